Source: an optimization exercise on an open RTL-to-GDS flow (aim: small area). Production flows keep margins and buffers that such runs may drop. RTL that was checked went through simulation tests only; none was proved equivalent to the original. Runs are listed by start time; runs that overlapped did not see each other's results, and the first one shown may already differ from the original design. Some runs may be left out. An edit can pass the tests and still lose a function that they never use. No functional check of the RTL was part of runs 12 to 15, 21 to 23 and 26.

===== flow/design.v =====
`timescale 1ns / 1ps
module clk_div #(parameter Isysclk_Tns =20 , Osysclk_Tns=200)
(
    input       locked   ,
    input       clk_in ,              
    output reg clkout 
);
reg [4:0] cnt;
localparam bps_tx_low=Osysclk_Tns/Isysclk_Tns/2;
localparam bps_tx_hig=Osysclk_Tns/Isysclk_Tns;
always @(posedge clk_in) begin
  if(!locked) begin
    clkout  <=0;
    cnt     <=5'd0;
  end 
  else if(cnt == bps_tx_low-1)
  begin
    clkout <= ~clkout;
    cnt <=5'd0;
  end
  else begin
    cnt <= cnt + 5'd1;
    clkout <= clkout;
  end
end
endmodule
  `timescale 1ns / 1ps
  module ads1258 #(parameter Fs_Hz = 1000)
  (
       input                  sysclk            ,
       input                  locked           ,
       input                  Rx_0              ,
       output    reg          Tx_0              ,
       output    reg          Clk_0              ,
       output    reg          CS                ,
       output                   en_Ain0     , 
       output    reg [31:0]   Ain0          
      );
  parameter [4:0] Bit_Num=8       ;
  localparam K_Fs = 28'h2F003A0;
  localparam Num_Cha = 4'd2;
  reg [4:0] spi_reg_c;
  reg          data_32_en;
  reg          data_8_en ;
  reg          CLK_DIV_s ;
  reg          CLK_pp    ;
  wire [7:0] spi_reg [0:23];
  assign spi_reg[0] = 8'h60, spi_reg[1] = 8'h12;
  assign spi_reg[2] = 8'h61, spi_reg[3] = 8'h10;                                              
  assign spi_reg[4] = 8'h62, spi_reg[5] = 8'h00;                                              
  assign spi_reg[6] = 8'h63, spi_reg[7] = 8'h00;                                              
  assign spi_reg[8] = 8'h64, spi_reg[9] = 8'h07;     
  assign spi_reg[10]= 8'h65, spi_reg[11]= 8'h00;     
  assign spi_reg[12]= 8'h66, spi_reg[13]= 8'h00;                                              
  assign spi_reg[14]= 8'h67, spi_reg[15]= 8'hff;                                              
  assign spi_reg[16]= 8'h68, spi_reg[17]= 8'h00;                                              
  assign spi_reg[18]= 8'h80, spi_reg[19]= 8'h30;                                              
  assign spi_reg[20]= 8'hff;                                                                 
  assign spi_reg[21]= 8'hff;                                                                 
  assign spi_reg[22]= 8'hff;                                                                 
  assign spi_reg[23]= 8'hff;                                                                 
  wire Sclk;
  clk_div #(.Isysclk_Tns(20), .Osysclk_Tns(320)) u_sclk(
      .locked(locked)   ,
      .clk_in(sysclk)   ,              
      .clkout(Sclk)
  );
  always @(posedge sysclk ) begin
      if (!locked) begin
          CLK_DIV_s <= 0;
      end else begin
          CLK_DIV_s <= Sclk;
      end
  end
  always @(posedge sysclk ) begin
      if (!locked) begin
          CLK_pp <= 0;
      end else begin
          if (Sclk == 1 && CLK_DIV_s == 0) begin
              CLK_pp <= 1;
          end else begin
              CLK_pp <= 0;
          end
      end
  end    
  wire  [7:0] Tx_med;
  assign Tx_med = spi_reg[spi_reg_c];
  reg [3:0] SPI_Write_State ;
  reg [8:0] Send_Num          ;
  reg [7:0] WRITE_CODE,Send_Code        ;
  reg [7:0] In_Code_0;
  reg [7:0]     READ_CODE_0       ;
  reg         spi_stop,spi_start        ;
  always @(posedge sysclk ) begin
      if (!locked) begin
          SPI_Write_State <= 4'd0;
          Send_Num <= 0;
          CS <= 1'b1;
          Clk_0 <= 1'b0;
          Tx_0 <= 1'b0;
          Send_Code <= 8'b0;
          In_Code_0 <= 8'b0;
          READ_CODE_0 <= 8'b0;
          spi_stop <= 1'b0;
      end 
      else begin
          case (SPI_Write_State)
              0: begin
                  Tx_0 <= 1'b0;
                  spi_stop <= 1'b0;
                  if (spi_start == 1'b1) begin
                      Send_Num <= 0;
                      SPI_Write_State <= 1;
                  end
              end
              1: begin
                  if (CLK_pp == 1'b1) begin
                      Clk_0 <= 1'b0;
                      Send_Code <= WRITE_CODE;
                      SPI_Write_State <= SPI_Write_State + 1;
                  end
              end
              2: begin
                  if (CLK_pp == 1'b1) begin
                      Clk_0 <= 1'b0;
                      Tx_0 <= Send_Code[Bit_Num - 1];    
                      Send_Code <= Send_Code<<1;
                      Send_Num <= Send_Num + 1;
                      SPI_Write_State <= SPI_Write_State + 1;
                      CS <= 1'b0;
                  end
              end
              3: begin
                  if (CLK_pp == 1'b1) begin
                      Clk_0 <= 1'b1;
                      In_Code_0 <= {In_Code_0[Bit_Num - 2:0], Rx_0};           
                      if (Send_Num >= Bit_Num) begin
                          Send_Num <= 0;
                          SPI_Write_State <= SPI_Write_State + 1;
                      end else begin
                          SPI_Write_State <= 2;
                      end
                  end
              end
              4: begin
                  READ_CODE_0 <= In_Code_0;
                  if (CLK_pp == 1'b1) begin
                      Clk_0 <= 1'b0;
                      CS    <= 1'b0;
                      SPI_Write_State <= SPI_Write_State + 1;
                  end
              end
              5: begin
                  Tx_0 <= 1'b0;
                  Clk_0 <= 1'b0;
                  CS <= 1'b0;
                  SPI_Write_State <= 0;
                  spi_stop <= 1'b1;
              end
              default: begin
                  CS <= 1'b1;
                  Clk_0 <= 1'b0;
                  Tx_0 <= 1'b0;
                  Send_Num <= 0;
                  SPI_Write_State <= 0;
              end
          endcase
      end
  end
  reg [15:0] delay_c0 ;
  reg [27:0] delay_c1;
  always @(posedge sysclk ) begin
      if (!locked) begin
          spi_start <= 1'b0;
          WRITE_CODE <= 8'b0;
          spi_reg_c <= 5'd0;
          delay_c0 <= 16'b0;
          delay_c1 <= 28'b0;
          data_8_en <= 1'b0;
          data_32_en <= 1'b0;
      end else begin
          case (spi_reg_c)
              0: begin
                  if (delay_c0 == 16'hf000) begin
                      spi_start <= 1'b1;
                      WRITE_CODE <= Tx_med; 
                      spi_reg_c <= spi_reg_c + 1;
                      delay_c0 <= 16'b0;
                      data_8_en <= 1'b0;
                      data_32_en <= 1'b0;
                  end else begin
                      spi_start <= 1'b0;
                      delay_c0 <= delay_c0 + 1;
                      data_8_en <= 1'b0;
                      data_32_en <= 1'b0;
                  end
              end
              1, 2, 3, 4, 5, 6, 7, 8, 9, 10, 11, 12, 13, 14, 15, 16, 17, 18, 20: begin
                  data_8_en <= 1'b0;
                  data_32_en <= 1'b0;
                  if (spi_stop == 1'b1) begin
                      spi_start <= 1'b1;
                      WRITE_CODE <= Tx_med; 
                      spi_reg_c <= spi_reg_c + 1;
                  end else begin
                      spi_start <= 1'b0;
                  end
              end
              19: begin
                  data_8_en <= 1'b0;
                  data_32_en <= 1'b0;                
                  if (delay_c1 == 28'd98568 ) begin      
                      spi_start <= 1'b1;
                      WRITE_CODE <= Tx_med; 
                      spi_reg_c <= spi_reg_c + 1;
                      delay_c1 <= 28'b0;
                  end else begin
                      spi_start <= 1'b0;
                      delay_c1 <= delay_c1 + 1;
                  end
              end
              21, 22, 23: begin
                  data_32_en <= 1'b0;
                  if (spi_stop == 1'b1) begin
                      spi_start <= 1'b1;
                      WRITE_CODE <= Tx_med; 
                      spi_reg_c <= spi_reg_c + 1;
                      data_8_en <= 1'b1;
                  end else begin
                      spi_start <= 1'b0;
                      data_8_en <= 1'b0;
                  end
              end
              24: begin
                  if (spi_stop == 1'b1) begin
                      spi_start <= 1'b1;
                      WRITE_CODE <= spi_reg[18];
                      spi_reg_c <= spi_reg_c + 1;
                      data_8_en <= 1'b1;
                 end else begin
                      spi_start <= 1'b0;
                      data_8_en <= 1'b0;
                      data_32_en <= 1'b0;
                  end
              end
              25: begin
                  data_8_en <= 1'b0;
                  spi_reg_c <= 18 + 1;
                  data_32_en <= 1'b1;
              end
              default: begin
                  spi_start <= 1'b0;
                  WRITE_CODE <= 8'b00000000;
                  spi_reg_c <= 5'd0;
                  data_8_en <= 1'b0;
                  data_32_en <= 1'b0;
              end
          endcase
      end
  end
    reg [2:0]  Odata_bit_num;
    reg [0:0]  en_Ain0_med,en_Ain1_med;   
    assign en_Ain0 = en_Ain0_med ;
    assign en_Ain1 = en_Ain1_med ;
 always @(posedge sysclk ) begin
      if (!locked) begin
           Ain0 <= 32'b0   ;
           en_Ain0_med <= 1'b0;
           en_Ain1_med <= 1'b0;
           Odata_bit_num<=3'b000;
      end
      else if(data_8_en==1) begin  
           case (Odata_bit_num)
              3'b000: begin
                  Ain0 <= {READ_CODE_0,24'b0};
                  Odata_bit_num<=3'b001;
                 end
              3'b001:begin
                  Ain0 <= {Ain0[31:24],READ_CODE_0,16'b0};
                  Odata_bit_num<=3'b011;
                end  
              3'b011:begin
                  Ain0 <= {Ain0[31:16],READ_CODE_0,8'b0};
                  Odata_bit_num<=3'b010;
                end 
              3'b010:begin
                  Ain0 <= {Ain0[31:8],READ_CODE_0};
                  en_Ain0_med <= 1'b1 ;
                  Odata_bit_num<=3'b000;
                end
              default: ;
          endcase  
     end
     else begin
        en_Ain0_med <= 1'b0 ;
        en_Ain1_med <= 1'b0 ;
     end
  end
endmodule
`timescale 1ns / 1ps
module PID_UV_LED(
    input wire          clk         ,             
    input wire          rst_n       , 
    input wire [31:0]   P_measure           ,       
    input wire [31:0]   P_target    , 
    output reg [31:0]   i_current 
);
parameter KP = 32'd41943040;         
parameter KI = 32'd838861;         
parameter KD = 32'd83886;         
reg [31:0] error;          
reg [31:0] integral;       
reg [31:0] previous_error;  
reg [31:0] derivative;     
reg [31:0] control_signal;  
always @(posedge clk ) begin
    if (!rst_n) begin
        i_current       <= 32'd0;
        error           <= 32'd0;
        integral        <= 32'd0;
        previous_error  <= 32'd0;
        derivative      <= 32'd0;
        control_signal  <= 32'd0;
    end else begin
        error <= P_target - P_measure;
        integral <= integral + error;
        derivative <= error - previous_error ;
        control_signal <= ((KP * error) >> 23) + ((KI * integral) >> 23) + ((KD * derivative) >> 23);
        i_current <= i_current + control_signal;
        if (i_current < 32'd0) begin
            i_current <= 32'd0;
        end else if (i_current > 32'd167772 ) begin  
            i_current <= 32'd167772  ;
        end
        previous_error <= error;
    end
end
endmodule
module fft_top(
    input                   sys_clk     	,
    input                   sys_rst_n   	,
    input                   Rx_0            ,
    output                  Tx_0            ,
    output                  Clk_0            ,
    output                  CS               ,
    output  [31:0]          ad_data0        ,
    output  [31:0]          ad_data1     ,
    output  [31:0]          ad_data2        ,
    output                  en_Ain0       ,
    output                  en_Ain1       ,
    input   [31:0]          P_target        ,
    output  [31:0]          i_current       ,
    input   [31:0]          P_measure
    );
wire [31:0]  Ain0             ;
ads1258 #(.Fs_Hz(1000)) u_ads1258
(
    .sysclk    (sys_clk),
    .locked    (sys_rst_n),
    .Rx_0      (Rx_0 ),
    .Tx_0      (Tx_0 ),
    .Clk_0     (Clk_0),
    .CS        (CS   ),
    .en_Ain0   (en_Ain0   ),
    .Ain0       (Ain0   )
);
reg [31:0] ad_data0_med ;
reg [31:0] ad_data1_med ;
reg [31:0] ad_data2_med ;
assign en_Ain1 = en_Ain0;
assign ad_data0=ad_data0_med[23]? {9'b1,ad_data0_med[22:0]}:{9'b0,ad_data0_med[22:0]} ;
assign ad_data1=ad_data1_med[23]? {9'b1,ad_data1_med[22:0]}:{9'b0,ad_data1_med[22:0]} ;
assign ad_data2=ad_data2_med[23]? {9'b1,ad_data2_med[22:0]}:{9'b0,ad_data2_med[22:0]} ;
    always @(posedge sys_clk)
        begin
            if(!sys_rst_n)   begin
                ad_data0_med <= 32'b111;
                ad_data1_med <= 32'b111;
                ad_data2_med <= 32'd0   ;
            end
            else if(en_Ain0 ==1'b1) begin
                if (Ain0[31:24]== 8'h88) begin
                    ad_data0_med <= Ain0;
                end
                else if (Ain0[31:24]== 8'h89) begin
                    ad_data1_med <= Ain0;
                end
                else if (Ain0[31:24]== 8'h8A) begin
                    ad_data2_med <= Ain0;
                end
                else begin
                    ad_data0_med <= ad_data0_med ;
                    ad_data1_med <= ad_data1_med ;
                    ad_data2_med <= ad_data2_med ;
                end
            end
            else begin
                ad_data0_med <= ad_data0_med ;
                ad_data1_med <= ad_data1_med ;
                ad_data2_med <= ad_data2_med ;
            end
        end
PID_UV_LED PID_UV_LED(
    .clk       (sys_clk)    ,
    .rst_n     (sys_rst_n)   ,
    .P_measure (P_measure)           ,
    .P_target  (P_target)           ,
    .i_current (i_current)
);
endmodule

===== flow/run.sh =====
#!/bin/bash
# synth_recipe.tcl (not shown) runs the flow's synth.tcl, then flattens the netlist and writes it again
# the make line also repeats each setting of config.mk as NAME=value (left out here)
make -C /OpenROAD-flow-scripts/flow DESIGN_CONFIG=/design/flow/config.mk WORK_HOME=/design/flow/orfs CLKGATE_MAP_FILE= SYNTH_SCRIPT=/design/flow/synth_recipe.tcl finish

===== flow/config.mk =====
export PLATFORM = sky130hd
export DESIGN_NAME = fft_top
export DESIGN_NICKNAME = fft_top
export VERILOG_FILES = /design/flow/design.v
export SDC_FILE = /design/flow/constraint.sdc
export NUM_CORES = 4
export LEC_CHECK = 0
export CAP_MARGIN = 20
export CORE_MARGIN = 2
export CORE_UTILIZATION = 40
export SLEW_MARGIN = 20

===== flow/constraint.sdc =====
create_clock -name core_clock -period 10.0 [get_ports {sys_clk}]
set_input_delay 2.0000 -clock core_clock [delete_from_list [all_inputs] [get_ports {sys_clk}]]
set_output_delay 2.0000 -clock core_clock [all_outputs]
set_load 0.01 [all_outputs]

==> results of run 1 <==
## stage by stage
stage / util / cells / area, µm²
2_1_floorplan: - / 3648 / 32700
3_3_place_gp: 0.439 / 4784 / 35300
3_5_place_dp: 0.439 / 4784 / 35300
4_1_cts: 0.457 / 4856 / 36800
5_1_grt: 0.457 / 4856 / 36800
6_report: 0.457 / 4856 / 36800
## state kept, by name (all words and copies together) (netlist names), 5 cells and up
signal / flops
u_ads1258.READ_CODE_0: 8
PID_UV_LED.control_signal: 11
PID_UV_LED.error: 32
u_ads1258.u_sclk.cnt: 5
u_ads1258.WRITE_CODE: 8
u_ads1258.Send_Code: 8
ad_data0_med: 24
u_ads1258.Send_Num: 9
u_ads1258.Ain0: 32
PID_UV_LED.integral: 32
u_ads1258.delay_c0: 16
PID_UV_LED.i_current: 32
u_ads1258.In_Code_0: 8
ad_data2_med: 24
u_ads1258.delay_c1: 28
u_ads1258.spi_reg_c: 5
PID_UV_LED.derivative: 31
ad_data1_med: 24
PID_UV_LED.previous_error: 31
## cell usage after synthesis (all sizes together), types with 29 or more instances
cell type | instances | area share
clkbuf | 72 | 0.0083
inv | 588 | 0.068
nor3 | 44 | 0.0069
nor2 | 282 | 0.033
a21o | 51 | 0.012
xor2 | 88 | 0.024
buf | 34 | 0.0069
and3 | 32 | 0.0061
ha | 446 | 0.17
dfxtp | 384 | 0.24
fa | 328 | 0.20
and2 | 54 | 0.010
xnor2 | 126 | 0.034
nor2b | 30 | 0.0060
a21oi | 257 | 0.040
nand3 | 62 | 0.0095
o21ai | 120 | 0.019
nand2 | 293 | 0.034
nand4 | 29 | 0.0056
## placed cells by master, fill, tap and decap left out, types with 25 or more instances in the layout
master,Yosys,routed
inv_1,586,586
ha_1,446,446
dfxtp_1,384,384
fa_1,328,328
nand2_1,293,293
nor2_1,282,282
a21oi_1,256,256
clkdlybuf4s50_1,0,174
xnor2_1,126,126
o21ai_0,115,115
xor2_1,88,88
nand3_1,62,62
and2_1,53,53
a21o_1,51,51
clkbuf_16,0,44
nor3_1,43,42
conb_1,1,38
and3_1,32,32
nand4_1,29,29
nor2b_1,29,29
or3_1,26,26
nand2b_1,25,25
mux2i_1,25,25
## final cells by class
class                   instances  area (µm²)  share of cell area
inverters                     588        2210              0.0602
well taps                    1060        1330              0.0361
clock buffers                  61        1240              0.0338
repair buffers                182        1800              0.0490
multi-input cells            2570       22300               0.607
flip-flops and latches        384        7690               0.209
clock inverters                11         190             0.00517
## worst max path at each step
| stage | start | to | slack, ps | cells past startpoint |
|---|---|---|---|---|
| 2_1_floorplan | PID_UV_LED.integral[1] | PID_UV_LED.control_signal[9] | 2550 | 31 |
| 3_3_place_gp | PID_UV_LED.integral[1] | PID_UV_LED.control_signal[9] | 2010 | 31 |
| 3_5_place_dp | PID_UV_LED.integral[1] | PID_UV_LED.control_signal[9] | 1920 | 31 |
| 4_1_cts | PID_UV_LED.integral[1] | PID_UV_LED.control_signal[9] | 1900 | 31 |
| 5_1_grt | PID_UV_LED.integral[1] | PID_UV_LED.control_signal[9] | 1250 | 31 |
| 6_report | PID_UV_LED.integral[1] | PID_UV_LED.control_signal[9] | 1880 | 31 |
## critical path, delay by kind of cell, from the launching register on
| family | cells | cell delay, ps |
|---|---|---|
| adders and majority gates | 11 | 4370 |
| and+or+nand+nor | 5 | 730 |
| AOI/OAI and AO/OA | 9 | 1550 |
| xor gates and xnor gates | 4 | 710 |
| buffers and inverters | 2 | 90 |
| DFF | 1 | 530 |
## per-layer routing
metal | part of all wire | GRT usage | vias up
met5 | 0 | 0 | -
met3 | 0.041 | 0.0264 | 83
li1 | - | - | 12100
met2 | 0.45 | 0.314 | 409
met1 | 0.48 | 0.281 | 11500
met4 | 0.019 | 0.0455 | 0
## logic make-up (layout without fill, tap and decap cells)
logic type               Yosys count  count (layout)
XOR/XNOR                         214             214
buffers and inverters            694             842
adder cells (fa/ha/maj)          774             774
AND/OR/NAND/NOR                  916             916
multiplexers                      25              25
AO/OA/AOI/OAI                    603             603
flip-flops                       384             384
other                              1              38
==> results.json, run 1 <==
{
  "status": "timing/DRC/antenna clean",
  "num_vias": 24100,
  "yosys.area_share.xor_xnor": 0.0576,
  "post-place-ws_ps": 1920,
  "num_io_pins": 200,
  "grt-ovfl-total": 0,
  "track_usage": 0.196,
  "place_congestion": 0.892,
  "cts_buffers": 44,
  "post-cts-setup-buffers": 0,
  "fin_ws_ps": 1880,
  "syn-instance-count": 3611,
  "syn_to_final_growth_pct": 13.0,
  "fmax_mhz": 123,
  "clkSinkCount": 384,
  "slowest_stage": "fa_1",
  "path_max_fanout": 9,
  "r2r_cells": 31,
  "end_kind": "flip-flop",
  "r2r_setup_slack_ps": 1880,
  "n_antenna_cell": 0,
  "synth_adder_area_share": 0.373,
  "drt_wl_total_um": 80400,
  "rr_startpoint": "PID_UV_LED.integral[1]",
  "clk_path_buf_depth": 3,
  "hold_viol": 0,
  "syn-mean-instance-area_um2": 9.02,
  "synth.cell_area_um2": 32600,
  "muxShareOfSynthArea": 0.00769,
  "holdPathStages": 1,
  "clock-root-buffer": "clkbuf_16",
  "start_util": 0.404,
  "r2r-end": "PID_UV_LED.control_signal[9]",
  "ys_ff_latch": 384,
  "worstMarginPinSlew_ps": 1140,
  "max_slew_margin": 0.233,
  "synth_top_family_by_area": "adder cells",
  "hp-start": "u_ads1258.u_sclk.cnt[0]",
  "max_cap_viol_count": 0,
  "fin_skew_ps": 35.9,
  "grt_max_degree": 92,
  "cpPeakStageDelay_ps": 540,
  "grt_pass1_vias": 24300,
  "synth_edf_count": 0,
  "cpMostUsedCell": "fa_1",
  "num-fill-cells": 7703,
  "async_reset_ff_frac": 0,
  "layout-drive-gt1-share": 0.0271,
  "final.setup.tns_ps": 0,
  "antenna_found_initial": 1,
  "yosysWarnings": 5,
  "ys_types": 78,
  "hold_path_end": "u_ads1258.u_sclk.cnt[0]",
  "synth-simple-area-share": 0.129,
  "via_per_inst": 4.96,
  "die_h_um": 289,
  "htreeDepth": 2,
  "clock_latency_ps": 590,
  "crit_arrival_ps": 8580,
  "clk_pin_slew_worst_paths_ps": 60,
  "critPathLaunchType": "flip-flop",
  "synth_compound_area_frac": 0.113,
  "fin_crit_sh": 0.812,
  "required_ps": 10450,
  "avgRoutedWirePerCell_um": 16.6,
  "drtIter0Drc": 1234,
  "portBuffers": 175,
  "row_count": 104,
  "hold_class": "flip-flop to flip-flop",
  "hold_buffers": 0,
  "die_width_um": 289,
  "setup_viol": 0,
  "die_area_um2": 83700,
  "post_cts_resize_count": 0,
  "drtAntennaViolNets": 0,
  "drv_slew": 0,
  "rsz0062_at_grt": "no",
  "criticalPathCategory": "flip-flop to flip-flop",
  "fin_nets": 4611,
  "synth_ff_type": "dfxtp_1",
  "dp_hpwl_um": 64600,
  "coreArea_um2": 80500,
  "yosysSeqAreaShare": 0.236,
  "route.detailed.drc": 0,
  "grt_pass1_wl_um": 131000,
  "holdWs_ps": 447,
  "drt_pass1_iterations": 5,
  "cts_tree": "done",
  "min_period_ps": 8120
}
Power of run 1 is left out: the tool's default activity adds up to more than one toggle a clock period on the data nets, which glitch-free logic cannot reach.
==> inputs of run 2 (changes only) <==
==> flow/design.v (replaced) <==
module clk_div (
    input            clk,
    input            rst_n,
    output reg [3:0] p
);
always @(posedge clk) begin
    if (!rst_n) p <= 4'd0;
    else        p <= p + 4'd1;
end
endmodule
module ads1258 (
    input             sysclk,
    input             locked,
    input             Rx_0,
    output reg        Tx_0,
    output reg        Clk_0,
    output reg        CS,
    output reg        en_Ain0,
    output reg [1:0]  tag,       
    output reg [23:0] sr         
);
wire [3:0] p;
clk_div u_sclk (.clk(sysclk), .rst_n(locked), .p(p));
wire pp = (p == 4'd9);
reg [2:0]  st;         
reg [2:0]  bn;         
reg        spi_stop, spi_start;
reg [4:0]  c;          
reg [12:0] wc;         
reg [7:0] code;
always @(*) begin
    case (c)
        5'd1:  code = 8'h60;  5'd2:  code = 8'h12;
        5'd3:  code = 8'h61;  5'd4:  code = 8'h10;
        5'd5:  code = 8'h62;  5'd6:  code = 8'h00;
        5'd7:  code = 8'h63;  5'd8:  code = 8'h00;
        5'd9:  code = 8'h64;  5'd10: code = 8'h07;
        5'd11: code = 8'h65;  5'd12: code = 8'h00;
        5'd13: code = 8'h66;  5'd14: code = 8'h00;
        5'd15: code = 8'h67;  5'd16: code = 8'hff;
        5'd17: code = 8'h68;  5'd18: code = 8'h00;
        5'd19: code = 8'h80;  5'd20: code = 8'h30;
        5'd21: code = 8'hff;  5'd22: code = 8'hff;
        5'd23: code = 8'hff;  5'd24: code = 8'hff;
        5'd26: code = 8'h80;
        default: code = 8'h00;
    endcase
end
wire txbit = code[~bn];
always @(posedge sysclk) begin
    if (!locked) begin
        st <= 3'd0; bn <= 3'd0;
        CS <= 1'b1; Clk_0 <= 1'b0; Tx_0 <= 1'b0;
        spi_stop <= 1'b0;
    end else begin
        if (pp) Clk_0 <= (st == 3'd3);
        case (st)
            3'd0: begin
                Tx_0 <= 1'b0;
                spi_stop <= 1'b0;
                if (spi_start) st <= 3'd1;
            end
            3'd1: if (pp) st <= 3'd2;
            3'd2: if (pp) begin
                Tx_0 <= txbit;
                bn <= bn + 3'd1;
                st <= 3'd3;
                CS <= 1'b0;
            end
            3'd3: if (pp) st <= (bn == 3'd0) ? 3'd4 : 3'd2;
            3'd4: if (pp) st <= 3'd5;
            default: begin
                Tx_0 <= 1'b0;
                st <= 3'd0;
                spi_stop <= 1'b1;
            end
        endcase
    end
end
always @(posedge sysclk) begin
    if (st == 3'd3 && pp) sr <= {sr[22:0], Rx_0};
end
wire wait_done = (c == 5'd0)  ? (wc == 13'd3840 && p == 4'd0) :
                 (c == 5'd19) ? (wc == 13'd6161 && p == 4'd4) :
                                (wc == 13'd6161 && p == 4'd5);
always @(posedge sysclk) begin
    if (!locked) begin
        spi_start <= 1'b0;
        c <= 5'd0;
        wc <= 13'd0;
        en_Ain0 <= 1'b0;
        tag <= 2'd3;
    end else begin
        en_Ain0 <= (c == 5'd25);
        if (c == 5'd21 && spi_stop)
            tag <= (sr[7:2] == 6'b100010) ? sr[1:0] : 2'd3;
        case (c)
            5'd0, 5'd19, 5'd26: begin
                if (wait_done) begin
                    spi_start <= 1'b1;
                    c <= (c == 5'd0) ? 5'd1 : 5'd20;
                    wc <= 13'd0;
                end else begin
                    spi_start <= 1'b0;
                    if (p == 4'd15) wc <= wc + 13'd1;
                end
            end
            5'd25: begin
                spi_start <= 1'b0;
                c <= 5'd26;
            end
            default: begin
                spi_start <= spi_stop;
                if (spi_stop) c <= c + 5'd1;
            end
        endcase
    end
end
endmodule
module PID_UV_LED (
    input  wire        clk,
    input  wire        rst_n,
    input  wire [31:0] P_measure,
    input  wire [31:0] P_target,
    output wire [31:0] i_current
);
reg [31:0] error, integral;
reg [30:0] prev;
reg [8:0]  cv;
reg [10:0] cs;
reg [17:0] ic;
wire [30:0] dd = error[30:0] - prev;
wire [30:0] yy = dd * 31'd41943;
wire [31:0] rr = integral * 32'd838861;
wire [8:0]  aa = error[8:0] * 9'd5;
always @(posedge clk) begin
    if (!rst_n) begin
        error <= 0; integral <= 0; prev <= 0; cv <= 0; cs <= 0; ic <= 0;
    end else begin
        error <= P_target - P_measure;
        integral <= integral + error;
        prev <= error[30:0];
        cv <= yy[30:22];
        cs <= {2'b0, aa} + {2'b0, rr[31:23]} + {2'b0, cv};
        ic <= (ic > 18'd167772) ? 18'd167772 : ic + {7'b0, cs};
    end
end
assign i_current = {14'd0, ic};
endmodule
module fft_top(
    input          sys_clk,
    input          sys_rst_n,
    input          Rx_0,
    output         Tx_0,
    output         Clk_0,
    output         CS,
    output [31:0]  ad_data0,
    output [31:0]  ad_data1,
    output [31:0]  ad_data2,
    output         en_Ain0,
    output         en_Ain1,
    input  [31:0]  P_target,
    output [31:0]  i_current,
    input  [31:0]  P_measure
);
wire [1:0]  tag;
wire [23:0] sr;
ads1258 u_ads1258 (
    .sysclk(sys_clk), .locked(sys_rst_n), .Rx_0(Rx_0),
    .Tx_0(Tx_0), .Clk_0(Clk_0), .CS(CS),
    .en_Ain0(en_Ain0), .tag(tag), .sr(sr)
);
assign en_Ain1 = en_Ain0;
reg [23:0] d0, d1, d2;
always @(posedge sys_clk) begin
    if (!sys_rst_n) begin
        d0 <= 24'd7; d1 <= 24'd7; d2 <= 24'd0;
    end else if (en_Ain0) begin
        if (tag == 2'd0) d0 <= sr;
        if (tag == 2'd1) d1 <= sr;
        if (tag == 2'd2) d2 <= sr;
    end
end
assign ad_data0 = {8'd0, d0};
assign ad_data1 = {8'd0, d1};
assign ad_data2 = {8'd0, d2};
PID_UV_LED PID_UV_LED (
    .clk(sys_clk), .rst_n(sys_rst_n),
    .P_measure(P_measure), .P_target(P_target), .i_current(i_current)
);
endmodule
==> run 2 against run 1 <==
Final cell count decreased by 13%. Register-to-register slack got worse by 770 ps. Area after synthesis down 12%. Clock-buffer cell count down 15. Routed wire length down 17%. Still clean. Critical path depth up 2. Core utilization decreased by 0.24 points. Sequential share of layout area fell by 3.2 points. Sequential cell count decreased by 111.
==> results.json, run 2 <==
{
  "status": "timing/DRC/antenna clean",
  "syn-mean-instance-area_um2": 9.21,
  "grt_pass1_vias": 20400,
  "clock-root-buffer": "clkbuf_16",
  "portBuffers": 161,
  "clkSinkCount": 273,
  "grt_pass1_wl_um": 110000,
  "hold_class": "flip-flop to flip-flop",
  "final.setup.tns_ps": 0,
  "crit_arrival_ps": 9400,
  "slowest_stage": "fa_1",
  "rsz0062_at_grt": "no",
  "antenna_found_initial": 0,
  "synth_common_cells": "inv_1, ha_1, fa_1, dfxtp_1, nand2_1",
  "hold_viol": 0,
  "placed_cells": 4183,
  "fmax_mhz": 112,
  "yosysWarnings": 4,
  "critPathLaunchType": "flip-flop",
  "synth_area_leader_cell": "fa_1",
  "cts_tree": "done",
  "post-cts-setup-buffers": 0,
  "clk_path_buf_depth": 3,
  "yosysMostFrequentCell": "inv_1",
  "drtAntennaViolNets": 0,
  "worstMarginPinSlew_ps": 1020,
  "layout-drive-gt1-share": 0.0319,
  "die_area_um2": 73700,
  "die_width_um": 271,
  "post_cts_resize_count": 0,
  "fin_skew_ps": 13.3,
  "seq_area_um2": 5710,
  "drtIter0Drc": 1043,
  "path_max_fanout": 6,
  "worst-path-buf-inv": 6,
  "grt-ovfl-total": 0,
  "htreeDepth": 1,
  "n_antenna_cell": 0,
  "clk_pin_slew_worst_paths_ps": 60,
  "synth_ff_type": "dfxtp_1",
  "hold_buffers": 0,
  "ys_types": 79,
  "synth_edf_count": 24,
  "drt_wl_total_um": 67100,
  "syn-instance-count": 3107,
  "start_util": 0.402,
  "avgRoutedWirePerCell_um": 15.8,
  "place_congestion": 0.887,
  "coreArea_um2": 71100,
  "num-fill-cells": 6970,
  "post-place-ws_ps": 1130,
  "cts_buffers": 31,
  "die_h_um": 271,
  "row_count": 98,
  "setup_viol": 0,
  "criticalPathCategory": "flip-flop to flip-flop",
  "max_cap_viol_count": 0,
  "cpLargestDelayFamily": "adder cells",
  "layout_common_cells": "inv_1, ha_1, fa_1",
  "drv_slew": 0,
  "synth.cell_area_um2": 28600,
  "fin_nets": 4110,
  "cpPeakStageDelay_ps": 590,
  "top_regs": "PID_UV_LED.error: 32 flops, PID_UV_LED.integral: 32 flops, PID_UV_LED.prev: 31 flops",
  "syn_to_final_growth_pct": 13.0,
  "via_per_inst": 4.79,
  "required_ps": 10510,
  "dp_hpwl_um": 55500,
  "multi_input_comb_area_um2": 20100,
  "netlist.area_leader.share": 0.230,
  "ys_ff_latch": 273,
  "yosysSeqAreaShare": 0.199,
  "max_slew_margin": 0.315,
  "layout_commonest_cell": "inv_1",
  "fin_ws_ps": 1110,
  "num_vias": 20300,
  "min_period_ps": 8890,
  "num_io_pins": 200,
  "route.detailed.drc": 0,
  "drt_pass1_iterations": 5,
  "clock_latency_ps": 590,
  "stdcell_count": 4240,
  "end_kind": "flip-flop",
  "grt_max_degree": 92,
  "fin_crit_sh": 0.889,
  "synth_area_leaders": "fa_1, ha_1, dfxtp_1, inv_1, xnor2_1",
  "track_usage": 0.186,
  "async_reset_ff_frac": 0
}
-- run 2: cell types whose count changed after synthesis, sizes merged, moves of 16 or more --
cell    previous run  this run
a21oi            257       177
a22oi             16         0
and3              32        12
clkbuf            72        45
dfxtp            384       249
edfxtp             0        24
inv              588       665
nand2            293       224
nand3             62        38
nor2             282       187
o21ai            120        72
xor2              88        62
-- run 2: cell families after synthesis --
family | synth area share
AND/OR/NAND/NOR | 0.106
other | 0.000131
buffers and inverters | 0.105
multiplexers | 0.00656
XOR/XNOR | 0.0552
flip-flops | 0.199
adder cells (fa/ha/maj) | 0.426
AO/OA/AOI/OAI | 0.101
-- run 2: final cells by class --
cell class              instances  share of cell area
clock buffers                  46              0.0289
clock inverters                11             0.00558
well taps                     950              0.0368
inverters                     665              0.0774
flip-flops and latches        273               0.177
repair buffers                179              0.0539
multi-input cells            2116               0.621
-- run 2: routing by layer --
metal | wire length (µm) | up-vias | part of all wire | global-route usage
li1 | - | 10200 | - | -
met1 | 32300 | 9638 | 0.48 | 0.264
met2 | 30000 | 405 | 0.45 | 0.299
met3 | 3650 | 58 | 0.054 | 0.0318
met4 | 1140 | 0 | 0.017 | 0.0331
met5 | 0 | - | 0 | 0
-- run 2: through the flow --
stage / util / hold WS, ps / area [µm²]
floorplan: - / 462 / 28700
global placement: 0.438 / 433 / 31200
detailed placement: 0.438 / 441 / 31200
CTS: 0.454 / 451 / 32300
global route: 0.454 / 469 / 32300
finish: 0.454 / 446 / 32300
-- run 2: final timing paths --
check                       from  slack, ps          endpoint  cells past startpoint
max          PID_UV_LED.error[0]       1110  PID_UV_LED.cv[8]                     33
min                 u_ads1258.CS        450      u_ads1258.CS                      2
max reg2reg  PID_UV_LED.error[0]       1110  PID_UV_LED.cv[8]                     33
min reg2reg         u_ads1258.CS        450      u_ads1258.CS                      2
-- run 2: worst min-delay path, delay by kind of cell, from the launching register on --
kind             cells  cell delay (ps)
DFF                  1              310
and+or+nand+nor      2               90
Power of run 2 is left out for the same reason.
==> inputs of run 3 (changes only) <==
--- a/flow/design.v
+++ b/flow/design.v
@@ -117,6 +117,42 @@
     end
 end
 endmodule
+module pid_rca #(parameter N = 16) (
+    input  [N-1:0] a,
+    input  [N-1:0] b,
+    input          ci,
+    output [N-1:0] s,
+    output         co
+);
+wire [N:0] c;
+assign c[0] = ci;
+genvar j;
+generate for (j = 0; j < N; j = j + 1) begin : g
+    assign s[j]   = a[j] ^ b[j] ^ c[j];
+    assign c[j+1] = (a[j] & b[j]) | (a[j] & c[j]) | (b[j] & c[j]);
+end endgenerate
+assign co = c[N];
+endmodule
+module pid_div5 #(parameter N = 16) (
+    input  [N-1:0] x,
+    input          bi,
+    input          r2i,
+    input          r1i,
+    output [N-1:0] r,
+    output         bo
+);
+wire [N+1:0] rr;
+wire [N:0]   b;
+assign rr[1:0] = {r1i, r2i};
+assign rr[N+1:2] = r;
+assign b[0] = bi;
+genvar j;
+generate for (j = 0; j < N; j = j + 1) begin : g
+    assign r[j]   = x[j] ^ rr[j] ^ b[j];
+    assign b[j+1] = (~x[j] & rr[j]) | (~x[j] & b[j]) | (rr[j] & b[j]);
+end endgenerate
+assign bo = b[N];
+endmodule
 module PID_UV_LED (
     input  wire        clk,
     input  wire        rst_n,
@@ -124,25 +160,79 @@
     input  wire [31:0] P_target,
     output wire [31:0] i_current
 );
-reg [31:0] error, integral;
-reg [30:0] prev;
-reg [8:0]  cv;
-reg [10:0] cs;
-reg [17:0] ic;
-wire [30:0] dd = error[30:0] - prev;
-wire [30:0] yy = dd * 31'd41943;
-wire [31:0] rr = integral * 32'd838861;
-wire [8:0]  aa = error[8:0] * 9'd5;
+reg  [31:0] eb;
+reg         ke;
+wire [15:0] eb_lo_n, eb_hi_n;
+wire        ke_n;
+pid_rca #(16) u_e0 (.a(P_target[15:0]),  .b(~P_measure[15:0]),  .ci(1'b1), .s(eb_lo_n), .co(ke_n));
+pid_rca #(16) u_e1 (.a(P_target[31:16]), .b(~P_measure[31:16]), .ci(1'b0), .s(eb_hi_n), .co());
+wire [15:0] er_hi;
+pid_rca #(16) u_e2 (.a(eb[31:16]), .b(16'd0), .ci(ke), .s(er_hi), .co());
+wire [31:0] er = {er_hi, eb[15:0]};
+reg  [31:0] ib;
+reg         ki;
+wire [15:0] ib_lo_n, ib_hi_n;
+wire        ki_n;
+pid_rca #(16) u_i0 (.a(ib[15:0]),  .b(eb[15:0]), .ci(1'b0), .s(ib_lo_n), .co(ki_n));
+pid_rca #(16) u_i1 (.a(ib[31:16]), .b(er_hi),    .ci(ki),   .s(ib_hi_n), .co());
+wire [15:0] rl;
+wire        rl_b;
+pid_div5 #(16) u_r0 (.x(ib_lo_n), .bi(1'b0), .r2i(1'b0), .r1i(1'b0), .r(rl), .bo(rl_b));
+reg  [2:0]  rs;
+wire [15:0] xh, rh;
+pid_rca  #(16) u_x  (.a(ib[31:16]), .b({ib[9:0], 6'd0}), .ci(ki), .s(xh), .co());
+pid_div5 #(16) u_r1 (.x(xh), .bi(rs[2]), .r2i(rs[1]), .r1i(rs[0]), .r(rh), .bo());
+reg  [30:0] pe;
+wire [15:0] xl;
+wire        xl_c;
+pid_rca #(16) u_d0 (.a(pe[15:0]), .b(~eb[15:0]), .ci(1'b1), .s(xl), .co(xl_c));
+wire [10:0] q_hi;
+pid_rca #(11) u_d1 (.a(pe[30:20]), .b(~xl[10:0]), .ci(1'b1), .s(q_hi), .co());
+wire [15:0] vl, wl;
+wire        vl_b, wl_b;
+pid_div5 #(16) u_v0 (.x(xl), .bi(1'b0), .r2i(1'b0), .r1i(1'b0), .r(vl), .bo(vl_b));
+pid_div5 #(16) u_w0 (.x(vl), .bi(1'b0), .r2i(1'b0), .r1i(1'b0), .r(wl), .bo(wl_b));
+reg  [14:0] dq;
+reg         dbw;
+reg  [2:0]  vs, ws;
+wire [14:0] xph, vh, wh;
+pid_rca  #(15) u_d2 (.a(dq), .b(~pe[30:16]), .ci(~dbw), .s(xph), .co());
+pid_div5 #(15) u_v1 (.x(xph), .bi(vs[2]), .r2i(vs[1]), .r1i(vs[0]), .r(vh), .bo());
+pid_div5 #(15) u_w1 (.x(vh),  .bi(ws[2]), .r2i(ws[1]), .r1i(ws[0]), .r(wh), .bo());
+reg  [8:0]  bv, cv;
+wire [6:0]  a_hi;
+pid_rca #(7) u_a (.a(pe[8:2]), .b(pe[6:0]), .ci(1'b0), .s(a_hi), .co());
+wire [8:0]  aa = {a_hi, pe[1:0]};
+wire [8:0]  s1 = aa ^ bv ^ cv;
+wire [8:0]  k1 = (aa & bv) | (aa & cv) | (bv & cv);
+wire [9:0]  cs;
+wire        cs_c;
+pid_rca #(9) u_c (.a({1'b0, s1[8:1]}), .b(k1), .ci(1'b0), .s(cs[9:1]), .co(cs_c));
+assign cs[0] = s1[0];
+reg  [17:0] ic;
+wire [17:0] ic_sum;
+pid_rca #(18) u_s (.a(ic), .b({7'd0, cs_c, cs}), .ci(1'b0), .s(ic_sum), .co());
+wire        clamp = (ic > 18'd167772);
 always @(posedge clk) begin
     if (!rst_n) begin
-        error <= 0; integral <= 0; prev <= 0; cv <= 0; cs <= 0; ic <= 0;
+        eb <= 32'd0; ke <= 1'b0;
+        ib <= 32'd0; ki <= 1'b0;
+        rs <= 3'd0;
+        pe <= 31'd0;
+        dq <= 15'd0; dbw <= 1'b0; vs <= 3'd0; ws <= 3'd0;
+        bv <= 9'd0; cv <= 9'd0;
+        ic <= 18'd0;
     end else begin
-        error <= P_target - P_measure;
-        integral <= integral + error;
-        prev <= error[30:0];
-        cv <= yy[30:22];
-        cs <= {2'b0, aa} + {2'b0, rr[31:23]} + {2'b0, cv};
-        ic <= (ic > 18'd167772) ? 18'd167772 : ic + {7'b0, cs};
+        eb <= {eb_hi_n, eb_lo_n}; ke <= ke_n;
+        ib <= {ib_hi_n, ib_lo_n}; ki <= ki_n;
+        rs <= {rl_b, rl[14], rl[15]};
+        pe <= er[30:0];
+        dq <= {q_hi, pe[19:16]}; dbw <= ~xl_c;
+        vs <= {vl_b, vl[14], vl[15]};
+        ws <= {wl_b, wl[14], wl[15]};
+        bv <= rh[15:7];
+        cv <= wh[14:6];
+        ic <= clamp ? 18'd167772 : ic_sum;
     end
 end
 assign i_current = {14'd0, ic};
==> run 3 against run 2 <==
Clock-buffer cell count grew 1. Via count decreased by 48%. Synthesized cell count shrank 47%. Worst setup slack improved by 410 ps. Final cell count decreased by 45%. Highest routed layer unchanged.
==> results.json, run 3 <==
{
  "via_per_inst": 4.51,
  "clkSinkCount": 298,
  "drv_slew": 0,
  "crit_arrival_ps": 8860,
  "fmax_mhz": 118,
  "layout_common_cells": "inv_1, dfxtp_1, fa_1",
  "synth_area_leader_cell": "dfxtp_1",
  "die_width_um": 206,
  "start_util": 0.403,
  "cts_buffers": 35,
  "end_kind": "flip-flop",
  "num_vias": 10500,
  "route.detailed.drc": 0,
  "grt_pass1_vias": 11100,
  "synth_edf_count": 24,
  "cpLargestDelayFamily": "adder cells",
  "path_max_fanout": 1,
  "synth_common_cells": "inv_1, dfxtp_1, fa_1, nand2_1, nor2_1",
  "min_period_ps": 8480,
  "synth.cell_area_um2": 16400,
  "drt_pass1_iterations": 4,
  "cpMostUsedCell": "fa_1",
  "post-cts-setup-buffers": 0,
  "yosysWarnings": 4,
  "worstMarginPinSlew_ps": 986,
  "fin_crit_sh": 0.848,
  "die_area_um2": 42500,
  "syn-instance-count": 1636,
  "layout_commonest_cell": "inv_1",
  "rsz0062_at_grt": "no",
  "netlist.area_leader.share": 0.335,
  "antenna_found_initial": 0,
  "setup_viol": 0,
  "n_antenna_cell": 0,
  "num_io_pins": 200,
  "status": "timing/DRC/antenna clean",
  "num-fill-cells": 3783,
  "criticalPathCategory": "primary input to flip-flop",
  "track_usage": 0.155,
  "cts_tree": "done",
  "clk_pin_slew_worst_paths_ps": 60,
  "grt-ovfl-total": 0,
  "drtAntennaViolNets": 0,
  "die_h_um": 206,
  "dp_hpwl_um": 23900,
  "place_congestion": 0.793,
  "fin_skew_ps": 20.9,
  "ys_ff_latch": 298,
  "required_ps": 10390,
  "fin_nets": 2117,
  "grt_max_degree": 86,
  "grt_pass1_wl_um": 53400,
  "clock_latency_ps": 510,
  "hold_viol": 0,
  "yosysSeqAreaShare": 0.379,
  "drtIter0Drc": 371,
  "worst-path-buf-inv": 3,
  "cpPeakStageDelay_ps": 450,
  "hold_class": "flip-flop to flip-flop",
  "max_slew_margin": 0.343,
  "syn_to_final_growth_pct": 19.0,
  "synth_area_leaders": "dfxtp_1, fa_1, inv_1, ha_1, edfxtp_1",
  "htreeDepth": 2,
  "critPathLaunchType": "primary input",
  "avgRoutedWirePerCell_um": 13.5,
  "synth_ff_type": "dfxtp_1",
  "row_count": 74,
  "coreArea_um2": 40600,
  "syn-mean-instance-area_um2": 10.0,
  "top_regs": "PID_UV_LED.eb: 32 flops, PID_UV_LED.ib: 32 flops, PID_UV_LED.pe: 31 flops",
  "clock-root-buffer": "clkbuf_16",
  "max_cap_viol_count": 0,
  "layout-drive-gt1-share": 0.0493,
  "final.setup.tns_ps": 0,
  "crit_chain": "clkdlybuf4s50_1 -> inv_1 -> ha_1 -> fa_1 -> fa_1 -> fa_1 -> fa_1 -> fa_1 -> fa_1 -> fa_1 -> fa_1 -> fa_1 -> fa_1 -> fa_1 -> fa_1 -> fa_1 -> fa_1 -> inv_1 -> fa_1 -> and2_1",
  "ys_types": 70,
  "yosysMostFrequentCell": "inv_1",
  "post_cts_resize_count": 0,
  "slowest_stage": "clkdlybuf4s50_1",
  "hold_buffers": 0,
  "clk_path_buf_depth": 3,
  "portBuffers": 161,
  "drt_wl_total_um": 31600,
  "async_reset_ff_frac": 0
}
[run 3: cell types whose count changed after synthesis, sizes merged, moves of 27 or more]
cell / previous run / this run
nand2: 224 / 165
nor2b: 28 / 1
ha: 448 / 65
xnor2: 111 / 35
a21o: 64 / 2
inv: 665 / 310
a21oi: 177 / 94
fa: 329 / 202
xor2: 62 / 26
o21ai: 72 / 11
[run 3: final cells by class]
class | count | area, µm² | share of cell area
multi-input combinational | 969 | 8600 | 0.442
sequential | 298 | 6210 | 0.319
timing repair buffer | 168 | 1670 | 0.0861
inverter | 311 | 1170 | 0.0603
clock buffer | 47 | 1010 | 0.0521
tap | 532 | 666 | 0.0342
clock inverter | 13 | 121 | 0.00624
[run 3: metrics by stage]
step                      utilization  instances  worst slack, ps  cell area (µm²)  hold WS [ps]
after CTS                       0.479       2337             1530            19400           457
after floorplan                     -       1673             1790            16500           427
after detailed placement        0.451       2277              998            18300           449
final                           0.480       2338             1520            19500           452
after global routing            0.480       2338             1270            19500           469
after global placement          0.451       2276             1070            18300           441
[run 3: final timing paths]
kind	slack, ps	endpoint	from	depth (start not counted)
worst max-delay path	1520	PID_UV_LED.eb[15]	P_target[0]	20
worst min-delay path	450	PID_UV_LED.dq[0]	PID_UV_LED.pe[16]	2
worst max register to register	1960	PID_UV_LED.cv[8]	PID_UV_LED.dbw	26
worst min register to register	450	PID_UV_LED.dq[0]	PID_UV_LED.pe[16]	2
[run 3: tightest hold or removal path, stage by stage (launching register included)]
cell	delay, ps
dfxtp_1	290
inv_1	70
nor2_1	40
[run 3: layer usage]
layer  GRT usage  share of wire  vias up  wire [µm]
li1            -              -     5193          -
met1       0.197           0.44     5106      14000
met2       0.281           0.50      210      15700
met3      0.0214          0.045       36       1430
met4      0.0352          0.015        0        469
met5           0              0        -          0
[run 3: kinds of logic (layout without fill, tap and decap cells)]
family	Yosys count	after routing	synth area share
AOI/OAI and AO/OA	142	142	0.0530
xor gates and xnor gates	61	61	0.0327
adders and majority gates	274	274	0.301
buffers and inverters	406	539	0.104
DFF	298	298	0.379
muxes	10	10	0.00773
other	1	38	0.000229
and+or+nand+nor	444	444	0.122
Power of run 3 is left out for the same reason.
==> inputs of run 4 (changes only) <==
--- a/flow/design.v
+++ b/flow/design.v
@@ -135,23 +135,50 @@
 endmodule
 module pid_div5 #(parameter N = 16) (
     input  [N-1:0] x,
-    input          bi,
-    input          r2i,
-    input          r1i,
+    input          nbi,
+    input          nr2i,
+    input          nr1i,
     output [N-1:0] r,
-    output         bo
-);
-wire [N+1:0] rr;
-wire [N:0]   b;
-assign rr[1:0] = {r1i, r2i};
-assign rr[N+1:2] = r;
-assign b[0] = bi;
+    output         nbo
+);
+wire [N+1:0] nrr;
+wire [N:0]   nb;
+assign nrr[1:0] = {nr1i, nr2i};
+assign nrr[N+1:2] = ~r;
+assign nb[0] = nbi;
 genvar j;
 generate for (j = 0; j < N; j = j + 1) begin : g
-    assign r[j]   = x[j] ^ rr[j] ^ b[j];
-    assign b[j+1] = (~x[j] & rr[j]) | (~x[j] & b[j]) | (rr[j] & b[j]);
+    assign r[j]    = x[j] ^ nrr[j] ^ nb[j];
+    assign nb[j+1] = (x[j] & nrr[j]) | (x[j] & nb[j]) | (nrr[j] & nb[j]);
 end endgenerate
-assign bo = b[N];
+assign nbo = nb[N];
+endmodule
+module pid_div25 #(parameter N = 16) (
+    input  [N-1:0] nx,
+    input  [3:0]   wi,       
+    input          b1i,
+    input          b2i,
+    output [N-1:0] w,
+    output         b1o,
+    output         b2o
+);
+wire [N+3:0] ww;
+wire [N-1:0] np, nw;
+wire [N:0]   b1, b2;
+assign ww[3:0] = wi;
+assign ww[N+3:4] = w;
+assign b1[0] = b1i;
+assign b2[0] = b2i;
+genvar j;
+generate for (j = 0; j < N; j = j + 1) begin : g
+    assign np[j]   = nx[j] ^ ww[j+1] ^ b1[j];
+    assign b1[j+1] = (nx[j] & ww[j+1]) | (nx[j] & b1[j]) | (ww[j+1] & b1[j]);
+    assign nw[j]   = np[j] ^ ww[j] ^ b2[j];
+    assign b2[j+1] = (np[j] & ww[j]) | (np[j] & b2[j]) | (ww[j] & b2[j]);
+    assign w[j]    = ~nw[j];
+end endgenerate
+assign b1o = b1[N];
+assign b2o = b2[N];
 endmodule
 module PID_UV_LED (
     input  wire        clk,
@@ -162,13 +189,13 @@
 );
 reg  [31:0] eb;
 reg         ke;
-wire [15:0] eb_lo_n, eb_hi_n;
-wire        ke_n;
-pid_rca #(16) u_e0 (.a(P_target[15:0]),  .b(~P_measure[15:0]),  .ci(1'b1), .s(eb_lo_n), .co(ke_n));
-pid_rca #(16) u_e1 (.a(P_target[31:16]), .b(~P_measure[31:16]), .ci(1'b0), .s(eb_hi_n), .co());
+wire [15:0] neb_lo_n, neb_hi_n;
+wire        nke_n;
+wire [31:0] nP_target = ~P_target;
+pid_rca #(16) u_e0 (.a(nP_target[15:0]),  .b(P_measure[15:0]),  .ci(1'b0), .s(neb_lo_n), .co(nke_n));
+pid_rca #(16) u_e1 (.a(nP_target[31:16]), .b(P_measure[31:16]), .ci(1'b1), .s(neb_hi_n), .co());
 wire [15:0] er_hi;
 pid_rca #(16) u_e2 (.a(eb[31:16]), .b(16'd0), .ci(ke), .s(er_hi), .co());
-wire [31:0] er = {er_hi, eb[15:0]};
 reg  [31:0] ib;
 reg         ki;
 wire [15:0] ib_lo_n, ib_hi_n;
@@ -176,62 +203,59 @@
 pid_rca #(16) u_i0 (.a(ib[15:0]),  .b(eb[15:0]), .ci(1'b0), .s(ib_lo_n), .co(ki_n));
 pid_rca #(16) u_i1 (.a(ib[31:16]), .b(er_hi),    .ci(ki),   .s(ib_hi_n), .co());
 wire [15:0] rl;
-wire        rl_b;
-pid_div5 #(16) u_r0 (.x(ib_lo_n), .bi(1'b0), .r2i(1'b0), .r1i(1'b0), .r(rl), .bo(rl_b));
-reg  [2:0]  rs;
+wire        nrl_b;
+pid_div5 #(16) u_r0 (.x(ib_lo_n), .nbi(1'b1), .nr2i(1'b1), .nr1i(1'b1), .r(rl), .nbo(nrl_b));
+reg  [2:0]  nrs;
 wire [15:0] xh, rh;
 pid_rca  #(16) u_x  (.a(ib[31:16]), .b({ib[9:0], 6'd0}), .ci(ki), .s(xh), .co());
-pid_div5 #(16) u_r1 (.x(xh), .bi(rs[2]), .r2i(rs[1]), .r1i(rs[0]), .r(rh), .bo());
-reg  [30:0] pe;
-wire [15:0] xl;
-wire        xl_c;
-pid_rca #(16) u_d0 (.a(pe[15:0]), .b(~eb[15:0]), .ci(1'b1), .s(xl), .co(xl_c));
+pid_div5 #(16) u_r1 (.x(xh), .nbi(nrs[2]), .nr2i(nrs[1]), .nr1i(nrs[0]), .r(rh), .nbo());
+reg  [15:0] npe_lo;
+reg  [14:0] pe_hi;
+wire [15:0] nxl;
+wire        dbw_n;
+pid_rca #(16) u_d0 (.a(npe_lo), .b(eb[15:0]), .ci(1'b0), .s(nxl), .co(dbw_n));
 wire [10:0] q_hi;
-pid_rca #(11) u_d1 (.a(pe[30:20]), .b(~xl[10:0]), .ci(1'b1), .s(q_hi), .co());
-wire [15:0] vl, wl;
-wire        vl_b, wl_b;
-pid_div5 #(16) u_v0 (.x(xl), .bi(1'b0), .r2i(1'b0), .r1i(1'b0), .r(vl), .bo(vl_b));
-pid_div5 #(16) u_w0 (.x(vl), .bi(1'b0), .r2i(1'b0), .r1i(1'b0), .r(wl), .bo(wl_b));
-reg  [14:0] dq;
+pid_rca #(11) u_d1 (.a(pe_hi[14:4]), .b(nxl[10:0]), .ci(1'b1), .s(q_hi), .co());
+wire [15:0] wl;
+wire        wl_b1, wl_b2;
+pid_div25 #(16) u_w0 (.nx(nxl), .wi(4'd0), .b1i(1'b0), .b2i(1'b0), .w(wl), .b1o(wl_b1), .b2o(wl_b2));
+reg  [14:0] ndq;
 reg         dbw;
-reg  [2:0]  vs, ws;
-wire [14:0] xph, vh, wh;
-pid_rca  #(15) u_d2 (.a(dq), .b(~pe[30:16]), .ci(~dbw), .s(xph), .co());
-pid_div5 #(15) u_v1 (.x(xph), .bi(vs[2]), .r2i(vs[1]), .r1i(vs[0]), .r(vh), .bo());
-pid_div5 #(15) u_w1 (.x(vh),  .bi(ws[2]), .r2i(ws[1]), .r1i(ws[0]), .r(wh), .bo());
-reg  [8:0]  bv, cv;
+reg  [5:0]  ws;
+wire [14:0] nxph, wh;
+pid_rca   #(15) u_d2 (.a(ndq), .b(pe_hi), .ci(dbw), .s(nxph), .co());
+pid_div25 #(15) u_w1 (.nx(nxph), .wi(ws[5:2]), .b1i(ws[1]), .b2i(ws[0]), .w(wh), .b1o(), .b2o());
 wire [6:0]  a_hi;
-pid_rca #(7) u_a (.a(pe[8:2]), .b(pe[6:0]), .ci(1'b0), .s(a_hi), .co());
-wire [8:0]  aa = {a_hi, pe[1:0]};
-wire [8:0]  s1 = aa ^ bv ^ cv;
-wire [8:0]  k1 = (aa & bv) | (aa & cv) | (bv & cv);
-wire [9:0]  cs;
-wire        cs_c;
-pid_rca #(9) u_c (.a({1'b0, s1[8:1]}), .b(k1), .ci(1'b0), .s(cs[9:1]), .co(cs_c));
-assign cs[0] = s1[0];
+pid_rca #(7) u_a (.a(eb[8:2]), .b(eb[6:0]), .ci(1'b0), .s(a_hi), .co());
+wire [8:0]  aa = {a_hi, eb[1:0]};
+wire [8:0]  bb = rh[15:7];
+wire [8:0]  cc = wh[14:6];
+wire [8:0]  s1 = aa ^ bb ^ cc;
+wire [8:0]  k1 = (aa & bb) | (aa & cc) | (bb & cc);
+wire [9:0]  cs_hi;
+pid_rca #(9) u_c (.a({1'b0, s1[8:1]}), .b(k1), .ci(1'b0), .s(cs_hi[8:0]), .co(cs_hi[9]));
+reg  [10:0] cs;
 reg  [17:0] ic;
 wire [17:0] ic_sum;
-pid_rca #(18) u_s (.a(ic), .b({7'd0, cs_c, cs}), .ci(1'b0), .s(ic_sum), .co());
+pid_rca #(18) u_s (.a(ic), .b({7'd0, cs}), .ci(1'b0), .s(ic_sum), .co());
 wire        clamp = (ic > 18'd167772);
 always @(posedge clk) begin
     if (!rst_n) begin
         eb <= 32'd0; ke <= 1'b0;
         ib <= 32'd0; ki <= 1'b0;
-        rs <= 3'd0;
-        pe <= 31'd0;
-        dq <= 15'd0; dbw <= 1'b0; vs <= 3'd0; ws <= 3'd0;
-        bv <= 9'd0; cv <= 9'd0;
+        nrs <= 3'b111;
+        npe_lo <= 16'hffff; pe_hi <= 15'd0;
+        ndq <= 15'h7fff; dbw <= 1'b0; ws <= 6'd0;
+        cs <= 11'd0;
         ic <= 18'd0;
     end else begin
-        eb <= {eb_hi_n, eb_lo_n}; ke <= ke_n;
+        eb <= ~{neb_hi_n, neb_lo_n}; ke <= ~nke_n;
         ib <= {ib_hi_n, ib_lo_n}; ki <= ki_n;
-        rs <= {rl_b, rl[14], rl[15]};
-        pe <= er[30:0];
-        dq <= {q_hi, pe[19:16]}; dbw <= ~xl_c;
-        vs <= {vl_b, vl[14], vl[15]};
-        ws <= {wl_b, wl[14], wl[15]};
-        bv <= rh[15:7];
-        cv <= wh[14:6];
+        nrs <= {nrl_b, ~rl[14], ~rl[15]};
+        npe_lo <= ~eb[15:0]; pe_hi <= er_hi[14:0];
+        ndq <= ~{q_hi, pe_hi[3:0]}; dbw <= dbw_n;
+        ws <= {wl[15], wl[14], wl[13], wl[12], wl_b1, wl_b2};
+        cs <= {cs_hi, s1[0]};
         ic <= clamp ? 18'd167772 : ic_sum;
     end
 end
==> run 4 against run 3 <==
Maximum frequency decreased by 8.4%. Non-clock buffer count decreased by 2. Final cell count down 3.1%. Critical path type is now flip-flop to flip-flop.
==> results.json, run 4 <==
{
  "hold_class": "flip-flop to flip-flop",
  "drt_wl_total_um": 33700,
  "min_period_ps": 9250,
  "die_width_um": 204,
  "via_per_inst": 4.53,
  "clock-root-buffer": "clkbuf_16",
  "async_reset_ff_frac": 0,
  "fin_crit_sh": 0.925,
  "fin_nets": 2055,
  "startpoint": "PID_UV_LED.dbw",
  "die_area_um2": 41400,
  "fin_skew_ps": 15.2,
  "syn-instance-count": 1568,
  "criticalPathCategory": "flip-flop to flip-flop",
  "clk_pin_slew_worst_paths_ps": 60,
  "synth_edf_count": 24,
  "clkSinkCount": 291,
  "num_io_pins": 200,
  "ys_ff_latch": 291,
  "syn_to_final_growth_pct": 19.4,
  "post_cts_resize_count": 0,
  "cpPeakStageDelay_ps": 590,
  "final.setup.tns_ps": 0,
  "worst-path-buf-inv": 5,
  "critPathLaunchType": "flip-flop",
  "grt_pass1_wl_um": 56100,
  "crit_arrival_ps": 9660,
  "max_cap_viol_count": 0,
  "clock_latency_ps": 510,
  "synth_ff_type": "dfxtp_1",
  "top_regs": "PID_UV_LED.eb: 32 flops, PID_UV_LED.ib: 32 flops",
  "route.detailed.drc": 0,
  "holdWs_ps": 388,
  "drt_pass1_iterations": 5,
  "num_vias": 10300,
  "use_met3": 0.0243,
  "synth_common_cells": "inv_1, dfxtp_1, fa_1, nand2_1, nor2_1",
  "cpMostUsedCell": "fa_1",
  "synth_area_leader_cell": "dfxtp_1",
  "required_ps": 10410,
  "hold_viol": 0,
  "setup_viol": 0,
  "clk_path_buf_depth": 3,
  "grt_max_degree": 109,
  "path_max_fanout": 3,
  "yosysSeqAreaShare": 0.381,
  "yosysMostFrequentCell": "inv_1",
  "start_util": 0.403,
  "dp_hpwl_um": 25800,
  "track_usage": 0.170,
  "netlist.area_leader.share": 0.336,
  "status": "timing/DRC/antenna clean",
  "cts_tree": "done",
  "ys_types": 71,
  "synth_area_leaders": "dfxtp_1, fa_1, inv_1, nand2_1, edfxtp_1",
  "seq_area_um2": 6070,
  "max_slew_margin": 0.291,
  "drv_slew": 0,
  "slowest_stage": "fa_1",
  "hold_buffers": 0,
  "drtIter0Drc": 442,
  "layout_commonest_cell": "inv_1",
  "row_count": 73,
  "hp-start": "PID_UV_LED.eb[11]",
  "r2r_setup_slack_ps": 750,
  "coreArea_um2": 39500,
  "cpLargestDelayFamily": "adder cells",
  "fmax_mhz": 108,
  "syn-mean-instance-area_um2": 10.2,
  "portBuffers": 161,
  "synth.cell_area_um2": 15900,
  "postLayoutCellArea_um2": 19000,
  "num-fill-cells": 3608,
  "met2_usage": 0.290,
  "grt_pass1_vias": 10800,
  "busiest_layer": "met2",
  "avgRoutedWirePerCell_um": 14.9,
  "post-cts-setup-buffers": 0,
  "n_antenna_cell": 0,
  "crit_chain": "fa_1 -> fa_1 -> fa_1 -> inv_1 -> fa_1 -> fa_1 -> fa_1 -> inv_1 -> fa_1 -> fa_1 -> inv_1 -> fa_1 -> fa_1 -> inv_1 -> fa_1 -> inv_1 -> fa_1 -> fa_1 -> fa_1 -> fa_1 -> fa_1 -> fa_1 -> ha_1 -> and2_1",
  "grt_util_met1": 0.230,
  "yosysWarnings": 4,
  "rr_startpoint": "PID_UV_LED.dbw",
  "htreeDepth": 2,
  "drtAntennaViolNets": 0,
  "end_kind": "flip-flop",
  "rsz0062_at_grt": "no",
  "die_h_um": 204,
  "multi_input_comb_area_um2": 8410,
  "layout-drive-gt1-share": 0.0500,
  "cts_buffers": 35,
  "worstMarginPinSlew_ps": 1060,
  "layout_common_cells": "inv_1, dfxtp_1, fa_1",
  "grt-ovfl-total": 0,
  "antenna_found_initial": 0,
  "post_dp_cell_area_um2": 17900,
  "place_congestion": 0.854
}
## run 4: cell types whose count changed in the layout (fill, tap and decap cells not counted), sizes merged, moves of 13 or more
cell / delta
xnor2: -13
xor2: -14
nor2: -31
fa: +14
nand2: +40
inv: -15
## run 4: path summary, 6_finish.rpt
path                                end  cells after the start
setup / recovery       PID_UV_LED.cs[9]                     24
hold / removal    PID_UV_LED.npe_lo[11]                      1
setup reg to reg       PID_UV_LED.cs[9]                     24
hold reg to reg   PID_UV_LED.npe_lo[11]                      1
## run 4: area by class of cell
type / count / share of cell area
flip-flops and latches: 291 / 0.319
multi-input cells: 928 / 0.442
well taps: 525 / 0.0345
clock inverters: 15 / 0.00658
repair buffers: 166 / 0.0874
inverters: 295 / 0.0587
clock buffers: 46 / 0.0520
## run 4: cell families (layout without fill, tap and decap cells)
logic type / Yosys count / count (layout) / synth area share
buffers and inverters: 386 / 522 / 0.101
adders and majority gates: 271 / 271 / 0.315
DFF: 291 / 291 / 0.381
AOI/OAI and AO/OA: 134 / 134 / 0.0526
xor gates and xnor gates: 34 / 34 / 0.0187
other: 1 / 38 / 0.000235
and+or+nand+nor: 438 / 438 / 0.122
muxes: 13 / 13 / 0.00997
## run 4: routing by layer
metal  vias up  wire (µm)
li1       4981          -
met2       158      16500
met3        35       1150
met4         0        525
met1      5080      15500
met5         -          0
## run 4: metrics by stage
stage           util  setup slack, ps  std cells
2_1_floorplan      -             1050       1605
3_3_place_gp   0.452              814       2202
3_5_place_dp   0.452              697       2202
4_1_cts        0.480              696       2263
5_1_grt        0.481              296       2266
6_report       0.481              748       2266
Power of run 4 is left out for the same reason.
==> inputs of run 5 (changes only) <==
--- a/flow/config.mk
+++ b/flow/config.mk
@@ -8,4 +8,5 @@
 export CAP_MARGIN = 20
 export CORE_MARGIN = 2
 export CORE_UTILIZATION = 40
+export CTS_BUF_LIST = sky130_fd_sc_hd__clkbuf_4
 export SLEW_MARGIN = 20
==> run 5 against run 4 <==
Worst setup slack lost 2.2 ps. Sequential cell count did not move. Die area is the same. Routed wire length increased by 2.3%. Still clean on timing, DRC and antenna. Global-route usage rose by 0.57 points. Maximum frequency hardly changed. Non-clock buffer count down 1. Clock-buffer cell count up 80. Final cell count is 3.8% higher. Area after synthesis unchanged.
==> results.json, run 5 <==
{
  "grt_pass1_wl_um": 57400,
  "layout_commonest_cell": "inv_1",
  "cpMostUsedCell": "fa_1",
  "critPathLaunchType": "flip-flop",
  "required_ps": 10610,
  "num_io_pins": 200,
  "rsz0062_at_grt": "no",
  "syn_to_final_growth_pct": 19.1,
  "drt_wl_total_um": 34500,
  "max_slew_margin": 0.260,
  "clkSinkCount": 291,
  "fmax_mhz": 108,
  "cts_tree": "done",
  "synth-simple-area-share": 0.122,
  "cts_buffers": 83,
  "criticalPathCategory": "flip-flop to flip-flop",
  "synth_area_leaders": "dfxtp_1, fa_1, inv_1, nand2_1, edfxtp_1",
  "portBuffers": 161,
  "dp_hpwl_um": 25800,
  "crit_arrival_ps": 9870,
  "synth_compound_area_frac": 0.0526,
  "avgRoutedWirePerCell_um": 14.6,
  "grt-ovfl-total": 0,
  "die_area_um2": 41400,
  "stdcell_count": 2353,
  "yosysMostFrequentCell": "inv_1",
  "drt_pass1_iterations": 5,
  "die_width_um": 204,
  "num_vias": 10600,
  "htreeDepth": 3,
  "hold_viol": 0,
  "track_usage": 0.176,
  "holdWs_ps": 383,
  "fin_crit_sh": 0.925,
  "post-cts-setup-buffers": 0,
  "clock_latency_ps": 740,
  "max_cap_viol_count": 0,
  "fin_skew_ps": 35.3,
  "path_max_fanout": 3,
  "r2r_setup_slack_ps": 750,
  "muxShareOfSynthArea": 0.00997,
  "clk_pin_slew_worst_paths_ps": 60,
  "top_regs": "PID_UV_LED.eb: 32 flops, PID_UV_LED.ib: 32 flops",
  "min_period_ps": 9250,
  "synth_ff_type": "dfxtp_1",
  "async_reset_ff_frac": 0,
  "grt_max_degree": 109,
  "row_count": 73,
  "hold_class": "flip-flop to flip-flop",
  "antenna_found_initial": 1,
  "layout-drive-gt1-share": 0.0914,
  "setup_viol": 0,
  "ys_ff_latch": 291,
  "fin_nets": 2102,
  "synth_area_leader_cell": "dfxtp_1",
  "drtIter0Drc": 440,
  "via_per_inst": 4.49,
  "syn-mean-instance-area_um2": 10.2,
  "yosysSeqAreaShare": 0.381,
  "synth_top_family_by_area": "adder cells",
  "clk_path_buf_depth": 3,
  "cpPeakStageDelay_ps": 590,
  "netlist.area_leader.share": 0.336,
  "drtAntennaViolNets": 0,
  "synth_edf_count": 24,
  "slowest_stage": "fa_1",
  "layout_common_cells": "inv_1, dfxtp_1, fa_1",
  "place_congestion": 0.854,
  "die_h_um": 204,
  "synth.cell_area_um2": 15900,
  "clock-root-buffer": "clkbuf_4",
  "grt_pass1_vias": 11300,
  "syn-instance-count": 1568,
  "hold_buffers": 0,
  "end_kind": "flip-flop",
  "yosysWarnings": 4,
  "final.setup.tns_ps": 0,
  "status": "timing/DRC/antenna clean",
  "multi_input_comb_area_um2": 8410,
  "post_cts_resize_count": 0,
  "worstMarginPinSlew_ps": 1110,
  "num-fill-cells": 3667,
  "placed_cells": 2202,
  "crit_chain": "fa_1 -> fa_1 -> fa_1 -> inv_1 -> fa_1 -> fa_1 -> fa_1 -> inv_1 -> fa_1 -> fa_1 -> inv_1 -> fa_1 -> fa_1 -> inv_1 -> fa_1 -> inv_1 -> fa_1 -> fa_1 -> fa_1 -> fa_1 -> fa_1 -> fa_1 -> ha_1 -> and2_1",
  "synth_common_cells": "inv_1, dfxtp_1, fa_1, nand2_1, nor2_1",
  "drv_slew": 0,
  "synth_adder_area_share": 0.315,
  "route.detailed.drc": 0,
  "ys_types": 71,
  "coreArea_um2": 39500,
  "yosys.area_share.xor_xnor": 0.0187,
  "start_util": 0.403,
  "seq_area_um2": 6070
}
[run 5: path summary, 6_finish.rpt]
path	start	endpoint	depth (start not counted)
worst max-delay path	PID_UV_LED.dbw	PID_UV_LED.cs[9]	24
worst min-delay path	PID_UV_LED.pe_hi[2]	PID_UV_LED.ndq[2]	1
worst max register to register	PID_UV_LED.dbw	PID_UV_LED.cs[9]	24
worst min register to register	PID_UV_LED.pe_hi[2]	PID_UV_LED.ndq[2]	1
[run 5: layout make-up]
type,count,area share
clock inverter,22,0.00646
antenna,1,0.000132
timing repair buffer,165,0.0869
inverter,295,0.0589
tap,525,0.0346
sequential,291,0.320
multi-input combinational,928,0.443
clock buffer,126,0.0499
[run 5: stage by stage]
step / cell area [µm²] / worst slack, ps / util
detailed placement: 17900 / 697 / 0.452
finish: 19000 / 746 / 0.480
CTS: 18900 / 717 / 0.479
floorplan: 16100 / 1050 / -
global placement: 17900 / 814 / 0.452
global route: 19000 / 317 / 0.480
[run 5: metal layers]
metal	wire, µm	vias to the layer above	share of wire	global-route usage
met5	0	-	0	0
met4	546	0	0.016	0.0555
met3	1650	46	0.048	0.0374
met2	16800	211	0.49	0.293
met1	15500	5162	0.45	0.229
li1	-	5139	-	-
[run 5: worst max-delay path: cells and delay by family (launching register included)]
kind                       cells  cell delay [ps]
and+or+nand+nor                1              150
buffers and inverters          5              390
adders and majority gates     18             8300
DFF                            1              320
[run 5: cells by family after synthesis]
family | Yosys count
multiplexers | 13
adder cells (fa/ha/maj) | 271
AND/OR/NAND/NOR | 438
flip-flops | 291
XOR/XNOR | 34
buffers and inverters | 386
other | 1
AO/OA/AOI/OAI | 134
Power of run 5 is left out for the same reason.
==> inputs of run 6 (changes only) <==
--- a/flow/design.v
+++ b/flow/design.v
@@ -1,11 +1,19 @@
 module clk_div (
-    input            clk,
-    input            rst_n,
-    output reg [3:0] p
-);
+    input             clk,
+    input             rst_n,
+    input             wclr,
+    output reg [3:0]  p,
+    output reg [12:0] wc
+);
+wire [16:0] nx = {wc, p} + 17'd1;
 always @(posedge clk) begin
-    if (!rst_n) p <= 4'd0;
-    else        p <= p + 4'd1;
+    if (!rst_n) begin
+        p  <= 4'd0;
+        wc <= 13'd0;
+    end else begin
+        p  <= nx[3:0];
+        wc <= wclr ? 13'd0 : nx[16:4];
+    end
 end
 endmodule
 module ads1258 (
@@ -19,14 +27,18 @@
     output reg [1:0]  tag,       
     output reg [23:0] sr         
 );
-wire [3:0] p;
-clk_div u_sclk (.clk(sysclk), .rst_n(locked), .p(p));
+localparam IDLE = 3'd0, WAIT1 = 3'd1, BIT = 3'd2, CLKH = 3'd3, ENDB = 3'd4;
+reg  [4:0]  c;          
+reg  [2:0]  st;         
+reg  [2:0]  bn;         
+wire [3:0]  p;
+wire [12:0] wc;
+wire in_wait   = (c == 5'd0) || (c == 5'd19) || (c == 5'd26);
+wire wait_done = in_wait && (p == 4'd0) &&
+                 (wc == ((c == 5'd0) ? 13'd3840 : 13'd6161));
+clk_div u_sclk (.clk(sysclk), .rst_n(locked), .wclr(!in_wait || wait_done), .p(p), .wc(wc));
 wire pp = (p == 4'd9);
-reg [2:0]  st;         
-reg [2:0]  bn;         
-reg        spi_stop, spi_start;
-reg [4:0]  c;          
-reg [12:0] wc;         
+wire byte_done = (st == ENDB) && pp;
 reg [7:0] code;
 always @(*) begin
     case (c)
@@ -46,73 +58,48 @@
         default: code = 8'h00;
     endcase
 end
-wire txbit = code[~bn];
 always @(posedge sysclk) begin
     if (!locked) begin
-        st <= 3'd0; bn <= 3'd0;
+        st <= IDLE; bn <= 3'd0;
         CS <= 1'b1; Clk_0 <= 1'b0; Tx_0 <= 1'b0;
-        spi_stop <= 1'b0;
-    end else begin
-        if (pp) Clk_0 <= (st == 3'd3);
+    end else begin
+        if (pp) Clk_0 <= (st == CLKH);
         case (st)
-            3'd0: begin
+            IDLE: begin
                 Tx_0 <= 1'b0;
-                spi_stop <= 1'b0;
-                if (spi_start) st <= 3'd1;
+                if (wait_done) st <= WAIT1;
             end
-            3'd1: if (pp) st <= 3'd2;
-            3'd2: if (pp) begin
-                Tx_0 <= txbit;
+            WAIT1: begin
+                Tx_0 <= 1'b0;
+                if (pp) st <= BIT;
+            end
+            BIT: if (pp) begin
+                Tx_0 <= code[~bn];
                 bn <= bn + 3'd1;
-                st <= 3'd3;
+                st <= CLKH;
                 CS <= 1'b0;
             end
-            3'd3: if (pp) st <= (bn == 3'd0) ? 3'd4 : 3'd2;
-            3'd4: if (pp) st <= 3'd5;
-            default: begin
-                Tx_0 <= 1'b0;
-                st <= 3'd0;
-                spi_stop <= 1'b1;
-            end
+            CLKH: if (pp) st <= (bn == 3'd0) ? ENDB : BIT;
+            default: if (pp) st <= (c == 5'd19 || c == 5'd26) ? IDLE : WAIT1;
         endcase
     end
 end
 always @(posedge sysclk) begin
-    if (st == 3'd3 && pp) sr <= {sr[22:0], Rx_0};
-end
-wire wait_done = (c == 5'd0)  ? (wc == 13'd3840 && p == 4'd0) :
-                 (c == 5'd19) ? (wc == 13'd6161 && p == 4'd4) :
-                                (wc == 13'd6161 && p == 4'd5);
+    if (st == CLKH && pp) sr <= {sr[22:0], Rx_0};
+    if (c == 5'd21 && byte_done)
+        tag <= (sr[7:2] == 6'b100010) ? sr[1:0] : 2'd3;
+end
 always @(posedge sysclk) begin
     if (!locked) begin
-        spi_start <= 1'b0;
         c <= 5'd0;
-        wc <= 13'd0;
         en_Ain0 <= 1'b0;
-        tag <= 2'd3;
-    end else begin
-        en_Ain0 <= (c == 5'd25);
-        if (c == 5'd21 && spi_stop)
-            tag <= (sr[7:2] == 6'b100010) ? sr[1:0] : 2'd3;
+    end else begin
+        en_Ain0 <= (c == 5'd25) && (p == 4'd12);
         case (c)
-            5'd0, 5'd19, 5'd26: begin
-                if (wait_done) begin
-                    spi_start <= 1'b1;
-                    c <= (c == 5'd0) ? 5'd1 : 5'd20;
-                    wc <= 13'd0;
-                end else begin
-                    spi_start <= 1'b0;
-                    if (p == 4'd15) wc <= wc + 13'd1;
-                end
-            end
-            5'd25: begin
-                spi_start <= 1'b0;
-                c <= 5'd26;
-            end
-            default: begin
-                spi_start <= spi_stop;
-                if (spi_stop) c <= c + 5'd1;
-            end
+            5'd0:          if (wait_done) c <= 5'd1;
+            5'd19, 5'd26:  if (wait_done) c <= 5'd20;
+            5'd25:         if (p == 4'd12) c <= 5'd26;
+            default:       if (byte_done) c <= c + 5'd1;
         endcase
     end
 end
@@ -239,9 +226,12 @@
 wire [17:0] ic_sum;
 pid_rca #(18) u_s (.a(ic), .b({7'd0, cs}), .ci(1'b0), .s(ic_sum), .co());
 wire        clamp = (ic > 18'd167772);
+reg  rst_d;
+wire run = rst_n & ~rst_d;
 always @(posedge clk) begin
-    if (!rst_n) begin
-        eb <= 32'd0; ke <= 1'b0;
+    rst_d <= ~rst_n;
+    eb <= ~{neb_hi_n, neb_lo_n}; ke <= ~nke_n;
+    if (!run) begin
         ib <= 32'd0; ki <= 1'b0;
         nrs <= 3'b111;
         npe_lo <= 16'hffff; pe_hi <= 15'd0;
@@ -249,7 +239,6 @@
         cs <= 11'd0;
         ic <= 18'd0;
     end else begin
-        eb <= ~{neb_hi_n, neb_lo_n}; ke <= ~nke_n;
         ib <= {ib_hi_n, ib_lo_n}; ki <= ki_n;
         nrs <= {nrl_b, ~rl[14], ~rl[15]};
         npe_lo <= ~eb[15:0]; pe_hi <= er_hi[14:0];
--- a/flow/config.mk
+++ b/flow/config.mk
@@ -8,5 +8,4 @@
 export CAP_MARGIN = 20
 export CORE_MARGIN = 2
 export CORE_UTILIZATION = 40
-export CTS_BUF_LIST = sky130_fd_sc_hd__clkbuf_4
 export SLEW_MARGIN = 20
==> run 6 against run 5 <==
Maximum frequency up 1.0%. Via count down 7.7%. Critical path depth unchanged. Clock skew down 24 ps. Register-to-register slack better by 90 ps. Final cell count down 5.4%. Die area down 1.4%. Hold slack worse by 4.1 ps. Sequential cell count down 1. Routed wire length down 9.1%. Critical path type unchanged. Critical endpoint unchanged. Largest cell class unchanged.
==> results.json, run 6 <==
{
  "status": "timing/DRC/antenna clean",
  "holdWs_ps": 379,
  "clk_path_buf_depth": 3,
  "yosysMostFrequentCell": "inv_1",
  "track_usage": 0.159,
  "hp-start": "PID_UV_LED.eb[10]",
  "drtIter0Drc": 384,
  "grt_pass1_vias": 10200,
  "synth_edf_count": 26,
  "htreeDepth": 1,
  "place_congestion": 0.804,
  "max_cap_viol_count": 0,
  "clock-root-buffer": "clkbuf_16",
  "syn-instance-count": 1530,
  "rr_startpoint": "PID_UV_LED.dbw",
  "synth_common_cells": "inv_1, dfxtp_1, fa_1, nand2_1",
  "crit_arrival_ps": 9620,
  "clkSinkCount": 290,
  "min_period_ps": 9160,
  "clk_pin_slew_worst_paths_ps": 60,
  "post_dp_cell_area_um2": 17700,
  "portBuffers": 161,
  "drtAntennaViolNets": 0,
  "cpPeakStageDelay_ps": 580,
  "cts_buffers": 30,
  "synth_ff_type": "dfxtp_1",
  "placed_cells": 2167,
  "die_h_um": 202,
  "n_antenna_cell": 0,
  "slowest_stage": "fa_1",
  "r2r-end": "PID_UV_LED.cs[9]",
  "syn_to_final_growth_pct": 19.0,
  "dp_hpwl_um": 24100,
  "start_util": 0.405,
  "postLayoutCellArea_um2": 18700,
  "fin_nets": 2019,
  "die_area_um2": 40900,
  "avgRoutedWirePerCell_um": 14.1,
  "num_io_pins": 200,
  "r2r_cells": 24,
  "hold_class": "flip-flop to flip-flop",
  "layout_commonest_cell": "inv_1",
  "fin_skew_ps": 11.5,
  "drv_slew": 0,
  "setup_viol": 0,
  "rsz0062_at_grt": "no",
  "synth.cell_area_um2": 15700,
  "hold_buffers": 0,
  "coreArea_um2": 38700,
  "synth_area_leaders": "dfxtp_1, fa_1, inv_1, edfxtp_1, nand2_1",
  "holdPathStages": 1,
  "path_max_fanout": 3,
  "required_ps": 10460,
  "fin_crit_sh": 0.916,
  "stdcell_count": 2225,
  "async_reset_ff_frac": 0,
  "grt-ovfl-total": 0,
  "post-cts-setup-buffers": 0,
  "drt_pass1_iterations": 4,
  "ys_types": 63,
  "layout_common_cells": "inv_1, dfxtp_1, fa_1",
  "criticalPathCategory": "flip-flop to flip-flop",
  "crit_chain": "fa_1 -> fa_1 -> fa_1 -> inv_1 -> fa_1 -> fa_1 -> fa_1 -> inv_1 -> fa_1 -> fa_1 -> inv_1 -> fa_1 -> fa_1 -> inv_1 -> fa_1 -> inv_1 -> fa_1 -> fa_1 -> fa_1 -> fa_1 -> fa_1 -> fa_1 -> ha_1 -> and2_1",
  "drt_wl_total_um": 31300,
  "critPathLaunchType": "flip-flop",
  "syn-mean-instance-area_um2": 10.3,
  "grt_pass1_wl_um": 52000,
  "antenna_found_initial": 0,
  "top_regs": "PID_UV_LED.eb: 32 flops, PID_UV_LED.ib: 32 flops",
  "die_width_um": 202,
  "hold_viol": 0,
  "route.detailed.drc": 0,
  "post_cts_resize_count": 0,
  "grt_max_degree": 80,
  "synth_area_leader_cell": "dfxtp_1",
  "end_kind": "flip-flop",
  "hold_path_end": "PID_UV_LED.npe_lo[10]",
  "worstMarginPinSlew_ps": 1010,
  "row_count": 72,
  "netlist.area_leader.share": 0.337,
  "num_vias": 9745,
  "ys_ff_latch": 290,
  "yosysSeqAreaShare": 0.386,
  "fmax_mhz": 109,
  "final.setup.tns_ps": 0,
  "max_slew_margin": 0.324,
  "layout-drive-gt1-share": 0.0504,
  "yosysWarnings": 4,
  "cpMostUsedCell": "fa_1",
  "cts_tree": "done",
  "r2r_setup_slack_ps": 840,
  "via_per_inst": 4.38,
  "clock_latency_ps": 570
}
run 6: changes by cell type after synthesis, moves of 4 or more:
cell      before  now
and2_1        28   19
and3_1         1   11
clkbuf_1      46   40
inv_1        293  332
nand2_1      204  193
nand3_1       19   23
nor2_1       132   86
o211ai_1       1    6
o21ai_0       13    5
or2_2          2    6
run 6: final cells by class:
cell class	instances	area, µm²
fillers	3581	20000
multi-input cells	857	8040
flip-flops and latches	290	6070
repair buffers	171	1700
inverters	334	1250
clock buffers	43	880
well taps	518	648
clock inverters	12	105
run 6: stage by stage:
stage,setup slack [ps],util
2_1_floorplan,1070,-
3_3_place_gp,856,0.456
3_5_place_dp,771,0.456
4_1_cts,761,0.482
5_1_grt,403,0.483
6_report,838,0.483
run 6: logic make-up after synthesis:
logic type | Yosys count | synth area share
buffers and inverters | 420 | 0.112
adders and majority gates | 268 | 0.317
AOI/OAI and AO/OA | 120 | 0.0457
and+or+nand+nor | 381 | 0.109
other | 1 | 0.000239
DFF | 290 | 0.386
xor gates and xnor gates | 37 | 0.0206
muxes | 13 | 0.0101
run 6: worst max-delay path by stage:
stage	from	end	depth (start not counted)
after global routing	PID_UV_LED.pe_hi[0]	PID_UV_LED.cs[9]	24
after detailed placement	PID_UV_LED.dbw	PID_UV_LED.cs[9]	24
after CTS	PID_UV_LED.dbw	PID_UV_LED.cs[9]	24
after floorplan	PID_UV_LED.dbw	PID_UV_LED.cs[9]	24
after global placement	PID_UV_LED.dbw	PID_UV_LED.cs[9]	24
final	PID_UV_LED.dbw	PID_UV_LED.cs[9]	24
run 6: metal layers:
layer | part of all wire | global-route usage
met5 | 0 | 0
met4 | 0.022 | 0.0438
met3 | 0.043 | 0.0237
met2 | 0.45 | 0.251
met1 | 0.48 | 0.228
run 6: critical path, delay by kind of cell, from the launching register on:
kind	cells	cell delay, ps
and+or+nand+nor	1	130
DFF	1	320
adders and majority gates	18	8240
buffers and inverters	5	360
Power of run 6 is left out for the same reason.
==> inputs of run 7 (changes only) <==
--- a/flow/config.mk
+++ b/flow/config.mk
@@ -8,4 +8,7 @@
 export CAP_MARGIN = 20
 export CORE_MARGIN = 2
 export CORE_UTILIZATION = 40
+export CTS_BUF_LIST = sky130_fd_sc_hd__clkbuf_8
+export CTS_CLUSTER_DIAMETER = 60
+export CTS_CLUSTER_SIZE = 12
 export SLEW_MARGIN = 20
==> run 7 against run 6 <==
Clock-buffer cell count is 13 lower. Hold slack got worse by 5.7 ps. Design area fell by 2.6%. Via count decreased by 1.2%.
==> results.json, run 7 <==
{
  "status": "timing/DRC/antenna clean",
  "max_cap_viol_count": 0,
  "drt_pass1_iterations": 5,
  "async_reset_ff_frac": 0,
  "yosysMostFrequentCell": "inv_1",
  "r2r_cells": 24,
  "worstMarginPinSlew_ps": 1020,
  "clk_path_buf_depth": 3,
  "synth_common_cells": "inv_1, dfxtp_1, fa_1, nand2_1",
  "clk_pin_slew_worst_paths_ps": 90,
  "num_vias": 9629,
  "final.setup.tns_ps": 0,
  "end_kind": "flip-flop",
  "post-place-ws_ps": 771,
  "fin_crit_sh": 0.918,
  "synth_area_leaders": "dfxtp_1, fa_1, inv_1, edfxtp_1, nand2_1",
  "ys_ff_latch": 290,
  "required_ps": 10510,
  "avgRoutedWirePerCell_um": 14.1,
  "hold_class": "flip-flop to flip-flop",
  "die_h_um": 202,
  "hold_viol": 0,
  "holdPathStages": 1,
  "fmax_mhz": 109,
  "synth_area_leader_cell": "dfxtp_1",
  "synth_edf_count": 26,
  "portBuffers": 161,
  "num_io_pins": 200,
  "fin_nets": 2018,
  "layout_common_cells": "inv_1, dfxtp_1, fa_1",
  "row_count": 72,
  "netlist.area_leader.share": 0.337,
  "crit_arrival_ps": 9690,
  "grt_pass1_vias": 10100,
  "grt_max_degree": 80,
  "clock_latency_ps": 630,
  "min_period_ps": 9180,
  "syn_to_final_growth_pct": 15.9,
  "grt-ovfl-total": 0,
  "die_area_um2": 40900,
  "drtIter0Drc": 335,
  "critPathLaunchType": "flip-flop",
  "drtAntennaViolNets": 0,
  "yosysWarnings": 4,
  "grt_pass1_wl_um": 51900,
  "drt_wl_total_um": 31100,
  "via_per_inst": 4.35,
  "cts_buffers": 29,
  "setup_viol": 0,
  "synth_ff_type": "dfxtp_1",
  "route.detailed.drc": 0,
  "max_slew_margin": 0.320,
  "fin_ws_ps": 818,
  "yosysSeqAreaShare": 0.386,
  "post-cts-setup-buffers": 0,
  "syn-mean-instance-area_um2": 10.3,
  "criticalPathCategory": "flip-flop to flip-flop",
  "dp_hpwl_um": 24100,
  "cts_tree": "done",
  "track_usage": 0.158,
  "r2r_setup_slack_ps": 820,
  "clkSinkCount": 290,
  "path_max_fanout": 3,
  "n_antenna_cell": 0,
  "post_cts_resize_count": 0,
  "layout-drive-gt1-share": 0.0406,
  "ys_types": 63,
  "coreArea_um2": 38700,
  "fin_skew_ps": 40.5,
  "antenna_found_initial": 0,
  "hold_buffers": 0,
  "htreeDepth": 1,
  "holdWs_ps": 373,
  "syn-instance-count": 1530,
  "place_congestion": 0.804,
  "postLayoutCellArea_um2": 18200,
  "drv_slew": 0,
  "layout_commonest_cell": "inv_1",
  "top_regs": "PID_UV_LED.eb: 32 flops, PID_UV_LED.ib: 32 flops",
  "post_dp_cell_area_um2": 17700,
  "synth.cell_area_um2": 15700,
  "die_width_um": 202,
  "rsz0062_at_grt": "no",
  "start_util": 0.405,
  "clock-root-buffer": "clkbuf_8"
}
-- run 7: cell count changes in the layout (fill, tap and decap cells not counted), sizes merged --
cell      previous run  this run
inv                334       349
clkinvlp             2         0
clkinv               9         1
bufinv               1         0
clkbuf              43        30
-- run 7: per-stage QoR --
| step | util | std cells |
|---|---|---|
| after floorplan | - | 1567 |
| after CTS | 0.469 | 2213 |
| after global placement | 0.456 | 2167 |
| after detailed placement | 0.456 | 2167 |
| final | 0.470 | 2216 |
| after global routing | 0.470 | 2216 |
-- run 7: logic make-up (layout without fill, tap and decap cells) --
group / after synthesis / count (layout) / share of synthesized area
buffers and inverters: 420 / 551 / 0.112
and+or+nand+nor: 381 / 381 / 0.109
DFF: 290 / 290 / 0.386
adders and majority gates: 268 / 268 / 0.317
AOI/OAI and AO/OA: 120 / 120 / 0.0457
xor gates and xnor gates: 37 / 37 / 0.0206
muxes: 13 / 13 / 0.0101
other: 1 / 38 / 0.000239
-- run 7: final timing paths --
kind	start	to
max	PID_UV_LED.dbw	PID_UV_LED.cs[9]
min	PID_UV_LED.eb[6]	PID_UV_LED.npe_lo[6]
max reg2reg	PID_UV_LED.dbw	PID_UV_LED.cs[9]
min reg2reg	PID_UV_LED.eb[6]	PID_UV_LED.npe_lo[6]
-- run 7: routing by layer --
metal,vias up,track usage,wire [µm]
met4,0,0.0386,589
li1,4793,-,-
met1,4618,0.228,15200
met5,-,0,0
met2,177,0.251,14100
met3,41,0.0218,1230
-- run 7: final cells by class --
type | count | area [µm²]
Inverter | 334 | 1250
Tap cell | 518 | 648
Fill cell | 3649 | 20500
Sequential cell | 290 | 6070
Clock buffer | 30 | 413
Multi-Input combinational cell | 857 | 8040
Timing Repair Buffer | 171 | 1700
Clock inverter | 16 | 80.1
-- run 7: critical path, stage by stage, from the launching register on --
cell and delay, ps:
dfxtp_1 320, fa_1 500, fa_1 460, fa_1 540, inv_1 50, fa_1 440
fa_1 540, fa_1 430, inv_1 70, fa_1 430, fa_1 580, inv_1 110
fa_1 460, fa_1 540, inv_1 50, fa_1 580, inv_1 80, fa_1 480
fa_1 460, fa_1 390, fa_1 390, fa_1 390, fa_1 370, ha_1 260
and2_1 130
Power of run 7 is left out for the same reason.
==> inputs of run 8 (changes only) <==
==> flow/flow/run.sh (new file) <==
#!/bin/bash
# Own layout flow: the standard flow, with two changes.
#  1. Port buffers are the smallest buffer cell (buffer_ports -buffer_cell).
#  2. After the standard synthesis, flow/faflip.py re-chooses the polarity
#     of the full-adder cells to drop inverters (registers untouched).
# Each tool's output goes to a log file of its own in this folder.
set -euo pipefail
export BUFFER_PORTS_ARGS="-buffer_cell sky130_fd_sc_hd__buf_1"
R=orfs/results/${FLOW_PLATFORM}/fft_top/base
bash standard.sh synth > synth.log 2>&1
cp $R/1_2_yosys.v 1_2_yosys.standard.v
python3 flow/faflip.py 1_2_yosys.standard.v $R/1_2_yosys.v > faflip.log 2>&1
bash standard.sh > layout.log 2>&1
==> flow/flow/faflip.py (new file) <==
#!/usr/bin/env python3
"""Re-choose the polarity of full-adder cells in a mapped netlist.

A full adder is self-dual: complementing its three inputs complements both
outputs. Yosys picks the polarity of each extracted adder on its own, which
leaves inverters on many adder inputs and outputs. This script chooses, for
every sky130 fa cell, whether to use it as is or complemented so that fewer
signals need an inverter, then rebuilds the inverters the netlist needs.
Registers and all other cells are left as they are.

usage: faflip.py IN.v OUT.v
"""
import re, sys, random, collections

src = open(sys.argv[1]).read()
m = re.search(r'module\s+(\w+)\s*\((.*?)\);', src, re.S)
top = m.group(1)
body = src[m.end():src.rindex('endmodule')]

decls = []      # port / wire declaration lines, kept verbatim
cells = []      # [type, name, {pin: net}]
pos = 0
cell_re = re.compile(r'\s*(\S+)\s+(\\\S+\s|\S+)\s*\((.*?)\);', re.S)
for stmt in re.finditer(r'(input|output|inout|wire)\b[^;]*;|(\S+)\s+(\\\S+\s|\S+)\s*\(((?:[^;])*?)\);', body, re.S):
    if stmt.group(1):
        decls.append(stmt.group(0).strip())
    else:
        typ, name, conns = stmt.group(2), stmt.group(3), stmt.group(4)
        pins = {}
        for pm in re.finditer(r'\.(\w+)\s*\(\s*((?:\\\S+\s)|[^()\s]+(?:\s*\[[^\]]*\])?)\s*\)', conns):
            pins[pm.group(1)] = pm.group(2).strip() if not pm.group(2).startswith('\\') else pm.group(2).rstrip() + ' '
        cells.append([typ, name, pins])

OUTP = {'X', 'Y', 'Q', 'Q_N', 'SUM', 'COUT', 'HI', 'LO'}
def is_inv(t):
    return re.match(r'sky130_fd_sc_hd__(clk)?inv_\d+$', t) is not None
def is_fa(t):
    return re.match(r'sky130_fd_sc_hd__fa_\d+$', t) is not None

inputs, outputs = set(), set()
for d in decls:
    mm = re.match(r'(input|output)\s*(\[(\d+):(\d+)\])?\s*(.*?);', d, re.S)
    if not mm:
        continue
    names = [x.strip() for x in mm.group(5).split(',')]
    for nm in names:
        if mm.group(2):
            hi, lo = int(mm.group(3)), int(mm.group(4))
            bits = [f'{nm}[{i}]' for i in range(min(hi, lo), max(hi, lo) + 1)]
        else:
            bits = [nm]
        (inputs if mm.group(1) == 'input' else outputs).update(bits)

def key(n):
    return n.strip()

driver = {}
loads = collections.defaultdict(list)
for ci, (t, nm, pins) in enumerate(cells):
    for p, n in pins.items():
        if p in OUTP:
            driver[key(n)] = (ci, p)
        else:
            loads[key(n)].append((ci, p))
for o in outputs:
    loads[o].append((None, 'PORT'))

netname = {}
for t, nm, pins in cells:
    for p, n in pins.items():
        netname[key(n)] = n

# root of each net through inverter chains
rootmemo = {}
def root(n):
    if n in rootmemo:
        return rootmemo[n]
    d = driver.get(n)
    if d is not None and is_inv(cells[d[0]][0]):
        a = key(cells[d[0]][2]['A'])
        r, p = root(a)
        res = (r, p ^ 1)
    else:
        res = (n, 0)
    rootmemo[n] = res
    return res

allnets = set(driver) | set(loads)
# consumers per root: list of (cell index or None, pin, polarity)
cons = collections.defaultdict(list)
for n in allnets:
    r, p = root(n)
    for ci, pin in loads.get(n, []):
        if ci is not None and is_inv(cells[ci][0]):
            continue
        cons[r].append((ci, pin, p))
fa_ids = [i for i, c in enumerate(cells) if is_fa(c[0])]
x = {i: 0 for i in fa_ids}
fixed = set()
# never flip an adder whose output net is a port or has no usable name
for i in fa_ids:
    for p in ('SUM', 'COUT'):
        n = cells[i][2].get(p)
        if n is not None and key(n) in outputs:
            fixed.add(i)

def drv_flip(r):
    d = driver.get(r)
    if d is not None and d[0] in x:
        return x[d[0]]
    return 0

def cost(r):
    f = drv_flip(r)
    for ci, pin, p in cons[r]:
        if (p ^ (x[ci] if ci in x else 0) ^ f):
            return 1
    return 0

roots_of = collections.defaultdict(set)
for r in cons:
    d = driver.get(r)
    if d is not None and d[0] in x:
        roots_of[d[0]].add(r)
    for ci, pin, p in cons[r]:
        if ci in x:
            roots_of[ci].add(r)
roots = list(cons)
before = sum(cost(r) for r in roots)

def delta(group):
    rs = set()
    for i in group:
        rs |= roots_of[i]
    b = sum(cost(r) for r in rs)
    for i in group:
        x[i] ^= 1
    a = sum(cost(r) for r in rs)
    for i in group:
        x[i] ^= 1
    return a - b

# carry-chain neighbours
nbr = collections.defaultdict(set)
for i in fa_ids:
    for r in roots_of[i]:
        for j in [driver.get(r, (None,))[0]] + [ci for ci, _, _ in cons[r]]:
            if j in x and j != i:
                nbr[i].add(j)

rng = random.Random(1)
free = [i for i in fa_ids if i not in fixed]
best = dict(x); bestc = before; cur = before
T = 1.0
for it in range(200000):
    i = rng.choice(free)
    if rng.random() < 0.3 and nbr[i]:
        j = rng.choice(sorted(nbr[i]))
        g = [i] if j in fixed else [i, j]
    else:
        g = [i]
    dl = delta(g)
    if dl <= 0 or rng.random() < pow(2.718, -dl / T):
        for k in g:
            x[k] ^= 1
        cur += dl
        if cur < bestc:
            bestc = cur; best = dict(x)
    T = max(0.02, 1.0 * (1 - it / 150000))
x = best
after = sum(cost(r) for r in roots)

# rebuild
FLIP = {'A': 'A', 'B': 'B', 'CIN': 'CIN'}
newcells = []
newwires = []
cnt = [0]
def fresh(base):
    cnt[0] += 1
    nm = 'faflip_n%d' % cnt[0]
    newwires.append(nm)
    return nm
invnet = {}   # root -> net carrying the complement of the physical root
for r in roots:
    f = drv_flip(r)
    need = [(ci, pin) for ci, pin, p in cons[r] if p ^ (x[ci] if ci in x else 0) ^ f]
    if not need:
        continue
    ports = [1 for ci, pin in need if ci is None]
    assert not ports, ('output port needs an inverted value', r)
    invnet[r] = fresh(r)
# connect consumers
for r in roots:
    f = drv_flip(r)
    for ci, pin, p in cons[r]:
        if ci is None:
            continue
        want = p ^ (x[ci] if ci in x else 0) ^ f
        cells[ci][2][pin] = invnet[r] if want else netname.get(r, r)
for r, nn in invnet.items():
    newcells.append(['sky130_fd_sc_hd__inv_1', 'faflip_i%s' % nn.split('n')[-1], {'A': netname.get(r, r), 'Y': nn}])
# an output port that was fed through inverters must now be driven directly
for o in outputs:
    r, p = root(o)
    assert p == 0 and drv_flip(r) == 0, ('port polarity', o)

out = ['/* faflip: %d -> %d inverted signals */' % (before, after),
       'module %s(%s);' % (top, m.group(2).strip())]
for d in decls:
    out.append('  ' + d)
for w in newwires:
    out.append('  wire %s;' % w)
for t, nm, pins in cells:
    if is_inv(t):
        continue
    out.append('  %s %s (%s);' % (t, nm, ', '.join('.%s(%s)' % (p, n) for p, n in pins.items())))
for t, nm, pins in newcells:
    out.append('  %s %s (%s);' % (t, nm, ', '.join('.%s(%s)' % (p, n) for p, n in pins.items())))
out.append('endmodule')
open(sys.argv[2], 'w').write('\n'.join(out) + '\n')
ninv = sum(1 for c in cells if is_inv(c[0]))
print('adders %d, flipped %d; inverted signals %d -> %d; inverter cells %d -> %d'
      % (len(fa_ids), sum(x.values()), before, after, ninv, len(newcells)))
==> flow/standard.sh (new file) <==
#!/bin/bash
# synth_recipe.tcl (not shown) runs the flow's synth.tcl, then flattens the netlist and writes it again
# the make line also repeats each setting of config.mk as NAME=value (left out here)
make -C /OpenROAD-flow-scripts/flow DESIGN_CONFIG=/design/flow/config.mk WORK_HOME=/design/flow/orfs CLKGATE_MAP_FILE= SYNTH_SCRIPT=/design/flow/synth_recipe.tcl "${@:-finish}"
removed: flow/run.sh
==> run 8 against run 7 <==
Clock skew is 16 ps lower. Critical path type unchanged. Via count shrank 4.6%. Sequential share of layout area rose by 3.1 points.
==> results.json, run 8 <==
{
  "status": "timing/DRC/antenna clean",
  "num_io_pins": 200,
  "critPathLaunchType": "flip-flop",
  "portBuffers": 161,
  "route.detailed.drc": 0,
  "post_cts_resize_count": 0,
  "antenna_found_initial": 0,
  "critPathCapture": "PID_UV_LED.cs[9]",
  "via_per_inst": 4.49,
  "num_vias": 9190,
  "die_width_um": 198,
  "use_met3": 0.0250,
  "criticalPathCategory": "flip-flop to flip-flop",
  "drtAntennaViolNets": 0,
  "max_slew_margin": 0.282,
  "rsz0062_at_grt": "no",
  "grt_pass1_wl_um": 48600,
  "grt-ovfl-total": 0,
  "end_kind": "flip-flop",
  "die_area_um2": 39200,
  "layout_commonest_cell": "dfxtp_1",
  "fmax_mhz": 104,
  "fin_crit_sh": 0.960,
  "required_ps": 10490,
  "fin_nets": 1849,
  "hold_buffers": 0,
  "row_count": 71,
  "busiest_layer": "met2",
  "start_util": 0.403,
  "setup_viol": 0,
  "drt_wl_total_um": 29400,
  "synth.cell_area_um2": 15100,
  "layout-drive-gt1-share": 0.0489,
  "path_max_fanout": 1,
  "cts_buffers": 31,
  "drtIter0Drc": 350,
  "r2r_cells": 22,
  "coreArea_um2": 37400,
  "rr_startpoint": "PID_UV_LED.dbw",
  "clkSinkCount": 290,
  "min_period_ps": 9600,
  "syn_to_final_growth_pct": 10.6,
  "place_congestion": 0.806,
  "avgRoutedWirePerCell_um": 14.4,
  "post-cts-setup-buffers": 0,
  "n_antenna_cell": 0,
  "max_cap_viol_count": 0,
  "dp_hpwl_um": 22700,
  "syn-mean-instance-area_um2": 11.1,
  "cts_tree": "done",
  "die_h_um": 198,
  "grt_pass1_vias": 9429,
  "syn-instance-count": 1361,
  "worstMarginPinSlew_ps": 1070,
  "r2r-end": "PID_UV_LED.cs[9]",
  "seq_area_um2": 6070,
  "final.setup.tns_ps": 0,
  "num-fill-cells": 3581,
  "hold_viol": 0,
  "track_usage": 0.155,
  "r2r_setup_slack_ps": 400,
  "htreeDepth": 1,
  "multi_input_comb_area_um2": 8050,
  "grt_util_met1": 0.225,
  "hold_class": "flip-flop to flip-flop",
  "crit_arrival_ps": 10090,
  "met2_usage": 0.245,
  "drv_slew": 0,
  "layout_common_cells": "dfxtp_1, fa_1, nand2_1",
  "clock-root-buffer": "clkbuf_8",
  "startpoint": "PID_UV_LED.dbw",
  "top_regs": "PID_UV_LED.eb: 32 flops, PID_UV_LED.ib: 32 flops",
  "clk_pin_slew_worst_paths_ps": 70,
  "drt_pass1_iterations": 4,
  "clk_path_buf_depth": 3,
  "yosysWarnings": 4,
  "fin_skew_ps": 24.9,
  "clock_latency_ps": 610,
  "grt_max_degree": 63
}
## run 8: worst min path at each step
stage | start | end | slack [ps] | cells past startpoint
6_report | PID_UV_LED.pe_hi[1] | PID_UV_LED.ndq[1] | 400 | 1
5_1_grt | PID_UV_LED.pe_hi[1] | PID_UV_LED.ndq[1] | 420 | 1
2_1_floorplan | PID_UV_LED.pe_hi[0] | PID_UV_LED.ndq[0] | 370 | 1
3_3_place_gp | PID_UV_LED.pe_hi[0] | PID_UV_LED.ndq[0] | 380 | 1
4_1_cts | PID_UV_LED.pe_hi[1] | PID_UV_LED.ndq[1] | 400 | 1
3_5_place_dp | PID_UV_LED.pe_hi[1] | PID_UV_LED.ndq[1] | 380 | 1
## run 8: final cells by class
cell class,instances,area share
clock buffer,33,0.0272
timing repair buffer,169,0.0408
multi-input combinational,857,0.483
tap,511,0.0384
clock inverter,21,0.00953
sequential,290,0.364
inverter,165,0.0372
## run 8: per-layer routing
| metal | part of all wire | up-vias |
|---|---|---|
| met1 | 0.48 | 4470 |
| met3 | 0.057 | 38 |
| met2 | 0.45 | 219 |
| met4 | 0.016 | 0 |
| met5 | 0 | - |
| li1 | - | 4463 |
## run 8: critical path: stages (launching register included)
cell and delay, ps:
dfxtp_1 320, fa_1 440, fa_1 460, fa_1 460, fa_1 460, fa_1 460
fa_1 470, fa_2 410, fa_1 450, fa_1 460, fa_1 460, fa_1 460
fa_1 460, fa_1 460, fa_1 570, fa_1 440, fa_1 520, inv_1 50
fa_1 460, fa_1 440, fa_1 370, ha_1 270, and2_1 130
## run 8: per-stage QoR
stage | setup WS [ps] | hold WS [ps] | instance area (µm²) | cells | utilization
2_1_floorplan | 513 | 371 | 15200 | 1398 | -
3_3_place_gp | 372 | 378 | 16000 | 1989 | 0.428
3_5_place_dp | 283 | 383 | 16000 | 1990 | 0.429
4_1_cts | 244 | 401 | 16600 | 2044 | 0.445
5_1_grt | 47.0 | 423 | 16700 | 2046 | 0.446
6_report | 404 | 398 | 16700 | 2046 | 0.446
Power of run 8 is left out for the same reason.
==> inputs of run 9 (changes only) <==
--- a/flow/config.mk
+++ b/flow/config.mk
@@ -7,8 +7,8 @@
 export LEC_CHECK = 0
 export CAP_MARGIN = 20
 export CORE_MARGIN = 2
-export CORE_UTILIZATION = 40
+export CORE_UTILIZATION = 65
 export CTS_BUF_LIST = sky130_fd_sc_hd__clkbuf_8
 export CTS_CLUSTER_DIAMETER = 60
-export CTS_CLUSTER_SIZE = 12
+export CTS_CLUSTER_SIZE = 16
 export SLEW_MARGIN = 20
==> run 9 against run 8 <==
Via count is 0.18% lower. Clock-buffer cell count down 5. Die area fell by 38%.
==> results.json, run 9 <==
{
  "status": "timing/DRC/antenna clean",
  "grt-ovfl-total": 0,
  "layout-drive-gt1-share": 0.0472,
  "syn-mean-instance-area_um2": 11.1,
  "post_dp_cell_area_um2": 15700,
  "max_cap_viol_count": 0,
  "startpoint": "PID_UV_LED.dbw",
  "hold_viol": 0,
  "seq_area_um2": 6070,
  "clock-root-buffer": "clkbuf_8",
  "coreArea_um2": 22700,
  "die_h_um": 156,
  "hp-start": "PID_UV_LED.pe_hi[0]",
  "path_max_fanout": 1,
  "grt_pass1_vias": 9051,
  "r2r_cells": 22,
  "slowest_stage": "fa_1",
  "fmax_mhz": 105,
  "via_per_inst": 5.07,
  "postLayoutCellArea_um2": 16300,
  "synth.cell_area_um2": 15100,
  "track_usage": 0.235,
  "rsz0062_at_grt": "no",
  "cpPeakStageDelay_ps": 570,
  "fin_nets": 1844,
  "grt_pass1_wl_um": 45300,
  "hold_class": "flip-flop to flip-flop",
  "clock_latency_ps": 560,
  "die_width_um": 156,
  "drtIter0Drc": 498,
  "end_kind": "flip-flop",
  "yosysWarnings": 4,
  "portBuffers": 161,
  "drtAntennaViolNets": 0,
  "required_ps": 10450,
  "syn-instance-count": 1361,
  "row_count": 55,
  "cts_tree": "done",
  "fin_crit_sh": 0.957,
  "num-fill-cells": 1726,
  "antenna_found_initial": 0,
  "rr_startpoint": "PID_UV_LED.dbw",
  "crit_arrival_ps": 10020,
  "place_congestion": 0.813,
  "holdPathStages": 1,
  "max_slew_margin": 0.274,
  "syn_to_final_growth_pct": 8.08,
  "top_regs": "PID_UV_LED.eb: 32 flops, PID_UV_LED.ib: 32 flops",
  "layout_commonest_cell": "dfxtp_1",
  "start_util": 0.664,
  "clk_pin_slew_worst_paths_ps": 100,
  "crit_chain": "fa_1 -> fa_1 -> fa_1 -> fa_1 -> fa_1 -> fa_1 -> fa_1 -> fa_1 -> fa_2 -> fa_2 -> fa_1 -> fa_1 -> fa_1 -> fa_1 -> fa_1 -> fa_1 -> inv_1 -> fa_1 -> fa_1 -> fa_1 -> ha_1 -> and2_1",
  "critPathLaunchType": "flip-flop",
  "hold_path_end": "PID_UV_LED.ndq[0]",
  "drv_slew": 0,
  "htreeDepth": 1,
  "drt_pass1_iterations": 4,
  "r2r-end": "PID_UV_LED.cs[9]",
  "avgRoutedWirePerCell_um": 15.2,
  "grt_max_degree": 81,
  "multi_input_comb_area_um2": 8060,
  "worst-path-buf-inv": 1,
  "drt_wl_total_um": 27500,
  "min_period_ps": 9570,
  "clk_path_buf_depth": 3,
  "criticalPathCategory": "flip-flop to flip-flop",
  "num_io_pins": 200,
  "clkSinkCount": 290,
  "dp_hpwl_um": 20900,
  "route.detailed.drc": 0,
  "post-cts-setup-buffers": 0,
  "die_area_um2": 24400,
  "cpMostUsedCell": "fa_1",
  "r2r_setup_slack_ps": 430,
  "final.setup.tns_ps": 0,
  "cts_buffers": 25,
  "cpLargestDelayFamily": "adder cells",
  "layout_common_cells": "dfxtp_1, fa_1, nand2_1",
  "num_vias": 9173,
  "fin_skew_ps": 23.2,
  "setup_viol": 0,
  "worstMarginPinSlew_ps": 1090
}
run 9: how the worst max path moves through the flow:
stage	end	cells past startpoint
final	PID_UV_LED.cs[9]	22
after global routing	PID_UV_LED.cs[9]	23
after CTS	PID_UV_LED.cs[9]	22
after detailed placement	PID_UV_LED.cs[9]	22
after global placement	PID_UV_LED.cs[9]	22
after floorplan	PID_UV_LED.cs[9]	22
run 9: worst reg2reg max path, cell delays in order (launching register included):
cell	delay, ps
dfxtp_1	330
fa_1	440
fa_1	460
fa_1	460
fa_1	460
fa_1	460
fa_1	470
fa_1	470
fa_1	460
fa_2	410
fa_2	400
fa_1	450
fa_1	460
fa_1	460
fa_1	570
fa_1	450
fa_1	520
inv_1	50
fa_1	460
fa_1	450
fa_1	380
ha_1	270
and2_1	130
run 9: metal layers:
metal | GRT usage | vias up | share of wire
li1 | - | 4452 | -
met1 | 0.355 | 4461 | 0.48
met2 | 0.372 | 225 | 0.46
met3 | 0.0271 | 35 | 0.047
met4 | 0.0516 | 0 | 0.019
met5 | 0 | - | 0
run 9: final cells by class:
class	count	share of cell area
diodes	1	0.000154
clock buffers	28	0.0237
clock inverters	15	0.00768
inverters	165	0.0380
multi-input cells	857	0.495
flip-flops and latches	290	0.372
well taps	285	0.0219
repair buffers	170	0.0416
run 9: stage by stage:
stage	cells	utilization	hold slack [ps]	setup slack, ps
final	1811	0.717	407	435
after global routing	1810	0.717	414	6.52
after CTS	1807	0.716	405	258
after detailed placement	1764	0.693	384	269
after global placement	1764	0.693	378	372
after floorplan	1398	-	371	513
run 9: repair_timing:
| item | 4_1_cts | 5_1_grt |
|---|---|---|
| hold endpoints to repair | 0 | 0 |
| endpoints found under the setup margin | 0 | 1 |
| hold buffers | 0 | 0 |
| resized for setup | 0 | 2 |
Power of run 9 is left out for the same reason.
==> inputs of run 10 (changes only) <==
==> flow/config.mk (replaced) <==
export PLATFORM = sky130hd
export DESIGN_NAME = fft_top
export DESIGN_NICKNAME = fft_top
export VERILOG_FILES = /design/flow/design.v
export SDC_FILE = /design/flow/constraint.sdc
export NUM_CORES = 4
export LEC_CHECK = 0
export ABC_AREA = 1
export CAP_MARGIN = 20
export CORE_MARGIN = 2
export CORE_UTILIZATION = 65
export CTS_BUF_LIST = sky130_fd_sc_hd__clkbuf_8
export CTS_CLUSTER_DIAMETER = 50
export CTS_CLUSTER_SIZE = 20
export SLEW_MARGIN = 20
==> run 10 against run 9 <==
Still clean. Via count increased by 2.2%. Core utilization is 0.51 points higher. Area after synthesis decreased by 0.46%. Register-to-register slack improved by 30 ps. Clock skew is 9.6 ps higher. Synthesized cell count grew 5.0%. Sequential cell count stayed put. Worst setup slack better by 28 ps. Maximum frequency grew 0.30%. Sequential share of layout area fell by 0.15 points. Die area shrank 0.45%. First-iteration DRC count decreased by 37%. Largest cell class unchanged. Highest routed layer unchanged.
==> results.json, run 10 <==
{
  "status": "timing/DRC/antenna clean",
  "cts_buffers": 27,
  "hold_class": "flip-flop to flip-flop",
  "antenna_found_initial": 0,
  "r2r_setup_slack_ps": 460,
  "synth.cell_area_um2": 15000,
  "rsz0062_at_grt": "no",
  "placed_cells": 1842,
  "hold_buffers": 0,
  "start_util": 0.663,
  "grt_max_degree": 88,
  "required_ps": 10420,
  "startpoint": "PID_UV_LED.dbw",
  "max_cap_viol_count": 0,
  "grt_pass1_wl_um": 47900,
  "critPathCapture": "PID_UV_LED.cs[9]",
  "hp-start": "PID_UV_LED.pe_hi[1]",
  "die_area_um2": 24300,
  "drv_slew": 0,
  "clock_latency_ps": 570,
  "syn-mean-instance-area_um2": 10.5,
  "hold_viol": 0,
  "cpPeakStageDelay_ps": 570,
  "crit_chain": "fa_1 -> fa_2 -> fa_1 -> fa_1 -> fa_1 -> fa_1 -> fa_2 -> fa_1 -> fa_1 -> fa_1 -> fa_2 -> fa_1 -> fa_1 -> fa_1 -> fa_1 -> fa_1 -> xor2_1 -> xnor2_1 -> xor2_1 -> fa_1 -> fa_1 -> ha_1 -> inv_1 -> nor2_1",
  "htreeDepth": 1,
  "critPathLaunchType": "flip-flop",
  "cts_tree": "done",
  "clock-root-buffer": "clkbuf_8",
  "max_slew_margin": 0.322,
  "crit_arrival_ps": 9960,
  "fin_nets": 1921,
  "n_antenna_cell": 0,
  "postLayoutCellArea_um2": 16400,
  "layout_commonest_cell": "dfxtp_1",
  "cpMostUsedCell": "fa_1",
  "top_regs": "PID_UV_LED.eb: 32 flops, PID_UV_LED.ib: 32 flops",
  "num_io_pins": 200,
  "num-fill-cells": 1736,
  "grt-ovfl-total": 0,
  "stdcell_count": 1891,
  "clkSinkCount": 290,
  "grt_pass1_vias": 9963,
  "clk_path_buf_depth": 3,
  "min_period_ps": 9540,
  "portBuffers": 161,
  "post_dp_cell_area_um2": 15700,
  "row_count": 55,
  "drtIter0Drc": 314,
  "r2r-end": "PID_UV_LED.cs[9]",
  "place_congestion": 0.914,
  "route.detailed.drc": 0,
  "r2r_cells": 24,
  "drt_wl_total_um": 28200,
  "final.setup.tns_ps": 0,
  "post-cts-setup-buffers": 0,
  "avgRoutedWirePerCell_um": 14.9,
  "drt_pass1_iterations": 5,
  "coreArea_um2": 22600,
  "path_max_fanout": 1,
  "track_usage": 0.247,
  "slowest_stage": "fa_1",
  "num_vias": 9375,
  "fin_crit_sh": 0.954,
  "rr_startpoint": "PID_UV_LED.dbw",
  "fin_skew_ps": 32.8,
  "holdWs_ps": 411,
  "end_kind": "flip-flop",
  "syn_to_final_growth_pct": 9.03,
  "die_width_um": 156,
  "clk_pin_slew_worst_paths_ps": 110,
  "via_per_inst": 4.96,
  "layout_common_cells": "dfxtp_1, inv_1, fa_1",
  "die_h_um": 156,
  "setup_viol": 0,
  "fmax_mhz": 105,
  "syn-instance-count": 1429,
  "layout-drive-gt1-share": 0.0523,
  "worstMarginPinSlew_ps": 1020,
  "dp_hpwl_um": 22000,
  "yosysWarnings": 4,
  "drtAntennaViolNets": 0,
  "criticalPathCategory": "flip-flop to flip-flop"
}
-- run 10: layout make-up --
class                   instances  area [µm²]  area share
clock buffers                  28         385      0.0236
inverters                     232         871      0.0533
multi-input cells             868        7770       0.475
clock inverters                21         250      0.0153
repair buffers                167         651      0.0398
well taps                     285         357      0.0218
flip-flops and latches        290        6070       0.371
-- run 10: through the flow --
stage                     utilization  setup slack (ps)
after floorplan                     -               540
after global placement          0.694               390
after detailed placement        0.694               304
after CTS                       0.722               256
after global routing            0.722              12.5
final                           0.722               463
-- run 10: worst min path at each step --
stage          depth (start not counted)  slack, ps                end
3_3_place_gp                           1        390  PID_UV_LED.ndq[0]
6_report                               1        410  PID_UV_LED.ndq[1]
2_1_floorplan                          1        380  PID_UV_LED.ndq[0]
4_1_cts                                1        410  PID_UV_LED.ndq[0]
5_1_grt                                1        440  PID_UV_LED.ndq[0]
3_5_place_dp                           1        390  PID_UV_LED.ndq[0]
-- run 10: worst max-delay path: cells and delay by family (launching register included) --
kind / cells / cell delay [ps]
xor+xnor: 3 / 570
fa+ha+maj: 19 / 8420
buf+inv: 1 / 50
flops: 1 / 330
simple gates: 1 / 30
-- run 10: repair_timing --
item | 4_1_cts | 5_1_grt
gates resized for setup | 0 | 3
endpoints found under the setup margin | 0 | 2
hold endpoints to repair | 0 | 0
-- run 10: layer usage --
metal | track usage | vias to the layer above | share of wire
met5 | 0 | - | 0
met3 | 0.0481 | 52 | 0.055
met2 | 0.447 | 199 | 0.51
met1 | 0.308 | 4515 | 0.41
li1 | - | 4609 | -
met4 | 0.0607 | 0 | 0.023
Power of run 10 is left out for the same reason.
==> inputs of run 11 (changes only) <==
--- a/flow/config.mk
+++ b/flow/config.mk
@@ -8,8 +8,8 @@
 export ABC_AREA = 1
 export CAP_MARGIN = 20
 export CORE_MARGIN = 2
-export CORE_UTILIZATION = 65
+export CORE_UTILIZATION = 80
 export CTS_BUF_LIST = sky130_fd_sc_hd__clkbuf_8
-export CTS_CLUSTER_DIAMETER = 50
-export CTS_CLUSTER_SIZE = 20
+export CTS_CLUSTER_DIAMETER = 60
+export CTS_CLUSTER_SIZE = 16
 export SLEW_MARGIN = 20
==> run 11 against run 10 <==
Critical endpoint unchanged. Worst setup slack worse by 120 ps. Design area down 2.0%. Non-clock buffer count up 1. Area after synthesis unchanged. Synthesized cell count unchanged. Routed wire length up 8.4%. Critical path depth unchanged. Sequential cell count unchanged. Die area down 18%. Global-route usage up 7.6 points. Clock skew up 4.0 ps. Final cell count down 3.5%.
==> results.json, run 11 <==
{
  "htreeDepth": 1,
  "dp_hpwl_um": 23900,
  "track_usage": 0.323,
  "n_antenna_cell": 0,
  "routed-wl-met2_um": 16100,
  "num_vias": 9766,
  "die_width_um": 141,
  "die_h_um": 141,
  "end_kind": "flip-flop",
  "rsz0062_at_grt": "no",
  "top_regs": "PID_UV_LED.eb: 32 flops, PID_UV_LED.ib: 32 flops",
  "min_period_ps": 9660,
  "drt_wl_total_um": 30500,
  "path_max_fanout": 1,
  "layout_commonest_cell": "dfxtp_1",
  "hold_class": "flip-flop to flip-flop",
  "fin_crit_sh": 0.966,
  "clock_latency_ps": 570,
  "num_io_pins": 200,
  "yosysWarnings": 4,
  "critPathLaunchType": "flip-flop",
  "grt_max_degree": 88,
  "cts_tree": "done",
  "crit_arrival_ps": 10090,
  "fin_skew_ps": 36.7,
  "drtAntennaViolNets": 0,
  "criticalPathCategory": "flip-flop to flip-flop",
  "drtIter0Drc": 628,
  "die_area_um2": 19900,
  "coreArea_um2": 18600,
  "route.detailed.drc": 0,
  "syn_to_final_growth_pct": 6.86,
  "cpPeakStageDelay_ps": 590,
  "clk_pin_slew_worst_paths_ps": 100,
  "syn-mean-instance-area_um2": 10.5,
  "status": "timing/DRC/antenna clean",
  "cpMostUsedCell": "fa_1",
  "wl_met3_um": 1770,
  "start_util": 0.807,
  "layout_common_cells": "dfxtp_1, inv_1, fa_1",
  "antenna_found_initial": 0,
  "required_ps": 10430,
  "crit_chain": "fa_1 -> fa_2 -> fa_2 -> fa_1 -> fa_1 -> fa_1 -> fa_1 -> fa_1 -> fa_1 -> fa_1 -> fa_1 -> fa_2 -> fa_2 -> fa_1 -> fa_1 -> fa_1 -> xor2_1 -> xnor2_1 -> xor2_1 -> fa_1 -> fa_1 -> ha_1 -> inv_1 -> nor2_1",
  "top_layer_used": "met4",
  "drt_pass1_iterations": 8,
  "hold_viol": 0,
  "grt_pass1_vias": 10700,
  "clk_path_buf_depth": 3,
  "max_slew_margin": 0.280,
  "syn-instance-count": 1429,
  "max_cap_viol_count": 0,
  "clkSinkCount": 290,
  "setup_viol": 0,
  "synth.cell_area_um2": 15000,
  "place_congestion": 0.850,
  "grt_pass1_wl_um": 50500,
  "drv_slew": 0,
  "slowest_stage": "fa_1",
  "row_count": 50,
  "final.setup.tns_ps": 0,
  "via_per_inst": 5.35,
  "avgRoutedWirePerCell_um": 16.7,
  "layout-drive-gt1-share": 0.0403,
  "cts_buffers": 22,
  "fmax_mhz": 104,
  "met1Wirelength_um": 11200,
  "fin_nets": 1917,
  "grt-ovfl-total": 0,
  "clock-root-buffer": "clkbuf_8",
  "worstMarginPinSlew_ps": 1080,
  "portBuffers": 161
}
run 11: cell types whose count changed in the layout (fill, tap and decap cells not counted), sizes merged:
cell	before	now
buf	166	167
inv	241	240
clkinvlp	0	1
clkinv	11	0
bufinv	1	0
clkbuf	29	24
run 11: layer usage:
layer	vias up	global-route usage
met1	4764	0.381
met2	339	0.581
met3	87	0.0571
met4	0	0.150
li1	4576	-
met5	-	0
run 11: final timing paths:
path	startpoint	endpoint	slack, ps	cells after the start
setup / recovery	PID_UV_LED.ndq[0]	PID_UV_LED.cs[9]	340	24
hold / removal	PID_UV_LED.pe_hi[2]	PID_UV_LED.ndq[2]	410	1
setup reg to reg	PID_UV_LED.ndq[0]	PID_UV_LED.cs[9]	340	24
hold reg to reg	PID_UV_LED.pe_hi[2]	PID_UV_LED.ndq[2]	410	1
run 11: what timing repair did:
item / in CTS / in global routing
endpoints found under the setup margin: 0 / 3
setup buffers: 0 / 0
resized for setup: 0 / 4
hold buffers: 0 / 0
run 11: worst max-delay path, delay by kind of cell (launching register included):
family | cells | cell delay, ps
DFF | 1 | 350
xor gates and xnor gates | 3 | 680
buffers and inverters | 1 | 50
and+or+nand+nor | 1 | 40
adders and majority gates | 19 | 8390
run 11: area by class of cell:
class / instances / area (µm²)
fillers: 1002 / 2550
multi-input cells: 868 / 7780
inverters: 232 / 871
flip-flops and latches: 290 / 6070
clock buffers: 23 / 317
clock inverters: 9 / 47.5
repair buffers: 168 / 658
well taps: 234 / 293
run 11: per-stage QoR:
stage	hold slack (ps)	instance area (µm²)	instances	util	setup slack (ps)
2_1_floorplan	380	15100	1466	-	540
3_3_place_gp	387	15700	1792	0.842	395
3_5_place_dp	397	15700	1792	0.842	72.5
4_1_cts	412	16000	1824	0.862	101
5_1_grt	439	16000	1824	0.863	19.3
6_report	413	16000	1824	0.863	338
Power of run 11 is left out for the same reason.
==> inputs of run 12 (changes only) <==
--- a/flow/design.v
+++ b/flow/design.v
@@ -21,9 +21,9 @@
     input             locked,
     input             Rx_0,
     output reg        Tx_0,
-    output reg        Clk_0,
-    output reg        CS,
-    output reg        en_Ain0,
+    output            Clk_0,
+    output            CS,
+    output            en_Ain0,
     output reg [1:0]  tag,       
     output reg [23:0] sr         
 );
@@ -39,6 +39,9 @@
 clk_div u_sclk (.clk(sysclk), .rst_n(locked), .wclr(!in_wait || wait_done), .p(p), .wc(wc));
 wire pp = (p == 4'd9);
 wire byte_done = (st == ENDB) && pp;
+assign en_Ain0 = (c == 5'd25) && (p == 4'd13);
+assign Clk_0 = (st == ENDB) || (st == BIT && bn != 3'd0);
+assign CS = (c == 5'd0) || (c == 5'd1 && bn == 3'd0 && (st == WAIT1 || st == BIT));
 reg [7:0] code;
 always @(*) begin
     case (c)
@@ -61,9 +64,8 @@
 always @(posedge sysclk) begin
     if (!locked) begin
         st <= IDLE; bn <= 3'd0;
-        CS <= 1'b1; Clk_0 <= 1'b0; Tx_0 <= 1'b0;
-    end else begin
-        if (pp) Clk_0 <= (st == CLKH);
+        Tx_0 <= 1'b0;
+    end else begin
         case (st)
             IDLE: begin
                 Tx_0 <= 1'b0;
@@ -77,7 +79,6 @@
                 Tx_0 <= code[~bn];
                 bn <= bn + 3'd1;
                 st <= CLKH;
-                CS <= 1'b0;
             end
             CLKH: if (pp) st <= (bn == 3'd0) ? ENDB : BIT;
             default: if (pp) st <= (c == 5'd19 || c == 5'd26) ? IDLE : WAIT1;
@@ -92,13 +93,11 @@
 always @(posedge sysclk) begin
     if (!locked) begin
         c <= 5'd0;
-        en_Ain0 <= 1'b0;
-    end else begin
-        en_Ain0 <= (c == 5'd25) && (p == 4'd12);
+    end else begin
         case (c)
             5'd0:          if (wait_done) c <= 5'd1;
             5'd19, 5'd26:  if (wait_done) c <= 5'd20;
-            5'd25:         if (p == 4'd12) c <= 5'd26;
+            5'd25:         if (p == 4'd13) c <= 5'd26;
             default:       if (byte_done) c <= c + 5'd1;
         endcase
     end
--- a/flow/flow/faflip.py
+++ b/flow/flow/faflip.py
@@ -181,14 +181,29 @@
     newwires.append(nm)
     return nm
 invnet = {}   # root -> net carrying the complement of the physical root
+portcells = []
 for r in roots:
     f = drv_flip(r)
-    need = [(ci, pin) for ci, pin, p in cons[r] if p ^ (x[ci] if ci in x else 0) ^ f]
-    if not need:
+    need = [(ci, pin) for ci, pin, p in cons[r] if ci is not None and p ^ (x[ci] if ci in x else 0) ^ f]
+    if need:
+        invnet[r] = fresh(r)
+    # output ports read the value of the root directly or through inverters;
+    # drive each from the physical root net with an inverter or a buffer
+    for ci, pin, p in cons[r]:
+        if ci is not None:
+            continue
+        pass
+for o in sorted(outputs):
+    r, p = root(o)
+    want = p ^ drv_flip(r)
+    if o == r:
+        assert want == 0, ('port polarity', o)
         continue
-    ports = [1 for ci, pin in need if ci is None]
-    assert not ports, ('output port needs an inverted value', r)
-    invnet[r] = fresh(r)
+    src = netname.get(r, r)
+    if want:
+        portcells.append(['sky130_fd_sc_hd__inv_1', 'faflip_po%d' % len(portcells), {'A': src, 'Y': o}])
+    else:
+        portcells.append(['sky130_fd_sc_hd__buf_1', 'faflip_po%d' % len(portcells), {'A': src, 'X': o}])
 # connect consumers
 for r in roots:
     f = drv_flip(r)
@@ -199,10 +214,7 @@
         cells[ci][2][pin] = invnet[r] if want else netname.get(r, r)
 for r, nn in invnet.items():
     newcells.append(['sky130_fd_sc_hd__inv_1', 'faflip_i%s' % nn.split('n')[-1], {'A': netname.get(r, r), 'Y': nn}])
-# an output port that was fed through inverters must now be driven directly
-for o in outputs:
-    r, p = root(o)
-    assert p == 0 and drv_flip(r) == 0, ('port polarity', o)
+newcells += portcells
 
 out = ['/* faflip: %d -> %d inverted signals */' % (before, after),
        'module %s(%s);' % (top, m.group(2).strip())]
--- a/flow/config.mk
+++ b/flow/config.mk
@@ -5,7 +5,6 @@
 export SDC_FILE = /design/flow/constraint.sdc
 export NUM_CORES = 4
 export LEC_CHECK = 0
-export ABC_AREA = 1
 export CAP_MARGIN = 20
 export CORE_MARGIN = 2
 export CORE_UTILIZATION = 80
==> run 12 against run 11 <==
Still clean. Via count is 1.0% higher. Clock-buffer cell count is 2 higher. Non-clock buffer count is 1 lower. Clock skew is 21 ps lower. Final cell count is 3.7% lower. Hold slack worse by 9.7 ps. First-iteration DRC count is 6.2% higher. Critical path type unchanged.
==> results.json, run 12 <==
{
  "grt-ovfl-total": 0,
  "post-place-ws_ps": 137,
  "clock-root-buffer": "clkbuf_8",
  "synth.cell_area_um2": 15100,
  "end_kind": "flip-flop",
  "start_util": 0.812,
  "portBuffers": 161,
  "place_congestion": 0.884,
  "avgRoutedWirePerCell_um": 19.1,
  "clk_pin_slew_worst_paths_ps": 100,
  "route.detailed.drc": 0,
  "placed_cells": 1720,
  "stdcell_count": 1757,
  "hold_viol": 0,
  "die_h_um": 141,
  "via_per_inst": 5.62,
  "die_width_um": 141,
  "layout-drive-gt1-share": 0.0466,
  "min_period_ps": 9700,
  "rsz0062_at_grt": "no",
  "syn_to_final_growth_pct": 6.97,
  "status": "timing/DRC/antenna clean",
  "post-cts-setup-buffers": 0,
  "seq_area_um2": 6010,
  "track_usage": 0.344,
  "drtAntennaViolNets": 0,
  "fin_ws_ps": 305,
  "drt_pass1_iterations": 5,
  "n_antenna_cell": 0,
  "num-fill-cells": 932,
  "row_count": 50,
  "cts_buffers": 22,
  "path_max_fanout": 1,
  "fmax_mhz": 103,
  "drt_wl_total_um": 33600,
  "slowest_stage": "fa_2",
  "criticalPathCategory": "flip-flop to flip-flop",
  "coreArea_um2": 18600,
  "fin_nets": 1845,
  "yosysWarnings": 4,
  "hold_class": "flip-flop to flip-flop",
  "drv_slew": 0,
  "max_slew_margin": 0.319,
  "die_area_um2": 20000,
  "setup_viol": 0,
  "worstMarginPinSlew_ps": 1020,
  "cpPeakStageDelay_ps": 600,
  "layout_common_cells": "dfxtp_1, fa_1, nand2_1",
  "htreeDepth": 1,
  "final.setup.tns_ps": 0,
  "cpMostUsedCell": "fa_1",
  "multi_input_comb_area_um2": 8210,
  "required_ps": 10460,
  "dp_hpwl_um": 25000,
  "num_vias": 9867,
  "grt_max_degree": 73,
  "critPathLaunchType": "flip-flop",
  "crit_arrival_ps": 10150,
  "clk_path_buf_depth": 3,
  "fin_skew_ps": 15.3,
  "syn-mean-instance-area_um2": 11.0,
  "top_regs": "PID_UV_LED.eb: 32 flops, PID_UV_LED.ib: 32 flops",
  "layout_commonest_cell": "dfxtp_1",
  "max_cap_viol_count": 0,
  "clock_latency_ps": 560,
  "fin_crit_sh": 0.970,
  "cts_tree": "done",
  "syn-instance-count": 1367,
  "num_io_pins": 200,
  "grt_pass1_wl_um": 52900,
  "antenna_found_initial": 0,
  "crit_chain": "fa_1 -> fa_1 -> fa_1 -> fa_1 -> fa_1 -> fa_1 -> fa_1 -> fa_2 -> fa_1 -> fa_1 -> fa_1 -> fa_1 -> fa_2 -> fa_1 -> fa_1 -> fa_2 -> inv_1 -> fa_1 -> fa_1 -> fa_1 -> ha_1 -> and2_1",
  "drtIter0Drc": 667,
  "clkSinkCount": 287,
  "grt_pass1_vias": 10200
}
[run 12: layout make-up]
type,count,area share
clock buffers,25,0.0213
inverters,154,0.0358
well taps,234,0.0181
multi-input cells,878,0.509
flip-flops and latches,287,0.372
repair buffers,167,0.0402
clock inverters,12,0.00326
[run 12: path summary, 6_finish.rpt]
kind                                     startpoint                 to  slack [ps]  cells after the start
worst max-delay path                 PID_UV_LED.dbw   PID_UV_LED.cs[9]         300                     22
worst max register to register       PID_UV_LED.dbw   PID_UV_LED.cs[9]         300                     22
worst min register to register  PID_UV_LED.pe_hi[3]  PID_UV_LED.ndq[3]         400                      1
worst min-delay path            PID_UV_LED.pe_hi[3]  PID_UV_LED.ndq[3]         400                      1
[run 12: per-layer routing]
| metal | track usage | part of all wire |
|---|---|---|
| met2 | 0.591 | 0.51 |
| met5 | 0 | 0 |
| met4 | 0.142 | 0.047 |
| met3 | 0.0537 | 0.058 |
| met1 | 0.444 | 0.38 |
[run 12: per-stage QoR]
stage          instance area (µm²)  hold slack (ps)   util
3_5_place_dp                 15700              392  0.846
3_3_place_gp                 15700              379  0.846
5_1_grt                      16100              421  0.868
6_report                     16100              403  0.868
2_1_floorplan                15200              371      -
4_1_cts                      16100              407  0.867
[run 12: worst max-delay path, delay by kind of cell (launching register included)]
family / cells / cell delay [ps]
DFF: 1 / 330
adders and majority gates: 20 / 9070
and+or+nand+nor: 1 / 140
buffers and inverters: 1 / 50
[run 12: repair_timing]
item / 4_1_cts / 5_1_grt
setup endpoints to repair: 0 / 2
resized for setup: 0 / 6
endpoints found under the hold margin: 0 / 0
hold buffers: 0 / 0
Power of run 12 is left out for the same reason.
==> inputs of run 13 (changes only) <==
--- a/flow/config.mk
+++ b/flow/config.mk
@@ -7,7 +7,7 @@
 export LEC_CHECK = 0
 export CAP_MARGIN = 20
 export CORE_MARGIN = 2
-export CORE_UTILIZATION = 80
+export CORE_UTILIZATION = 90
 export CTS_BUF_LIST = sky130_fd_sc_hd__clkbuf_8
 export CTS_CLUSTER_DIAMETER = 60
 export CTS_CLUSTER_SIZE = 16
==> run 13 against run 12 <==
The run now fails in clock tree synthesis (4_1_cts). Synthesized cell count did not move. Area after synthesis unchanged.
==> results.json, run 13 <==
{
  "start_util": 0.916,
  "clock-root-buffer": "clkbuf_8",
  "post_dp_cell_area_um2": 15700,
  "error_line": "[ERROR DPL-0033] detailed placement checks failed during check placement.",
  "htreeDepth": 1,
  "cts_buffers": 21,
  "hold_buffers": 0,
  "status": "aborted with a tool error",
  "post-cts-setup-buffers": 0,
  "post-place-ws_ps": -39.2,
  "die_h_um": 133,
  "syn-mean-instance-area_um2": 11.0,
  "num_io_pins": 200,
  "yosysWarnings": 4,
  "place_congestion": 0.880,
  "portBuffers": 161,
  "post_cts_resize_count": 7,
  "die_width_um": 133,
  "clk_path_buf_depth": 3,
  "row_count": 47,
  "haltStage": "clock tree synthesis (4_1_cts)",
  "syn-instance-count": 1367,
  "dp_hpwl_um": 32000,
  "synth.cell_area_um2": 15100
}
-- run 13: worst max-delay path by stage --
stage                        start  depth (start not counted)               end  slack (ps)
global placement    PID_UV_LED.dbw                         22  PID_UV_LED.cs[9]         370
detailed placement  PID_UV_LED.dbw                         23  PID_UV_LED.cs[9]         -40
floorplan           PID_UV_LED.dbw                         22  PID_UV_LED.cs[9]         510
-- run 13: metrics by stage --
step / util / instances
after floorplan: - / 1404
after global placement: 0.953 / 1704
after detailed placement: 0.953 / 1704
==> inputs of run 14 (changes only) <==
--- a/flow/config.mk
+++ b/flow/config.mk
@@ -5,9 +5,10 @@
 export SDC_FILE = /design/flow/constraint.sdc
 export NUM_CORES = 4
 export LEC_CHECK = 0
+export ABC_AREA = 1
 export CAP_MARGIN = 20
 export CORE_MARGIN = 2
-export CORE_UTILIZATION = 90
+export CORE_UTILIZATION = 80
 export CTS_BUF_LIST = sky130_fd_sc_hd__clkbuf_8
 export CTS_CLUSTER_DIAMETER = 60
 export CTS_CLUSTER_SIZE = 16
==> run 14 against run 13 <==
Now clean on timing, DRC and antenna. Area after synthesis increased by 0.76%. Synthesized cell count increased by 4.6%.
==> results.json, run 14 <==
{
  "clk_path_buf_depth": 3,
  "n_antenna_cell": 0,
  "synth.cell_area_um2": 15200,
  "cpLargestDelayFamily": "adder cells",
  "rr_startpoint": "PID_UV_LED.dbw",
  "portBuffers": 161,
  "coreArea_um2": 18700,
  "avgRoutedWirePerCell_um": 18.0,
  "rsz0062_at_grt": "no",
  "path_max_fanout": 1,
  "top_regs": "PID_UV_LED.eb: 32 flops, PID_UV_LED.ib: 32 flops",
  "fin_crit_sh": 0.967,
  "clk_pin_slew_worst_paths_ps": 100,
  "dp_hpwl_um": 24500,
  "num_io_pins": 200,
  "slowest_stage": "fa_1",
  "post-cts-setup-buffers": 0,
  "cts_tree": "done",
  "final.setup.tns_ps": 0,
  "die_width_um": 142,
  "cpMostUsedCell": "fa_1",
  "clkSinkCount": 287,
  "end_kind": "flip-flop",
  "drtIter0Drc": 597,
  "grt_max_degree": 79,
  "startpoint": "PID_UV_LED.dbw",
  "drt_pass1_iterations": 5,
  "hold_viol": 0,
  "die_h_um": 142,
  "worst-path-buf-inv": 1,
  "syn_to_final_growth_pct": 7.29,
  "track_usage": 0.344,
  "post-place-ws_ps": 150,
  "clock-root-buffer": "clkbuf_8",
  "min_period_ps": 9670,
  "hold_buffers": 0,
  "grt_pass1_wl_um": 54000,
  "hold_class": "flip-flop to flip-flop",
  "holdPathStages": 1,
  "clock_latency_ps": 570,
  "status": "timing/DRC/antenna clean",
  "r2r_cells": 24,
  "setup_viol": 0,
  "crit_arrival_ps": 10090,
  "grt_pass1_vias": 10900,
  "max_slew_margin": 0.309,
  "wl_met3_um": 2330,
  "htreeDepth": 1,
  "max_cap_viol_count": 0,
  "cpPeakStageDelay_ps": 600,
  "syn-instance-count": 1430,
  "syn-mean-instance-area_um2": 10.6,
  "die_area_um2": 20100,
  "layout_commonest_cell": "dfxtp_1",
  "hold_path_end": "PID_UV_LED.ndq[1]",
  "layout_common_cells": "dfxtp_1, inv_1, fa_1",
  "required_ps": 10410,
  "met1Wirelength_um": 12500,
  "fmax_mhz": 103,
  "yosysWarnings": 4,
  "cts_buffers": 23,
  "drt_wl_total_um": 32900,
  "drtAntennaViolNets": 0,
  "antenna_found_initial": 2,
  "criticalPathCategory": "flip-flop to flip-flop",
  "fin_skew_ps": 26.2,
  "top_layer_used": "met5",
  "routed-wl-met2_um": 16900,
  "layout-drive-gt1-share": 0.0583,
  "grt-ovfl-total": 0,
  "via_per_inst": 5.56,
  "crit_chain": "fa_2 -> fa_2 -> fa_2 -> fa_1 -> fa_2 -> fa_1 -> fa_1 -> fa_2 -> fa_1 -> fa_1 -> fa_1 -> fa_1 -> fa_1 -> fa_1 -> fa_1 -> fa_1 -> xor2_1 -> xnor2_1 -> xor2_1 -> fa_1 -> fa_1 -> ha_1 -> inv_1 -> nor2_1",
  "row_count": 50,
  "r2r-end": "PID_UV_LED.cs[9]",
  "start_util": 0.813,
  "fin_ws_ps": 329,
  "r2r_setup_slack_ps": 330,
  "post_cts_resize_count": 0,
  "worstMarginPinSlew_ps": 1040,
  "fin_nets": 1916,
  "critPathLaunchType": "flip-flop",
  "num_vias": 10200,
  "route.detailed.drc": 0,
  "place_congestion": 0.876,
  "hp-start": "PID_UV_LED.pe_hi[1]",
  "drv_slew": 0
}
==> run 14: per-layer routing <==
metal  GRT usage  vias to the layer above
met5           0                        -
met4       0.124                        2
met3      0.0722                      107
met2       0.592                      417
met1       0.437                     5009
li1            -                     4633
==> run 14: per-stage QoR <==
stage / instance area (µm²) / utilization / instances / hold WS, ps
global placement: 15800 / 0.847 / 1790 / 387
finish: 16300 / 0.872 / 1830 / 427
detailed placement: 15800 / 0.847 / 1790 / 396
global route: 16300 / 0.872 / 1830 / 436
CTS: 16300 / 0.871 / 1830 / 423
floorplan: 15300 / - / 1467 / 380
==> run 14: layout make-up <==
cell class                      instances  area (µm²)
Clock buffer                           23         317
Clock inverter                         17         138
Fill cell                             925        2400
Inverter                              248         945
Multi-Input combinational cell        852        7950
Sequential cell                       287        6010
Tap cell                              234         293
Timing Repair Buffer                  169         666
==> run 14: worst register-to-register path, delay by kind of cell (launching register included) <==
kind	cells	cell delay (ps)
xor+xnor	3	700
fa+ha+maj	19	8410
buf+inv	1	50
flops	1	330
simple gates	1	40
==> run 14: worst max-delay path by stage <==
stage                             endpoint  depth (start not counted)
after floorplan           PID_UV_LED.cs[9]                         23
after global placement    PID_UV_LED.cs[9]                         24
after detailed placement  PID_UV_LED.cs[9]                         24
after CTS                 PID_UV_LED.cs[9]                         24
after global routing      PID_UV_LED.cs[9]                         24
final                     PID_UV_LED.cs[9]                         24
Power of run 14 is left out for the same reason.
==> inputs of run 15 (changes only) <==
--- a/flow/config.mk
+++ b/flow/config.mk
@@ -8,7 +8,7 @@
 export ABC_AREA = 1
 export CAP_MARGIN = 20
 export CORE_MARGIN = 2
-export CORE_UTILIZATION = 80
+export CORE_UTILIZATION = 75
 export CTS_BUF_LIST = sky130_fd_sc_hd__clkbuf_8
 export CTS_CLUSTER_DIAMETER = 60
 export CTS_CLUSTER_SIZE = 16
==> run 15 against run 14 <==
Hold slack worse by 5.6 ps. Via count is 3.2% lower. Final cell count increased by 2.1%. Routed wire length decreased by 8.2%. Clock skew shrank 4.6 ps. Design area up 0.16%. Maximum frequency barely moved. Critical endpoint unchanged. Largest cell class unchanged.
==> results.json, run 15 <==
{
  "required_ps": 10450,
  "start_util": 0.759,
  "syn-instance-count": 1430,
  "post-cts-setup-buffers": 0,
  "setup_viol": 0,
  "drtIter0Drc": 540,
  "busiest_layer": "met2",
  "drt_wl_total_um": 30200,
  "cts_tree": "done",
  "row_count": 52,
  "fin_nets": 1918,
  "fmax_mhz": 103,
  "top_regs": "PID_UV_LED.eb: 32 flops, PID_UV_LED.ib: 32 flops",
  "grt_max_degree": 69,
  "clock-root-buffer": "clkbuf_8",
  "synth.cell_area_um2": 15200,
  "use_met3": 0.0659,
  "end_kind": "flip-flop",
  "syn_to_final_growth_pct": 7.47,
  "grt_pass1_wl_um": 50500,
  "portBuffers": 161,
  "met2_usage": 0.489,
  "clock_latency_ps": 570,
  "cts_buffers": 24,
  "place_congestion": 0.851,
  "avgRoutedWirePerCell_um": 16.2,
  "die_area_um2": 21400,
  "status": "timing/DRC/antenna clean",
  "rsz0062_at_grt": "no",
  "num_vias": 9840,
  "clk_path_buf_depth": 3,
  "min_period_ps": 9670,
  "clk_pin_slew_worst_paths_ps": 100,
  "max_slew_margin": 0.374,
  "syn-mean-instance-area_um2": 10.6,
  "grt_pass1_vias": 10300,
  "dp_hpwl_um": 22700,
  "final.setup.tns_ps": 0,
  "drtAntennaViolNets": 0,
  "hold_class": "flip-flop to flip-flop",
  "die_width_um": 146,
  "fin_skew_ps": 21.6,
  "via_per_inst": 5.27,
  "clkSinkCount": 287,
  "hold_viol": 0,
  "critPathLaunchType": "flip-flop",
  "crit_arrival_ps": 10120,
  "grt-ovfl-total": 0,
  "antenna_found_initial": 2,
  "layout-drive-gt1-share": 0.0582,
  "route.detailed.drc": 0,
  "post-route-util": 0.815,
  "drt_pass1_iterations": 4,
  "path_max_fanout": 1,
  "criticalPathCategory": "flip-flop to flip-flop",
  "worstMarginPinSlew_ps": 939,
  "grt_util_met1": 0.395,
  "drv_slew": 0,
  "layout_commonest_cell": "dfxtp_1",
  "die_h_um": 146,
  "coreArea_um2": 20000,
  "yosysWarnings": 4,
  "htreeDepth": 1,
  "track_usage": 0.296,
  "num_io_pins": 200,
  "fin_crit_sh": 0.967,
  "n_antenna_cell": 0,
  "max_cap_viol_count": 0,
  "layout_common_cells": "dfxtp_1, inv_1, fa_1"
}
run 15: worst paths after layout:
kind / startpoint / end / slack (ps) / cells past startpoint
min reg2reg: PID_UV_LED.pe_hi[1] / PID_UV_LED.ndq[1] / 420 / 1
min: PID_UV_LED.pe_hi[1] / PID_UV_LED.ndq[1] / 420 / 1
max: PID_UV_LED.dbw / PID_UV_LED.cs[9] / 330 / 24
max reg2reg: PID_UV_LED.dbw / PID_UV_LED.cs[9] / 330 / 24
run 15: cell type report:
type,instances,area (µm²)
fillers,1229,3700
repair buffers,170,673
flip-flops and latches,287,6010
multi-input cells,852,7940
inverters,248,945
well taps,270,338
clock buffers,25,344
clock inverters,16,93.8
run 15: metrics by stage:
step / cells / area, µm² / hold WS, ps / setup WS, ps
finish: 1868 / 16300 / 421 / 329
global route: 1868 / 16300 / 442 / 0.386
CTS: 1868 / 16300 / 418 / 230
detailed placement: 1827 / 15900 / 398 / 278
global placement: 1827 / 15900 / 387 / 380
floorplan: 1467 / 15300 / 380 / 540
run 15: critical path, cell delays in order (launching register included):
cell and delay (ps):
dfxtp_1 330, fa_1 450, fa_1 470, fa_1 470, fa_1 460, fa_1 460
fa_1 460, fa_1 460, fa_1 460, fa_1 460, fa_1 470, fa_1 480
fa_2 410, fa_1 450, fa_1 570, fa_1 440, fa_1 430, xor2_1 210
xnor2_1 160, xor2_1 210, fa_1 470, fa_1 440, ha_1 270, inv_1 50
nor2_1 40
run 15: what timing repair did:
action / CTS / global route
gates resized for setup: 0 / 1
setup endpoints to repair: 0 / 2
hold buffers: 0 / 0
run 15: per-layer routing:
metal  up-vias  part of all wire
met2       273              0.49
met3        71             0.066
met4         4             0.033
met1      4855              0.41
li1       4637                 -
met5         -           0.00089
Power of run 15 is left out for the same reason.
==> inputs of run 16 (changes only) <==
--- a/flow/design.v
+++ b/flow/design.v
@@ -273,15 +273,17 @@
     .en_Ain0(en_Ain0), .tag(tag), .sr(sr)
 );
 assign en_Ain1 = en_Ain0;
-reg [23:0] d0, d1, d2;
+reg  [23:0] d0, d1, d2;
+wire [23:0] rkeep = {24{sys_rst_n}};
+wire [23:0] dat01 = (sr & rkeep) | {21'd0, ~rkeep[2:0]};
+wire [23:0] dat2  = sr & rkeep;
+wire ld0 = (en_Ain0 && tag == 2'd0) || !sys_rst_n;
+wire ld1 = (en_Ain0 && tag == 2'd1) || !sys_rst_n;
+wire ld2 = (en_Ain0 && tag == 2'd2) || !sys_rst_n;
 always @(posedge sys_clk) begin
-    if (!sys_rst_n) begin
-        d0 <= 24'd7; d1 <= 24'd7; d2 <= 24'd0;
-    end else if (en_Ain0) begin
-        if (tag == 2'd0) d0 <= sr;
-        if (tag == 2'd1) d1 <= sr;
-        if (tag == 2'd2) d2 <= sr;
-    end
+    if (ld0) d0 <= dat01;
+    if (ld1) d1 <= dat01;
+    if (ld2) d2 <= dat2;
 end
 assign ad_data0 = {8'd0, d0};
 assign ad_data1 = {8'd0, d1};
--- a/flow/config.mk
+++ b/flow/config.mk
@@ -5,10 +5,9 @@
 export SDC_FILE = /design/flow/constraint.sdc
 export NUM_CORES = 4
 export LEC_CHECK = 0
-export ABC_AREA = 1
 export CAP_MARGIN = 20
 export CORE_MARGIN = 2
-export CORE_UTILIZATION = 75
+export CORE_UTILIZATION = 80
 export CTS_BUF_LIST = sky130_fd_sc_hd__clkbuf_8
 export CTS_CLUSTER_DIAMETER = 60
 export CTS_CLUSTER_SIZE = 16
==> run 16 against run 15 <==
Die area decreased by 7.8%. Clock-buffer cell count decreased by 3. Worst setup slack got worse by 64 ps. Still clean. First-iteration DRC count increased by 3.7%. Sequential share of layout area increased by 5.1 points. Highest routed layer is now met4. Routed wire length increased by 4.4%. Final cell count decreased by 16%. Synthesized cell count decreased by 19%. Core utilization increased by 6.9 points. Hold slack got worse by 3.4 ps. Design area decreased by 1.7%.
==> results.json, run 16 <==
{
  "r2r_cells": 22,
  "grt_pass1_wl_um": 50700,
  "critPathLaunchType": "flip-flop",
  "drv_slew": 0,
  "post-cts-setup-buffers": 0,
  "portBuffers": 161,
  "grt_pass1_vias": 9686,
  "rsz0062_at_grt": "no",
  "fin_crit_sh": 0.974,
  "r2r_setup_slack_ps": 260,
  "syn-instance-count": 1162,
  "syn_to_final_growth_pct": 7.59,
  "row_count": 49,
  "end_kind": "flip-flop",
  "track_usage": 0.339,
  "criticalPathCategory": "flip-flop to flip-flop",
  "final.setup.tns_ps": 0,
  "yosysWarnings": 4,
  "die_width_um": 141,
  "clk_pin_slew_worst_paths_ps": 100,
  "drtAntennaViolNets": 0,
  "dp_hpwl_um": 22400,
  "avgRoutedWirePerCell_um": 20.2,
  "fmax_mhz": 103,
  "num_io_pins": 200,
  "status": "timing/DRC/antenna clean",
  "setup_viol": 0,
  "hold_viol": 0,
  "grt-ovfl-total": 0,
  "max_slew_margin": 0.275,
  "multi_input_comb_area_um2": 7410,
  "worstMarginPinSlew_ps": 1080,
  "htreeDepth": 1,
  "path_max_fanout": 1,
  "drtIter0Drc": 560,
  "synth.cell_area_um2": 14900,
  "hold_path_end": "PID_UV_LED.ndq[2]",
  "post_dp_cell_area_um2": 15600,
  "holdPathStages": 1,
  "fin_skew_ps": 32.8,
  "num_vias": 8917,
  "route.detailed.drc": 0,
  "crit_arrival_ps": 10210,
  "layout_commonest_cell": "fa_1",
  "drt_wl_total_um": 31600,
  "layout_common_cells": "fa_1, dfxtp_1, inv_1",
  "clock-root-buffer": "clkbuf_8",
  "place_congestion": 0.880,
  "cts_tree": "done",
  "start_util": 0.822,
  "cts_buffers": 22,
  "min_period_ps": 9740,
  "num-fill-cells": 779,
  "n_antenna_cell": 0,
  "fin_nets": 1656,
  "grt_max_degree": 64,
  "seq_area_um2": 6730,
  "layout-drive-gt1-share": 0.0458,
  "syn-mean-instance-area_um2": 12.8,
  "clkSinkCount": 287,
  "hp-start": "PID_UV_LED.pe_hi[2]",
  "hold_buffers": 0,
  "die_area_um2": 19800,
  "required_ps": 10470,
  "antenna_found_initial": 1,
  "hold_class": "flip-flop to flip-flop",
  "max_cap_viol_count": 0,
  "postLayoutCellArea_um2": 16100,
  "drt_pass1_iterations": 5,
  "clock_latency_ps": 570,
  "coreArea_um2": 18100,
  "clk_path_buf_depth": 3,
  "rr_startpoint": "PID_UV_LED.dbw",
  "via_per_inst": 5.71,
  "top_regs": "PID_UV_LED.eb: 32 flops, PID_UV_LED.ib: 32 flops",
  "die_h_um": 141,
  "r2r-end": "PID_UV_LED.cs[9]"
}
==> run 16: changes by cell type in the layout (fill, tap and decap cells not counted), sizes merged, moves of 9 or more <==
cell / before / now
inv: 258 / 167
dfxtp: 261 / 189
edfxtp: 26 / 98
nand2: 124 / 54
a21oi: 78 / 9
o21ai: 67 / 11
and2: 1 / 50
nor2: 145 / 105
nand4: 31 / 4
nand3: 33 / 15
xnor2: 13 / 25
nand2b: 0 / 10
nor3: 14 / 5
==> run 16: how the worst max path moves through the flow <==
stage	start	end	depth (start not counted)
floorplan	PID_UV_LED.dbw	PID_UV_LED.cs[9]	22
global placement	PID_UV_LED.dbw	PID_UV_LED.cs[9]	22
detailed placement	PID_UV_LED.dbw	PID_UV_LED.cs[9]	22
CTS	PID_UV_LED.dbw	PID_UV_LED.cs[9]	23
global route	PID_UV_LED.dbw	PID_UV_LED.cs[9]	23
finish	PID_UV_LED.dbw	PID_UV_LED.cs[9]	22
==> run 16: worst max-delay path, stage by stage (launching register included) <==
cell     delay (ps)
dfxtp_1         340
fa_1            460
fa_1            460
fa_1            460
fa_1            470
fa_1            460
fa_1            460
fa_1            470
fa_2            430
fa_2            410
fa_1            460
fa_2            410
fa_1            450
fa_1            460
fa_1            570
fa_1            460
fa_2            550
inv_1            60
fa_1            480
fa_1            460
fa_1            410
ha_1            300
and2_1          150
==> run 16: per-stage QoR <==
stage / worst slack [ps] / std cells / utilization / hold WS [ps]
5_1_grt: 36.8 / 1562 / 0.885 / 431
3_5_place_dp: 154 / 1526 / 0.860 / 389
2_1_floorplan: 513 / 1199 / - / 371
6_report: 265 / 1562 / 0.885 / 418
3_3_place_gp: 416 / 1526 / 0.860 / 377
4_1_cts: 36.2 / 1562 / 0.883 / 416
==> run 16: what timing repair did <==
action,in CTS,in global routing
endpoints found under the setup margin,1,2
gates resized for setup,2,5
gates cloned,0,0
pin swaps,1,2
==> run 16: final cells by class <==
class,count,area share
well taps,229,0.0178
repair buffers,165,0.0395
flip-flops and latches,287,0.419
inverters,155,0.0362
multi-input cells,690,0.461
clock inverters,14,0.00717
clock buffers,22,0.0189
==> run 16: metal layers <==
metal | track usage | vias to the layer above | share of wire | routed length [µm]
li1 | - | 3882 | - | -
met1 | 0.437 | 4456 | 0.37 | 11800
met2 | 0.587 | 470 | 0.52 | 16300
met3 | 0.0489 | 109 | 0.066 | 2090
met4 | 0.140 | 0 | 0.044 | 1380
met5 | 0 | - | 0 | 0
Power of run 16 is left out for the same reason.
==> inputs of run 17 (changes only) <==
--- a/flow/config.mk
+++ b/flow/config.mk
@@ -9,6 +9,6 @@
 export CORE_MARGIN = 2
 export CORE_UTILIZATION = 80
 export CTS_BUF_LIST = sky130_fd_sc_hd__clkbuf_8
-export CTS_CLUSTER_DIAMETER = 60
-export CTS_CLUSTER_SIZE = 16
+export CTS_CLUSTER_DIAMETER = 45
+export CTS_CLUSTER_SIZE = 22
 export SLEW_MARGIN = 20
==> run 17 against run 16 <==
Still clean. Register-to-register slack lost 20 ps. Design area grew 1.7%. Hold slack gained 7.4 ps. Non-clock buffer count grew 1. Via count grew 2.5%. Clock-buffer cell count grew 10. Critical path type unchanged. Critical endpoint unchanged. Largest cell class unchanged.
==> results.json, run 17 <==
{
  "max_slew_margin": 0.461,
  "drt_pass1_iterations": 6,
  "post-route-util": 0.900,
  "htreeDepth": 1,
  "syn-instance-count": 1162,
  "r2r-end": "PID_UV_LED.cs[9]",
  "criticalPathCategory": "flip-flop to flip-flop",
  "end_kind": "flip-flop",
  "yosysWarnings": 4,
  "holdWs_ps": 425,
  "fmax_mhz": 102,
  "r2r_cells": 22,
  "post_cts_resize_count": 0,
  "row_count": 49,
  "via_per_inst": 5.78,
  "min_period_ps": 9760,
  "top_regs": "PID_UV_LED.eb: 32 flops, PID_UV_LED.ib: 32 flops",
  "layout_common_cells": "fa_1, dfxtp_1, buf_1",
  "holdPathStages": 0,
  "num_io_pins": 200,
  "post-cts-setup-buffers": 0,
  "clock_latency_ps": 620,
  "layout_commonest_cell": "fa_1",
  "die_area_um2": 19800,
  "status": "timing/DRC/antenna clean",
  "clkSinkCount": 287,
  "crit_arrival_ps": 10270,
  "hold_class": "flip-flop to flip-flop",
  "dp_hpwl_um": 23100,
  "cts_buffers": 29,
  "portBuffers": 161,
  "syn-mean-instance-area_um2": 12.8,
  "hold_path_end": "u_ads1258.sr[9]",
  "clk_path_buf_depth": 3,
  "place_congestion": 0.881,
  "fin_crit_sh": 0.976,
  "hp-start": "u_ads1258.sr[8]",
  "grt_pass1_wl_um": 54500,
  "slowest_stage": "fa_1",
  "crit_chain": "fa_1 -> fa_1 -> fa_1 -> fa_1 -> fa_1 -> fa_1 -> fa_1 -> fa_1 -> fa_1 -> fa_1 -> fa_2 -> fa_2 -> fa_1 -> fa_1 -> fa_1 -> fa_2 -> inv_1 -> fa_1 -> fa_1 -> fa_1 -> ha_1 -> and2_1",
  "num_vias": 9136,
  "seq_area_um2": 6730,
  "r2r_setup_slack_ps": 240,
  "fin_nets": 1664,
  "track_usage": 0.367,
  "coreArea_um2": 18100,
  "setup_viol": 0,
  "hold_viol": 0,
  "start_util": 0.822,
  "grt_max_degree": 64,
  "synth.cell_area_um2": 14900,
  "grt-ovfl-total": 0,
  "drtIter0Drc": 725,
  "path_max_fanout": 1,
  "critPathLaunchType": "flip-flop",
  "drtAntennaViolNets": 0,
  "clock-root-buffer": "clkbuf_8",
  "num-fill-cells": 693,
  "fin_skew_ps": 46.6,
  "syn_to_final_growth_pct": 9.47,
  "antenna_found_initial": 0,
  "rr_startpoint": "PID_UV_LED.dbw",
  "n_antenna_cell": 0,
  "route.detailed.drc": 0,
  "drt_wl_total_um": 34700,
  "die_h_um": 141,
  "multi_input_comb_area_um2": 7380,
  "worstMarginPinSlew_ps": 802,
  "cpPeakStageDelay_ps": 580,
  "drv_slew": 0,
  "cpMostUsedCell": "fa_1",
  "layout-drive-gt1-share": 0.0629,
  "required_ps": 10510,
  "max_cap_viol_count": 0,
  "cts_tree": "done",
  "clk_pin_slew_worst_paths_ps": 110,
  "avgRoutedWirePerCell_um": 22.0,
  "grt_pass1_vias": 10200,
  "hold_buffers": 0,
  "die_width_um": 141,
  "final.setup.tns_ps": 0
}
==> run 17: cell types whose count changed in the layout (fill, tap and decap cells not counted), moves of 2 or more <==
| cell | change |
|---|---|
| clkbuf_8 | +10 |
| clkinv_8 | +4 |
| inv_1 | -9 |
| inv_12 | +2 |
| inv_6 | +4 |
| inv_8 | +4 |
| xnor2_1 | +2 |
| xnor2_2 | -2 |
==> run 17: area by class of cell <==
class	count	share of cell area
Multi-Input combinational cell	690	0.452
Inverter	155	0.0356
Clock inverter	21	0.0167
Clock buffer	32	0.0270
Timing Repair Buffer	166	0.0393
Sequential cell	287	0.412
Tap cell	229	0.0175
==> run 17: worst max path at each step <==
stage,endpoint,depth (start not counted),slack [ps],start
floorplan,PID_UV_LED.cs[9],22,510,PID_UV_LED.dbw
global placement,PID_UV_LED.cs[9],22,410,PID_UV_LED.dbw
detailed placement,PID_UV_LED.cs[9],23,190,PID_UV_LED.dbw
CTS,PID_UV_LED.cs[9],23,80,PID_UV_LED.dbw
global route,PID_UV_LED.cs[9],22,-20,PID_UV_LED.dbw
finish,PID_UV_LED.cs[9],22,240,PID_UV_LED.dbw
==> run 17: through the flow <==
step / worst slack [ps] / instances / area, µm²
6_report: 240 / 1580 / 16300
5_1_grt: -21.4 / 1580 / 16300
4_1_cts: 76.5 / 1580 / 16300
3_5_place_dp: 193 / 1527 / 15600
3_3_place_gp: 413 / 1527 / 15600
2_1_floorplan: 513 / 1199 / 15100
==> run 17: worst max-delay path, delay by kind of cell, from the launching register on <==
| kind | cells | cell delay [ps] |
|---|---|---|
| AND/OR/NAND/NOR | 1 | 170 |
| flip-flops | 1 | 330 |
| buffers and inverters | 1 | 50 |
| adder cells (fa/ha/maj) | 20 | 9120 |
==> run 17: metal layers <==
metal,GRT usage,part of all wire,vias up
met1,0.438,0.35,4606
met5,0,0,-
li1,-,-,3913
met3,0.0738,0.072,124
met2,0.651,0.52,493
met4,0.165,0.050,0
Power of run 17 is left out for the same reason.
==> inputs of run 18 (changes only) <==
==> flow/flow/run.sh (replaced) <==
#!/bin/bash
# Own layout flow: the standard flow, with these changes.
#  1. Port buffers are the smallest buffer cell (buffer_ports -buffer_cell).
#  2. The synthesis's single tie-low cell is kept for all constant outputs
#     (no per-load tie cells).
#  3. After the standard synthesis, flow/faflip.py re-chooses the polarity
#     of the full-adder cells to drop inverters (registers untouched).
# Each tool's output goes to a log file of its own in this folder.
set -euo pipefail
export BUFFER_PORTS_ARGS="-buffer_cell sky130_fd_sc_hd__buf_1"
export SKIP_REPAIR_TIE_FANOUT=1
R=orfs/results/${FLOW_PLATFORM}/fft_top/base
bash standard.sh synth > synth.log 2>&1
cp $R/1_2_yosys.v 1_2_yosys.standard.v
python3 flow/faflip.py 1_2_yosys.standard.v $R/1_2_yosys.v > faflip.log 2>&1
bash standard.sh > layout.log 2>&1
--- a/flow/config.mk
+++ b/flow/config.mk
@@ -9,6 +9,6 @@
 export CORE_MARGIN = 2
 export CORE_UTILIZATION = 80
 export CTS_BUF_LIST = sky130_fd_sc_hd__clkbuf_8
-export CTS_CLUSTER_DIAMETER = 45
-export CTS_CLUSTER_SIZE = 22
+export CTS_CLUSTER_DIAMETER = 60
+export CTS_CLUSTER_SIZE = 16
 export SLEW_MARGIN = 20
==> run 18 against run 17 <==
Critical path depth stayed put. Global-route usage decreased by 5.5 points. Worst setup slack gained 64 ps. Register-to-register slack improved by 60 ps. Sequential share of layout area is 1.0 points higher. Area after synthesis stayed put.
==> results.json, run 18 <==
{
  "status": "timing/DRC/antenna clean",
  "num_vias": 8654,
  "coreArea_um2": 18100,
  "startpoint": "PID_UV_LED.dbw",
  "die_width_um": 141,
  "fin_crit_sh": 0.970,
  "num_io_pins": 200,
  "hold_class": "flip-flop to flip-flop",
  "avgRoutedWirePerCell_um": 19.4,
  "hp-start": "PID_UV_LED.pe_hi[0]",
  "fin_nets": 1620,
  "required_ps": 10450,
  "r2r_setup_slack_ps": 300,
  "clk_pin_slew_worst_paths_ps": 100,
  "worstMarginPinSlew_ps": 1100,
  "clk_path_buf_depth": 3,
  "via_per_inst": 5.67,
  "r2r_cells": 22,
  "cts_buffers": 22,
  "drv_slew": 0,
  "track_usage": 0.312,
  "fmax_mhz": 103,
  "yosysWarnings": 4,
  "num-fill-cells": 786,
  "layout_common_cells": "fa_1, dfxtp_1, inv_1",
  "syn_to_final_growth_pct": 6.88,
  "drtAntennaViolNets": 0,
  "dp_hpwl_um": 21600,
  "layout_commonest_cell": "fa_1",
  "path_max_fanout": 2,
  "layout-drive-gt1-share": 0.0455,
  "crit_arrival_ps": 10150,
  "drt_pass1_iterations": 7,
  "syn-mean-instance-area_um2": 12.8,
  "criticalPathCategory": "flip-flop to flip-flop",
  "rsz0062_at_grt": "no",
  "end_kind": "flip-flop",
  "setup_viol": 0,
  "antenna_found_initial": 0,
  "syn-instance-count": 1162,
  "critPathCapture": "PID_UV_LED.cs[9]",
  "route.detailed.drc": 0,
  "grt_max_degree": 64,
  "top_regs": "PID_UV_LED.eb: 32 flops, PID_UV_LED.ib: 32 flops",
  "drt_wl_total_um": 29700,
  "drtIter0Drc": 543,
  "critPathLaunchType": "flip-flop",
  "rr_startpoint": "PID_UV_LED.dbw",
  "htreeDepth": 1,
  "grt-ovfl-total": 0,
  "clock-root-buffer": "clkbuf_8",
  "synth.cell_area_um2": 14900,
  "start_util": 0.822,
  "grt_pass1_wl_um": 47500,
  "max_slew_margin": 0.266,
  "clock_latency_ps": 550,
  "die_h_um": 141,
  "hold_buffers": 0,
  "clkSinkCount": 287,
  "n_antenna_cell": 0,
  "place_congestion": 0.870,
  "row_count": 49,
  "fin_skew_ps": 20.0,
  "die_area_um2": 19800,
  "portBuffers": 161,
  "grt_pass1_vias": 9523,
  "final.setup.tns_ps": 0,
  "hold_viol": 0,
  "cts_tree": "done",
  "min_period_ps": 9700,
  "max_cap_viol_count": 0,
  "r2r-end": "PID_UV_LED.cs[9]"
}
[run 18: cell types whose count changed in the layout (fill, tap and decap cells not counted), moves of 2 or more]
cell and change:
clkbuf_8 -7, clkinv_8 -4, conb_1 -37, inv_1 +7, inv_12 -2, inv_6 -6, inv_8 -4
[run 18: routing by layer]
| metal | part of all wire | wire (µm) | global-route usage | vias up |
|---|---|---|---|---|
| li1 | - | - | - | 3855 |
| met1 | 0.40 | 11900 | 0.413 | 4324 |
| met2 | 0.51 | 15200 | 0.551 | 406 |
| met3 | 0.058 | 1740 | 0.0414 | 69 |
| met4 | 0.031 | 908 | 0.0963 | 0 |
| met5 | 0 | 0 | 0 | - |
[run 18: repair_timing]
| item | CTS | global route |
|---|---|---|
| hold endpoints to repair | 0 | 0 |
| setup endpoints to repair | 0 | 2 |
| buffers inserted | 0 | 0 |
| resized for setup | 0 | 3 |
[run 18: how the worst min path moves through the flow]
stage,endpoint,slack [ps],depth (start not counted)
after floorplan,PID_UV_LED.ndq[0],370,1
after CTS,PID_UV_LED.ndq[1],400,1
after global routing,PID_UV_LED.ndq[0],440,1
final,PID_UV_LED.ndq[0],420,1
after global placement,PID_UV_LED.ndq[0],380,1
after detailed placement,PID_UV_LED.ndq[1],390,1
[run 18: critical path, stage by stage (launching register included)]
cell and delay, ps:
dfxtp_1 340, fa_1 440, fa_1 460, fa_1 470, fa_1 460, fa_1 470, fa_2 410, fa_1 470
fa_2 410, fa_2 400, fa_1 470, fa_1 460, fa_1 550, fa_1 550, fa_1 550, inv_1 80
fa_1 490, fa_1 470, fa_1 420, fa_1 400, fa_1 380, ha_1 290, and2_1 140
[run 18: metrics by stage]
stage	instances	setup slack [ps]	hold slack [ps]	instance area, µm²	util
finish	1526	305	416	15900	0.879
global route	1526	20.1	438	15900	0.879
CTS	1525	122	403	15900	0.877
detailed placement	1489	138	386	15500	0.852
global placement	1489	372	378	15500	0.852
floorplan	1162	513	371	14900	-
[run 18: area by class of cell]
cell class / count / area [µm²] / share of cell area
Clock inverter: 11 / 120 / 0.00753
Multi-Input combinational cell: 653 / 7240 / 0.454
Clock buffer: 25 / 344 / 0.0216
Tap cell: 229 / 287 / 0.0180
Timing Repair Buffer: 166 / 649 / 0.0407
Inverter: 155 / 582 / 0.0365
Sequential cell: 287 / 6730 / 0.422
Power of run 18 is left out for the same reason.
==> inputs of run 19 (changes only) <==
--- a/flow/config.mk
+++ b/flow/config.mk
@@ -8,7 +8,7 @@
 export CAP_MARGIN = 20
 export CORE_MARGIN = 2
 export CORE_UTILIZATION = 80
-export CTS_BUF_LIST = sky130_fd_sc_hd__clkbuf_8
+export CTS_BUF_LIST = sky130_fd_sc_hd__clkbuf_16
 export CTS_CLUSTER_DIAMETER = 60
-export CTS_CLUSTER_SIZE = 16
+export CTS_CLUSTER_SIZE = 24
 export SLEW_MARGIN = 20
==> run 19 against run 18 <==
Final cell count is essentially flat. Sequential cell count stayed put. Design area is 1.1% higher. Via count fell by 0.76%. Routed wire length shrank 2.0%. Register-to-register slack better by 80 ps. Non-clock buffer count increased by 1. Critical path depth did not move. Hold slack got worse by 7.0 ps. Maximum frequency grew 0.86%. Largest cell class unchanged. Highest routed layer unchanged.
==> results.json, run 19 <==
{
  "drtAntennaViolNets": 0,
  "row_count": 49,
  "place_congestion": 0.874,
  "cts_tree": "done",
  "htreeDepth": 1,
  "setup_viol": 0,
  "track_usage": 0.312,
  "yosysWarnings": 4,
  "drtIter0Drc": 571,
  "die_width_um": 141,
  "worstMarginPinSlew_ps": 695,
  "post-cts-setup-buffers": 0,
  "grt_pass1_wl_um": 47400,
  "clk_pin_slew_worst_paths_ps": 80,
  "die_area_um2": 19800,
  "layout_common_cells": "fa_1, dfxtp_1, buf_1",
  "post-place-ws_ps": 202,
  "syn_to_final_growth_pct": 8.08,
  "drt_wl_total_um": 29100,
  "path_max_fanout": 1,
  "top_regs": "PID_UV_LED.eb: 32 flops, PID_UV_LED.ib: 32 flops",
  "fin_ws_ps": 388,
  "worst-path-buf-inv": 1,
  "max_slew_margin": 0.537,
  "critPathLaunchType": "flip-flop",
  "min_period_ps": 9610,
  "clock_latency_ps": 510,
  "required_ps": 10390,
  "synth.cell_area_um2": 14900,
  "holdWs_ps": 409,
  "cpPeakStageDelay_ps": 590,
  "grt-ovfl-total": 0,
  "drv_slew": 0,
  "final.setup.tns_ps": 0,
  "syn-mean-instance-area_um2": 12.8,
  "cts_buffers": 19,
  "slowest_stage": "fa_1",
  "fin_skew_ps": 25.3,
  "die_h_um": 141,
  "crit_arrival_ps": 10000,
  "rsz0062_at_grt": "no",
  "drt_pass1_iterations": 5,
  "num_vias": 8588,
  "cpLargestDelayFamily": "adder cells",
  "max_cap_viol_count": 0,
  "grt_pass1_vias": 9541,
  "end_kind": "flip-flop",
  "fin_crit_sh": 0.961,
  "via_per_inst": 5.63,
  "hold_class": "flip-flop to flip-flop",
  "start_util": 0.822,
  "clock-root-buffer": "clkbuf_16",
  "crit_chain": "fa_2 -> fa_2 -> fa_1 -> fa_2 -> fa_1 -> fa_1 -> fa_1 -> fa_1 -> fa_1 -> fa_1 -> fa_2 -> fa_1 -> fa_1 -> fa_1 -> fa_1 -> fa_2 -> inv_1 -> fa_1 -> fa_2 -> fa_1 -> ha_1 -> and2_1",
  "n_antenna_cell": 0,
  "grt_max_degree": 64,
  "hold_buffers": 0,
  "fin_nets": 1618,
  "antenna_found_initial": 0,
  "syn-instance-count": 1162,
  "portBuffers": 161,
  "layout-drive-gt1-share": 0.0502,
  "coreArea_um2": 18100,
  "clk_path_buf_depth": 3,
  "status": "timing/DRC/antenna clean",
  "layout_commonest_cell": "fa_1",
  "criticalPathCategory": "flip-flop to flip-flop",
  "post_cts_resize_count": 0,
  "avgRoutedWirePerCell_um": 19.1,
  "dp_hpwl_um": 22200,
  "fmax_mhz": 104,
  "cpMostUsedCell": "fa_1",
  "route.detailed.drc": 0,
  "num_io_pins": 200,
  "clkSinkCount": 287,
  "hold_viol": 0
}
run 19: metrics by stage:
| stage | utilization | instance area [µm²] | cells |
|---|---|---|---|
| after floorplan | - | 14900 | 1162 |
| after global placement | 0.852 | 15500 | 1490 |
| after detailed placement | 0.852 | 15500 | 1490 |
| after CTS | 0.887 | 16100 | 1524 |
| after global routing | 0.889 | 16100 | 1525 |
| final | 0.889 | 16100 | 1525 |
run 19: worst paths after layout:
path | startpoint | end | slack (ps) | cells past startpoint
setup reg to reg | PID_UV_LED.dbw | PID_UV_LED.cs[9] | 390 | 22
hold reg to reg | PID_UV_LED.pe_hi[0] | PID_UV_LED.ndq[0] | 410 | 1
setup / recovery | PID_UV_LED.dbw | PID_UV_LED.cs[9] | 390 | 22
hold / removal | PID_UV_LED.pe_hi[0] | PID_UV_LED.ndq[0] | 410 | 1
run 19: worst register-to-register path: stages (launching register included):
cell and delay (ps):
dfxtp_1 330, fa_2 410, fa_2 410, fa_1 460, fa_2 420, fa_1 460
fa_1 460, fa_1 460, fa_1 460, fa_1 460, fa_1 470, fa_2 410
fa_1 470, fa_1 470, fa_1 590, fa_1 450, fa_2 550, inv_1 60
fa_1 470, fa_2 410, fa_1 380, ha_1 310, and2_1 160
run 19: cell type report:
class | count | area, µm²
flip-flops and latches | 287 | 6730
clock buffers | 19 | 475
fillers | 730 | 2020
repair buffers | 167 | 653
clock inverters | 15 | 149
multi-input cells | 653 | 7250
well taps | 229 | 287
inverters | 155 | 582
run 19: routing by layer:
| layer | GRT usage | vias to the layer above | part of all wire |
|---|---|---|---|
| li1 | - | 3854 | - |
| met1 | 0.401 | 4307 | 0.39 |
| met2 | 0.545 | 344 | 0.51 |
| met3 | 0.0540 | 83 | 0.062 |
| met4 | 0.113 | 0 | 0.037 |
| met5 | 0 | - | 0 |
Power of run 19 is left out for the same reason.
==> inputs of run 20 (changes only) <==
--- a/flow/config.mk
+++ b/flow/config.mk
@@ -8,7 +8,7 @@
 export CAP_MARGIN = 20
 export CORE_MARGIN = 2
 export CORE_UTILIZATION = 80
-export CTS_BUF_LIST = sky130_fd_sc_hd__clkbuf_16
-export CTS_CLUSTER_DIAMETER = 60
-export CTS_CLUSTER_SIZE = 24
+export CTS_BUF_LIST = sky130_fd_sc_hd__clkbuf_4
+export CTS_CLUSTER_DIAMETER = 45
+export CTS_CLUSTER_SIZE = 10
 export SLEW_MARGIN = 20
==> run 20 against run 19 <==
Still clean on timing, DRC and antenna. Clock skew increased by 26 ps. Sequential cell count unchanged. Final cell count increased by 1.8%. Design area decreased by 0.67%. First-iteration DRC count decreased by 10%. Maximum frequency decreased by 1.1%. Critical path depth increased by 1. Core utilization decreased by 0.60 points. Via count increased by 1.3%. Area after synthesis unchanged. Clock-buffer cell count increased by 32. Critical endpoint unchanged.
==> results.json, run 20 <==
{
  "track_usage": 0.309,
  "portBuffers": 161,
  "max_cap_viol_count": 0,
  "num-fill-cells": 825,
  "syn-instance-count": 1162,
  "route.detailed.drc": 0,
  "r2r_setup_slack_ps": 280,
  "clock_latency_ps": 660,
  "path_max_fanout": 1,
  "min_period_ps": 9720,
  "num_vias": 8700,
  "drt_pass1_iterations": 6,
  "critPathLaunchType": "flip-flop",
  "start_util": 0.822,
  "place_congestion": 0.878,
  "grt_max_degree": 64,
  "hold_viol": 0,
  "grt_pass1_vias": 9316,
  "stdcell_count": 1553,
  "drv_slew": 0,
  "hold_class": "flip-flop to flip-flop",
  "hp-start": "PID_UV_LED.pe_hi[2]",
  "layout-drive-gt1-share": 0.0733,
  "htreeDepth": 2,
  "hold_buffers": 0,
  "syn_to_final_growth_pct": 7.35,
  "required_ps": 10570,
  "multi_input_comb_area_um2": 7260,
  "drtIter0Drc": 514,
  "fin_nets": 1635,
  "grt-ovfl-total": 0,
  "cts_tree": "done",
  "layout_common_cells": "fa_1, dfxtp_1, buf_1",
  "crit_arrival_ps": 10290,
  "layout_commonest_cell": "fa_1",
  "via_per_inst": 5.60,
  "clk_pin_slew_worst_paths_ps": 120,
  "dp_hpwl_um": 21800,
  "criticalPathCategory": "flip-flop to flip-flop",
  "row_count": 49,
  "clkSinkCount": 287,
  "die_width_um": 141,
  "end_kind": "flip-flop",
  "rr_startpoint": "PID_UV_LED.dbw",
  "syn-mean-instance-area_um2": 12.8,
  "cts_buffers": 37,
  "r2r_cells": 23,
  "coreArea_um2": 18100,
  "avgRoutedWirePerCell_um": 18.6,
  "fmax_mhz": 103,
  "antenna_found_initial": 0,
  "placed_cells": 1489,
  "holdPathStages": 1,
  "drt_wl_total_um": 28800,
  "die_h_um": 141,
  "fin_crit_sh": 0.972,
  "n_antenna_cell": 0,
  "num_io_pins": 200,
  "r2r-end": "PID_UV_LED.cs[9]",
  "die_area_um2": 19800,
  "setup_viol": 0,
  "status": "timing/DRC/antenna clean",
  "clk_path_buf_depth": 3,
  "synth.cell_area_um2": 14900,
  "hold_path_end": "PID_UV_LED.ndq[2]",
  "clock-root-buffer": "clkbuf_4",
  "fin_skew_ps": 51.3,
  "post-route-util": 0.883,
  "worstMarginPinSlew_ps": 1110,
  "seq_area_um2": 6730,
  "grt_pass1_wl_um": 46500,
  "top_regs": "PID_UV_LED.eb: 32 flops, PID_UV_LED.ib: 32 flops",
  "max_slew_margin": 0.261,
  "yosysWarnings": 4,
  "drtAntennaViolNets": 0
}
==> run 20: worst max path at each step <==
stage	startpoint	end	slack, ps	cells past startpoint
after floorplan	PID_UV_LED.dbw	PID_UV_LED.cs[9]	510	22
after global placement	PID_UV_LED.dbw	PID_UV_LED.cs[9]	390	22
after detailed placement	PID_UV_LED.dbw	PID_UV_LED.cs[9]	90	23
after CTS	PID_UV_LED.dbw	PID_UV_LED.cs[9]	50	23
after global routing	PID_UV_LED.dbw	PID_UV_LED.cs[9]	-20	23
final	PID_UV_LED.dbw	PID_UV_LED.cs[9]	280	23
==> run 20: layout make-up <==
class	count	share of cell area
clock inverter	12	0.00711
timing repair buffer	166	0.0413
tap	229	0.0179
sequential	287	0.420
clock buffer	51	0.0239
multi-input combinational	653	0.454
inverter	155	0.0363
==> run 20: layer usage <==
layer | global-route usage | up-vias | part of all wire | wire length [µm]
li1 | - | 3906 | - | -
met1 | 0.403 | 4338 | 0.38 | 11100
met2 | 0.526 | 385 | 0.51 | 14700
met3 | 0.0663 | 71 | 0.074 | 2150
met4 | 0.108 | 0 | 0.033 | 945
met5 | 0 | - | 0 | 0
==> run 20: stage by stage <==
| stage | TNS (ps) | setup slack (ps) | area (µm²) | hold WS [ps] |
|---|---|---|---|---|
| 2_1_floorplan | 0 | 513 | 14900 | 371 |
| 3_3_place_gp | 0 | 390 | 15500 | 378 |
| 3_5_place_dp | 0 | 88.2 | 15500 | 387 |
| 4_1_cts | 0 | 53.2 | 16000 | 404 |
| 5_1_grt | -17.6 | -17.6 | 16000 | 430 |
| 6_report | 0 | 281 | 16000 | 404 |
==> run 20: repair_timing <==
item	in CTS	in global routing
gates resized for setup	0	7
setup buffers	0	0
endpoints found under the setup margin	0	2
==> run 20: critical path: stages, from the launching register on <==
cell,delay [ps]
dfxtp_1,350
fa_2,410
fa_2,410
fa_1,460
fa_1,460
fa_1,460
fa_1,470
fa_1,470
fa_1,460
fa_1,470
fa_2,410
fa_1,460
fa_1,470
fa_1,460
fa_1,570
fa_1,460
fa_2,400
xor2_2,200
xnor2_2,260
xnor2_2,130
fa_1,520
fa_1,450
ha_1,290
and2_1,140
Power of run 20 is left out for the same reason.
==> inputs of run 21 (changes only) <==
--- a/flow/design.v
+++ b/flow/design.v
@@ -25,7 +25,7 @@
     output            CS,
     output            en_Ain0,
     output reg [1:0]  tag,       
-    output reg [23:0] sr         
+    output reg [23:0] nsr        
 );
 localparam IDLE = 3'd0, WAIT1 = 3'd1, BIT = 3'd2, CLKH = 3'd3, ENDB = 3'd4;
 reg  [4:0]  c;          
@@ -86,9 +86,9 @@
     end
 end
 always @(posedge sysclk) begin
-    if (st == CLKH && pp) sr <= {sr[22:0], Rx_0};
+    if (st == CLKH && pp) nsr <= {nsr[22:0], ~Rx_0};
     if (c == 5'd21 && byte_done)
-        tag <= (sr[7:2] == 6'b100010) ? sr[1:0] : 2'd3;
+        tag <= (nsr[7:2] == 6'b011101) ? ~nsr[1:0] : 2'd3;
 end
 always @(posedge sysclk) begin
     if (!locked) begin
@@ -266,17 +266,17 @@
     input  [31:0]  P_measure
 );
 wire [1:0]  tag;
-wire [23:0] sr;
+wire [23:0] nsr;
 ads1258 u_ads1258 (
     .sysclk(sys_clk), .locked(sys_rst_n), .Rx_0(Rx_0),
     .Tx_0(Tx_0), .Clk_0(Clk_0), .CS(CS),
-    .en_Ain0(en_Ain0), .tag(tag), .sr(sr)
+    .en_Ain0(en_Ain0), .tag(tag), .nsr(nsr)
 );
 assign en_Ain1 = en_Ain0;
 reg  [23:0] d0, d1, d2;
 wire [23:0] rkeep = {24{sys_rst_n}};
-wire [23:0] dat01 = (sr & rkeep) | {21'd0, ~rkeep[2:0]};
-wire [23:0] dat2  = sr & rkeep;
+wire [23:0] dat01 = (~nsr & rkeep) | {21'd0, ~rkeep[2:0]};
+wire [23:0] dat2  = ~nsr & rkeep;
 wire ld0 = (en_Ain0 && tag == 2'd0) || !sys_rst_n;
 wire ld1 = (en_Ain0 && tag == 2'd1) || !sys_rst_n;
 wire ld2 = (en_Ain0 && tag == 2'd2) || !sys_rst_n;
--- a/flow/config.mk
+++ b/flow/config.mk
@@ -8,7 +8,7 @@
 export CAP_MARGIN = 20
 export CORE_MARGIN = 2
 export CORE_UTILIZATION = 80
-export CTS_BUF_LIST = sky130_fd_sc_hd__clkbuf_4
-export CTS_CLUSTER_DIAMETER = 45
-export CTS_CLUSTER_SIZE = 10
+export CTS_BUF_LIST = sky130_fd_sc_hd__clkbuf_8
+export CTS_CLUSTER_DIAMETER = 60
+export CTS_CLUSTER_SIZE = 16
 export SLEW_MARGIN = 20
==> run 21 against run 20 <==
Still clean. Non-clock buffer count did not move. Clock-buffer cell count fell by 29. Design area fell by 1.2%. Critical path depth fell by 1. Worst setup slack got worse by 2.7 ps. Clock skew fell by 36 ps. Register-to-register slack barely moved. Final cell count fell by 1.8%. Global-route usage barely moved. Sequential share of layout area rose by 0.50 points. Area after synthesis barely moved.
==> results.json, run 21 <==
{
  "coreArea_um2": 18100,
  "die_width_um": 141,
  "clkSinkCount": 287,
  "cts_tree": "done",
  "startpoint": "PID_UV_LED.dbw",
  "num_vias": 8614,
  "layout_commonest_cell": "fa_1",
  "fmax_mhz": 103,
  "min_period_ps": 9720,
  "required_ps": 10460,
  "r2r-end": "PID_UV_LED.cs[9]",
  "via_per_inst": 5.65,
  "clk_path_buf_depth": 3,
  "top_regs": "PID_UV_LED.eb: 32 flops, PID_UV_LED.ib: 32 flops",
  "critPathLaunchType": "flip-flop",
  "syn-mean-instance-area_um2": 12.8,
  "drv_slew": 0,
  "grt_max_degree": 64,
  "max_slew_margin": 0.271,
  "clock-root-buffer": "clkbuf_8",
  "htreeDepth": 1,
  "antenna_found_initial": 0,
  "drtIter0Drc": 504,
  "dp_hpwl_um": 22100,
  "track_usage": 0.309,
  "clk_pin_slew_worst_paths_ps": 100,
  "final.setup.tns_ps": 0,
  "max_cap_viol_count": 0,
  "drtAntennaViolNets": 0,
  "syn-instance-count": 1161,
  "hold_viol": 0,
  "fin_crit_sh": 0.972,
  "worstMarginPinSlew_ps": 1090,
  "hold_class": "flip-flop to flip-flop",
  "route.detailed.drc": 0,
  "path_max_fanout": 1,
  "portBuffers": 161,
  "criticalPathCategory": "flip-flop to flip-flop",
  "num_io_pins": 200,
  "drt_wl_total_um": 28900,
  "avgRoutedWirePerCell_um": 18.9,
  "start_util": 0.822,
  "row_count": 49,
  "n_antenna_cell": 0,
  "cts_buffers": 22,
  "die_area_um2": 19800,
  "fin_nets": 1619,
  "grt_pass1_vias": 9564,
  "critPathCapture": "PID_UV_LED.cs[9]",
  "post-cts-setup-buffers": 0,
  "yosysWarnings": 4,
  "end_kind": "flip-flop",
  "crit_arrival_ps": 10180,
  "place_congestion": 0.844,
  "die_h_um": 141,
  "setup_viol": 0,
  "num-fill-cells": 810,
  "syn_to_final_growth_pct": 6.13,
  "layout-drive-gt1-share": 0.0440,
  "drt_pass1_iterations": 5,
  "layout_common_cells": "fa_1, dfxtp_1, inv_1",
  "status": "timing/DRC/antenna clean",
  "r2r_setup_slack_ps": 280,
  "rr_startpoint": "PID_UV_LED.dbw",
  "grt-ovfl-total": 0,
  "clock_latency_ps": 560,
  "r2r_cells": 22,
  "fin_skew_ps": 15.7,
  "rsz0062_at_grt": "no",
  "synth.cell_area_um2": 14900,
  "grt_pass1_wl_um": 47200
}
run 21: changes by cell type in the layout (fill, tap and decap cells not counted), sizes merged, moves of 4 or more:
cell    before  now
clkinv       8    2
o31ai        7    3
nand2b      10    2
clkbuf      51   22
nor2       105  125
inv        156  169
and2        50   29
run 21: per-layer routing:
metal / share of wire / global-route usage / vias to the layer above / routed length, µm
met4: 0.037 / 0.117 / 0 / 1080
met5: 0 / 0 / - / 0
met3: 0.055 / 0.0492 / 87 / 1570
met1: 0.36 / 0.372 / 4362 / 10400
li1: - / - / 3839 / -
met2: 0.55 / 0.567 / 326 / 15800
run 21: area by class of cell:
cell class	count	area, µm²	share of cell area
multi-input combinational	650	7200	0.455
sequential	287	6730	0.425
timing repair buffer	166	654	0.0413
inverter	157	589	0.0372
clock buffer	22	303	0.0191
tap	229	287	0.0181
clock inverter	14	68.8	0.00435
run 21: what timing repair did:
item | CTS | global route
endpoints found under the hold margin | 0 | 0
gates resized for setup | 0 | 3
endpoints found under the setup margin | 0 | 1
hold buffers | 0 | 0
run 21: worst max-delay path, stage by stage (launching register included):
cell and delay, ps:
dfxtp_1 330, fa_1 440, fa_1 460, fa_1 470, fa_1 470, fa_1 470, fa_2 410, fa_1 460
fa_1 460, fa_1 460, fa_1 470, fa_1 470, fa_1 460, fa_1 470, fa_1 580, fa_1 450
fa_2 560, inv_1 50, fa_1 460, fa_1 440, fa_1 380, ha_1 270, and2_1 130
run 21: per-stage QoR:
| step | instances | setup WS (ps) | hold WS, ps | utilization | area, µm² |
|---|---|---|---|---|---|
| after detailed placement | 1488 | 189 | 392 | 0.850 | 15400 |
| after CTS | 1524 | 158 | 415 | 0.870 | 15800 |
| final | 1525 | 279 | 409 | 0.872 | 15800 |
| after floorplan | 1161 | 513 | 371 | - | 14900 |
| after global placement | 1488 | 383 | 378 | 0.850 | 15400 |
| after global routing | 1525 | 1.44 | 428 | 0.872 | 15800 |
run 21: how the worst min path moves through the flow:
stage / to / start / depth (start not counted) / slack (ps)
3_5_place_dp: PID_UV_LED.ndq[0] / PID_UV_LED.pe_hi[0] / 1 / 390
3_3_place_gp: PID_UV_LED.ndq[0] / PID_UV_LED.pe_hi[0] / 1 / 380
5_1_grt: PID_UV_LED.ndq[0] / PID_UV_LED.pe_hi[0] / 1 / 430
6_report: PID_UV_LED.ndq[0] / PID_UV_LED.pe_hi[0] / 1 / 410
2_1_floorplan: PID_UV_LED.ndq[0] / PID_UV_LED.pe_hi[0] / 1 / 370
4_1_cts: PID_UV_LED.ndq[0] / PID_UV_LED.pe_hi[0] / 1 / 420
Power of run 21 is left out for the same reason.
==> inputs of run 22 (changes only) <==
--- a/flow/config.mk
+++ b/flow/config.mk
@@ -7,8 +7,8 @@
 export LEC_CHECK = 0
 export CAP_MARGIN = 20
 export CORE_MARGIN = 2
-export CORE_UTILIZATION = 80
+export CORE_UTILIZATION = 85
 export CTS_BUF_LIST = sky130_fd_sc_hd__clkbuf_8
-export CTS_CLUSTER_DIAMETER = 60
-export CTS_CLUSTER_SIZE = 16
+export CTS_CLUSTER_DIAMETER = 50
+export CTS_CLUSTER_SIZE = 12
 export SLEW_MARGIN = 20
==> run 22 against run 21 <==
Core utilization is 5.7 points higher. Register-to-register slack hardly changed. Design area is 1.2% higher. Clock-buffer cell count is 9 higher. Die area is 5.7% lower. Worst setup slack better by 3.4 ps. Via count is 17% higher. Final cell count is 0.66% higher. Critical path depth is 1 higher.
==> results.json, run 22 <==
{
  "die_area_um2": 18600,
  "die_width_um": 136,
  "status": "timing/DRC/antenna clean",
  "num_vias": 10100,
  "drtAntennaViolNets": 0,
  "post-cts-setup-buffers": 0,
  "route.detailed.drc": 0,
  "row_count": 48,
  "hold_class": "flip-flop to flip-flop",
  "fin_nets": 1627,
  "slowest_stage": "fa_1",
  "die_h_um": 136,
  "layout_common_cells": "fa_1, dfxtp_1, inv_1",
  "portBuffers": 161,
  "max_cap_viol_count": 0,
  "clock_latency_ps": 630,
  "critPathLaunchType": "flip-flop",
  "cts_tree": "done",
  "seq_area_um2": 6730,
  "syn-mean-instance-area_um2": 12.8,
  "track_usage": 0.475,
  "cpLargestDelayFamily": "adder cells",
  "drt_wl_total_um": 41500,
  "drtIter0Drc": 1350,
  "grt-ovfl-total": 0,
  "fin_skew_ps": 55.5,
  "place_congestion": 0.819,
  "syn-instance-count": 1161,
  "clock-root-buffer": "clkbuf_8",
  "hold_viol": 0,
  "antenna_found_initial": 1,
  "rsz0062_at_grt": "no",
  "syn_to_final_growth_pct": 7.44,
  "start_util": 0.865,
  "drv_slew": 0,
  "top_regs": "PID_UV_LED.eb: 32 flops, PID_UV_LED.ib: 32 flops",
  "fin_crit_sh": 0.972,
  "num-fill-cells": 490,
  "cts_buffers": 30,
  "dp_hpwl_um": 25300,
  "crit_arrival_ps": 10240,
  "clkSinkCount": 287,
  "coreArea_um2": 17200,
  "multi_input_comb_area_um2": 7200,
  "criticalPathCategory": "flip-flop to flip-flop",
  "cpMostUsedCell": "fa_1",
  "yosysWarnings": 4,
  "final.setup.tns_ps": 0,
  "num_io_pins": 200,
  "grt_pass1_vias": 11200,
  "clk_path_buf_depth": 3,
  "required_ps": 10520,
  "max_slew_margin": 0.489,
  "crit_chain": "fa_1 -> fa_1 -> fa_1 -> fa_2 -> fa_2 -> fa_1 -> fa_1 -> fa_1 -> fa_1 -> fa_1 -> fa_1 -> fa_1 -> fa_1 -> fa_1 -> fa_1 -> fa_1 -> xor2_1 -> xnor2_1 -> xnor2_1 -> fa_1 -> fa_1 -> ha_1 -> and2_1",
  "layout_commonest_cell": "fa_1",
  "post-route-util": 0.930,
  "hold_buffers": 0,
  "worstMarginPinSlew_ps": 767,
  "worst-path-buf-inv": 0,
  "grt_pass1_wl_um": 63200,
  "drt_pass1_iterations": 8,
  "post_cts_resize_count": 0,
  "clk_pin_slew_worst_paths_ps": 90,
  "layout-drive-gt1-share": 0.0535,
  "via_per_inst": 6.58,
  "htreeDepth": 1,
  "grt_max_degree": 64,
  "avgRoutedWirePerCell_um": 27.1,
  "fmax_mhz": 103,
  "end_kind": "flip-flop",
  "min_period_ps": 9720,
  "path_max_fanout": 1,
  "cpPeakStageDelay_ps": 580,
  "synth.cell_area_um2": 14900,
  "setup_viol": 0
}
run 22: final timing paths:
kind | end | cells after the start | startpoint | slack [ps]
worst max-delay path | PID_UV_LED.cs[9] | 23 | PID_UV_LED.dbw | 280
worst min-delay path | PID_UV_LED.ndq[2] | 1 | PID_UV_LED.pe_hi[2] | 430
worst max register to register | PID_UV_LED.cs[9] | 23 | PID_UV_LED.dbw | 280
worst min register to register | PID_UV_LED.ndq[2] | 1 | PID_UV_LED.pe_hi[2] | 430
run 22: metrics by stage:
step           setup slack, ps  area (µm²)  hold WS [ps]  instances
2_1_floorplan              513       14900           371       1161
3_3_place_gp               381       15400           377       1484
5_1_grt                   8.10       16000           431       1534
6_report                   282       16000           430       1535
4_1_cts                    140       16000           430       1533
3_5_place_dp               211       15400           394       1484
run 22: cell type report:
| type | count | area share |
|---|---|---|
| Tap cell | 225 | 0.0176 |
| Clock buffer | 31 | 0.0266 |
| Sequential cell | 287 | 0.420 |
| Multi-Input combinational cell | 650 | 0.449 |
| Antenna cell | 1 | 0.000156 |
| Timing Repair Buffer | 166 | 0.0413 |
| Clock inverter | 18 | 0.00859 |
| Inverter | 157 | 0.0368 |
run 22: worst register-to-register path: stages (launching register included):
cell     delay (ps)
dfxtp_1         330
fa_1            450
fa_1            470
fa_1            470
fa_2            420
fa_2            410
fa_1            460
fa_1            460
fa_1            460
fa_1            470
fa_1            470
fa_1            460
fa_1            470
fa_1            470
fa_1            580
fa_1            450
fa_1            420
xor2_1          190
xnor2_1         220
xnor2_1         130
fa_1            540
fa_1            430
ha_1            280
and2_1          150
run 22: layer usage:
layer	wire length (µm)	share of wire	up-vias	track usage
li1	-	-	3875	-
met5	0	0	-	0
met3	3920	0.094	380	0.107
met2	20900	0.50	993	0.806
met4	4590	0.11	0	0.397
met1	12100	0.29	4847	0.502
Power of run 22 is left out for the same reason.
==> inputs of run 23 (changes only) <==
--- a/flow/design.v
+++ b/flow/design.v
@@ -33,7 +33,7 @@
 reg  [2:0]  bn;         
 wire [3:0]  p;
 wire [12:0] wc;
-wire in_wait   = (c == 5'd0) || (c == 5'd19) || (c == 5'd26);
+wire in_wait   = (c == 5'd0) || (c == 5'd19);
 wire wait_done = in_wait && (p == 4'd0) &&
                  (wc == ((c == 5'd0) ? 13'd3840 : 13'd6161));
 clk_div u_sclk (.clk(sysclk), .rst_n(locked), .wclr(!in_wait || wait_done), .p(p), .wc(wc));
@@ -57,7 +57,7 @@
         5'd19: code = 8'h80;  5'd20: code = 8'h30;
         5'd21: code = 8'hff;  5'd22: code = 8'hff;
         5'd23: code = 8'hff;  5'd24: code = 8'hff;
-        5'd26: code = 8'h80;
+        5'd25: code = 8'h80;
         default: code = 8'h00;
     endcase
 end
@@ -81,7 +81,7 @@
                 st <= CLKH;
             end
             CLKH: if (pp) st <= (bn == 3'd0) ? ENDB : BIT;
-            default: if (pp) st <= (c == 5'd19 || c == 5'd26) ? IDLE : WAIT1;
+            default: if (pp) st <= (c == 5'd19) ? IDLE : WAIT1;
         endcase
     end
 end
@@ -96,8 +96,8 @@
     end else begin
         case (c)
             5'd0:          if (wait_done) c <= 5'd1;
-            5'd19, 5'd26:  if (wait_done) c <= 5'd20;
-            5'd25:         if (p == 4'd13) c <= 5'd26;
+            5'd19:         if (wait_done) c <= 5'd20;
+            5'd25:         if (p == 4'd13) c <= 5'd19;
             default:       if (byte_done) c <= c + 5'd1;
         endcase
     end
--- a/flow/config.mk
+++ b/flow/config.mk
@@ -7,8 +7,8 @@
 export LEC_CHECK = 0
 export CAP_MARGIN = 20
 export CORE_MARGIN = 2
-export CORE_UTILIZATION = 85
+export CORE_UTILIZATION = 80
 export CTS_BUF_LIST = sky130_fd_sc_hd__clkbuf_8
-export CTS_CLUSTER_DIAMETER = 50
-export CTS_CLUSTER_SIZE = 12
+export CTS_CLUSTER_DIAMETER = 60
+export CTS_CLUSTER_SIZE = 16
 export SLEW_MARGIN = 20
==> run 23 against run 22 <==
First-iteration DRC count is 66% lower. Design area decreased by 1.3%. Area after synthesis is 0.74% lower. Largest cell class unchanged. Register-to-register slack better by 110 ps. Hold slack worse by 20 ps. Maximum frequency up 1.1%. Synthesized cell count about the same. Critical path type unchanged.
==> results.json, run 23 <==
{
  "status": "timing/DRC/antenna clean",
  "grt_max_degree": 64,
  "seq_area_um2": 6730,
  "criticalPathCategory": "flip-flop to flip-flop",
  "clock-root-buffer": "clkbuf_8",
  "hold_viol": 0,
  "syn-mean-instance-area_um2": 12.7,
  "crit_arrival_ps": 10060,
  "antenna_found_initial": 0,
  "htreeDepth": 1,
  "min_period_ps": 9610,
  "grt_pass1_vias": 9394,
  "grt-ovfl-total": 0,
  "synth.cell_area_um2": 14800,
  "route.detailed.drc": 0,
  "via_per_inst": 5.60,
  "layout_commonest_cell": "fa_1",
  "hold_class": "flip-flop to flip-flop",
  "syn_to_final_growth_pct": 6.85,
  "max_cap_viol_count": 0,
  "layout-drive-gt1-share": 0.0439,
  "die_h_um": 140,
  "post-cts-setup-buffers": 0,
  "fin_skew_ps": 20.3,
  "end_kind": "flip-flop",
  "drtIter0Drc": 461,
  "clock_latency_ps": 560,
  "dp_hpwl_um": 21100,
  "die_area_um2": 19600,
  "n_antenna_cell": 0,
  "yosysWarnings": 4,
  "stdcell_count": 1528,
  "row_count": 49,
  "syn-instance-count": 1162,
  "layout_common_cells": "fa_1, dfxtp_1, inv_1",
  "multi_input_comb_area_um2": 7130,
  "cts_buffers": 22,
  "worstMarginPinSlew_ps": 813,
  "hold_buffers": 0,
  "drt_pass1_iterations": 26,
  "clk_path_buf_depth": 3,
  "num_io_pins": 200,
  "cts_tree": "done",
  "clkSinkCount": 287,
  "setup_viol": 0,
  "fin_nets": 1621,
  "avgRoutedWirePerCell_um": 18.6,
  "start_util": 0.819,
  "fmax_mhz": 104,
  "num_vias": 8558,
  "track_usage": 0.305,
  "grt_pass1_wl_um": 46200,
  "required_ps": 10450,
  "top_regs": "PID_UV_LED.eb: 32 flops, PID_UV_LED.ib: 32 flops",
  "num-fill-cells": 826,
  "die_width_um": 140,
  "path_max_fanout": 1,
  "holdWs_ps": 410,
  "coreArea_um2": 18100,
  "drv_slew": 0,
  "final.setup.tns_ps": 0,
  "post_cts_resize_count": 0,
  "place_congestion": 0.861,
  "portBuffers": 161,
  "critPathLaunchType": "flip-flop",
  "drt_wl_total_um": 28400,
  "drtAntennaViolNets": 0,
  "max_slew_margin": 0.443,
  "placed_cells": 1491,
  "rsz0062_at_grt": "no",
  "fin_crit_sh": 0.961,
  "clk_pin_slew_worst_paths_ps": 110
}
[run 23: area by class of cell]
| type | count | share of cell area |
|---|---|---|
| clock buffers | 22 | 0.0191 |
| clock inverters | 14 | 0.00728 |
| inverters | 157 | 0.0373 |
| multi-input cells | 652 | 0.451 |
| flip-flops and latches | 287 | 0.425 |
| well taps | 229 | 0.0181 |
| repair buffers | 167 | 0.0423 |
[run 23: stage by stage]
step / utilization / worst slack (ps) / area (µm²)
floorplan: - / 513 / 14800
global placement: 0.849 / 387 / 15400
detailed placement: 0.849 / 156 / 15400
CTS: 0.872 / 117 / 15800
global route: 0.875 / 49.1 / 15800
finish: 0.875 / 389 / 15800
[run 23: metal layers]
layer / global-route usage / up-vias / wire, µm / share of wire
met4: 0.135 / 0 / 1230 / 0.043
li1: - / 3838 / - / -
met1: 0.380 / 4285 / 10700 / 0.38
met2: 0.541 / 354 / 15000 / 0.53
met5: 0 / - / 0 / 0
met3: 0.0414 / 81 / 1500 / 0.053
[run 23: worst paths after layout]
kind                             from                end  slack, ps  depth (start not counted)
setup / recovery       PID_UV_LED.dbw   PID_UV_LED.cs[9]        390                         23
hold / removal    PID_UV_LED.pe_hi[0]  PID_UV_LED.ndq[0]        410                          1
setup reg to reg       PID_UV_LED.dbw   PID_UV_LED.cs[9]        390                         23
hold reg to reg   PID_UV_LED.pe_hi[0]  PID_UV_LED.ndq[0]        410                          1
[run 23: worst max-delay path, cell delays in order (launching register included)]
cell	delay, ps
dfxtp_1	340
fa_1	450
fa_2	430
fa_2	410
fa_1	450
fa_1	460
fa_1	460
fa_1	460
fa_1	460
fa_1	460
fa_1	480
fa_2	420
fa_1	470
fa_2	410
fa_1	560
fa_1	440
fa_1	440
xor2_1	190
xnor2_1	230
xnor2_1	170
fa_1	470
fa_1	430
ha_1	270
and2_1	140
Power of run 23 is left out for the same reason.
==> inputs of run 24 (changes only) <==
--- a/flow/design.v
+++ b/flow/design.v
@@ -1,18 +1,18 @@
 module clk_div (
     input             clk,
     input             rst_n,
-    input             wclr,
+    input             inc,
+    input             clr,
     output reg [3:0]  p,
     output reg [12:0] wc
 );
-wire [16:0] nx = {wc, p} + 17'd1;
 always @(posedge clk) begin
     if (!rst_n) begin
         p  <= 4'd0;
-        wc <= 13'd0;
+        wc <= 13'd2303;
     end else begin
-        p  <= nx[3:0];
-        wc <= wclr ? 13'd0 : nx[16:4];
+        p  <= p + 4'd1;
+        wc <= clr ? 13'd0 : wc + {12'd0, inc};
     end
 end
 endmodule
@@ -27,21 +27,21 @@
     output reg [1:0]  tag,       
     output reg [23:0] nsr        
 );
-localparam IDLE = 3'd0, WAIT1 = 3'd1, BIT = 3'd2, CLKH = 3'd3, ENDB = 3'd4;
-reg  [4:0]  c;          
-reg  [2:0]  st;         
-reg  [2:0]  bn;         
+reg  [4:0]  c;
 wire [3:0]  p;
 wire [12:0] wc;
-wire in_wait   = (c == 5'd0) || (c == 5'd19);
-wire wait_done = in_wait && (p == 4'd0) &&
-                 (wc == ((c == 5'd0) ? 13'd3840 : 13'd6161));
-clk_div u_sclk (.clk(sysclk), .rst_n(locked), .wclr(!in_wait || wait_done), .p(p), .wc(wc));
-wire pp = (p == 4'd9);
-wire byte_done = (st == ENDB) && pp;
-assign en_Ain0 = (c == 5'd25) && (p == 4'd13);
-assign Clk_0 = (st == ENDB) || (st == BIT && bn != 3'd0);
-assign CS = (c == 5'd0) || (c == 5'd1 && bn == 3'd0 && (st == WAIT1 || st == BIT));
+wire pp     = (p == 4'd9);             
+wire waits  = (c == 5'd0) || (c == 5'd20);
+wire [4:0] s = wc[4:0];
+wire byte_done = !waits && pp && (s == 5'd17);
+wire wait_done = waits && (p == 4'd0) && (wc == 13'd6143);
+clk_div u_sclk (.clk(sysclk), .rst_n(locked),
+                .inc(waits ? (p == 4'd15) : pp),
+                .clr(waits ? wait_done : byte_done),
+                .p(p), .wc(wc));
+assign en_Ain0 = (c == 5'd26) && (s == 5'd0) && (p == 4'd13);
+assign Clk_0 = !waits && s[0] && (s[4:1] != 4'd0);
+assign CS = (c == 5'd0) || (c == 5'd1 && s[4:1] == 4'd0);
 reg [7:0] code;
 always @(*) begin
     case (c)
@@ -54,53 +54,28 @@
         5'd13: code = 8'h66;  5'd14: code = 8'h00;
         5'd15: code = 8'h67;  5'd16: code = 8'hff;
         5'd17: code = 8'h68;  5'd18: code = 8'h00;
-        5'd19: code = 8'h80;  5'd20: code = 8'h30;
-        5'd21: code = 8'hff;  5'd22: code = 8'hff;
-        5'd23: code = 8'hff;  5'd24: code = 8'hff;
-        5'd25: code = 8'h80;
+        5'd19: code = 8'h80;  5'd21: code = 8'h30;
+        5'd22: code = 8'hff;  5'd23: code = 8'hff;
+        5'd24: code = 8'hff;  5'd25: code = 8'hff;
+        5'd26: code = 8'h80;
         default: code = 8'h00;
     endcase
 end
 always @(posedge sysclk) begin
     if (!locked) begin
-        st <= IDLE; bn <= 3'd0;
         Tx_0 <= 1'b0;
-    end else begin
-        case (st)
-            IDLE: begin
-                Tx_0 <= 1'b0;
-                if (wait_done) st <= WAIT1;
-            end
-            WAIT1: begin
-                Tx_0 <= 1'b0;
-                if (pp) st <= BIT;
-            end
-            BIT: if (pp) begin
-                Tx_0 <= code[~bn];
-                bn <= bn + 3'd1;
-                st <= CLKH;
-            end
-            CLKH: if (pp) st <= (bn == 3'd0) ? ENDB : BIT;
-            default: if (pp) st <= (c == 5'd19) ? IDLE : WAIT1;
-        endcase
-    end
-end
-always @(posedge sysclk) begin
-    if (st == CLKH && pp) nsr <= {nsr[22:0], ~Rx_0};
-    if (c == 5'd21 && byte_done)
-        tag <= (nsr[7:2] == 6'b011101) ? ~nsr[1:0] : 2'd3;
-end
-always @(posedge sysclk) begin
-    if (!locked) begin
         c <= 5'd0;
     end else begin
-        case (c)
-            5'd0:          if (wait_done) c <= 5'd1;
-            5'd19:         if (wait_done) c <= 5'd20;
-            5'd25:         if (p == 4'd13) c <= 5'd19;
-            default:       if (byte_done) c <= c + 5'd1;
-        endcase
+        if (waits || s == 5'd0) Tx_0 <= 1'b0;
+        else if (pp && s[0] && !s[4]) Tx_0 <= code[~s[3:1]];
+        if (wait_done || byte_done)
+            c <= (c == 5'd26) ? 5'd20 : c + 5'd1;
     end
+end
+always @(posedge sysclk) begin
+    if (!waits && pp && !s[0] && s != 5'd0) nsr <= {nsr[22:0], ~Rx_0};
+    if (c == 5'd22 && byte_done)
+        tag <= (nsr[7:2] == 6'b011101) ? ~nsr[1:0] : 2'd3;
 end
 endmodule
 module pid_rca #(parameter N = 16) (
==> run 24 against run 23 <==
Register-to-register slack got worse by 70 ps. Clock skew increased by 9.2 ps. Highest routed layer unchanged. Die area decreased by 1.5%. Clock-buffer cell count increased by 1. Largest cell class unchanged. Worst setup slack got worse by 74 ps. Routed wire length decreased by 2.4%. Core utilization decreased by 0.70 points. Critical path type unchanged. Non-clock buffer count increased by 1. First-iteration DRC count increased by 8.7%. Hold slack got worse by 2.1 ps. Synthesized cell count decreased by 3.4%. Critical path depth decreased by 1.
==> results.json, run 24 <==
{
  "fmax_mhz": 103,
  "start_util": 0.814,
  "post_cts_resize_count": 0,
  "clkSinkCount": 281,
  "htreeDepth": 1,
  "clk_pin_slew_worst_paths_ps": 100,
  "cts_tree": "done",
  "holdWs_ps": 408,
  "layout-drive-gt1-share": 0.0437,
  "fin_skew_ps": 29.5,
  "num_vias": 8357,
  "critPathLaunchType": "flip-flop",
  "grt_pass1_wl_um": 46200,
  "num_io_pins": 200,
  "track_usage": 0.305,
  "syn_to_final_growth_pct": 6.58,
  "post-route-util": 0.868,
  "fin_nets": 1581,
  "drt_wl_total_um": 27700,
  "final.setup.tns_ps": 0,
  "hold_buffers": 0,
  "hold_viol": 0,
  "criticalPathCategory": "flip-flop to flip-flop",
  "worstMarginPinSlew_ps": 1100,
  "postLayoutCellArea_um2": 15500,
  "die_h_um": 139,
  "grt_pass1_vias": 9154,
  "drt_pass1_iterations": 5,
  "drv_slew": 0,
  "grt_util_met1": 0.389,
  "num-fill-cells": 829,
  "row_count": 49,
  "antenna_found_initial": 0,
  "path_max_fanout": 1,
  "grt-ovfl-total": 0,
  "coreArea_um2": 17900,
  "top_regs": "PID_UV_LED.eb: 32 flops, PID_UV_LED.ib: 32 flops",
  "crit_arrival_ps": 10130,
  "grt_max_degree": 64,
  "clock-root-buffer": "clkbuf_8",
  "route.detailed.drc": 0,
  "setup_viol": 0,
  "via_per_inst": 5.62,
  "dp_hpwl_um": 21000,
  "avgRoutedWirePerCell_um": 18.6,
  "layout_commonest_cell": "fa_1",
  "die_width_um": 139,
  "hold_class": "flip-flop to flip-flop",
  "status": "timing/DRC/antenna clean",
  "required_ps": 10450,
  "holdPathStages": 1,
  "die_area_um2": 19300,
  "syn-mean-instance-area_um2": 13.0,
  "drtIter0Drc": 501,
  "max_cap_viol_count": 0,
  "use_met3": 0.0525,
  "post_dp_cell_area_um2": 15100,
  "portBuffers": 161,
  "fin_crit_sh": 0.968,
  "syn-instance-count": 1123,
  "n_antenna_cell": 0,
  "end_kind": "flip-flop",
  "met2_usage": 0.538,
  "post-cts-setup-buffers": 0,
  "synth.cell_area_um2": 14600,
  "yosysWarnings": 4,
  "clock_latency_ps": 560,
  "rsz0062_at_grt": "no",
  "max_slew_margin": 0.266,
  "busiest_layer": "met2",
  "cts_buffers": 22,
  "r2r_cells": 22,
  "layout_common_cells": "fa_1, dfxtp_1, inv_1, buf_1, nor2_1",
  "place_congestion": 0.847,
  "min_period_ps": 9680,
  "clk_path_buf_depth": 3,
  "drtAntennaViolNets": 0
}
[run 24: changes by cell type in the layout (fill, tap and decap cells not counted), moves of 4 or more]
cell / before / now
a21oi_1: 8 / 4
nor2_1: 138 / 113
nand3_1: 13 / 19
inv_1: 167 / 161
dfxtp_1: 189 / 183
[run 24: area by class of cell]
cell class / count / area (µm²) / area share
Sequential cell: 281 / 6610 / 0.425
Tap cell: 229 / 287 / 0.0184
Clock inverter: 14 / 96.3 / 0.00620
Multi-Input combinational cell: 622 / 7000 / 0.451
Clock buffer: 23 / 317 / 0.0204
Inverter: 151 / 567 / 0.0365
Timing Repair Buffer: 168 / 657 / 0.0423
[run 24: path summary, 6_finish.rpt]
| check | endpoint | startpoint | slack, ps |
|---|---|---|---|
| max | PID_UV_LED.cs[9] | PID_UV_LED.dbw | 320 |
| min | PID_UV_LED.ndq[0] | PID_UV_LED.pe_hi[0] | 410 |
| max reg2reg | PID_UV_LED.cs[9] | PID_UV_LED.dbw | 320 |
| min reg2reg | PID_UV_LED.ndq[0] | PID_UV_LED.pe_hi[0] | 410 |
[run 24: critical path, cell delays in order, from the launching register on]
cell     delay, ps
dfxtp_1        340
fa_1           470
fa_1           470
fa_1           460
fa_1           460
fa_1           460
fa_1           460
fa_1           460
fa_1           470
fa_1           460
fa_1           460
fa_1           460
fa_1           470
fa_2           410
fa_1           570
fa_1           440
fa_1           520
inv_1           50
fa_1           470
fa_1           460
fa_1           380
ha_1           270
and2_1         140
[run 24: layer usage]
layer	share of wire	up-vias
li1	-	3724
met1	0.37	4251
met2	0.53	316
met3	0.062	66
met4	0.034	0
met5	0	-
[run 24: metrics by stage]
step                std cells  worst slack [ps]
floorplan                1123               513
finish                   1488               315
detailed placement       1451               218
CTS                      1488               191
global route             1488              5.75
global placement         1451               378
Power of run 24 is left out for the same reason.
==> inputs of run 25 (changes only) <==
==> flow/flow/run.sh (replaced) <==
#!/bin/bash
# Own layout flow: the standard flow, with these changes.
#  1. Port buffers are the smallest buffer cell (buffer_ports -buffer_cell).
#  2. The synthesis's single tie-low cell is kept for all constant outputs
#     (no per-load tie cells).
#  3. After the standard synthesis, flow/faflip.py re-chooses the polarity
#     of the full-adder cells to drop inverters, and flow/invfold.py folds
#     single-load inverters into the NOR2/NAND2 they feed (registers are
#     left exactly as the standard synthesis made them).
# Each tool's output goes to a log file of its own in this folder.
set -euo pipefail
export BUFFER_PORTS_ARGS="-buffer_cell sky130_fd_sc_hd__buf_1"
export SKIP_REPAIR_TIE_FANOUT=1
R=orfs/results/${FLOW_PLATFORM}/fft_top/base
bash standard.sh synth > synth.log 2>&1
cp $R/1_2_yosys.v 1_2_yosys.standard.v
python3 flow/faflip.py 1_2_yosys.standard.v 1_2_yosys.faflip.v > faflip.log 2>&1
python3 flow/invfold.py 1_2_yosys.faflip.v $R/1_2_yosys.v > invfold.log 2>&1
bash standard.sh > layout.log 2>&1
--- a/flow/flow/faflip.py
+++ b/flow/flow/faflip.py
@@ -110,12 +110,16 @@
         return x[d[0]]
     return 0
 
+FOLD = {'sky130_fd_sc_hd__nor2_1': 0.33, 'sky130_fd_sc_hd__nand2_1': 0.33,
+        'sky130_fd_sc_hd__xor2_1': 0.0, 'sky130_fd_sc_hd__xnor2_1': 0.0}
 def cost(r):
     f = drv_flip(r)
-    for ci, pin, p in cons[r]:
-        if (p ^ (x[ci] if ci in x else 0) ^ f):
-            return 1
-    return 0
+    need = [ci for ci, pin, p in cons[r] if (p ^ (x[ci] if ci in x else 0) ^ f)]
+    if not need:
+        return 0
+    if len(need) == 1 and need[0] is not None and cells[need[0]][0] in FOLD:
+        return FOLD[cells[need[0]][0]]
+    return 1
 
 roots_of = collections.defaultdict(set)
 for r in cons:
@@ -231,5 +235,5 @@
 out.append('endmodule')
 open(sys.argv[2], 'w').write('\n'.join(out) + '\n')
 ninv = sum(1 for c in cells if is_inv(c[0]))
-print('adders %d, flipped %d; inverted signals %d -> %d; inverter cells %d -> %d'
+print('adders %d, flipped %d; inverter cost %.1f -> %.1f; inverter cells %d -> %d'
       % (len(fa_ids), sum(x.values()), before, after, ninv, len(newcells)))
==> flow/flow/invfold.py (new file) <==
#!/usr/bin/env python3
"""Fold single-load inverters into the 2-input gate they feed.

nor2(~x, y) = nor2b(A=y, B_N=x), nand2(~x, y) = nand2b(A_N=x, B=y),
xor2(~x, y) = xnor2(x, y) and xnor2(~x, y) = xor2(x, y): an inverter whose
only load is such a gate is removed and the gate replaced accordingly.
usage: invfold.py IN.v OUT.v
"""
import re, sys, collections
src = open(sys.argv[1]).read()
cell_re = re.compile(r'^(\s*)(sky130_fd_sc_hd__\w+)\s+(\S+)\s*\((.*?)\);\s*$', re.M | re.S)
cells = []
for m in cell_re.finditer(src):
    pins = dict((p, n.strip()) for p, n in re.findall(r'\.(\w+)\(([^()]*)\)', m.group(4)))
    cells.append([m.start(), m.end(), m.group(2), m.group(3), pins])
OUTP = {'X', 'Y', 'Q', 'Q_N', 'SUM', 'COUT', 'HI', 'LO'}
loads = collections.defaultdict(list)
for i, (s, e, t, nm, pins) in enumerate(cells):
    for p, n in pins.items():
        if p not in OUTP:
            loads[n].append((i, p))
ports = set()
for m in re.finditer(r'^\s*output\s*(\[[^\]]*\])?\s*([^;]*);', src, re.M):
    for x in m.group(2).split(','):
        ports.add(x.strip())
def isport(n):
    return n.split('[')[0].strip() in ports
drop = set(); repl = {}
for i, (s, e, t, nm, pins) in enumerate(cells):
    if t != 'sky130_fd_sc_hd__inv_1':
        continue
    y, a = pins['Y'], pins['A']
    if isport(y) or len(loads[y]) != 1:
        continue
    j, pin = loads[y][0]
    kinds = ('sky130_fd_sc_hd__nor2_1', 'sky130_fd_sc_hd__nand2_1',
             'sky130_fd_sc_hd__xor2_1', 'sky130_fd_sc_hd__xnor2_1')
    if j in repl or cells[j][2] not in kinds:
        continue
    gp = cells[j][4]
    other = gp['B'] if pin == 'A' else gp['A']
    if other == y:
        continue
    out_pin = 'X' if cells[j][2] == 'sky130_fd_sc_hd__xor2_1' else 'Y'
    if cells[j][2] == 'sky130_fd_sc_hd__nor2_1':
        repl[j] = ('sky130_fd_sc_hd__nor2b_1', {'A': other, 'B_N': a, 'Y': gp['Y']})
    elif cells[j][2] == 'sky130_fd_sc_hd__nand2_1':
        repl[j] = ('sky130_fd_sc_hd__nand2b_1', {'A_N': a, 'B': other, 'Y': gp['Y']})
    elif cells[j][2] == 'sky130_fd_sc_hd__xor2_1':
        # xor2(~a, b) = xnor2(a, b)
        repl[j] = ('sky130_fd_sc_hd__xnor2_1', {'A': a, 'B': other, 'Y': gp['X']})
    else:
        # xnor2(~a, b) = xor2(a, b)
        repl[j] = ('sky130_fd_sc_hd__xor2_1', {'A': a, 'B': other, 'X': gp['Y']})
    drop.add(i)
out = []; pos = 0
for i, (s, e, t, nm, pins) in enumerate(cells):
    out.append(src[pos:s]); pos = e
    if i in drop:
        continue
    if i in repl:
        t2, p2 = repl[i]
        out.append('\n  %s %s (%s);' % (t2, nm, ', '.join('.%s(%s)' % (k, v + ' ' if v.startswith('\\') else v) for k, v in p2.items())))
    else:
        out.append(src[s:e])
out.append(src[pos:])
open(sys.argv[2], 'w').write(''.join(out))
print('folded %d inverters' % len(drop))
==> run 25 against run 24 <==
Still clean on timing, DRC and antenna. Highest routed layer unchanged. Sequential share of layout area up 0.35 points. Routed wire length shrank 2.8%. Worst setup slack better by 19 ps. Maximum frequency up 0.20%. Sequential cell count unchanged. Via count shrank 3.7%.
==> results.json, run 25 <==
{
  "r2r_cells": 22,
  "clock_latency_ps": 560,
  "yosysWarnings": 4,
  "route.detailed.drc": 0,
  "via_per_inst": 5.60,
  "htreeDepth": 1,
  "r2r-end": "PID_UV_LED.cs[9]",
  "n_antenna_cell": 0,
  "num_vias": 8050,
  "die_width_um": 139,
  "coreArea_um2": 17800,
  "num_io_pins": 200,
  "fin_skew_ps": 20.0,
  "drv_slew": 0,
  "clock-root-buffer": "clkbuf_8",
  "clkSinkCount": 281,
  "hold_class": "flip-flop to flip-flop",
  "top_regs": "PID_UV_LED.eb: 32 flops, PID_UV_LED.ib: 32 flops",
  "path_max_fanout": 1,
  "status": "timing/DRC/antenna clean",
  "synth.cell_area_um2": 14500,
  "row_count": 49,
  "layout-drive-gt1-share": 0.0439,
  "num-fill-cells": 857,
  "place_congestion": 0.831,
  "rr_startpoint": "PID_UV_LED.dbw",
  "grt_max_degree": 64,
  "final.setup.tns_ps": 0,
  "avgRoutedWirePerCell_um": 18.7,
  "hold_buffers": 0,
  "die_h_um": 139,
  "max_cap_viol_count": 0,
  "layout_commonest_cell": "fa_1",
  "seq_area_um2": 6610,
  "critPathCapture": "PID_UV_LED.cs[9]",
  "portBuffers": 161,
  "drt_pass1_iterations": 5,
  "die_area_um2": 19200,
  "r2r_setup_slack_ps": 330,
  "critPathLaunchType": "flip-flop",
  "end_kind": "flip-flop",
  "min_period_ps": 9670,
  "criticalPathCategory": "flip-flop to flip-flop",
  "fin_crit_sh": 0.967,
  "drt_wl_total_um": 26900,
  "grt_pass1_vias": 8917,
  "max_slew_margin": 0.487,
  "drtIter0Drc": 490,
  "drtAntennaViolNets": 0,
  "cts_tree": "done",
  "cpMostUsedCell": "fa_1",
  "required_ps": 10450,
  "start_util": 0.812,
  "antenna_found_initial": 0,
  "worstMarginPinSlew_ps": 762,
  "clk_path_buf_depth": 3,
  "cpLargestDelayFamily": "adder cells",
  "cts_buffers": 21,
  "crit_arrival_ps": 10120,
  "setup_viol": 0,
  "dp_hpwl_um": 20500,
  "worst-path-buf-inv": 1,
  "crit_chain": "fa_1 -> fa_1 -> fa_2 -> fa_1 -> fa_1 -> fa_1 -> fa_1 -> fa_1 -> fa_1 -> fa_1 -> fa_1 -> fa_1 -> fa_1 -> fa_1 -> fa_1 -> fa_1 -> inv_1 -> fa_1 -> fa_1 -> fa_1 -> ha_1 -> and2_1",
  "syn-instance-count": 1074,
  "startpoint": "PID_UV_LED.dbw",
  "slowest_stage": "fa_1",
  "holdPathStages": 1,
  "multi_input_comb_area_um2": 7100,
  "hold_viol": 0,
  "grt-ovfl-total": 0,
  "rsz0062_at_grt": "no",
  "cpPeakStageDelay_ps": 570,
  "fin_nets": 1532,
  "grt_pass1_wl_um": 44000,
  "crit_cells": 22,
  "clk_pin_slew_worst_paths_ps": 100,
  "layout_common_cells": "fa_1, dfxtp_1, buf_1",
  "syn-mean-instance-area_um2": 13.5,
  "fmax_mhz": 103,
  "syn_to_final_growth_pct": 6.33,
  "track_usage": 0.291
}
run 25: cell types whose count changed in the layout (fill, tap and decap cells not counted), moves of 6 or more:
cell	before	now
inv_1	161	112
nor2_1	113	74
nor2b_1	3	42
xnor2_1	21	15
xor2_1	13	19
run 25: through the flow:
stage	std cells	util	instance area (µm²)	hold slack (ps)	setup WS (ps)
after floorplan	1074	-	14500	371	513
after global placement	1402	0.842	15000	378	372
after detailed placement	1402	0.842	15000	389	249
after CTS	1436	0.862	15400	412	218
after global routing	1437	0.863	15400	444	4.55
final	1437	0.863	15400	414	334
run 25: how the worst min path moves through the flow:
| stage | startpoint | endpoint | slack, ps |
|---|---|---|---|
| global route | PID_UV_LED.pe_hi[1] | PID_UV_LED.ndq[1] | 440 |
| floorplan | PID_UV_LED.pe_hi[0] | PID_UV_LED.ndq[0] | 370 |
| detailed placement | PID_UV_LED.pe_hi[1] | PID_UV_LED.ndq[1] | 390 |
| finish | PID_UV_LED.pe_hi[1] | PID_UV_LED.ndq[1] | 410 |
| global placement | PID_UV_LED.pe_hi[1] | PID_UV_LED.ndq[1] | 380 |
| CTS | PID_UV_LED.pe_hi[1] | PID_UV_LED.ndq[1] | 410 |
run 25: metal layers:
metal	part of all wire	vias up	global-route usage	routed length, µm
li1	-	3624	-	-
met1	0.38	4075	0.371	10100
met2	0.54	289	0.521	14500
met3	0.056	62	0.0428	1500
met4	0.031	0	0.0967	830
met5	0	-	0	0
run 25: what timing repair did:
action / CTS / global route
gates resized for setup: 0 / 1
setup endpoints to repair: 0 / 1
buffers inserted: 0 / 0
run 25: cell type report:
class | count | share of cell area
repair buffers | 169 | 0.0444
flip-flops and latches | 281 | 0.429
well taps | 229 | 0.0186
clock inverters | 13 | 0.00357
clock buffers | 21 | 0.0188
multi-input cells | 622 | 0.461
inverters | 102 | 0.0249
Power of run 25 is left out for the same reason.
==> inputs of run 26 (changes only) <==
--- a/flow/design.v
+++ b/flow/design.v
@@ -3,16 +3,24 @@
     input             rst_n,
     input             inc,
     input             clr,
+    input             clr_all,
+    input             shift,
+    input             sin,
     output reg [3:0]  p,
     output reg [12:0] wc
 );
+wire [12:0] nx = wc + {12'd0, inc};
 always @(posedge clk) begin
     if (!rst_n) begin
         p  <= 4'd0;
         wc <= 13'd2303;
     end else begin
-        p  <= p + 4'd1;
-        wc <= clr ? 13'd0 : wc + {12'd0, inc};
+        p <= p + 4'd1;
+        wc[4:0] <= (clr || clr_all) ? 5'd0 : nx[4:0];
+        if (shift)
+            wc[12:5] <= {wc[11:5], sin};
+        else
+            wc[12:5] <= clr_all ? 8'd0 : nx[12:5];
     end
 end
 endmodule
@@ -25,7 +33,7 @@
     output            CS,
     output            en_Ain0,
     output reg [1:0]  tag,       
-    output reg [23:0] nsr        
+    output [23:0]     nsr        
 );
 reg  [4:0]  c;
 wire [3:0]  p;
@@ -35,10 +43,15 @@
 wire [4:0] s = wc[4:0];
 wire byte_done = !waits && pp && (s == 5'd17);
 wire wait_done = waits && (p == 4'd0) && (wc == 13'd6143);
+wire sample = !waits && pp && !s[0] && (s != 5'd0);
+reg  [15:0] nsr_lo;
 clk_div u_sclk (.clk(sysclk), .rst_n(locked),
                 .inc(waits ? (p == 4'd15) : pp),
-                .clr(waits ? wait_done : byte_done),
+                .clr(byte_done),
+                .clr_all(wait_done || (byte_done && (c == 5'd19 || c == 5'd26))),
+                .shift(sample), .sin(nsr_lo[15]),
                 .p(p), .wc(wc));
+assign nsr = {wc[12:5], nsr_lo};
 assign en_Ain0 = (c == 5'd26) && (s == 5'd0) && (p == 4'd13);
 assign Clk_0 = !waits && s[0] && (s[4:1] != 4'd0);
 assign CS = (c == 5'd0) || (c == 5'd1 && s[4:1] == 4'd0);
@@ -73,7 +86,7 @@
     end
 end
 always @(posedge sysclk) begin
-    if (!waits && pp && !s[0] && s != 5'd0) nsr <= {nsr[22:0], ~Rx_0};
+    if (sample) nsr_lo <= {nsr_lo[14:0], ~Rx_0};
     if (c == 5'd22 && byte_done)
         tag <= (nsr[7:2] == 6'b011101) ? ~nsr[1:0] : 2'd3;
 end
==> run 26 against run 25 <==
Still clean on timing, DRC and antenna. Via count decreased by 0.81%. First-iteration DRC count decreased by 3.9%. Clock skew is 15 ps higher. Hold slack got worse by 3.3 ps. Largest cell class unchanged. Highest routed layer unchanged.
==> results.json, run 26 <==
{
  "end_kind": "flip-flop",
  "clk_pin_slew_worst_paths_ps": 100,
  "drt_wl_total_um": 26700,
  "fin_skew_ps": 34.8,
  "yosysWarnings": 4,
  "num_vias": 7985,
  "post-route-util": 0.876,
  "track_usage": 0.309,
  "path_max_fanout": 1,
  "fmax_mhz": 104,
  "status": "timing/DRC/antenna clean",
  "syn-instance-count": 1057,
  "syn_to_final_growth_pct": 6.37,
  "synth.cell_area_um2": 14300,
  "portBuffers": 161,
  "die_width_um": 138,
  "rsz0062_at_grt": "no",
  "holdWs_ps": 410,
  "antenna_found_initial": 0,
  "n_antenna_cell": 0,
  "fin_nets": 1515,
  "grt_pass1_vias": 8769,
  "start_util": 0.823,
  "max_slew_margin": 0.448,
  "crit_arrival_ps": 10100,
  "critPathLaunchType": "flip-flop",
  "fin_crit_sh": 0.964,
  "dp_hpwl_um": 21300,
  "cts_tree": "done",
  "final.setup.tns_ps": 0,
  "grt_max_degree": 66,
  "drtAntennaViolNets": 0,
  "clock-root-buffer": "clkbuf_8",
  "hold_class": "flip-flop to flip-flop",
  "r2r-end": "PID_UV_LED.cs[9]",
  "r2r_cells": 23,
  "drv_slew": 0,
  "top_regs": "PID_UV_LED.eb: 32 flops, PID_UV_LED.ib: 32 flops",
  "min_period_ps": 9640,
  "rr_startpoint": "PID_UV_LED.dbw",
  "layout_common_cells": "fa_1, dfxtp_1, buf_1",
  "drtIter0Drc": 471,
  "route.detailed.drc": 0,
  "worstMarginPinSlew_ps": 821,
  "setup_viol": 0,
  "grt-ovfl-total": 0,
  "layout-drive-gt1-share": 0.0495,
  "via_per_inst": 5.64,
  "num_io_pins": 200,
  "layout_commonest_cell": "fa_1",
  "startpoint": "PID_UV_LED.dbw",
  "syn-mean-instance-area_um2": 13.5,
  "clock_latency_ps": 560,
  "clkSinkCount": 273,
  "place_congestion": 0.831,
  "criticalPathCategory": "flip-flop to flip-flop",
  "holdPathStages": 1,
  "grt_pass1_wl_um": 43900,
  "critPathCapture": "PID_UV_LED.cs[9]",
  "required_ps": 10460,
  "htreeDepth": 1,
  "die_area_um2": 18900,
  "hold_viol": 0,
  "cts_buffers": 21,
  "max_cap_viol_count": 0,
  "r2r_setup_slack_ps": 360,
  "row_count": 48,
  "avgRoutedWirePerCell_um": 18.9,
  "fin_ws_ps": 363,
  "drt_pass1_iterations": 5,
  "clk_path_buf_depth": 3,
  "die_h_um": 138,
  "coreArea_um2": 17400,
  "post-place-ws_ps": 96.6
}
==> run 26: cell count changes in the layout (fill, tap and decap cells not counted), moves of 8 or more <==
| cell | previous run | this run |
|---|---|---|
| nor2_1 | 74 | 54 |
| nand3_1 | 19 | 11 |
| o21a_1 | 1 | 10 |
| o21ai_0 | 14 | 6 |
| edfxtp_1 | 98 | 90 |
| and2_1 | 27 | 18 |
==> run 26: how the worst min path moves through the flow <==
stage	start	to	slack (ps)
5_1_grt	PID_UV_LED.pe_hi[1]	PID_UV_LED.ndq[1]	440
6_report	PID_UV_LED.pe_hi[1]	PID_UV_LED.ndq[1]	410
4_1_cts	PID_UV_LED.pe_hi[1]	PID_UV_LED.ndq[1]	410
3_5_place_dp	PID_UV_LED.pe_hi[1]	PID_UV_LED.ndq[1]	390
2_1_floorplan	PID_UV_LED.pe_hi[0]	PID_UV_LED.ndq[0]	370
3_3_place_gp	PID_UV_LED.pe_hi[0]	PID_UV_LED.ndq[0]	380
==> run 26: per-stage QoR <==
stage          area (µm²)  instances
3_3_place_gp        14800       1382
3_5_place_dp        14800       1382
6_report            15200       1416
5_1_grt             15200       1416
4_1_cts             15200       1416
2_1_floorplan       14300       1057
==> run 26: per-layer routing <==
metal  global-route usage  routed length (µm)  vias to the layer above
met3               0.0427                1410                       50
met1                0.389                9930                     4070
met5                    0                   0                        -
met4               0.0934                 757                        0
met2                0.561               14600                      270
li1                     -                   -                     3595
==> run 26: cell type report <==
type	instances	area, µm²
multi-input cells	610	7150
flip-flops and latches	273	6370
fillers	784	2150
repair buffers	168	657
inverters	106	398
clock buffers	21	289
well taps	225	282
clock inverters	13	61.3
==> run 26: critical path, stage by stage (launching register included) <==
cell     delay, ps
dfxtp_1        330
fa_1           440
fa_1           460
fa_1           460
fa_1           460
fa_1           470
fa_1           480
fa_2           440
fa_2           420
fa_1           470
fa_1           470
fa_2           420
fa_2           420
fa_1           450
fa_1           580
fa_1           440
fa_1           430
xor2_1         190
xnor2_1        230
xnor2_1        130
fa_1           520
fa_1           440
ha_1           280
and2_1         130
==> run 26: repair_timing <==
action                                  in CTS  in global routing
hold buffers                                 0                  0
gates resized for setup                      0                  4
setup buffers                                0                  0
endpoints found under the setup margin       0                  2
Power of run 26 is left out for the same reason.
==> inputs of run 27 (changes only) <==
--- a/flow/design.v
+++ b/flow/design.v
@@ -9,18 +9,19 @@
     output reg [3:0]  p,
     output reg [12:0] wc
 );
-wire [12:0] nx = wc + {12'd0, inc};
+wire       wrap = inc && (wc[4:0] == 5'd31);
+wire       fb   = ~(wc[12] ^ wc[10] ^ wc[9] ^ wc[8]);
 always @(posedge clk) begin
     if (!rst_n) begin
         p  <= 4'd0;
-        wc <= 13'd2303;
+        wc <= 13'd3583;
     end else begin
         p <= p + 4'd1;
-        wc[4:0] <= (clr || clr_all) ? 5'd0 : nx[4:0];
-        if (shift)
-            wc[12:5] <= {wc[11:5], sin};
-        else
-            wc[12:5] <= clr_all ? 8'd0 : nx[12:5];
+        wc[4:0] <= (clr || clr_all) ? 5'd0 : wc[4:0] + {4'd0, inc};
+        if (shift || wrap)
+            wc[12:5] <= {wc[11:5], shift ? sin : fb};
+        else if (clr_all)
+            wc[12:5] <= 8'd0;
     end
 end
 endmodule
@@ -42,7 +43,7 @@
 wire waits  = (c == 5'd0) || (c == 5'd20);
 wire [4:0] s = wc[4:0];
 wire byte_done = !waits && pp && (s == 5'd17);
-wire wait_done = waits && (p == 4'd0) && (wc == 13'd6143);
+wire wait_done = waits && (p == 4'd0) && (wc == 13'd6239);
 wire sample = !waits && pp && !s[0] && (s != 5'd0);
 reg  [15:0] nsr_lo;
 clk_div u_sclk (.clk(sysclk), .rst_n(locked),
==> run 27 against run 26 <==
Area after synthesis shrank 0.94%. Via count is 1.3% higher. Maximum frequency about the same. Critical path depth down 1. Synthesized cell count down 1.6%. Final cell count shrank 1.2%. Sequential share of layout area rose by 0.36 points. Still clean. Largest cell class unchanged.
==> results.json, run 27 <==
{
  "dp_hpwl_um": 21600,
  "drt_wl_total_um": 27500,
  "via_per_inst": 5.78,
  "use_met3": 0.0389,
  "criticalPathCategory": "flip-flop to flip-flop",
  "max_cap_viol_count": 0,
  "coreArea_um2": 17300,
  "fin_crit_sh": 0.964,
  "die_width_um": 137,
  "cts_tree": "done",
  "holdWs_ps": 420,
  "synth.cell_area_um2": 14200,
  "drtIter0Drc": 588,
  "num_vias": 8090,
  "htreeDepth": 1,
  "status": "timing/DRC/antenna clean",
  "clkSinkCount": 273,
  "hp-start": "PID_UV_LED.pe_hi[0]",
  "top_regs": "PID_UV_LED.eb: 32 flops, PID_UV_LED.ib: 32 flops",
  "yosysWarnings": 4,
  "critPathLaunchType": "flip-flop",
  "required_ps": 10440,
  "grt-ovfl-total": 0,
  "hold_class": "flip-flop to flip-flop",
  "fin_nets": 1498,
  "n_antenna_cell": 0,
  "grt_max_degree": 66,
  "r2r_cells": 22,
  "drt_pass1_iterations": 7,
  "clk_path_buf_depth": 3,
  "num_io_pins": 200,
  "clock-root-buffer": "clkbuf_8",
  "place_congestion": 0.810,
  "antenna_found_initial": 0,
  "start_util": 0.819,
  "hold_buffers": 0,
  "r2r_setup_slack_ps": 360,
  "max_slew_margin": 0.344,
  "final.setup.tns_ps": 0,
  "path_max_fanout": 1,
  "cpPeakStageDelay_ps": 570,
  "syn_to_final_growth_pct": 6.47,
  "met2_usage": 0.561,
  "hold_path_end": "PID_UV_LED.ndq[0]",
  "clk_pin_slew_worst_paths_ps": 100,
  "fin_skew_ps": 24.4,
  "avgRoutedWirePerCell_um": 19.7,
  "rsz0062_at_grt": "no",
  "slowest_stage": "fa_1",
  "die_area_um2": 18800,
  "syn-mean-instance-area_um2": 13.6,
  "grt_util_met1": 0.398,
  "die_h_um": 137,
  "end_kind": "flip-flop",
  "busiest_layer": "met2",
  "route.detailed.drc": 0,
  "worstMarginPinSlew_ps": 979,
  "portBuffers": 161,
  "worst-path-buf-inv": 1,
  "layout-drive-gt1-share": 0.0426,
  "drv_slew": 0,
  "setup_viol": 0,
  "fmax_mhz": 104,
  "drtAntennaViolNets": 0,
  "r2r-end": "PID_UV_LED.cs[9]",
  "clock_latency_ps": 550,
  "rr_startpoint": "PID_UV_LED.dbw",
  "crit_chain": "fa_1 -> fa_1 -> fa_1 -> fa_1 -> fa_1 -> fa_2 -> fa_1 -> fa_1 -> fa_1 -> fa_1 -> fa_1 -> fa_1 -> fa_1 -> fa_1 -> fa_1 -> fa_1 -> inv_1 -> fa_1 -> fa_1 -> fa_1 -> ha_1 -> and2_1",
  "min_period_ps": 9640,
  "grt_pass1_vias": 8725,
  "layout_commonest_cell": "fa_1",
  "cpMostUsedCell": "fa_1",
  "syn-instance-count": 1040,
  "grt_pass1_wl_um": 44300,
  "layout_common_cells": "fa_1, dfxtp_1, buf_1",
  "crit_arrival_ps": 10080,
  "hold_viol": 0,
  "holdPathStages": 1,
  "cts_buffers": 21,
  "track_usage": 0.314,
  "cpLargestDelayFamily": "adder cells",
  "row_count": 48
}
run 27: what timing repair did:
action | in CTS | in global routing
buffers inserted | 0 | 0
resized for setup | 0 | 1
setup endpoints to repair | 0 | 1
run 27: metal layers:
layer	routed length, µm	vias up
met5	0	-
met4	1070	0
li1	-	3546
met3	1690	79
met1	9970	4084
met2	14800	381
run 27: how the worst max path moves through the flow:
| stage | from | endpoint | cells past startpoint |
|---|---|---|---|
| finish | PID_UV_LED.dbw | PID_UV_LED.cs[9] | 22 |
| global route | PID_UV_LED.dbw | PID_UV_LED.cs[9] | 22 |
| CTS | PID_UV_LED.dbw | PID_UV_LED.cs[9] | 22 |
| detailed placement | PID_UV_LED.dbw | PID_UV_LED.cs[9] | 22 |
| global placement | PID_UV_LED.dbw | PID_UV_LED.cs[9] | 22 |
| floorplan | PID_UV_LED.dbw | PID_UV_LED.cs[9] | 22 |
run 27: area by class of cell:
class | count | area, µm²
Multi-Input combinational cell | 594 | 7020
Clock buffer | 21 | 289
Fill cell | 802 | 2220
Sequential cell | 273 | 6370
Inverter | 105 | 394
Clock inverter | 13 | 61.3
Tap cell | 225 | 282
Timing Repair Buffer | 168 | 657
run 27: worst register-to-register path, stage by stage, from the launching register on:
cell and delay, ps:
dfxtp_1 340, fa_1 470, fa_1 470, fa_1 460
fa_1 460, fa_1 470, fa_2 410, fa_1 470
fa_1 460, fa_1 460, fa_1 460, fa_1 460
fa_1 460, fa_1 460, fa_1 570, fa_1 440
fa_1 520, inv_1 50, fa_1 460, fa_1 450
fa_1 370, ha_1 270, and2_1 130
run 27: through the flow:
step	cells	utilization	cell area [µm²]	worst slack, ps
2_1_floorplan	1040	-	14200	513
3_3_place_gp	1365	0.851	14700	387
6_report	1399	0.871	15100	357
3_5_place_dp	1365	0.851	14700	247
5_1_grt	1399	0.871	15100	24.1
4_1_cts	1399	0.871	15100	235
Power of run 27 is left out for the same reason.
==> inputs of run 28 (changes only) <==
--- a/flow/config.mk
+++ b/flow/config.mk
@@ -8,7 +8,7 @@
 export CAP_MARGIN = 20
 export CORE_MARGIN = 2
 export CORE_UTILIZATION = 80
-export CTS_BUF_LIST = sky130_fd_sc_hd__clkbuf_8
+export CTS_BUF_LIST = sky130_fd_sc_hd__clkbuf_4 sky130_fd_sc_hd__clkbuf_8
 export CTS_CLUSTER_DIAMETER = 60
 export CTS_CLUSTER_SIZE = 16
 export SLEW_MARGIN = 20
==> run 28 against run 27 <==
Non-clock buffer count unchanged. Maximum frequency down 0.55%. Global-route usage down 0.19 points. Largest cell class unchanged. Worst setup slack worse by 53 ps. Clock skew about the same. Critical path type unchanged. Sequential cell count unchanged. Design area up 0.25%. Still clean on timing, DRC and antenna. Sequential share of layout area down 0.10 points.
==> results.json, run 28 <==
{
  "status": "timing/DRC/antenna clean",
  "n_antenna_cell": 0,
  "drt_wl_total_um": 27700,
  "required_ps": 10440,
  "min_period_ps": 9700,
  "via_per_inst": 5.74,
  "start_util": 0.819,
  "max_slew_margin": 0.345,
  "postLayoutCellArea_um2": 15100,
  "coreArea_um2": 17300,
  "setup_viol": 0,
  "row_count": 48,
  "worstMarginPinSlew_ps": 979,
  "layout-drive-gt1-share": 0.0520,
  "portBuffers": 161,
  "cts_tree": "done",
  "clock-root-buffer": "clkbuf_8",
  "cts_buffers": 21,
  "post_dp_cell_area_um2": 14700,
  "rr_startpoint": "PID_UV_LED.dbw",
  "htreeDepth": 1,
  "fmax_mhz": 103,
  "grt-ovfl-total": 0,
  "clk_path_buf_depth": 3,
  "crit_cells": 22,
  "place_congestion": 0.815,
  "drtAntennaViolNets": 0,
  "post_cts_resize_count": 0,
  "syn-mean-instance-area_um2": 13.6,
  "num-fill-cells": 812,
  "stdcell_count": 1399,
  "num_vias": 8028,
  "grt_max_degree": 66,
  "r2r_cells": 22,
  "fin_skew_ps": 24.6,
  "drt_pass1_iterations": 4,
  "clock_latency_ps": 550,
  "syn_to_final_growth_pct": 6.73,
  "drv_slew": 0,
  "layout_commonest_cell": "fa_1",
  "worst-path-buf-inv": 1,
  "layout_common_cells": "fa_1, dfxtp_1, buf_1",
  "hold_class": "flip-flop to flip-flop",
  "path_max_fanout": 1,
  "crit_arrival_ps": 10130,
  "placed_cells": 1365,
  "fin_nets": 1498,
  "cpLargestDelayFamily": "adder cells",
  "hold_buffers": 0,
  "startpoint": "PID_UV_LED.dbw",
  "syn-instance-count": 1040,
  "top_regs": "PID_UV_LED.eb: 32 flops, PID_UV_LED.ib: 32 flops",
  "post-route-util": 0.874,
  "fin_crit_sh": 0.970,
  "antenna_found_initial": 0,
  "die_width_um": 137,
  "drtIter0Drc": 541,
  "cpPeakStageDelay_ps": 580,
  "dp_hpwl_um": 21000,
  "grt_pass1_wl_um": 44200,
  "cpMostUsedCell": "fa_1",
  "critPathCapture": "PID_UV_LED.cs[9]",
  "r2r_setup_slack_ps": 300,
  "track_usage": 0.312,
  "final.setup.tns_ps": 0,
  "critPathLaunchType": "flip-flop",
  "end_kind": "flip-flop",
  "criticalPathCategory": "flip-flop to flip-flop",
  "r2r-end": "PID_UV_LED.cs[9]",
  "num_io_pins": 200,
  "clkSinkCount": 273,
  "max_cap_viol_count": 0,
  "grt_pass1_vias": 8794,
  "hold_viol": 0,
  "die_h_um": 137,
  "post-cts-setup-buffers": 0,
  "avgRoutedWirePerCell_um": 19.8,
  "yosysWarnings": 4,
  "rsz0062_at_grt": "no",
  "clk_pin_slew_worst_paths_ps": 110,
  "die_area_um2": 18800,
  "slowest_stage": "fa_1",
  "route.detailed.drc": 0,
  "crit_chain": "fa_1 -> fa_1 -> fa_1 -> fa_1 -> fa_2 -> fa_1 -> fa_1 -> fa_2 -> fa_1 -> fa_1 -> fa_1 -> fa_1 -> fa_1 -> fa_1 -> fa_1 -> fa_1 -> inv_1 -> fa_1 -> fa_1 -> fa_1 -> ha_1 -> and2_1",
  "synth.cell_area_um2": 14200
}
-- run 28: changes by cell type in the layout (fill, tap and decap cells not counted), sizes merged --
cell,delta
clkinvlp,+1
clkbuf,+9
inv,-11
clkinv,+1
-- run 28: through the flow --
stage | setup WS (ps) | hold WS [ps]
after floorplan | 513 | 371
after global placement | 388 | 378
final | 304 | 419
after detailed placement | 188 | 386
after CTS | 141 | 410
after global routing | 27.8 | 441
-- run 28: how the worst min path moves through the flow --
stage                              to                start  cells after the start
global placement    PID_UV_LED.ndq[0]  PID_UV_LED.pe_hi[0]                      1
CTS                 PID_UV_LED.ndq[0]  PID_UV_LED.pe_hi[0]                      1
global route        PID_UV_LED.ndq[1]  PID_UV_LED.pe_hi[1]                      1
detailed placement  PID_UV_LED.ndq[1]  PID_UV_LED.pe_hi[1]                      1
finish              PID_UV_LED.ndq[1]  PID_UV_LED.pe_hi[1]                      1
floorplan           PID_UV_LED.ndq[0]  PID_UV_LED.pe_hi[0]                      1
-- run 28: cell type report --
class,count,area (µm²),share of cell area
Clock buffer,30,357,0.0236
Clock inverter,4,28.8,0.00190
Inverter,105,394,0.0261
Multi-Input combinational cell,594,7030,0.465
Sequential cell,273,6370,0.421
Tap cell,225,282,0.0186
Timing Repair Buffer,168,657,0.0435
-- run 28: per-layer routing --
layer	wire length, µm	vias to the layer above	share of wire	GRT usage
met4	1080	0	0.039	0.119
li1	-	3545	-	-
met2	14800	334	0.53	0.547
met3	1500	75	0.054	0.0415
met1	10400	4074	0.37	0.400
met5	0	-	0	0
Power of run 28 is left out for the same reason.
==> inputs of run 29 (changes only) <==
--- a/flow/config.mk
+++ b/flow/config.mk
@@ -8,7 +8,8 @@
 export CAP_MARGIN = 20
 export CORE_MARGIN = 2
 export CORE_UTILIZATION = 80
-export CTS_BUF_LIST = sky130_fd_sc_hd__clkbuf_4 sky130_fd_sc_hd__clkbuf_8
+export CTS_BUF_LIST = sky130_fd_sc_hd__clkbuf_8
 export CTS_CLUSTER_DIAMETER = 60
 export CTS_CLUSTER_SIZE = 16
+export GPL_ROUTABILITY_DRIVEN = 0
 export SLEW_MARGIN = 20
==> run 29 against run 28 <==
Area after synthesis stayed put. Worst setup slack gained 5.7 ps. Design area shrank 0.26%. Routed wire length rose by 2.6%. Maximum frequency barely moved. Hold slack better by 2.7 ps. Sequential cell count unchanged. Clock-buffer cell count decreased by 9. Register-to-register slack is essentially flat.
==> results.json, run 29 <==
{
  "syn-instance-count": 1040,
  "drtAntennaViolNets": 0,
  "post-place-ws_ps": 194,
  "drtIter0Drc": 567,
  "cpMostUsedCell": "fa_1",
  "cpPeakStageDelay_ps": 600,
  "worst-path-buf-inv": 1,
  "criticalPathCategory": "flip-flop to flip-flop",
  "coreArea_um2": 17300,
  "grt_pass1_vias": 8882,
  "drt_wl_total_um": 28400,
  "fin_crit_sh": 0.969,
  "layout_common_cells": "fa_1, dfxtp_1, buf_1",
  "top_regs": "PID_UV_LED.eb: 32 flops, PID_UV_LED.ib: 32 flops",
  "grt-ovfl-total": 0,
  "layout-drive-gt1-share": 0.0444,
  "syn_to_final_growth_pct": 6.46,
  "critPathLaunchType": "flip-flop",
  "path_max_fanout": 2,
  "fmax_mhz": 103,
  "max_slew_margin": 0.257,
  "clkSinkCount": 273,
  "grt_pass1_wl_um": 45000,
  "drv_slew": 0,
  "slowest_stage": "fa_1",
  "cts_tree": "done",
  "final.setup.tns_ps": 0,
  "track_usage": 0.322,
  "die_width_um": 137,
  "yosysWarnings": 4,
  "setup_viol": 0,
  "hold_class": "flip-flop to flip-flop",
  "end_kind": "flip-flop",
  "post-cts-setup-buffers": 0,
  "n_antenna_cell": 0,
  "wl_met3_um": 1670,
  "portBuffers": 161,
  "dp_hpwl_um": 21700,
  "cpLargestDelayFamily": "adder cells",
  "clk_path_buf_depth": 3,
  "max_cap_viol_count": 0,
  "status": "timing/DRC/antenna clean",
  "grt_max_degree": 66,
  "holdWs_ps": 422,
  "die_area_um2": 18800,
  "crit_arrival_ps": 10130,
  "seq_area_um2": 6370,
  "worstMarginPinSlew_ps": 1110,
  "min_period_ps": 9690,
  "hold_viol": 0,
  "start_util": 0.819,
  "num_io_pins": 200,
  "required_ps": 10440,
  "via_per_inst": 5.79,
  "routed-wl-met2_um": 15200,
  "fin_skew_ps": 23.8,
  "row_count": 48,
  "layout_commonest_cell": "fa_1",
  "num-fill-cells": 795,
  "met1Wirelength_um": 10300,
  "num_vias": 8091,
  "antenna_found_initial": 0,
  "drt_pass1_iterations": 5,
  "fin_nets": 1497,
  "syn-mean-instance-area_um2": 13.6,
  "clock-root-buffer": "clkbuf_8",
  "multi_input_comb_area_um2": 7030,
  "fin_ws_ps": 309,
  "clock_latency_ps": 560,
  "top_layer_used": "met4",
  "synth.cell_area_um2": 14200,
  "avgRoutedWirePerCell_um": 20.4,
  "route.detailed.drc": 0,
  "cts_buffers": 21,
  "die_h_um": 137,
  "post-route-util": 0.871,
  "crit_chain": "fa_2 -> fa_1 -> fa_1 -> fa_1 -> fa_1 -> fa_1 -> fa_1 -> fa_1 -> fa_1 -> fa_1 -> fa_1 -> fa_1 -> fa_1 -> inv_2 -> fa_1 -> fa_1 -> fa_1 -> fa_1 -> fa_1 -> fa_1 -> ha_1 -> and2_1",
  "htreeDepth": 1,
  "clk_pin_slew_worst_paths_ps": 110
}
==> run 29: changes by cell type in the layout (fill, tap and decap cells not counted), sizes merged <==
cell	previous run	this run
inv	105	114
clkbuf	30	21
clkinvlp	2	1
buf	168	167
==> run 29: layout make-up <==
cell class / instances / share of cell area
flip-flops and latches: 273 / 0.422
inverters: 105 / 0.0261
well taps: 225 / 0.0187
clock inverters: 12 / 0.00415
multi-input cells: 594 / 0.466
clock buffers: 21 / 0.0192
repair buffers: 167 / 0.0431
==> run 29: worst register-to-register path: cells and delay by family, from the launching register on <==
family                   cells  cell delay (ps)
flip-flops                   1              350
buffers and inverters        1               90
adder cells (fa/ha/maj)     20             9000
AND/OR/NAND/NOR              1              150
==> run 29: routing by layer <==
| metal | global-route usage | up-vias |
|---|---|---|
| li1 | - | 3549 |
| met1 | 0.393 | 4103 |
| met2 | 0.576 | 350 |
| met3 | 0.0456 | 89 |
| met4 | 0.139 | 0 |
| met5 | 0 | - |
==> run 29: worst paths after layout <==
path	from	endpoint	cells after the start	slack, ps
worst max-delay path	PID_UV_LED.dbw	PID_UV_LED.cs[9]	22	310
worst min-delay path	PID_UV_LED.pe_hi[0]	PID_UV_LED.ndq[0]	1	420
worst max register to register	PID_UV_LED.dbw	PID_UV_LED.cs[9]	22	310
worst min register to register	PID_UV_LED.pe_hi[0]	PID_UV_LED.ndq[0]	1	420
==> run 29: stage by stage <==
stage | instance area, µm² | instances
after CTS | 15100 | 1397
after floorplan | 14200 | 1040
after global routing | 15100 | 1397
after detailed placement | 14700 | 1364
after global placement | 14700 | 1364
final | 15100 | 1397
==> run 29: timing repair <==
action                     CTS  global route
gates resized for setup      0             4
setup endpoints to repair    0             2
hold buffers                 0             0
Power of run 29 is left out for the same reason.
==> inputs of run 30 (changes only) <==
--- a/flow/config.mk
+++ b/flow/config.mk
@@ -11,5 +11,5 @@
 export CTS_BUF_LIST = sky130_fd_sc_hd__clkbuf_8
 export CTS_CLUSTER_DIAMETER = 60
 export CTS_CLUSTER_SIZE = 16
-export GPL_ROUTABILITY_DRIVEN = 0
+export GPL_TIMING_DRIVEN = 0
 export SLEW_MARGIN = 20
==> run 30 against run 29 <==
Via count is 9.1% higher. Routed wire length increased by 12%. Hold slack worse by 11 ps. Non-clock buffer count increased by 66. Register-to-register slack hardly changed. Core utilization up 2.5 points. Maximum frequency barely moved. Clock-buffer cell count increased by 1. Clock skew decreased by 0.55 ps. Sequential share of layout area is 1.2 points lower. Critical path depth is the same. Synthesized cell count stayed put. Critical endpoint unchanged.
==> results.json, run 30 <==
{
  "cts_tree": "done",
  "max_slew_margin": 0.380,
  "clock-root-buffer": "clkbuf_8",
  "num_io_pins": 200,
  "layout_commonest_cell": "fa_1",
  "grt_pass1_vias": 9621,
  "post_cts_resize_count": 0,
  "hold_class": "flip-flop to flip-flop",
  "avgRoutedWirePerCell_um": 21.7,
  "holdWs_ps": 411,
  "worstMarginPinSlew_ps": 930,
  "criticalPathCategory": "flip-flop to flip-flop",
  "place_congestion": 0.864,
  "drv_slew": 0,
  "clk_path_buf_depth": 3,
  "setup_viol": 0,
  "n_antenna_cell": 0,
  "layout_common_cells": "fa_1, dfxtp_1, buf_1",
  "fmax_mhz": 103,
  "min_period_ps": 9690,
  "track_usage": 0.356,
  "clock_latency_ps": 550,
  "cpPeakStageDelay_ps": 540,
  "via_per_inst": 6.04,
  "portBuffers": 160,
  "layout-drive-gt1-share": 0.0760,
  "cts_buffers": 21,
  "antenna_found_initial": 0,
  "clkSinkCount": 273,
  "die_width_um": 137,
  "yosysWarnings": 4,
  "die_h_um": 137,
  "drtIter0Drc": 844,
  "cpLargestDelayFamily": "adder cells",
  "syn_to_final_growth_pct": 9.47,
  "crit_chain": "fa_1 -> fa_1 -> fa_2 -> fa_1 -> fa_1 -> fa_1 -> fa_1 -> fa_1 -> fa_2 -> fa_2 -> fa_1 -> fa_1 -> fa_1 -> fa_1 -> fa_1 -> fa_1 -> inv_1 -> fa_1 -> fa_1 -> fa_1 -> ha_1 -> and2_1",
  "synth.cell_area_um2": 14200,
  "start_util": 0.819,
  "drtAntennaViolNets": 0,
  "required_ps": 10440,
  "status": "timing/DRC/antenna clean",
  "die_area_um2": 18800,
  "hold_buffers": 0,
  "grt-ovfl-total": 0,
  "hold_viol": 0,
  "crit_arrival_ps": 10130,
  "slowest_stage": "fa_1",
  "coreArea_um2": 17300,
  "grt_max_degree": 39,
  "clk_pin_slew_worst_paths_ps": 100,
  "drt_pass1_iterations": 7,
  "post-cts-setup-buffers": 0,
  "rsz0062_at_grt": "no",
  "stdcell_count": 1462,
  "grt_pass1_wl_um": 49600,
  "dp_hpwl_um": 24400,
  "fin_nets": 1563,
  "route.detailed.drc": 0,
  "fin_crit_sh": 0.969,
  "worst-path-buf-inv": 1,
  "critPathLaunchType": "flip-flop",
  "placed_cells": 1430,
  "end_kind": "flip-flop",
  "max_cap_viol_count": 0,
  "num_vias": 8830,
  "path_max_fanout": 1,
  "syn-instance-count": 1040,
  "row_count": 48,
  "cpMostUsedCell": "fa_1",
  "syn-mean-instance-area_um2": 13.6,
  "fin_skew_ps": 23.3,
  "drt_wl_total_um": 31800,
  "htreeDepth": 1,
  "final.setup.tns_ps": 0,
  "top_regs": "PID_UV_LED.eb: 32 flops, PID_UV_LED.ib: 32 flops"
}
[run 30: cell count changes in the layout (fill, tap and decap cells not counted), moves of 2 or more]
cell | before | now
buf_4 | 6 | 40
clkbuf_1 | 0 | 20
buf_2 | 0 | 7
buf_8 | 0 | 2
[run 30: routing by layer]
layer	vias up	routed length, µm	global-route usage
li1	3672	-	-
met1	4482	10800	0.418
met2	550	17500	0.658
met3	126	2130	0.0474
met4	0	1370	0.152
met5	-	0	0
[run 30: area by class of cell]
class | instances | area, µm²
Tap cell | 225 | 282
Fill cell | 694 | 1800
Clock buffer | 22 | 303
Multi-Input combinational cell | 594 | 7020
Sequential cell | 273 | 6370
Clock inverter | 10 | 68.8
Buffer | 68 | 419
Timing Repair Buffer | 165 | 646
Inverter | 105 | 394
[run 30: per-stage QoR]
stage | instance area [µm²] | worst slack, ps | util
final | 15500 | 311 | 0.896
after CTS | 15500 | 91.5 | 0.896
after global placement | 15000 | 203 | 0.870
after floorplan | 14200 | 513 | -
after detailed placement | 15100 | 160 | 0.874
after global routing | 15500 | 26.1 | 0.896
[run 30: path summary, 6_finish.rpt]
kind,startpoint,to,slack [ps],cells after the start
hold / removal,PID_UV_LED.pe_hi[3],PID_UV_LED.ndq[3],410,1
hold reg to reg,PID_UV_LED.pe_hi[3],PID_UV_LED.ndq[3],410,1
setup / recovery,PID_UV_LED.dbw,PID_UV_LED.cs[9],310,22
setup reg to reg,PID_UV_LED.dbw,PID_UV_LED.cs[9],310,22
Power of run 30 is left out for the same reason.
==> inputs of run 31 (changes only) <==
==> flow/config.mk (replaced) <==
export PLATFORM = sky130hd
export DESIGN_NAME = fft_top
export DESIGN_NICKNAME = fft_top
export VERILOG_FILES = /design/flow/design.v
export SDC_FILE = /design/flow/constraint.sdc
export NUM_CORES = 4
export LEC_CHECK = 0
export CAP_MARGIN = 5
export CORE_MARGIN = 2
export CORE_UTILIZATION = 80
export CTS_BUF_LIST = sky130_fd_sc_hd__clkbuf_8
export CTS_CLUSTER_DIAMETER = 60
export CTS_CLUSTER_SIZE = 16
export SLEW_MARGIN = 5
==> run 31 against run 30 <==
Critical endpoint unchanged. Non-clock buffer count is 65 lower. Critical path type unchanged. Core utilization is 2.4 points lower. Worst setup slack better by 9.5 ps.
==> results.json, run 31 <==
{
  "start_util": 0.819,
  "drtAntennaViolNets": 0,
  "hold_class": "flip-flop to flip-flop",
  "syn_to_final_growth_pct": 6.56,
  "clkSinkCount": 273,
  "htreeDepth": 1,
  "end_kind": "flip-flop",
  "layout_common_cells": "fa_1, dfxtp_1, buf_1",
  "route.detailed.drc": 0,
  "max_slew_margin": 0.363,
  "holdWs_ps": 421,
  "crit_arrival_ps": 10100,
  "fin_skew_ps": 46.4,
  "track_usage": 0.325,
  "clk_pin_slew_worst_paths_ps": 100,
  "syn-mean-instance-area_um2": 13.6,
  "critPathLaunchType": "flip-flop",
  "rsz0062_at_grt": "no",
  "num-fill-cells": 785,
  "postLayoutCellArea_um2": 15100,
  "hold_viol": 0,
  "max_cap_viol_count": 0,
  "fmax_mhz": 103,
  "synth.cell_area_um2": 14200,
  "portBuffers": 161,
  "clock_latency_ps": 560,
  "via_per_inst": 5.84,
  "clock-root-buffer": "clkbuf_8",
  "n_antenna_cell": 0,
  "grt-ovfl-total": 0,
  "setup_viol": 0,
  "cts_buffers": 21,
  "drt_pass1_iterations": 4,
  "clk_path_buf_depth": 3,
  "min_period_ps": 9680,
  "drtIter0Drc": 493,
  "required_ps": 10420,
  "final.setup.tns_ps": 0,
  "cts_tree": "done",
  "yosysWarnings": 4,
  "drv_slew": 0,
  "drt_wl_total_um": 28500,
  "coreArea_um2": 17300,
  "num_io_pins": 200,
  "row_count": 48,
  "avgRoutedWirePerCell_um": 20.4,
  "num_vias": 8165,
  "die_h_um": 137,
  "grt_pass1_wl_um": 45700,
  "criticalPathCategory": "flip-flop to flip-flop",
  "grt_pass1_vias": 9032,
  "fin_nets": 1498,
  "layout-drive-gt1-share": 0.0452,
  "fin_crit_sh": 0.968,
  "post_dp_cell_area_um2": 14700,
  "antenna_found_initial": 0,
  "dp_hpwl_um": 22200,
  "place_congestion": 0.826,
  "grt_max_degree": 66,
  "die_area_um2": 18800,
  "post-place-ws_ps": 149,
  "layout_commonest_cell": "fa_1",
  "die_width_um": 137,
  "post-cts-setup-buffers": 0,
  "fin_ws_ps": 320,
  "worstMarginPinSlew_ps": 951,
  "top_regs": "PID_UV_LED.eb: 32 flops, PID_UV_LED.ib: 32 flops",
  "path_max_fanout": 1,
  "status": "timing/DRC/antenna clean",
  "syn-instance-count": 1040
}
## run 31: cell types whose count changed in the layout (fill, tap and decap cells not counted), moves of 2 or more
cell and change:
clkbuf_1 -20, buf_8 -2, buf_2 -7, buf_4 -33
## run 31: layer usage
| metal | global-route usage | up-vias | part of all wire |
|---|---|---|---|
| met4 | 0.131 | 0 | 0.042 |
| met5 | 0 | - | 0 |
| li1 | - | 3549 | - |
| met1 | 0.409 | 4114 | 0.36 |
| met3 | 0.0378 | 90 | 0.064 |
| met2 | 0.579 | 412 | 0.54 |
## run 31: metrics by stage
| stage | instances | util |
|---|---|---|
| floorplan | 1040 | - |
| global placement | 1365 | 0.851 |
| detailed placement | 1365 | 0.851 |
| CTS | 1398 | 0.872 |
| global route | 1398 | 0.872 |
| finish | 1398 | 0.872 |
## run 31: area by class of cell
cell class | instances | area, µm² | area share
clock buffer | 22 | 303 | 0.0201
clock inverter | 11 | 55.1 | 0.00365
inverter | 105 | 394 | 0.0261
multi-input combinational | 594 | 7030 | 0.466
sequential | 273 | 6370 | 0.422
tap | 225 | 282 | 0.0187
timing repair buffer | 168 | 657 | 0.0435
## run 31: final timing paths
kind                  startpoint           endpoint  slack [ps]  cells past startpoint
max               PID_UV_LED.dbw   PID_UV_LED.cs[9]         320                     22
min          PID_UV_LED.pe_hi[1]  PID_UV_LED.ndq[1]         420                      1
max reg2reg       PID_UV_LED.dbw   PID_UV_LED.cs[9]         320                     22
min reg2reg  PID_UV_LED.pe_hi[1]  PID_UV_LED.ndq[1]         420                      1
## run 31: critical path, cell delays in order (launching register included)
cell and delay [ps]:
dfxtp_1 350, fa_2 420, fa_1 470, fa_1 470
fa_1 470, fa_2 410, fa_1 450, fa_1 460
fa_1 470, fa_2 420, fa_1 460, fa_1 470
fa_1 470, fa_1 460, fa_1 570, fa_1 440
fa_1 510, inv_1 50, fa_1 460, fa_1 450
fa_1 370, ha_1 280, and2_1 140
## run 31: timing repair
action	CTS	global route
hold buffers	0	0
endpoints found under the setup margin	0	2
gates resized for setup	0	3
Power of run 31 is left out for the same reason.

==> afterwards: timing with drivers on the ports <==
Ports are ideal in the flow. The routed layouts listed here were re-timed in OpenROAD. Step 1 (the two cells are an assumption about what drives the block):
set clk [get_ports {sys_clk}]
set_driving_cell -lib_cell sky130_fd_sc_hd__clkbuf_16 $clk
set_driving_cell -lib_cell sky130_fd_sc_hd__buf_2 [delete_from_list [all_inputs] $clk]
Step 2 adds t to the input delays and takes it off the output delays; t is the mean of the earliest and latest rising clock arrival at the registers after step 1. Input paths then give back, and output paths get back, about the clock's delay inside the block. Slacks: ideal ports / drivers / drivers and shift; pairs: ideal ports / drivers.
run | t, ns | setup slack, ns | worst setup path at the end | worst register clock-pin slew, ns
run 1 | 0.638 | 1.877 / 1.877 / 1.877 | register to register | 0.06 / 0.06
run 2 | 0.642 | 1.107 / 1.107 / 1.107 | register to register | 0.07 / 0.07
run 3 | 0.546 | 1.522 / 1.549 / 1.003 | input to register | 0.06 / 0.06
run 4 | 0.566 | 0.748 / 0.748 / 0.748 | register to register | 0.06 / 0.06
run 5 | 0.780 | 0.746 / 0.746 / 0.746 | register to register | 0.07 / 0.07
run 6 | 0.608 | 0.838 / 0.838 / 0.838 | register to register | 0.07 / 0.07
run 7 | 0.657 | 0.818 / 0.818 / 0.818 | register to register | 0.09 / 0.09
run 8 | 0.653 | 0.404 / 0.404 / 0.404 | register to register | 0.09 / 0.09
run 9 | 0.589 | 0.435 / 0.435 / 0.435 | register to register | 0.11 / 0.11
run 10 | 0.603 | 0.463 / 0.463 / 0.463 | register to register | 0.11 / 0.11
run 11 | 0.597 | 0.338 / 0.338 / 0.338 | register to register | 0.11 / 0.11
run 12 | 0.595 | 0.305 / 0.305 / 0.305 | register to register | 0.11 / 0.11
run 14 | 0.599 | 0.329 / 0.329 / 0.329 | register to register | 0.11 / 0.11
run 15 | 0.599 | 0.329 / 0.329 / 0.329 | register to register | 0.11 / 0.11
run 16 | 0.597 | 0.265 / 0.265 / 0.265 | register to register | 0.11 / 0.11
run 17 | 0.641 | 0.240 / 0.240 / 0.240 | register to register | 0.12 / 0.12
run 18 | 0.589 | 0.305 / 0.305 / 0.305 | register to register | 0.11 / 0.11
run 19 | 0.550 | 0.388 / 0.388 / 0.388 | register to register | 0.09 / 0.09
run 20 | 0.677 | 0.281 / 0.281 / 0.281 | register to register | 0.12 / 0.12
run 21 | 0.599 | 0.279 / 0.279 / 0.279 | register to register | 0.11 / 0.11
run 22 | 0.651 | 0.282 / 0.282 / 0.282 | register to register | 0.10 / 0.10
run 23 | 0.593 | 0.389 / 0.389 / 0.389 | register to register | 0.11 / 0.11
run 24 | 0.589 | 0.315 / 0.315 / 0.315 | register to register | 0.11 / 0.11
run 25 | 0.595 | 0.334 / 0.334 / 0.334 | register to register | 0.11 / 0.11
run 26 | 0.586 | 0.363 / 0.363 / 0.363 | register to register | 0.11 / 0.11
run 27 | 0.574 | 0.357 / 0.357 / 0.357 | register to register | 0.10 / 0.10
run 28 | 0.585 | 0.304 / 0.304 / 0.304 | register to register | 0.11 / 0.11
run 29 | 0.593 | 0.309 / 0.309 / 0.309 | register to register | 0.11 / 0.11
run 30 | 0.579 | 0.311 / 0.311 / 0.311 | register to register | 0.11 / 0.11
run 31 | 0.576 | 0.320 / 0.320 / 0.320 | register to register | 0.11 / 0.11
After both steps every run listed still meets setup and hold. The setup slack of run 3, which loses most, moves by +0.027 ns with the drivers and by -0.519 ns with both steps.
